Source: an optimization exercise on an open RTL-to-GDS flow (aim: small area). Production flows keep margins and buffers that such runs may drop.
The RTL was checked by simulation tests, not by an equivalence proof against the original design.
Runs are listed by start time; runs that overlapped did not see each other's results, and the first one shown may already differ from the original design.
The series may have gaps, and a smaller design here may also do less where the tests do not look.
The clock port is modelled as an ideal driver; clocking choices that lean on that would not hold on a real chip.
Power and IR drop assume default switching activity.

--- design/flow/run.sh ---
#!/bin/bash
# synth_recipe.tcl (not shown) runs the flow's synth.tcl, then flattens the netlist and writes it again
# the make line also repeats each setting of config.mk as NAME=value (left out here)
make -C /OpenROAD-flow-scripts/flow DESIGN_CONFIG=/design/flow/config.mk WORK_HOME=/design/flow/orfs CLKGATE_MAP_FILE= SYNTH_SCRIPT=/design/flow/synth_recipe.tcl finish
--- design/flow/config.mk ---
export PLATFORM = sky130hd
export DESIGN_NAME = cacheline
export DESIGN_NICKNAME = cacheline
export VERILOG_FILES = /design/flow/design.v
export SDC_FILE = /design/flow/constraint.sdc
export NUM_CORES = 4
export LEC_CHECK = 0
export CAP_MARGIN = 20
export CORE_MARGIN = 2
export CORE_UTILIZATION = 40
export SLEW_MARGIN = 20
--- design/flow/constraint.sdc ---
create_clock -name core_clock -period 5.0 [get_ports {clk}]
set_input_delay 1.0000 -clock core_clock [delete_from_list [all_inputs] [get_ports {clk}]]
set_output_delay 1.0000 -clock core_clock [all_outputs]
set_load 0.01 [all_outputs]
--- design/flow/design.v ---
module cacheline (
    input clk,
    input reset,
    input os_req,
    input [8-1:0] hitmap,
    input user_req,
    input [32-1:0] addr,
    output reg hit
);
    reg [32-1:0] tags [8-1:0];
    reg [8-1:0] metadata;
    reg [8-1:0] valid;
    reg [8-1:0] policy_hitmap;
    wire [8-1:0] plru_policy;
    wire [8-1:0] plru_mask;
    assign plru_mask[4] = !(policy_hitmap[0] && policy_hitmap[1]);
    assign plru_mask[5] = !(policy_hitmap[2] && policy_hitmap[3]);
    assign plru_mask[6] = !(policy_hitmap[4] && policy_hitmap[5]);
    assign plru_mask[7] = !(policy_hitmap[6] && policy_hitmap[7]);
    assign plru_mask[2] = !(!plru_mask[4] && !plru_mask[5]);
    assign plru_mask[3] = !(!plru_mask[6] && !plru_mask[7]);
    assign plru_mask[1] = !(!plru_mask[2] && !plru_mask[3]);
    assign plru_mask[0] = 1'b1;
    assign plru_policy[0] = 1'b0;
    assign plru_policy[4] = policy_hitmap[1];
    assign plru_policy[5] = policy_hitmap[3];
    assign plru_policy[6] = policy_hitmap[5];
    assign plru_policy[7] = policy_hitmap[7];
    assign plru_policy[2] = policy_hitmap[3] || policy_hitmap[2];
    assign plru_policy[3] = policy_hitmap[6] || policy_hitmap[7];
    assign plru_policy[1] = policy_hitmap[6] || policy_hitmap[7] || policy_hitmap[5] || policy_hitmap[4];
    reg [3-1:0] victim_way;
    reg [3-1:0] hit_way;
    wire [32-1:0] tags_0;
    wire [32-1:0] tags_1;
    wire [32-1:0] tags_2;
    wire [32-1:0] tags_3;
    wire [32-1:0] tags_4;
    wire [32-1:0] tags_5;
    wire [32-1:0] tags_6;
    wire [32-1:0] tags_7;
    assign tags_0 = tags[0];
    assign tags_1 = tags[1];
    assign tags_2 = tags[2];
    assign tags_3 = tags[3];
    assign tags_4 = tags[4];
    assign tags_5 = tags[5];
    assign tags_6 = tags[6];
    assign tags_7 = tags[7];
    task switch_domain;
        input [8-1:0] _hitmap; 
        begin
            policy_hitmap[4] = _hitmap[4];
            policy_hitmap[5] = _hitmap[5];
            policy_hitmap[6] = _hitmap[6];
            policy_hitmap[7] = _hitmap[7];
            policy_hitmap[2] = _hitmap[2];
            policy_hitmap[3] = _hitmap[3];
            policy_hitmap[1] = _hitmap[1];
            policy_hitmap[0] = _hitmap[0];
        end
    endtask
    task flush_cache;
        begin
            if (policy_hitmap[0]) begin
                tags[0] = 0;
                valid[0] = 0;
            end
            if (policy_hitmap[1]) begin
                tags[1] = 0;
                valid[1] = 0;
            end
            if (policy_hitmap[2]) begin
                tags[2] = 0;
                valid[2] = 0;
            end
            if (policy_hitmap[3]) begin
                tags[3] = 0;
                valid[3] = 0;
            end
            if (policy_hitmap[4]) begin
                tags[4] = 0;
                valid[4] = 0;
            end
            if (policy_hitmap[5]) begin
                tags[5] = 0;
                valid[5] = 0;
            end
            if (policy_hitmap[6]) begin
                tags[6] = 0;
                valid[6] = 0;
            end
            if (policy_hitmap[7]) begin
                tags[7] = 0;
                valid[7] = 0;
            end
        end
    endtask
    task update_plru_tree;
        input [3-1:0] hit_ways;
        reg [8-1:0] plru_update;
        begin
            plru_update[0] = metadata[0];
            plru_update[1] = metadata[1];
            plru_update[2] = metadata[2];
            plru_update[3] = metadata[3];
            plru_update[4] = metadata[4];
            plru_update[5] = metadata[5];
            plru_update[6] = metadata[6];
            plru_update[7] = metadata[7];
            if (hit_ways == 0) begin
                plru_update[1] = 1;
                plru_update[2] = 1;
                plru_update[4] = 1;
            end
            if (hit_ways == 1) begin
                plru_update[1] = 1;
                plru_update[2] = 1;
                plru_update[4] = 0;
            end
            if (hit_ways == 2) begin
                plru_update[1] = 1;
                plru_update[2] = 0;
                plru_update[5] = 1;
            end
            if (hit_ways == 3) begin
                plru_update[1] = 1;
                plru_update[2] = 0;
                plru_update[5] = 0;
            end
            if (hit_ways == 4) begin
                plru_update[1] = 0;
                plru_update[3] = 1;
                plru_update[6] = 1;
            end
            if (hit_ways == 5) begin
                plru_update[1] = 0;
                plru_update[3] = 1;
                plru_update[6] = 0;
            end
            if (hit_ways == 6) begin
                plru_update[1] = 0;
                plru_update[3] = 0;
                plru_update[7] = 1;
            end
            if (hit_ways == 7) begin
                plru_update[1] = 0;
                plru_update[3] = 0;
                plru_update[7] = 0;
            end
            if (!plru_mask[0]) begin
                metadata[0] = plru_update[0];
            end
            if (!plru_mask[1]) begin
                metadata[1] = plru_update[1];
            end
            if (!plru_mask[2]) begin
                metadata[2] = plru_update[2];
            end
            if (!plru_mask[3]) begin
                metadata[3] = plru_update[3];
            end
            if (!plru_mask[4]) begin
                metadata[4] = plru_update[4];
            end
            if (!plru_mask[5]) begin
                metadata[5] = plru_update[5];
            end
            if (!plru_mask[6]) begin
                metadata[6] = plru_update[6];
            end
            if (!plru_mask[7]) begin
                metadata[7] = plru_update[7];
            end
        end
    endtask
    reg [8-1:0] v_plru_victim;
    task find_plru_victim;
        begin
            v_plru_victim[0] = (metadata[0] && !plru_mask[0]) || (plru_mask[0] && plru_policy[0]);
            v_plru_victim[1] = (metadata[1] && !plru_mask[1]) || (plru_mask[1] && plru_policy[1]);
            v_plru_victim[2] = (metadata[2] && !plru_mask[2]) || (plru_mask[2] && plru_policy[2]);
            v_plru_victim[3] = (metadata[3] && !plru_mask[3]) || (plru_mask[3] && plru_policy[3]);
            v_plru_victim[4] = (metadata[4] && !plru_mask[4]) || (plru_mask[4] && plru_policy[4]);
            v_plru_victim[5] = (metadata[5] && !plru_mask[5]) || (plru_mask[5] && plru_policy[5]);
            v_plru_victim[6] = (metadata[6] && !plru_mask[6]) || (plru_mask[6] && plru_policy[6]);
            v_plru_victim[7] = (metadata[7] && !plru_mask[7]) || (plru_mask[7] && plru_policy[7]);
            if (!v_plru_victim[1]) begin
                if (!v_plru_victim[2]) begin
                    if (!v_plru_victim[4]) begin
                        victim_way = 0;
                    end else begin
                        victim_way = 1;
                    end
                end else begin
                    if (!v_plru_victim[5]) begin
                        victim_way = 2;
                    end else begin
                        victim_way = 3;
                    end
                end
            end else begin
                if (!v_plru_victim[3]) begin
                    if (!v_plru_victim[6]) begin
                        victim_way = 4;
                    end else begin
                        victim_way = 5;
                    end
                end else begin
                    if (!v_plru_victim[7]) begin
                        victim_way = 6;
                    end else begin
                        victim_way = 7;
                    end
                end
            end
        end
    endtask
    task check_hit;
        input [32-1:0] _addr;
        begin
            if (valid[0] && tags[0] == _addr && policy_hitmap[0]) begin
                hit = 1;
                hit_way = 0;
            end else if (valid[1] && tags[1] == _addr && policy_hitmap[1]) begin
                hit = 1;
                hit_way = 1;
            end else if (valid[2] && tags[2] == _addr && policy_hitmap[2]) begin
                hit = 1;
                hit_way = 2;
            end else if (valid[3] && tags[3] == _addr && policy_hitmap[3]) begin
                hit = 1;
                hit_way = 3;
            end else if (valid[4] && tags[4] == _addr && policy_hitmap[4]) begin
                hit = 1;
                hit_way = 4;
            end else if (valid[5] && tags[5] == _addr && policy_hitmap[5]) begin
                hit = 1;
                hit_way = 5;
            end else if (valid[6] && tags[6] == _addr && policy_hitmap[6]) begin
                hit = 1;
                hit_way = 6;
            end else if (valid[7] && tags[7] == _addr && policy_hitmap[7]) begin
                hit = 1;
                hit_way = 7;
            end else begin
                hit = 0;
            end
        end
    endtask
    always @(posedge clk) begin
        if (reset) begin
            tags[0] = 0;
            tags[1] = 0;
            tags[2] = 0;
            tags[3] = 0;
            tags[4] = 0;
            tags[5] = 0;
            tags[6] = 0;
            tags[7] = 0;
            metadata = 0;
            valid = 0;
            policy_hitmap = 0;
            victim_way = 0;
            hit_way = 0;
            hit = 0;
        end else if (os_req) begin
            switch_domain(hitmap);
            hit = 0;
        end else if (user_req) begin
            check_hit(addr);
            if (hit) begin
                update_plru_tree(hit_way);
            end else begin
                find_plru_victim();
                update_plru_tree(victim_way);
                tags[victim_way] = addr;
                valid[victim_way] = 1;
            end
        end
    end
endmodule
==> results of run 1 <==
## per-layer routing
| metal | vias up | part of all wire | track usage |
|---|---|---|---|
| li1 | 5427 | - | - |
| met1 | 5473 | 0.48 | 0.3010 |
| met2 | 305 | 0.43 | 0.3264 |
| met3 | 68 | 0.059 | 0.02638 |
| met4 | 0 | 0.026 | 0.05796 |
| met5 | - | 0 | 0 |
## metrics by stage
step | util | setup slack, ps | instance area [sq um]
after floorplan | - | 1342 | 14560
after global placement | 0.4287 | 299.8 | 15320
after detailed placement | 0.4287 | 270.7 | 15320
after CTS | 0.4583 | 641.2 | 16380
after global routing | 0.4584 | 347.6 | 16380
final | 0.4584 | 643.3 | 16380
## worst max-delay path, delay by kind of cell, from the launching register on
| family | cells | cell delay, ps |
|---|---|---|
| and+or+nand+nor | 5 | 1280 |
| adders and majority gates | 1 | 310 |
| DFF | 1 | 490 |
| buffers and inverters | 3 | 640 |
| muxes | 1 | 250 |
| AOI/OAI and AO/OA | 4 | 1220 |
## flip-flops by register name, summed over array words and instances, names as in the netlist
| register | count |
|---|---|
| valid | 8 |
| policy_hitmap | 8 |
| tags | 256 |
| hit | 1 |
| metadata | 7 |
| hit_way | 2 |
## layout make-up
type | instances | share of cell area
Tap cell | 461 | 0.03521
Sequential cell | 282 | 0.3446
Inverter | 8 | 0.001909
Clock buffer | 44 | 0.05705
Timing Repair Buffer | 98 | 0.06354
Clock inverter | 11 | 0.007484
Multi-Input combinational cell | 1174 | 0.4902
## Yosys cell counts, drive strengths merged
cell type	instances	area [sq um]
a211o	1	8.760
a211oi	4	40.03
a21boi	1	7.510
a21o	1	7.510
a21oi	50	250.2
a31o	1	8.760
a31oi	3	18.77
a41oi	1	8.760
and3	3	18.77
buf	96	724.4
clkbuf	39	146.4
clkinv	1	5.000
dfxtp	282	5645
ha	6	75.07
inv	7	26.28
mux2i	234	2342
nand2	97	364.1
nand2b	5	31.28
nand3	13	70.07
nand3b	2	27.53
nand4	30	187.7
nand4b	2	17.52
nor2	273	1025
nor2b	5	31.28
nor3	23	115.1
nor3b	1	7.510
nor4	108	742.0
nor4b	3	26.28
o2111ai	1	8.760
o211ai	2	15.01
o21a	2	15.01
o21ai	13	65.06
o22ai	2	12.51
o311ai	1	8.760
o31ai	1	7.510
o32a	1	10.01
or2	5	31.28
or3	13	81.33
or4	7	52.55
or4b	2	20.02
xnor2	19	166.4
xor2	238	2085
## worst min path at each step
stage,endpoint,slack (ps),cells past startpoint,from
final,metadata[7],450,2,metadata[7]
after global routing,metadata[7],470,2,metadata[7]
after CTS,metadata[7],450,2,metadata[7]
after detailed placement,metadata[7],450,2,metadata[7]
after global placement,hit_way[1],440,2,hit_way[1]
after floorplan,hit_way[1],430,2,hit_way[1]
## kinds of logic after synthesis
logic type               Yosys count  synth area share
AO/OA/AOI/OAI                     85           0.03386
XOR/XNOR                         257            0.1546
adder cells (fa/ha/maj)            6          0.005157
buffers and inverters            143           0.06197
flip-flops                       282            0.3878
multiplexers                     234            0.1609
AND/OR/NAND/NOR                  592            0.1957
## power by group
group / switching, uW / leakage [uW] / total, uW / internal (uW)
sequential: 70.4 / 0.00228 / 2420 / 2350
clock: 952 / 0.000529 / 2350 / 1400
combinational: 538 / 0.00399 / 886 / 348
==> PnR_summary.wiki, run 1 <==
{| class="wikitable"
! Metric !! Value
|-
| First-pass GRT wire length || 62.08 mm
|-
| Crit share post-route || 0.8713
|-
| Total Negative Setup Slacks || 0 ps
|-
| Cell area power density || 345.0 nW/um^2
|-
| DPL Wire Length || 26.40 mm
|-
| Slew of the pin with the lowest slew margin || 850.4 ps
|-
| Die Y || 194.8 microns
|-
| Clock-pin transition on the worst setup and hold timing paths || 60 ps
|-
| Layout cells sized above 1 || 0.07669
|-
| Most common cell after layout, fill and taps aside || sky130_fd_sc_hd__dfxtp_1
|-
| Worst setup path start || policy_hitmap[6]
|-
| Library cell appearing most often on the critical path || sky130_fd_sc_hd__or3_1
|-
| Syn Nets || 1649
|-
| Origin of the critical flop-to-flop path || policy_hitmap[6]
|-
| Start-to-end type of the worst setup path || flip-flop to flip-flop
|-
| Area of combinational cells with multiple inputs || 8031 sq um
|-
| Area growth from synthesis to layout || 12.54%
|-
| Antenna violations before repair || 0
|-
| Reg2reg path depth || 14
|-
| Placed instance count || 2023
|-
| # IOs || 45
|-
| Residual overflow from global routing || 0
|-
| Upper clock frequency limit || 0.2295 GHz
|-
| Starting density of the core || 0.4073
|-
| Reg area || 5645 sq um
|-
| Instance count of the mapped netlist || 1599
|-
| Largest voltage drop on the vdd net || 0.2663 mV
|-
| Reported max-cap violation count || 0
|-
| Number of buffers on the longest clock path || 3
|-
| H-tree depth reported by CTS || 1
|-
| Share of synthesized area occupied by flip-flops and latches || 0.3878
|-
| Sink Count || 282
|-
| Destination of the critical timing path || tags[2][10]
|-
| Hold crit path type || flip-flop to flip-flop
|-
| Root buf cell || sky130_fd_sc_hd__clkbuf_16
|-
| Leading cell types in the layout, fill and taps excluded || 282 x sky130_fd_sc_hd__dfxtp_1, 272 x sky130_fd_sc_hd__nor2_1, 238 x sky130_fd_sc_hd__xor2_1, 234 x sky130_fd_sc_hd__mux2i_1, 103 x sky130_fd_sc_hd__nor4_1
|-
| Arrival time at the worst endpoint || 4790 ps
|-
| Post-CTS sizing || 0
|-
| Post-CTS Setup Repair Bufs || 0
|-
| Yosys synthesis warning count || 2
|-
| Cell with the largest stage delay on the worst path || sky130_fd_sc_hd__dfxtp_1
|-
| Insertion delay of the later-clocked pin in the worst-skew pair || 580 ps
|-
| Unrepaired setup endpoints after global routing || no
|-
| Iter 0 DRT Violations || 818
|-
| Required time reported for the critical path endpoint || 5430 ps
|-
| Filler instances || 3528
|-
| Leak pwr || 0.006802 uW
|-
| Number of slew-limit violations in the final report || 0
|-
| Cell Count, Final, Fillers Out || 2078
|-
| Final RePlAce weighted congestion || 0.8985
|-
| Flip-flop and latch count after synthesis || 282
|-
| Global-route usage over all layers || 0.2085
|-
| TritonCTS clock tree || yes
|-
| Avg Vias per Cell || 5.425
|-
| Routed wire length || 40.23 mm
|-
| Number of routed nets with antenna violations || 0
|-
| Largest fanout of any net on the critical path || 32
|-
| Setup crit end kind || flip-flop
|-
| Die area || 37940 sq um
|-
| Worst slew margin || 0.4287
|-
| Setup Viol. Count Final || 0
|-
| Pin count of the biggest net entering global routing || 169
|-
| Std-Cell Core Area || 35740 sq um
|-
| Reg-to-reg setup timing slack || 640 ps
|-
| Final Net Count || 1645
|-
| DRC Markers || 0
|-
| Hold Slack || 453.5 ps
|-
| Post-synthesis cell type count || 51
|-
| Antenna diode count || 0
|-
| Count of input and output buffers || 44
|-
| Result of the run || complete, no violations
|-
| Cell chain of the critical path || or3_1 -> o32a_1 -> clkinv_2 -> a21oi_1 -> a31o_1 -> nand3b_4 -> inv_1 -> ha_1 -> or2_2 -> or3_1 -> a211oi_4 -> buf_12 -> mux2i_1 -> nor2_1
|-
| Chip Width || 194.8 microns
|-
| Average instance area after synthesis || 9.104 sq um
|-
| Vias in the first global route || 10.76k
|-
| Average wire length per cell after detail routing || 19.36 microns
|-
| Startpoint type of the worst setup path || flip-flop
|-
| Reg-to-Reg End || tags[2][10]
|-
| Tot Pwr || 5653 uW
|-
| CTS Buf Count || 31
|-
| Worst stage delay on the critical path || 490 ps
|-
| Setup skew after layout || 22.95 ps
|-
| Total number of vias || 11.27k
|-
| Cell row count || 69
|-
| CTS Hold Bufs || 0
|-
| Cell area after synthesis || 14560 sq um
|-
| Number of hold-slack violations in the final timing report || 0
|-
| 1st-pass router iterations || 5
|-
| Final worst path period need || 4357 ps
|}
==> run 2: changes to the inputs <==
==> design/flow/design.v (replaced) <==
module cacheline (
    input clk,
    input reset,
    input os_req,
    input [8-1:0] hitmap,
    input user_req,
    input [32-1:0] addr,
    output reg hit
);
    reg [32-1:0] tag0, tag1, tag2, tag3, tag4, tag5, tag6, tag7;
    reg [7:0] valid;
    reg [7:0] dom;         
    reg [7:1] meta;        
    wire u4 = dom[0] & dom[1];
    wire u5 = dom[2] & dom[3];
    wire u6 = dom[4] & dom[5];
    wire u7 = dom[6] & dom[7];
    wire u2 = u4 & u5;
    wire u3 = u6 & u7;
    wire u1 = u2 & u3;
    wire v1 = u1 ? meta[1] : (dom[4] | dom[5] | dom[6] | dom[7]);
    wire v2 = u2 ? meta[2] : (dom[2] | dom[3]);
    wire v3 = u3 ? meta[3] : (dom[6] | dom[7]);
    wire v4 = u4 ? meta[4] : dom[1];
    wire v5 = u5 ? meta[5] : dom[3];
    wire v6 = u6 ? meta[6] : dom[5];
    wire v7 = u7 ? meta[7] : dom[7];
    wire [7:0] m;
    assign m[0] = valid[0] & dom[0] & (tag0 == addr);
    assign m[1] = valid[1] & dom[1] & (tag1 == addr);
    assign m[2] = valid[2] & dom[2] & (tag2 == addr);
    assign m[3] = valid[3] & dom[3] & (tag3 == addr);
    assign m[4] = valid[4] & dom[4] & (tag4 == addr);
    assign m[5] = valid[5] & dom[5] & (tag5 == addr);
    assign m[6] = valid[6] & dom[6] & (tag6 == addr);
    assign m[7] = valid[7] & dom[7] & (tag7 == addr);
    wire any = |m;
    reg [2:0] hw;
    always @* begin
        casez (m)
            8'b???????1: hw = 3'd0;
            8'b??????10: hw = 3'd1;
            8'b?????100: hw = 3'd2;
            8'b????1000: hw = 3'd3;
            8'b???10000: hw = 3'd4;
            8'b??100000: hw = 3'd5;
            8'b?1000000: hw = 3'd6;
            default:     hw = 3'd7;
        endcase
    end
    wire [2:0] vw;
    assign vw[2] = v1;
    assign vw[1] = v1 ? v3 : v2;
    assign vw[0] = v1 ? (v3 ? v7 : v6) : (v2 ? v5 : v4);
    wire [2:0] aw = any ? hw : vw;
    wire req = !reset && !os_req && user_req;
    wire fill = req && !any;
    wire [7:0] we = fill ? (8'd1 << vw) : 8'd0;
    always @(posedge clk) begin
        if (we[0]) tag0 <= addr;
        if (we[1]) tag1 <= addr;
        if (we[2]) tag2 <= addr;
        if (we[3]) tag3 <= addr;
        if (we[4]) tag4 <= addr;
        if (we[5]) tag5 <= addr;
        if (we[6]) tag6 <= addr;
        if (we[7]) tag7 <= addr;
    end
    always @(posedge clk) begin
        if (reset) begin
            valid <= 8'd0;
            dom <= 8'd0;
            meta <= 7'd0;
            hit <= 1'b0;
        end else if (os_req) begin
            dom <= hitmap;
            hit <= 1'b0;
        end else if (user_req) begin
            hit <= any;
            valid <= valid | we;
            if (u1) meta[1] <= !aw[2];
            if (u2 && !aw[2]) meta[2] <= !aw[1];
            if (u3 && aw[2]) meta[3] <= !aw[1];
            if (u4 && aw[2:1] == 2'd0) meta[4] <= !aw[0];
            if (u5 && aw[2:1] == 2'd1) meta[5] <= !aw[0];
            if (u6 && aw[2:1] == 2'd2) meta[6] <= !aw[0];
            if (u7 && aw[2:1] == 2'd3) meta[7] <= !aw[0];
        end
    end
endmodule
==> run 2 against run 1 <==
Final cell count fell by 30%. Non-clock buffer count rose by 26. Clock-buffer cell count fell by 3. Design area fell by 6.8%. Sequential share of layout area rose by 19 points. Clock power fell by 7%. Still clean. Sequential power rose by 8%. Clock skew fell by 3.8 ps. Synthesized cell count fell by 44%. Largest cell class is now flip-flops and latches. Via count fell by 30%.
==> PnR_summary.wiki, run 2 <==
{| class="wikitable"
! Metric !! Value
|-
| Vias in the first global route || 7786
|-
| Cell types occupying the most area after synthesis || sky130_fd_sc_hd__edfxtp_1 61%, sky130_fd_sc_hd__xor2_1 11%, sky130_fd_sc_hd__xnor2_1 6.9%
|-
| Chip Width || 181.9 microns
|-
| Number of buffers on the longest clock path || 3
|-
| H-tree depth reported by CTS || 1
|-
| Internal power consumption || 4056 uW
|-
| Reported max-cap violation count || 0
|-
| Largest fanout of any net on the critical path || 32
|-
| Leading cell types by count after synthesis || 256 x sky130_fd_sc_hd__edfxtp_1, 156 x sky130_fd_sc_hd__xor2_1, 100 x sky130_fd_sc_hd__xnor2_1, 54 x sky130_fd_sc_hd__nor4_1
|-
| Area share of the largest cell type after synthesis || 0.6071
|-
| Residual overflow from global routing || 0
|-
| Cell with the most instances after synthesis || sky130_fd_sc_hd__edfxtp_1
|-
| Switching share of total power || 0.2277
|-
| Leak pwr || 0.004996 uW
|-
| Flip-flop and latch count after synthesis || 280
|-
| TritonCTS clock tree || yes
|-
| Primary flip-flop cell chosen by synthesis mapping || sky130_fd_sc_hd__edfxtp_1
|-
| Pre-CTS setup slack || 138.8 ps
|-
| Die Y || 181.9 microns
|-
| Cell area power density || 343.8 nW/um^2
|-
| DPL Wire Length || 24.19 mm
|-
| Share of synthesized area occupied by flip-flops and latches || 0.6451
|-
| Origin of the critical flop-to-flop path || tag3[13]
|-
| Routed wire length || 34.45 mm
|-
| Leading cell types in the layout, fill and taps excluded || 256 x sky130_fd_sc_hd__edfxtp_1, 156 x sky130_fd_sc_hd__xor2_1, 100 x sky130_fd_sc_hd__xnor2_1, 60 x sky130_fd_sc_hd__buf_4, 52 x sky130_fd_sc_hd__nor4_1
|-
| Setup Viol. Count Final || 0
|-
| Clock-pin transition on the worst setup and hold timing paths || 60 ps
|-
| Antenna violations before repair || 0
|-
| Final Net Count || 1063
|-
| Unrepaired setup endpoints after global routing || no
|-
| Post-CTS Setup Repair Bufs || 0
|-
| Slew of the pin with the lowest slew margin || 937.1 ps
|-
| Fraction of power consumed by sequential logic || 0.497
|-
| Net switching power figure || 1196 uW
|-
| Most common cell after layout, fill and taps aside || sky130_fd_sc_hd__edfxtp_1
|-
| Pin count of the biggest net entering global routing || 33
|-
| Crit share post-route || 0.8664
|-
| CTS Hold Bufs || 0
|-
| Final worst-path setup slack || 667.9 ps
|-
| Fraction of power consumed by the clock network || 0.415
|-
| Start-to-end type of the worst setup path || input pin to flip-flop
|-
| Count of input and output buffers || 44
|-
| Avg Vias per Cell || 5.493
|-
| Total number of vias || 7937
|-
| Global-route usage over all layers || 0.2098
|-
| Required time reported for the critical path endpoint || 5180 ps
|-
| Layout cells sized above 1 || 0.1361
|-
| Post-CTS sizing || 0
|-
| Combinational group share of total power || 0.088
|-
| Instance count of the mapped netlist || 902
|-
| Worst setup path start || addr[18]
|-
| Std-Cell Core Area || 31390 sq um
|-
| Sink Count || 280
|-
| Number of routed nets with antenna violations || 0
|-
| Hold crit path type || flip-flop to flip-flop
|-
| Setup skew after layout || 19.19 ps
|-
| 1st-pass router iterations || 5
|-
| Number of synthesized flops with an enable pin || 256
|-
| Die area || 33090 sq um
|-
| # IOs || 45
|-
| CTS Buf Count || 30
|-
| Number of hold-slack violations in the final timing report || 0
|-
| Worst slew margin || 0.3738
|-
| Largest voltage drop on the vdd net || 0.2376 mV
|-
| Arrival time at the worst endpoint || 4510 ps
|-
| Average wire length per cell after detail routing || 23.84 microns
|-
| Syn Nets || 946
|-
| Number of slew-limit violations in the final report || 0
|-
| Antenna diode count || 0
|-
| Critical hold path startpoint || valid[4]
|-
| Root buf cell || sky130_fd_sc_hd__clkbuf_16
|-
| Starting density of the core || 0.4033
|-
| Proportion of register bits with asynchronous set or reset after synthesis || 0
|-
| Final RePlAce weighted congestion || 0.9278
|-
| Yosys synthesis warning count || 1
|-
| Setup crit end kind || flip-flop
|-
| Insertion delay of the later-clocked pin in the worst-skew pair || 560 ps
|-
| Final worst path period need || 4332 ps
|-
| Cell type with the highest aggregate area in the netlist || sky130_fd_sc_hd__edfxtp_1
|-
| Cell area after synthesis || 12660 sq um
|-
| First-pass GRT wire length || 51.14 mm
|-
| Tot Pwr || 5252 uW
|-
| DRC Markers || 0
|-
| Upper clock frequency limit || 0.2308 GHz
|-
| Startpoint type of the worst setup path || input pin
|-
| Iter 0 DRT Violations || 721
|-
| Average instance area after synthesis || 14.04 sq um
|-
| Area growth from synthesis to layout || 20.63%
|-
| Cell row count || 65
|-
| Result of the run || complete, no violations
|-
| Post-synthesis cell type count || 52
|}
## run 2: cell types whose count changed after synthesis, sizes merged, moves of 62 or more
cell,previous run,this run
nand2,97,28
edfxtp,0,256
dfxtp,282,24
nor2,273,38
xor2,238,156
xnor2,19,100
mux2i,234,13
buf,96,34
## run 2: cell type report
cell class	count	area, sq um
fill	2741	16120
clock inverter	15	121.4
multi-input combinational	571	4293
tap	402	503.0
inverter	12	45.04
timing repair buffer	124	1291
clock buffer	41	853.3
sequential	280	8168
## run 2: power groups by stage
stage,Clock [uW],Combinational (uW),Sequential (uW)
global route,2310,495,2610
finish,2180,463,2610
CTS,2220,463,2610
detailed placement,0,461,2660
global placement,0,458,2660
floorplan,0,233,2650
## run 2: routing by layer
metal	track usage	vias up	wire length, microns
met3	0.03710	78	2460
li1	-	3605	-
met1	0.3044	3914	15720
met2	0.3172	340	14980
met5	0	-	0
met4	0.07516	0	1290
## run 2: cell families (layout without fill, tap and decap cells)
| group | Yosys count | in the layout | share of synthesized area |
|---|---|---|---|
| mux | 13 | 13 | 0.01028 |
| xor+xnor | 256 | 256 | 0.1771 |
| flops | 280 | 280 | 0.6451 |
| simple gates | 263 | 263 | 0.1253 |
| buf+inv | 51 | 192 | 0.02006 |
| compound gates | 39 | 39 | 0.02223 |
## run 2: through the flow
stage | hold slack (ps) | TNS, ps | instances | area, sq um | util
after floorplan | 426.2 | -62750 | 902 | 12670 | -
after CTS | 459.0 | 0 | 1445 | 15270 | 0.4866
after detailed placement | 447.2 | 0 | 1389 | 14300 | 0.4555
after global routing | 475.2 | 0 | 1445 | 15270 | 0.4866
final | 455.9 | 0 | 1445 | 15270 | 0.4866
after global placement | 433.2 | 0 | 1389 | 14300 | 0.4555
## run 2: worst paths after layout
kind	to	slack, ps	cells past startpoint
worst max-delay path	tag5[12]	670	10
worst min register to register	valid[4]	460	2
worst max register to register	tag5[12]	1430	8
worst min-delay path	valid[4]	460	2
## run 2: worst max-delay path: stages
cell,delay [ps]
sky130_fd_sc_hd__clkdlybuf4s50_1,630
sky130_fd_sc_hd__buf_4,350
sky130_fd_sc_hd__xor2_1,220
sky130_fd_sc_hd__nor4_1,80
sky130_fd_sc_hd__nand4_1,110
sky130_fd_sc_hd__nor3_1,120
sky130_fd_sc_hd__nor4_1,560
sky130_fd_sc_hd__nand3_1,200
sky130_fd_sc_hd__or2_2,430
sky130_fd_sc_hd__nor2_4,760
==> run 3: changes to the inputs <==
--- a/design/flow/config.mk
+++ b/design/flow/config.mk
@@ -8,4 +8,6 @@
 export CAP_MARGIN = 20
 export CORE_MARGIN = 2
 export CORE_UTILIZATION = 40
+export CTS_BUF_LIST = sky130_fd_sc_hd__clkbuf_4
+export GPL_TIMING_DRIVEN = 0
 export SLEW_MARGIN = 20
==> run 3 against run 2 <==
Still clean on timing, DRC and antenna. Final cell count up 4.1%. Sequential cell count unchanged. Clock skew up 21 ps. First-iteration DRC count up 15%. Worst hold slack better by 2.5 ps. Clock power down 6%. Die area unchanged. Global-route usage up 3.3 points. Design area down 2.2%. Total power down 2.4%. Critical path type unchanged. Critical endpoint is now tag5[9].
==> PnR_summary.wiki, run 3 <==
{| class="wikitable"
! Metric !! Value
|-
| Leak pwr || 0.004938 uW
|-
| Average wire length per cell after detail routing || 26.40 microns
|-
| Area share of the largest cell type after synthesis || 0.6071
|-
| Total number of vias || 8258
|-
| Number of buffers on the longest clock path || 3
|-
| Start-to-end type of the worst setup path || input pin to flip-flop
|-
| Most common cell after layout, fill and taps aside || sky130_fd_sc_hd__edfxtp_1
|-
| Final RePlAce weighted congestion || 0.9375
|-
| Final worst-path setup slack || 352.2 ps
|-
| Setup Viol. Count Final || 0
|-
| Starting density of the core || 0.4033
|-
| Reg area || 8168 sq um
|-
| Residual overflow from global routing || 0
|-
| Largest voltage drop on the vdd net || 0.1764 mV
|-
| Startpoint type of the worst setup path || input pin
|-
| Count of input and output buffers || 43
|-
| Family of cells with the greatest summed delay on the critical path || simple AND/OR/NAND/NOR gates
|-
| Post-synthesis cell type count || 52
|-
| Leading cell types in the layout, fill and taps excluded || 256 x sky130_fd_sc_hd__edfxtp_1, 156 x sky130_fd_sc_hd__xor2_1, 108 x sky130_fd_sc_hd__clkbuf_4, 100 x sky130_fd_sc_hd__xnor2_1, 49 x sky130_fd_sc_hd__nor4_1
|-
| Instance count of the mapped netlist || 902
|-
| Primary flip-flop cell chosen by synthesis mapping || sky130_fd_sc_hd__edfxtp_1
|-
| Sink Count || 280
|-
| Xor/xnor share of the synthesized area || 0.1771
|-
| Leading cell types by count after synthesis || 256 x sky130_fd_sc_hd__edfxtp_1, 156 x sky130_fd_sc_hd__xor2_1, 100 x sky130_fd_sc_hd__xnor2_1, 54 x sky130_fd_sc_hd__nor4_1
|-
| Reported max-cap violation count || 0
|-
| Cell Count, Final, Fillers Out || 1504
|-
| Routed wire length || 39.70 mm
|-
| Iter 0 DRT Violations || 831
|-
| Setup skew after layout || 40.39 ps
|-
| CTS Hold Bufs || 0
|-
| First-pass GRT wire length || 56.19 mm
|-
| Pre-CTS setup slack || -1198 ps
|-
| Adder and majority cell fraction of the synthesized area || 0
|-
| DPL Wire Length || 30.34 mm
|-
| Worst stage delay on the critical path || 700 ps
|-
| Final worst path period need || 4648 ps
|-
| Average instance area after synthesis || 14.04 sq um
|-
| # IOs || 45
|-
| Placed instance count || 1369
|-
| Filler instances || 2857
|-
| Compound-gate portion of the synthesized area || 0.02223
|-
| Hold crit path type || flip-flop to flip-flop
|-
| Chip Width || 181.9 microns
|-
| Root buf cell || sky130_fd_sc_hd__clkbuf_4
|-
| Setup crit end kind || flip-flop
|-
| Upper clock frequency limit || 0.2152 GHz
|-
| Pin count of the biggest net entering global routing || 21
|-
| Cell type with the highest aggregate area in the netlist || sky130_fd_sc_hd__edfxtp_1
|-
| Cell with the largest stage delay on the worst path || sky130_fd_sc_hd__clkdlybuf4s50_1
|-
| Die Y || 181.9 microns
|-
| Cell row count || 65
|-
| TritonCTS clock tree || yes
|-
| Unrepaired setup endpoints after global routing || no
|-
| Tot Pwr || 5127 uW
|-
| Yosys synthesis warning count || 1
|-
| Layout cells sized above 1 || 0.1807
|-
| Flip-flop and latch count after synthesis || 280
|-
| Number of hold-slack violations in the final timing report || 0
|-
| Vias in the first global route || 8087
|-
| CTS Buf Count || 80
|-
| Arrival time at the worst endpoint || 5030 ps
|-
| Cell area after synthesis || 12660 sq um
|-
| Result of the run || complete, no violations
|-
| Area growth from synthesis to layout || 17.95%
|-
| 1st-pass router iterations || 5
|-
| Cell types occupying the most area after synthesis || sky130_fd_sc_hd__edfxtp_1 61%, sky130_fd_sc_hd__xor2_1 11%, sky130_fd_sc_hd__xnor2_1 6.9%
|-
| Fraction of synthesized area in multiplexers || 0.01028
|-
| Slew of the pin with the lowest slew margin || 1199 ps
|-
| Clock-pin transition on the worst setup and hold timing paths || 50 ps
|-
| Post-Route M1 WL || 17.03 mm
|-
| Cell chain of the critical path || clkdlybuf4s50_1 -> buf_2 -> xor2_1 -> nor4b_1 -> and4b_1 -> and4_1 -> nor4_2 -> nand3_1 -> or2_2 -> nor2_4 -> buf_16
|-
| Number of routed nets with antenna violations || 0
|-
| Share of synthesized area occupied by flip-flops and latches || 0.6451
|-
| Cell area power density || 343.2 nW/um^2
|-
| Area of combinational cells with multiple inputs || 4330 sq um
|-
| H-tree depth reported by CTS || 3
|-
| Die area || 33090 sq um
|-
| Cell with the most instances after synthesis || sky130_fd_sc_hd__edfxtp_1
|-
| Proportion of register bits with asynchronous set or reset after synthesis || 0
|-
| Std-Cell Core Area || 31390 sq um
|-
| Top routing layer in use || met4
|-
| Routed wire length on met2 || 18.96 mm
|-
| Required time reported for the critical path endpoint || 5380 ps
|-
| Global-route usage over all layers || 0.2427
|-
| Area share of and/or/nand/nor cells after synthesis || 0.1253
|-
| Final Net Count || 1097
|-
| Number of synthesized flops with an enable pin || 256
|-
| Largest fanout of any net on the critical path || 17
|-
| Crit share post-route || 0.9296
|-
| Number of slew-limit violations in the final report || 0
|-
| Insertion delay of the later-clocked pin in the worst-skew pair || 720 ps
|-
| Avg Vias per Cell || 5.491
|-
| Syn Nets || 946
|-
| Wire length on met3 || 2.549 mm
|-
| Worst slew margin || 0.1931
|-
| DRC Markers || 0
|-
| Combined buffer and inverter count along the critical path || 3
|-
| Antenna violations before repair || 1
|-
| Dominant combinational cell family by area after synthesis || XOR/XNOR gates
|}
run 3: path summary, 6_finish.rpt:
check / startpoint / to / depth (start not counted) / slack [ps]
min reg2reg: valid[4] / valid[4] / 2 / 460
max: addr[25] / tag5[9] / 11 / 350
max reg2reg: tag3[13] / tag4[7] / 11 / 1120
min: valid[4] / valid[4] / 2 / 460
run 3: stage by stage:
stage | cell area [sq um] | hold WS (ps) | setup TNS, ps | util
2_1_floorplan | 12670 | 426.2 | -62750 | -
3_3_place_gp | 13610 | 437.8 | -763540 | 0.4335
3_5_place_dp | 13900 | 444.7 | -145050 | 0.4428
4_1_cts | 14910 | 459.2 | 0 | 0.4749
5_1_grt | 14940 | 477.9 | 0 | 0.4758
6_report | 14940 | 458.4 | 0 | 0.4758
run 3: cells by family after synthesis:
family                 Yosys count
AO/OA/AOI/OAI                   39
flip-flops                     280
AND/OR/NAND/NOR                263
XOR/XNOR                       256
buffers and inverters           51
multiplexers                    13
run 3: what timing repair did:
action,CTS,global route
cloned,0,0
buffers inserted,3,2
hold endpoints to repair,0,0
pin swaps,4,1
resized for setup,4,2
setup endpoints to repair,77,106
run 3: worst min-delay path, stage by stage (launching register included):
cell and delay [ps]:
sky130_fd_sc_hd__dfxtp_1 310, sky130_fd_sc_hd__inv_1 50, sky130_fd_sc_hd__o32ai_1 50
run 3: cell type report:
type | instances | share of cell area
Sequential cell | 280 | 0.5469
Multi-Input combinational cell | 571 | 0.2899
Clock buffer | 108 | 0.05428
Timing Repair Buffer | 70 | 0.04817
Tap cell | 402 | 0.03368
Buffer | 38 | 0.01374
Clock inverter | 22 | 0.01014
Inverter | 12 | 0.003016
Antenna cell | 1 | 0.0001675
run 3: power breakdown:
| group | switching [uW] | internal [uW] | leakage, uW |
|---|---|---|---|
| combinational | 314 | 148 | 0.00186 |
| sequential | 16.9 | 2590 | 0.00250 |
| clock | 960 | 1100 | 0.000572 |
run 3: metal layers:
metal / vias to the layer above / GRT usage
met4: 0 / 0.09194
li1: 3724 / -
met2: 348 / 0.3960
met5: - / 0
met3: 78 / 0.04392
met1: 4108 / 0.3247
==> run 4: changes to the inputs <==
==> design/flow/flow/run.sh (new file) <==
#!/bin/bash
# Layout flow: the standard synthesis and layout, with two changes after
# synthesis: ports are buffered with a small buffer instead of the resizer's
# default pick, and clock-tree synthesis uses large clusters of clkbuf_16
# leaves without dummy balancing loads. Each step's full log is in
# orfs/logs/; the make output goes to synth.log and layout.log here.
set -euo pipefail
PORT_BUF=${PORT_BUF:-sky130_fd_sc_hd__buf_2}
CTS="-sink_clustering_enable -repair_clock_nets -dont_use_dummy_load -buf_list {sky130_fd_sc_hd__clkbuf_16} -sink_clustering_size 25 -sink_clustering_max_diameter 100"
bash standard.sh synth > synth.log 2>&1
bash standard.sh "BUFFER_PORTS_ARGS=-buffer_cell $PORT_BUF" "CTS_ARGS=$CTS" finish > layout.log 2>&1
==> design/flow/standard.sh (new file) <==
#!/bin/bash
# synth_recipe.tcl (not shown) runs the flow's synth.tcl, then flattens the netlist and writes it again
# the make line also repeats each setting of config.mk as NAME=value (left out here)
make -C /OpenROAD-flow-scripts/flow DESIGN_CONFIG=/design/flow/config.mk WORK_HOME=/design/flow/orfs CLKGATE_MAP_FILE= SYNTH_SCRIPT=/design/flow/synth_recipe.tcl "${@:-finish}"
--- a/design/flow/config.mk
+++ b/design/flow/config.mk
@@ -8,6 +8,5 @@
 export CAP_MARGIN = 20
 export CORE_MARGIN = 2
 export CORE_UTILIZATION = 40
-export CTS_BUF_LIST = sky130_fd_sc_hd__clkbuf_4
 export GPL_TIMING_DRIVEN = 0
 export SLEW_MARGIN = 20
removed: design/flow/run.sh
==> run 4 against run 3 <==
Worst hold slack worse by 2.1 ps. Setup slack worse by 110 ps. Register-to-register slack worse by 400 ps. Total power is 16% lower. Clock skew is 20 ps higher. Combinational power is 4.6% lower. Final cell count is 7.6% lower. Clock power is 38% lower. Non-clock buffer count is 2 higher. Global-route usage is 1.2 points lower. Critical path type unchanged. Largest cell class unchanged. Largest power group unchanged.
==> PnR_summary.wiki, run 4 <==
{| class="wikitable"
! Metric !! Value
|-
| CTS Buf Count || 15
|-
| Largest voltage drop on the vdd net || 0.2500 mV
|-
| Worst slew margin || 0.2277
|-
| Cell with the most instances after synthesis || sky130_fd_sc_hd__edfxtp_1
|-
| Number of slew-limit violations in the final report || 0
|-
| Leak pwr || 0.004548 uW
|-
| Arrival time at the worst endpoint || 5040 ps
|-
| First-pass GRT wire length || 53.46 mm
|-
| Instance count of the mapped netlist || 902
|-
| Final worst path period need || 4762 ps
|-
| Insertion delay of the later-clocked pin in the worst-skew pair || 530 ps
|-
| Die Y || 181.9 microns
|-
| Final RePlAce weighted congestion || 0.9542
|-
| Antenna diode count || 0
|-
| Global-route usage over all layers || 0.2308
|-
| Cell types occupying the most area after synthesis || sky130_fd_sc_hd__edfxtp_1 61%, sky130_fd_sc_hd__xor2_1 11%, sky130_fd_sc_hd__xnor2_1 6.9%
|-
| Primary flip-flop cell chosen by synthesis mapping || sky130_fd_sc_hd__edfxtp_1
|-
| Worst Hold Path EP || valid[4]
|-
| Slew of the pin with the lowest slew margin || 1148 ps
|-
| Average wire length per cell after detail routing || 27.36 microns
|-
| Area growth from synthesis to layout || 11.54%
|-
| Number of hold-slack violations in the final timing report || 0
|-
| Upper clock frequency limit || 0.2100 GHz
|-
| CTS Hold Bufs || 0
|-
| Pre-CTS setup slack || -561.3 ps
|-
| Iter 0 DRT Violations || 842
|-
| Root buf cell || sky130_fd_sc_hd__clkbuf_16
|-
| Critical hold path startpoint || valid[4]
|-
| Reg-to-reg setup timing slack || 720 ps
|-
| Chip Width || 181.9 microns
|-
| Pin count of the biggest net entering global routing || 26
|-
| Leading cell types by count after synthesis || 256 x sky130_fd_sc_hd__edfxtp_1, 156 x sky130_fd_sc_hd__xor2_1, 100 x sky130_fd_sc_hd__xnor2_1, 54 x sky130_fd_sc_hd__nor4_1
|-
| Unrepaired setup endpoints after global routing || no
|-
| DRC Markers || 0
|-
| Leading cell types in the layout, fill and taps excluded || 256 x sky130_fd_sc_hd__edfxtp_1, 156 x sky130_fd_sc_hd__xor2_1, 100 x sky130_fd_sc_hd__xnor2_1, 72 x sky130_fd_sc_hd__buf_2, 50 x sky130_fd_sc_hd__nor4_1
|-
| Total number of vias || 7714
|-
| Share of synthesized area occupied by flip-flops and latches || 0.6451
|-
| Startpoint type of the worst setup path || input pin
|-
| Syn Nets || 946
|-
| 1st-pass router iterations || 5
|-
| Cell type with the highest aggregate area in the netlist || sky130_fd_sc_hd__edfxtp_1
|-
| # IOs || 45
|-
| Sink Count || 280
|-
| TritonCTS clock tree || yes
|-
| Origin of the critical flop-to-flop path || tag2[9]
|-
| Post-synthesis cell type count || 52
|-
| Antenna violations before repair || 0
|-
| Residual overflow from global routing || 0
|-
| Count of input and output buffers || 43
|-
| H-tree depth reported by CTS || 1
|-
| Average instance area after synthesis || 14.04 sq um
|-
| Number of buffers on the longest clock path || 3
|-
| Die area || 33090 sq um
|-
| Required time reported for the critical path endpoint || 5280 ps
|-
| Clock-pin transition on the worst setup and hold timing paths || 90 ps
|-
| Final worst-path setup slack || 238.0 ps
|-
| Number of routed nets with antenna violations || 0
|-
| Std-Cell Core Area || 31390 sq um
|-
| Area share of the largest cell type after synthesis || 0.6071
|-
| DPL Wire Length || 29.75 mm
|-
| Setup skew after layout || 59.90 ps
|-
| Number of synthesized flops with an enable pin || 256
|-
| Reg-to-Reg End || tag4[15]
|-
| Hold depth || 2
|-
| Reported max-cap violation count || 0
|-
| Setup crit end kind || flip-flop
|-
| Avg Vias per Cell || 5.550
|-
| Final Net Count || 1034
|-
| Filler instances || 2828
|-
| Layout cells sized above 1 || 0.1427
|-
| Cell area power density || 305.1 nW/um^2
|-
| Setup Viol. Count Final || 0
|-
| Starting density of the core || 0.4033
|-
| Cell area after synthesis || 12660 sq um
|-
| Crit share post-route || 0.9524
|-
| Yosys synthesis warning count || 1
|-
| Hold crit path type || flip-flop to flip-flop
|-
| Largest fanout of any net on the critical path || 10
|-
| Total Negative Setup Slacks || 0 ps
|-
| Proportion of register bits with asynchronous set or reset after synthesis || 0
|-
| Routed wire length || 38.03 mm
|-
| Flip-flop and latch count after synthesis || 280
|-
| Result of the run || complete, no violations
|-
| Most common cell after layout, fill and taps aside || sky130_fd_sc_hd__edfxtp_1
|-
| Cell row count || 65
|-
| Reg2reg path depth || 12
|-
| Vias in the first global route || 7356
|-
| Start-to-end type of the worst setup path || input pin to flip-flop
|}
[run 4: cell counts after synthesis]
No cell type changed its count.
[run 4: kinds of logic (layout without fill, tap and decap cells)]
group                  after synthesis  count (layout)  share of synthesized area
XOR/XNOR                           256             256                     0.1771
multiplexers                        13              13                    0.01028
AND/OR/NAND/NOR                    263             263                     0.1253
buffers and inverters               51             137                    0.02006
flip-flops                         280             280                     0.6451
AO/OA/AOI/OAI                       39              39                    0.02223
[run 4: metal layers]
| metal | GRT usage | routed length, microns | vias up |
|---|---|---|---|
| met1 | 0.3249 | 16490 | 3832 |
| li1 | - | - | 3518 |
| met3 | 0.03730 | 2737 | 58 |
| met4 | 0.07806 | 1409 | 0 |
| met2 | 0.3657 | 17390 | 306 |
| met5 | 0 | 0 | - |
[run 4: through the flow]
step	util	total power (uW)	std cells	instance area [sq um]	hold WS, ps
finish	0.4499	4309	1390	14120	456.3
global placement	0.4266	3076	1347	13390	438.2
CTS	0.4485	4327	1386	14080	458.6
floorplan	-	2888	902	12670	426.2
global route	0.4499	4433	1390	14120	495.1
detailed placement	0.4364	3088	1371	13700	450.0
[run 4: repair_timing]
| action | CTS | global route |
|---|---|---|
| endpoints found under the setup margin | 8 | 46 |
| pin swaps | 0 | 1 |
| setup buffers | 0 | 4 |
| resized for setup | 1 | 2 |
[run 4: worst max path at each step]
| stage | start | to | slack [ps] | cells past startpoint |
|---|---|---|---|---|
| after floorplan | addr[25] | tag4[0] | -590 | 10 |
| after global placement | addr[24] | tag3[17] | -3900 | 11 |
| after detailed placement | addr[24] | tag4[0] | -560 | 14 |
| after CTS | addr[24] | tag1[0] | 40 | 13 |
| after global routing | addr[13] | tag4[15] | 40 | 14 |
| final | addr[13] | tag4[15] | 240 | 14 |
[run 4: layout make-up]
class | count | area [sq um] | area share
repair buffers | 71 | 511.7 | 0.03623
flip-flops and latches | 280 | 8168 | 0.5783
plain buffers | 39 | 209.0 | 0.01479
well taps | 402 | 503.0 | 0.03561
multi-input cells | 571 | 4312 | 0.3053
inverters | 12 | 45.04 | 0.003189
clock buffers | 15 | 375.4 | 0.02658
[run 4: power breakdown]
| group | switching (uW) | internal, uW |
|---|---|---|
| combinational | 308 | 131 |
| clock | 727 | 541 |
| sequential | 16.1 | 2590 |
[run 4: worst max-delay path, stage by stage]
cell	delay, ps
sky130_fd_sc_hd__buf_2	140
sky130_fd_sc_hd__buf_2	200
sky130_fd_sc_hd__xnor2_1	630
sky130_fd_sc_hd__or4b_2	640
sky130_fd_sc_hd__nor4_1	210
sky130_fd_sc_hd__and4_1	350
sky130_fd_sc_hd__nor4_2	100
sky130_fd_sc_hd__nand3_1	260
sky130_fd_sc_hd__or2_2	160
sky130_fd_sc_hd__clkbuf_1	550
sky130_fd_sc_hd__nor3_4	190
sky130_fd_sc_hd__buf_6	200
sky130_fd_sc_hd__buf_4	190
sky130_fd_sc_hd__buf_4	200
==> run 5: changes to the inputs <==
--- a/design/flow/design.v
+++ b/design/flow/design.v
@@ -26,14 +26,23 @@
     wire v6 = u6 ? meta[6] : dom[5];
     wire v7 = u7 ? meta[7] : dom[7];
     wire [7:0] m;
-    assign m[0] = valid[0] & dom[0] & (tag0 == addr);
-    assign m[1] = valid[1] & dom[1] & (tag1 == addr);
-    assign m[2] = valid[2] & dom[2] & (tag2 == addr);
-    assign m[3] = valid[3] & dom[3] & (tag3 == addr);
-    assign m[4] = valid[4] & dom[4] & (tag4 == addr);
-    assign m[5] = valid[5] & dom[5] & (tag5 == addr);
-    assign m[6] = valid[6] & dom[6] & (tag6 == addr);
-    assign m[7] = valid[7] & dom[7] & (tag7 == addr);
+    wire [7:0] e;
+    cacheline_tageq eq0 (.a(tag0), .b(addr), .eq(e[0]));
+    assign m[0] = valid[0] & dom[0] & e[0];
+    cacheline_tageq eq1 (.a(tag1), .b(addr), .eq(e[1]));
+    assign m[1] = valid[1] & dom[1] & e[1];
+    cacheline_tageq eq2 (.a(tag2), .b(addr), .eq(e[2]));
+    assign m[2] = valid[2] & dom[2] & e[2];
+    cacheline_tageq eq3 (.a(tag3), .b(addr), .eq(e[3]));
+    assign m[3] = valid[3] & dom[3] & e[3];
+    cacheline_tageq eq4 (.a(tag4), .b(addr), .eq(e[4]));
+    assign m[4] = valid[4] & dom[4] & e[4];
+    cacheline_tageq eq5 (.a(tag5), .b(addr), .eq(e[5]));
+    assign m[5] = valid[5] & dom[5] & e[5];
+    cacheline_tageq eq6 (.a(tag6), .b(addr), .eq(e[6]));
+    assign m[6] = valid[6] & dom[6] & e[6];
+    cacheline_tageq eq7 (.a(tag7), .b(addr), .eq(e[7]));
+    assign m[7] = valid[7] & dom[7] & e[7];
     wire any = |m;
     reg [2:0] hw;
     always @* begin
@@ -88,3 +97,10 @@
         end
     end
 endmodule
+module cacheline_tageq (
+    input [32-1:0] a,
+    input [32-1:0] b,
+    output eq
+);
+    assign eq = (a == b);
+endmodule
--- a/design/flow/config.mk
+++ b/design/flow/config.mk
@@ -10,3 +10,4 @@
 export CORE_UTILIZATION = 40
 export GPL_TIMING_DRIVEN = 0
 export SLEW_MARGIN = 20
+export SYNTH_HIERARCHICAL = 1
==> run 5 against run 4 <==
Final cell count is 13% lower. Register-to-register slack better by 1100 ps. Design area shrank 6.3%. Area after synthesis shrank 6.2%. Via count is 24% lower. Setup slack better by 1200 ps. Sequential cell count unchanged. Maximum frequency grew 32%. Sequential power about the same. Sequential share of layout area up 3.9 points. Critical endpoint is now tag2[28]. Clock power decreased by 5%. Largest power group unchanged. Critical path type unchanged. First-iteration DRC count is 54% lower.
==> PnR_summary.wiki, run 5 <==
{| class="wikitable"
! Metric !! Value
|-
| Result of the run || complete, no violations
|-
| Reg-to-reg setup timing slack || 1830 ps
|-
| Routed wire length || 21.70 mm
|-
| Proportion of register bits with asynchronous set or reset after synthesis || 0
|-
| Peak-usage layer in the global routing report || met2
|-
| Leading cell types in the layout, fill and taps excluded || 256 x sky130_fd_sc_hd__xor2_1, 256 x sky130_fd_sc_hd__edfxtp_1, 64 x sky130_fd_sc_hd__nor4_1, 43 x sky130_fd_sc_hd__buf_2, 29 x sky130_fd_sc_hd__nor2_1
|-
| Met2 capacity usage during global routing || 0.2376
|-
| Residual overflow from global routing || 0
|-
| CTS Hold Bufs || 0
|-
| Cell row count || 63
|-
| Hold depth || 2
|-
| Placed instance count || 1200
|-
| Hold Slack || 458.3 ps
|-
| Met3 track demand over resource || 0.01981
|-
| Upper clock frequency limit || 0.2775 GHz
|-
| 1st-pass router iterations || 4
|-
| Setup crit end kind || flip-flop
|-
| Syn Nets || 804
|-
| Global-route usage over all layers || 0.1426
|-
| Arrival time at the worst endpoint || 3810 ps
|-
| Cell area power density || 308.7 nW/um^2
|-
| Startpoint type of the worst setup path || input pin
|-
| Area of combinational cells with multiple inputs || 3711 sq um
|-
| Reg-to-Reg End || tag2[28]
|-
| Unrepaired setup endpoints after global routing || no
|-
| CTS Buf Count || 15
|-
| DRC Markers || 0
|-
| TritonCTS clock tree || yes
|-
| Number of buffers on the longest clock path || 3
|-
| Insertion delay of the later-clocked pin in the worst-skew pair || 490 ps
|-
| Vias in the first global route || 5774
|-
| Number of slew-limit violations in the final report || 0
|-
| Setup skew after layout || 39.34 ps
|-
| Worst slew margin || 0.3977
|-
| Leading cell types by count after synthesis || 256 x sky130_fd_sc_hd__edfxtp_1, 256 x sky130_fd_sc_hd__xor2_1, 64 x sky130_fd_sc_hd__nor4_1, 37 x sky130_fd_sc_hd__nor2_1, 24 x sky130_fd_sc_hd__dfxtp_1
|-
| Crit share post-route || 0.7208
|-
| Avg Vias per Cell || 4.845
|-
| Layout cells sized above 1 || 0.1200
|-
| First-pass GRT wire length || 34.00 mm
|-
| Antenna diode count || 0
|-
| Primary flip-flop cell chosen by synthesis mapping || sky130_fd_sc_hd__edfxtp_1
|-
| Final worst path period need || 3604 ps
|-
| Origin of the critical flop-to-flop path || tag3[24]
|-
| Starting density of the core || 0.4039
|-
| DPL Wire Length || 14.10 mm
|-
| Share of synthesized area occupied by flip-flops and latches || 0.6877
|-
| Cell type with the highest aggregate area in the netlist || sky130_fd_sc_hd__edfxtp_1
|-
| Root buf cell || sky130_fd_sc_hd__clkbuf_16
|-
| Worst Hold Path EP || meta[4]
|-
| Post-CTS Setup Repair Bufs || 0
|-
| Met1 Track Usage GR || 0.1998
|-
| Average instance area after synthesis || 15.63 sq um
|-
| Post-synthesis cell type count || 50
|-
| Reg2reg path depth || 11
|-
| Reg area || 8168 sq um
|-
| Number of hold-slack violations in the final timing report || 0
|-
| Total Negative Setup Slacks || 0 ps
|-
| Final Net Count || 871
|-
| Slew of the pin with the lowest slew margin || 894.1 ps
|-
| Largest voltage drop on the vdd net || 0.2252 mV
|-
| Total number of vias || 5887
|-
| Leak pwr || 0.004414 uW
|-
| Filler instances || 2574
|-
| Setup Viol. Count Final || 0
|-
| Antenna violations before repair || 0
|-
| Die area || 31090 sq um
|-
| Reported max-cap violation count || 0
|-
| Cell Count, Final, Fillers Out || 1215
|-
| Sink Count || 280
|-
| Cell area after synthesis || 11880 sq um
|-
| Flip-flop and latch count after synthesis || 280
|-
| Post-CTS sizing || 0
|-
| Final RePlAce weighted congestion || 0.7631
|-
| # IOs || 45
|-
| Critical hold path startpoint || meta[4]
|-
| Average wire length per cell after detail routing || 17.86 microns
|-
| Area growth from synthesis to layout || 11.40%
|-
| Yosys synthesis warning count || 7
|-
| Iter 0 DRT Violations || 388
|-
| Number of routed nets with antenna violations || 0
|-
| Instance count of the mapped netlist || 760
|-
| Clock-pin transition on the worst setup and hold timing paths || 90 ps
|-
| Largest fanout of any net on the critical path || 17
|-
| Cell types occupying the most area after synthesis || sky130_fd_sc_hd__edfxtp_1 65%, sky130_fd_sc_hd__xor2_1 19%, sky130_fd_sc_hd__dfxtp_1 4.0%
|-
| Required time reported for the critical path endpoint || 5210 ps
|-
| Std-Cell Core Area || 29400 sq um
|-
| H-tree depth reported by CTS || 1
|-
| Pin count of the biggest net entering global routing || 26
|-
| Count of input and output buffers || 42
|-
| Start-to-end type of the worst setup path || input pin to flip-flop
|-
| Chip Width || 176.3 microns
|-
| Die Y || 176.3 microns
|-
| Area share of the largest cell type after synthesis || 0.6473
|-
| Hold crit path type || flip-flop to flip-flop
|-
| Number of synthesized flops with an enable pin || 256
|}
==> run 5: cell count changes after synthesis, moves of 12 or more <==
| cell | delta |
|---|---|
| sky130_fd_sc_hd__nand4_1 | -17 |
| sky130_fd_sc_hd__nand4b_1 | -12 |
| sky130_fd_sc_hd__nand2_1 | -19 |
| sky130_fd_sc_hd__or4_1 | -13 |
| sky130_fd_sc_hd__xnor2_1 | -100 |
| sky130_fd_sc_hd__xor2_1 | +100 |
| sky130_fd_sc_hd__buf_2 | -28 |
| sky130_fd_sc_hd__nor3_1 | -13 |
==> run 5: power by group <==
group / internal [uW] / switching [uW] / leakage (uW) / total (uW)
clock network: 539 / 669 / 0.000185 / 1210
registers: 2580 / 15.2 / 0.00250 / 2600
logic: 98.8 / 181 / 0.00173 / 280
total: 3220 / 865 / 0.00441 / 4080
==> run 5: Yosys stat by module (local to each module, per instance) <==
module,cell area (sq um),times used,flops+latches
cacheline,9104,1,280
cacheline_tageq,346.6,8,0
==> run 5: per-layer routing <==
metal	wire, microns	up-vias	share of wire
met3	786	24	0.036
met4	391	0	0.018
met1	10180	2833	0.47
met2	10350	71	0.48
li1	-	2959	-
met5	0	-	0
==> run 5: cell families after synthesis <==
group | count (synthesis) | synth area share
AOI/OAI and AO/OA | 38 | 0.02760
xor gates and xnor gates | 256 | 0.1888
buffers and inverters | 8 | 0.004846
DFF | 280 | 0.6877
muxes | 12 | 0.01011
and+or+nand+nor | 166 | 0.08091
==> run 5: critical path, cell delays in order <==
cell                      delay, ps
sky130_fd_sc_hd__buf_2          330
sky130_fd_sc_hd__xor2_1         120
sky130_fd_sc_hd__nor4_1         510
sky130_fd_sc_hd__nand4_1        340
sky130_fd_sc_hd__nor2_1         260
sky130_fd_sc_hd__nand3_1        180
sky130_fd_sc_hd__and4_2         230
sky130_fd_sc_hd__nand4_1        160
sky130_fd_sc_hd__nor2_1          80
sky130_fd_sc_hd__nand2_1        180
sky130_fd_sc_hd__nor2_4         160
sky130_fd_sc_hd__buf_16         250
==> run 5: layout make-up <==
class                      instances  area share
sequential                       280      0.6174
clock buffer                      15     0.02837
inverter                           3   0.0008511
tap                              390     0.03688
multi-input combinational        472      0.2805
timing repair buffer              50     0.03253
buffer                             5    0.003499
==> run 5: through the flow <==
| step | power, uW | util | worst slack (ps) | instance area (sq um) |
|---|---|---|---|---|
| 2_1_floorplan | 2795 | - | 902.7 | 11880 |
| 3_5_place_dp | 2938 | 0.4372 | 787.2 | 12850 |
| 3_3_place_gp | 2924 | 0.4277 | -813.0 | 12570 |
| 4_1_cts | 4151 | 0.4500 | 1260 | 13230 |
| 5_1_grt | 4246 | 0.4500 | 1149 | 13230 |
| 6_report | 4084 | 0.4500 | 1396 | 13230 |
==> run 5: worst max path at each step <==
stage / end / start / slack (ps)
after CTS: tag2[28] / addr[25] / 1260
after global placement: tag4[0] / addr[25] / -810
after detailed placement: tag2[28] / addr[25] / 790
after global routing: tag2[28] / addr[25] / 1150
final: tag2[28] / addr[24] / 1400
after floorplan: tag4[0] / addr[27] / 900
==> run 6: changes to the inputs <==
==> design/flow/run.sh (new file) <==
#!/bin/bash
# synth_recipe.tcl (not shown) runs the flow's synth.tcl, then flattens the netlist and writes it again
# the make line also repeats each setting of config.mk as NAME=value (left out here)
make -C /OpenROAD-flow-scripts/flow DESIGN_CONFIG=/design/flow/config.mk WORK_HOME=/design/flow/orfs CLKGATE_MAP_FILE= SYNTH_SCRIPT=/design/flow/synth_recipe.tcl finish
--- a/design/flow/config.mk
+++ b/design/flow/config.mk
@@ -8,6 +8,9 @@
 export CAP_MARGIN = 20
 export CORE_MARGIN = 2
 export CORE_UTILIZATION = 40
+export CTS_BUF_LIST = sky130_fd_sc_hd__clkbuf_16
+export CTS_CLUSTER_DIAMETER = 100
+export CTS_CLUSTER_SIZE = 25
 export GPL_TIMING_DRIVEN = 0
 export SLEW_MARGIN = 20
 export SYNTH_HIERARCHICAL = 1
removed: design/flow/flow/run.sh
removed: design/flow/standard.sh
==> run 6 against run 5 <==
Via count is 1.7% higher. Clock power is 5% higher. Wire length is 0.39% higher. Largest power group unchanged. Highest routed layer unchanged.
==> PnR_summary.wiki, run 6 <==
{| class="wikitable"
! Metric !! Value
|-
| Post-CTS Setup Repair Bufs || 0
|-
| Cell chain of the critical path || clkdlybuf4s50_1 -> xor2_1 -> nor4_1 -> nand4_1 -> nor2_1 -> and3_1 -> nor2b_2 -> nand4_1 -> or3_1 -> nor2_4 -> buf_16
|-
| Primary flip-flop cell chosen by synthesis mapping || sky130_fd_sc_hd__edfxtp_1
|-
| Cell type with the highest aggregate area in the netlist || sky130_fd_sc_hd__edfxtp_1
|-
| Flip-flop and latch count after synthesis || 280
|-
| Required time reported for the critical path endpoint || 5200 ps
|-
| Die area || 31090 sq um
|-
| Leak pwr || 0.004461 uW
|-
| Chip Width || 176.3 microns
|-
| Library cell appearing most often on the critical path || sky130_fd_sc_hd__nand4_1
|-
| Avg Vias per Cell || 4.886
|-
| Crit share post-route || 0.8661
|-
| Insertion delay of the later-clocked pin in the worst-skew pair || 490 ps
|-
| Worst slew margin || 0.3497
|-
| Layout cells sized above 1 || 0.07066
|-
| Slew of the pin with the lowest slew margin || 965.2 ps
|-
| Combined buffer and inverter count along the critical path || 2
|-
| Number of routed nets with antenna violations || 0
|-
| Area share of the largest cell type after synthesis || 0.6473
|-
| Number of synthesized flops with an enable pin || 256
|-
| H-tree depth reported by CTS || 1
|-
| Cell with the largest stage delay on the worst path || sky130_fd_sc_hd__clkdlybuf4s50_1
|-
| Global-route usage over all layers || 0.1430
|-
| Worst stage delay on the critical path || 980 ps
|-
| Setup Viol. Count Final || 0
|-
| Unrepaired setup endpoints after global routing || no
|-
| Utilization after layout || 0.4586
|-
| Largest voltage drop on the vdd net || 0.2673 mV
|-
| Area growth from synthesis to layout || 13.54%
|-
| Hold crit path type || flip-flop to flip-flop
|-
| Start-to-end type of the worst setup path || input pin to flip-flop
|-
| Leading cell types in the layout, fill and taps excluded || 256 x sky130_fd_sc_hd__xor2_1, 256 x sky130_fd_sc_hd__edfxtp_1, 64 x sky130_fd_sc_hd__nor4_1, 42 x sky130_fd_sc_hd__clkdlybuf4s50_1, 29 x sky130_fd_sc_hd__nor2_1
|-
| Tot Pwr || 4164 uW
|-
| Yosys synthesis warning count || 7
|-
| Root buf cell || sky130_fd_sc_hd__clkbuf_16
|-
| Antenna diode count || 0
|-
| Reported max-cap violation count || 0
|-
| Syn Nets || 804
|-
| Count of input and output buffers || 42
|-
| Antenna violations before repair || 0
|-
| Family of cells with the greatest summed delay on the critical path || simple AND/OR/NAND/NOR gates
|-
| Final worst path period need || 4330 ps
|-
| Average instance area after synthesis || 15.63 sq um
|-
| DRC Markers || 0
|-
| Cell types occupying the most area after synthesis || sky130_fd_sc_hd__edfxtp_1 65%, sky130_fd_sc_hd__xor2_1 19%, sky130_fd_sc_hd__dfxtp_1 4.0%
|-
| Share of synthesized area occupied by flip-flops and latches || 0.6877
|-
| Post-CTS sizing || 0
|-
| Final RePlAce weighted congestion || 0.7634
|-
| Final non-filler cell area || 13480 sq um
|-
| Result of the run || complete, no violations
|-
| Arrival time at the worst endpoint || 4530 ps
|-
| Cell area power density || 308.8 nW/um^2
|-
| Iter 0 DRT Violations || 411
|-
| TritonCTS clock tree || yes
|-
| Number of buffers on the longest clock path || 3
|-
| Filler instances || 2601
|-
| Clock-pin transition on the worst setup and hold timing paths || 110 ps
|-
| Cell area after synthesis || 11880 sq um
|-
| Residual overflow from global routing || 0
|-
| Setup crit end kind || flip-flop
|-
| Total number of vias || 5985
|-
| Proportion of register bits with asynchronous set or reset after synthesis || 0
|-
| Hold depth || 2
|-
| Std-Cell Core Area || 29400 sq um
|-
| Instance count of the mapped netlist || 760
|-
| Die Y || 176.3 microns
|-
| Starting density of the core || 0.4039
|-
| First-pass GRT wire length || 34.40 mm
|-
| CTS Hold Bufs || 0
|-
| Leading cell types by count after synthesis || 256 x sky130_fd_sc_hd__edfxtp_1, 256 x sky130_fd_sc_hd__xor2_1, 64 x sky130_fd_sc_hd__nor4_1, 37 x sky130_fd_sc_hd__nor2_1, 24 x sky130_fd_sc_hd__dfxtp_1
|-
| CTS Buf Count || 15
|-
| Reg2reg path depth || 11
|-
| Startpoint type of the worst setup path || input pin
|-
| Setup skew after layout || 31.24 ps
|-
| Cell row count || 63
|-
| Routed wire length || 21.79 mm
|-
| Cell depth of the worst setup path || 11
|-
| Area post-placement || 13060 sq um
|-
| Number of slew-limit violations in the final report || 0
|-
| Post-synthesis cell type count || 50
|-
| 1st-pass router iterations || 4
|-
| Vias in the first global route || 5966
|-
| Number of hold-slack violations in the final timing report || 0
|-
| DPL Wire Length || 14.35 mm
|-
| # IOs || 45
|-
| Largest fanout of any net on the critical path || 17
|-
| Sink Count || 280
|-
| Upper clock frequency limit || 0.2309 GHz
|-
| Average wire length per cell after detail routing || 17.79 microns
|-
| Pin count of the biggest net entering global routing || 27
|-
| Final Net Count || 871
|}
run 6: layer usage:
layer	vias up	track usage	wire length, microns
met4	0	0.02927	393
met2	61	0.2407	10520
met5	-	0	0
met1	2937	0.2017	10280
met3	22	0.01593	600
li1	2965	-	-
run 6: per-module statistics from Yosys (local to each module, per instance):
module | flops+latches | copies in the design | cells inside
cacheline_tageq | 0 | 8 | 43
cacheline | 280 | 1 | 416
run 6: area by class of cell:
type	count	area, sq um	share of cell area
multi-input combinational	472	3711	0.2752
clock buffer	15	375.4	0.02784
timing repair buffer	50	633.1	0.04695
buffer	5	46.29	0.003433
tap	390	488.0	0.03619
sequential	280	8168	0.6057
clock inverter	10	51.30	0.003804
inverter	3	11.26	0.0008351
run 6: final timing paths:
kind                  from  slack [ps]  endpoint
hold reg to reg    meta[4]         470   meta[4]
setup / recovery  addr[24]         670  tag6[22]
hold / removal     meta[4]         470   meta[4]
setup reg to reg  tag0[23]        1780  valid[7]
run 6: metrics by stage:
step / hold WS (ps) / TNS, ps / setup WS [ps] / std cells
6_report: 471.1 / 0 / 669.6 / 1225
5_1_grt: 505.2 / 0 / 389.7 / 1225
4_1_cts: 475.2 / 0 / 611.9 / 1225
3_5_place_dp: 452.1 / 0 / 110.2 / 1200
3_3_place_gp: 441.7 / -333050 / -1443 / 1192
2_1_floorplan: 432.9 / 0 / 902.7 / 760
run 6: cell families after synthesis:
| group | synth area share |
|---|---|
| flops | 0.6877 |
| buf+inv | 0.004846 |
| mux | 0.01011 |
| xor+xnor | 0.1888 |
| simple gates | 0.08091 |
| compound gates | 0.02760 |
run 6: report_power, final:
group	internal (uW)	switching, uW	leakage [uW]
Sequential	2580	15.2	0.00250
Clock	560	710	0.000239
Combinational	116	181	0.00172
run 6: worst reg2reg max path, stage by stage, from the launching register on:
cell and delay [ps]:
sky130_fd_sc_hd__edfxtp_1 390, sky130_fd_sc_hd__xor2_1 150, sky130_fd_sc_hd__nor4_1 620, sky130_fd_sc_hd__nand4_1 230
sky130_fd_sc_hd__nor2_1 190, sky130_fd_sc_hd__nand3_1 190, sky130_fd_sc_hd__and4_2 310, sky130_fd_sc_hd__and3_1 230
sky130_fd_sc_hd__nand4_1 250, sky130_fd_sc_hd__nor2_4 190, sky130_fd_sc_hd__buf_16 200, sky130_fd_sc_hd__o21a_1 170
==> run 7: changes to the inputs <==
==> design/flow/flow/run.sh (new file) <==
#!/bin/bash
# Layout flow: the standard synthesis (standard.sh synth, unchanged), then
# the standard layout steps with these changes:
#  - ports are buffered with a small buffer instead of the resizer's default
#    pick (a slow delay cell);
#  - clock-tree synthesis uses clusters of clkbuf_16 leaves and no dummy
#    balancing loads;
#  - the largest plain buffers are kept out of the post-synthesis repair steps.
# Each ORFS step writes its full log under orfs/logs/; make's own output goes
# to synth.log and layout.log in this folder.
set -euo pipefail
PORT_BUF=sky130_fd_sc_hd__buf_1
CTS="-sink_clustering_enable -repair_clock_nets -dont_use_dummy_load -buf_list {sky130_fd_sc_hd__clkbuf_16} -sink_clustering_size 30 -sink_clustering_max_diameter 100"
PLATFORM_DONT_USE="sky130_fd_sc_hd__probe_p_8 sky130_fd_sc_hd__probec_p_8 sky130_fd_sc_hd__lpflow_bleeder_1 sky130_fd_sc_hd__lpflow_clkbufkapwr_1 sky130_fd_sc_hd__lpflow_clkbufkapwr_16 sky130_fd_sc_hd__lpflow_clkbufkapwr_2 sky130_fd_sc_hd__lpflow_clkbufkapwr_4 sky130_fd_sc_hd__lpflow_clkbufkapwr_8 sky130_fd_sc_hd__lpflow_clkinvkapwr_1 sky130_fd_sc_hd__lpflow_clkinvkapwr_16 sky130_fd_sc_hd__lpflow_clkinvkapwr_2 sky130_fd_sc_hd__lpflow_clkinvkapwr_4 sky130_fd_sc_hd__lpflow_clkinvkapwr_8 sky130_fd_sc_hd__lpflow_decapkapwr_12 sky130_fd_sc_hd__lpflow_decapkapwr_3 sky130_fd_sc_hd__lpflow_decapkapwr_4 sky130_fd_sc_hd__lpflow_decapkapwr_6 sky130_fd_sc_hd__lpflow_decapkapwr_8 sky130_fd_sc_hd__lpflow_inputiso0n_1 sky130_fd_sc_hd__lpflow_inputiso0p_1 sky130_fd_sc_hd__lpflow_inputiso1n_1 sky130_fd_sc_hd__lpflow_inputiso1p_1 sky130_fd_sc_hd__lpflow_inputisolatch_1 sky130_fd_sc_hd__lpflow_isobufsrc_1 sky130_fd_sc_hd__lpflow_isobufsrc_16 sky130_fd_sc_hd__lpflow_isobufsrc_2 sky130_fd_sc_hd__lpflow_isobufsrc_4 sky130_fd_sc_hd__lpflow_isobufsrc_8 sky130_fd_sc_hd__lpflow_isobufsrckapwr_16 sky130_fd_sc_hd__lpflow_lsbuf_lh_hl_isowell_tap_1 sky130_fd_sc_hd__lpflow_lsbuf_lh_hl_isowell_tap_2 sky130_fd_sc_hd__lpflow_lsbuf_lh_hl_isowell_tap_4 sky130_fd_sc_hd__lpflow_lsbuf_lh_isowell_4 sky130_fd_sc_hd__lpflow_lsbuf_lh_isowell_tap_1 sky130_fd_sc_hd__lpflow_lsbuf_lh_isowell_tap_2 sky130_fd_sc_hd__lpflow_lsbuf_lh_isowell_tap_4"
EXTRA_DONT_USE=""
bash standard.sh synth > synth.log 2>&1
bash standard.sh "BUFFER_PORTS_ARGS=-buffer_cell $PORT_BUF" "CTS_ARGS=$CTS" "DONT_USE_CELLS=$PLATFORM_DONT_USE $EXTRA_DONT_USE" finish > layout.log 2>&1
==> design/flow/standard.sh (new file) <==
#!/bin/bash
# synth_recipe.tcl (not shown) runs the flow's synth.tcl, then flattens the netlist and writes it again
# the make line also repeats each setting of config.mk as NAME=value (left out here)
make -C /OpenROAD-flow-scripts/flow DESIGN_CONFIG=/design/flow/config.mk WORK_HOME=/design/flow/orfs CLKGATE_MAP_FILE= SYNTH_SCRIPT=/design/flow/synth_recipe.tcl "${@:-finish}"
--- a/design/flow/config.mk
+++ b/design/flow/config.mk
@@ -8,9 +8,6 @@
 export CAP_MARGIN = 20
 export CORE_MARGIN = 2
 export CORE_UTILIZATION = 40
-export CTS_BUF_LIST = sky130_fd_sc_hd__clkbuf_16
-export CTS_CLUSTER_DIAMETER = 100
-export CTS_CLUSTER_SIZE = 25
 export GPL_TIMING_DRIVEN = 0
 export SLEW_MARGIN = 20
 export SYNTH_HIERARCHICAL = 1
removed: design/flow/run.sh
==> run 7 against run 6 <==
Clock skew grew 2.4 ps. Register-to-register slack improved by 90 ps. Total power is 3.9% lower. Sequential share of layout area grew 1.6 points. Highest routed layer unchanged. Maximum frequency is 9.1% higher. Via count fell by 1.2%. Non-clock buffer count stayed put. Wire length shrank 1.2%. Sequential cell count did not move. Worst hold slack worse by 3.8 ps.
==> PnR_summary.wiki, run 7 <==
{| class="wikitable"
! Metric !! Value
|-
| Starting density of the core || 0.4039
|-
| Setup crit end kind || flip-flop
|-
| Iter 0 DRT Violations || 388
|-
| Number of buffers on the longest clock path || 3
|-
| Cell type with the highest aggregate area in the netlist || sky130_fd_sc_hd__edfxtp_1
|-
| Startpoint type of the worst setup path || input pin
|-
| Area share of the largest cell type after synthesis || 0.6473
|-
| DRC Markers || 0
|-
| Leading cell types by count after synthesis || 256 x sky130_fd_sc_hd__edfxtp_1, 256 x sky130_fd_sc_hd__xor2_1, 64 x sky130_fd_sc_hd__nor4_1, 37 x sky130_fd_sc_hd__nor2_1, 24 x sky130_fd_sc_hd__dfxtp_1
|-
| Area growth from synthesis to layout || 10.54%
|-
| Tot Pwr || 4001 uW
|-
| Placed instance count || 1200
|-
| Antenna violations before repair || 0
|-
| Average wire length per cell after detail routing || 17.75 microns
|-
| Leak pwr || 0.004272 uW
|-
| Required time reported for the critical path endpoint || 5200 ps
|-
| Number of hold-slack violations in the final timing report || 0
|-
| Primary flip-flop cell chosen by synthesis mapping || sky130_fd_sc_hd__edfxtp_1
|-
| Cell area after synthesis || 11880 sq um
|-
| H-tree depth reported by CTS || 1
|-
| Worst slew margin || 0.3292
|-
| Total number of vias || 5915
|-
| Routed wire length || 21.54 mm
|-
| Cell types occupying the most area after synthesis || sky130_fd_sc_hd__edfxtp_1 65%, sky130_fd_sc_hd__xor2_1 19%, sky130_fd_sc_hd__dfxtp_1 4.0%
|-
| Upper clock frequency limit || 0.2520 GHz
|-
| Cell row count || 63
|-
| Count of input and output buffers || 42
|-
| CTS Hold Bufs || 0
|-
| CTS Buf Count || 13
|-
| Layout cells sized above 1 || 0.06683
|-
| Std-Cell Core Area || 29400 sq um
|-
| DPL Wire Length || 14.14 mm
|-
| # IOs || 45
|-
| Insertion delay of the later-clocked pin in the worst-skew pair || 480 ps
|-
| Flip-flop and latch count after synthesis || 280
|-
| Slew of the pin with the lowest slew margin || 1006 ps
|-
| Result of the run || complete, no violations
|-
| Sink Count || 280
|-
| 1st-pass router iterations || 6
|-
| Hold crit path type || flip-flop to flip-flop
|-
| Start-to-end type of the worst setup path || input pin to flip-flop
|-
| Number of routed nets with antenna violations || 0
|-
| Vias in the first global route || 5723
|-
| Unrepaired setup endpoints after global routing || no
|-
| Post-CTS Setup Repair Bufs || 0
|-
| Final Net Count || 869
|-
| Leading cell types in the layout, fill and taps excluded || 256 x sky130_fd_sc_hd__xor2_1, 256 x sky130_fd_sc_hd__edfxtp_1, 64 x sky130_fd_sc_hd__nor4_1, 42 x sky130_fd_sc_hd__buf_1, 29 x sky130_fd_sc_hd__nor2_1
|-
| Number of slew-limit violations in the final report || 0
|-
| Root buf cell || sky130_fd_sc_hd__clkbuf_16
|-
| Number of synthesized flops with an enable pin || 256
|-
| Reported max-cap violation count || 0
|-
| First-pass GRT wire length || 33.83 mm
|-
| Instance count of the mapped netlist || 760
|-
| Die Y || 176.3 microns
|-
| Antenna diode count || 0
|-
| Final worst path period need || 3968 ps
|-
| TritonCTS clock tree || yes
|-
| Clock-pin transition on the worst setup and hold timing paths || 100 ps
|-
| Arrival time at the worst endpoint || 4160 ps
|-
| Crit share post-route || 0.7935
|-
| Global-route usage over all layers || 0.1420
|-
| Avg Vias per Cell || 4.876
|-
| Largest fanout of any net on the critical path || 17
|-
| Chip Width || 176.3 microns
|-
| Setup skew after layout || 33.62 ps
|-
| Average instance area after synthesis || 15.63 sq um
|-
| Post-synthesis cell type count || 50
|-
| Die area || 31090 sq um
|-
| Post-CTS sizing || 0
|-
| Setup Viol. Count Final || 0
|-
| Final RePlAce weighted congestion || 0.7754
|-
| Yosys synthesis warning count || 7
|-
| Largest voltage drop on the vdd net || 0.2387 mV
|-
| Syn Nets || 804
|-
| Cell Count, Final, Fillers Out || 1213
|-
| Cell area power density || 304.8 nW/um^2
|-
| Residual overflow from global routing || 0
|-
| Share of synthesized area occupied by flip-flops and latches || 0.6877
|-
| Pin count of the biggest net entering global routing || 31
|-
| Proportion of register bits with asynchronous set or reset after synthesis || 0
|}
## run 7: cell count changes in the layout (fill, tap and decap cells not counted), sizes merged
cell,previous run,this run
buf,13,55
inv,11,2
clkdlybuf4s50,42,0
clkbuf,15,13
clkinv,2,1
## run 7: critical path, cell delays in order
cell,delay [ps]
sky130_fd_sc_hd__buf_1,680
sky130_fd_sc_hd__xor2_1,200
sky130_fd_sc_hd__nor4_1,110
sky130_fd_sc_hd__nand4_1,160
sky130_fd_sc_hd__nor2_1,100
sky130_fd_sc_hd__and3_2,240
sky130_fd_sc_hd__a31oi_4,240
sky130_fd_sc_hd__nand4_1,230
sky130_fd_sc_hd__or3_1,450
sky130_fd_sc_hd__nor2_4,510
sky130_fd_sc_hd__buf_16,230
## run 7: power by group
part           leakage [uW]  internal (uW)  switching (uW)  total, uW
clock              0.000160            472             658       1130
combinational       0.00161           93.8             181        275
sequential          0.00250           2580            15.2       2600
## run 7: worst paths after layout
check	start	end	slack, ps	cells after the start
max reg2reg	tag6[1]	tag4[23]	1870	10
min	valid[4]	valid[4]	470	1
max	addr[9]	tag4[23]	1030	11
min reg2reg	valid[4]	valid[4]	470	1
## run 7: Yosys stat by module (local to each module, per instance)
module / flops+latches / cells
cacheline: 280 / 416
cacheline_tageq: 0 / 43
## run 7: per-stage QoR
stage | setup slack, ps | setup TNS, ps | hold WS (ps) | cell area [sq um] | util
after global placement | -1115 | -254940 | 439.0 | 12520 | 0.4259
after CTS | 914.7 | 0 | 471.8 | 13130 | 0.4465
after detailed placement | 380.1 | 0 | 450.5 | 12800 | 0.4354
after floorplan | 902.7 | 0 | 432.9 | 11880 | -
final | 1032 | 0 | 467.4 | 13130 | 0.4465
after global routing | 781.1 | 0 | 484.7 | 13130 | 0.4465
## run 7: cells by family (layout without fill, tap and decap cells)
kind of cell,count (synthesis),after routing,synth area share
flip-flops,280,280,0.6877
XOR/XNOR,256,256,0.1888
AND/OR/NAND/NOR,166,166,0.08091
AO/OA/AOI/OAI,38,38,0.02760
multiplexers,12,12,0.01011
buffers and inverters,8,71,0.004846
## run 7: layout make-up
class                   count  area (sq um)
fillers                  2599         16270
well taps                 390         488.0
inverters                   3         11.26
flip-flops and latches    280          8168
repair buffers             50         377.9
clock buffers              13         325.3
plain buffers               5         46.29
multi-input cells         472          3711
## run 7: per-layer routing
| layer | track usage | share of wire | vias up |
|---|---|---|---|
| met2 | 0.2364 | 0.47 | 75 |
| met3 | 0.02024 | 0.030 | 23 |
| li1 | - | - | 2950 |
| met4 | 0.03237 | 0.020 | 0 |
| met1 | 0.1982 | 0.48 | 2867 |
| met5 | 0 | 0 | - |
==> run 8: changes to the inputs <==
--- a/design/flow/flow/run.sh
+++ b/design/flow/flow/run.sh
@@ -10,8 +10,8 @@
 # to synth.log and layout.log in this folder.
 set -euo pipefail
 PORT_BUF=sky130_fd_sc_hd__buf_1
-CTS="-sink_clustering_enable -repair_clock_nets -dont_use_dummy_load -buf_list {sky130_fd_sc_hd__clkbuf_16} -sink_clustering_size 30 -sink_clustering_max_diameter 100"
+CTS="-sink_clustering_enable -repair_clock_nets -dont_use_dummy_load -buf_list {sky130_fd_sc_hd__clkbuf_16} -sink_clustering_size 25 -sink_clustering_max_diameter 100"
 PLATFORM_DONT_USE="sky130_fd_sc_hd__probe_p_8 sky130_fd_sc_hd__probec_p_8 sky130_fd_sc_hd__lpflow_bleeder_1 sky130_fd_sc_hd__lpflow_clkbufkapwr_1 sky130_fd_sc_hd__lpflow_clkbufkapwr_16 sky130_fd_sc_hd__lpflow_clkbufkapwr_2 sky130_fd_sc_hd__lpflow_clkbufkapwr_4 sky130_fd_sc_hd__lpflow_clkbufkapwr_8 sky130_fd_sc_hd__lpflow_clkinvkapwr_1 sky130_fd_sc_hd__lpflow_clkinvkapwr_16 sky130_fd_sc_hd__lpflow_clkinvkapwr_2 sky130_fd_sc_hd__lpflow_clkinvkapwr_4 sky130_fd_sc_hd__lpflow_clkinvkapwr_8 sky130_fd_sc_hd__lpflow_decapkapwr_12 sky130_fd_sc_hd__lpflow_decapkapwr_3 sky130_fd_sc_hd__lpflow_decapkapwr_4 sky130_fd_sc_hd__lpflow_decapkapwr_6 sky130_fd_sc_hd__lpflow_decapkapwr_8 sky130_fd_sc_hd__lpflow_inputiso0n_1 sky130_fd_sc_hd__lpflow_inputiso0p_1 sky130_fd_sc_hd__lpflow_inputiso1n_1 sky130_fd_sc_hd__lpflow_inputiso1p_1 sky130_fd_sc_hd__lpflow_inputisolatch_1 sky130_fd_sc_hd__lpflow_isobufsrc_1 sky130_fd_sc_hd__lpflow_isobufsrc_16 sky130_fd_sc_hd__lpflow_isobufsrc_2 sky130_fd_sc_hd__lpflow_isobufsrc_4 sky130_fd_sc_hd__lpflow_isobufsrc_8 sky130_fd_sc_hd__lpflow_isobufsrckapwr_16 sky130_fd_sc_hd__lpflow_lsbuf_lh_hl_isowell_tap_1 sky130_fd_sc_hd__lpflow_lsbuf_lh_hl_isowell_tap_2 sky130_fd_sc_hd__lpflow_lsbuf_lh_hl_isowell_tap_4 sky130_fd_sc_hd__lpflow_lsbuf_lh_isowell_4 sky130_fd_sc_hd__lpflow_lsbuf_lh_isowell_tap_1 sky130_fd_sc_hd__lpflow_lsbuf_lh_isowell_tap_2 sky130_fd_sc_hd__lpflow_lsbuf_lh_isowell_tap_4"
-EXTRA_DONT_USE=""
+EXTRA_DONT_USE="sky130_fd_sc_hd__buf_8 sky130_fd_sc_hd__buf_12 sky130_fd_sc_hd__buf_16 sky130_fd_sc_hd__bufbuf_8 sky130_fd_sc_hd__bufbuf_16 sky130_fd_sc_hd__buf_6"
 bash standard.sh synth > synth.log 2>&1
 bash standard.sh "BUFFER_PORTS_ARGS=-buffer_cell $PORT_BUF" "CTS_ARGS=$CTS" "DONT_USE_CELLS=$PLATFORM_DONT_USE $EXTRA_DONT_USE" finish > layout.log 2>&1
==> run 8 against run 7 <==
Critical path depth unchanged. Die area unchanged. Register-to-register slack got worse by 90 ps. Setup slack got worse by 120 ps. First-iteration DRC count decreased by 11%. Design area decreased by 0.84%. Clock skew increased by 8.5 ps. Total power increased by 1.9%.
==> PnR_summary.wiki, run 8 <==
{| class="wikitable"
! Metric !! Value
|-
| Result of the run || complete, no violations
|-
| Setup skew after layout || 42.07 ps
|-
| Final worst-path setup slack || 908.8 ps
|-
| TritonCTS clock tree || yes
|-
| Hold crit path type || flip-flop to flip-flop
|-
| 1st-pass router iterations || 4
|-
| Number of routed nets with antenna violations || 0
|-
| Yosys synthesis warning count || 7
|-
| Area share of the largest cell type after synthesis || 0.6473
|-
| Flip-flop and latch count after synthesis || 280
|-
| Total Negative Setup Slacks || 0 ps
|-
| DRC Markers || 0
|-
| Post-CTS sizing || 0
|-
| Fraction of power consumed by sequential logic || 0.637
|-
| Met2 capacity usage during global routing || 0.2405
|-
| Reported max-cap violation count || 0
|-
| Hold Slack || 467.3 ps
|-
| Residual overflow from global routing || 0
|-
| Avg Vias per Cell || 4.851
|-
| Proportion of register bits with asynchronous set or reset after synthesis || 0
|-
| Primary flip-flop cell chosen by synthesis mapping || sky130_fd_sc_hd__edfxtp_1
|-
| Routed wire length || 21.61 mm
|-
| Cell types occupying the most area after synthesis || sky130_fd_sc_hd__edfxtp_1 65%, sky130_fd_sc_hd__xor2_1 19%, sky130_fd_sc_hd__dfxtp_1 4.0%
|-
| Average wire length per cell after detail routing || 17.79 microns
|-
| Antenna violations before repair || 0
|-
| Number of buffers on the longest clock path || 3
|-
| Cell Count, Final, Fillers Out || 1215
|-
| Share of synthesized area occupied by flip-flops and latches || 0.6877
|-
| Net switching power figure || 864.6 uW
|-
| Start-to-end type of the worst setup path || input pin to flip-flop
|-
| Clock-pin transition on the worst setup and hold timing paths || 90 ps
|-
| Chip Width || 176.3 microns
|-
| Total number of vias || 5894
|-
| Crit share post-route || 0.8182
|-
| Global-route usage over all layers || 0.1421
|-
| Sink Count || 280
|-
| Root buf cell || sky130_fd_sc_hd__clkbuf_16
|-
| Die area || 31090 sq um
|-
| Post-synthesis cell type count || 50
|-
| Worst slew margin || 0.3205
|-
| Internal power consumption || 3211 uW
|-
| Cell row count || 63
|-
| Starting density of the core || 0.4039
|-
| Pre-CTS setup slack || 294.4 ps
|-
| First-pass GRT wire length || 33.89 mm
|-
| Layout cells sized above 1 || 0.06909
|-
| Cell area after synthesis || 11880 sq um
|-
| # IOs || 45
|-
| Largest voltage drop on the vdd net || 0.2207 mV
|-
| Final RePlAce weighted congestion || 0.7754
|-
| Instance count of the mapped netlist || 760
|-
| H-tree depth reported by CTS || 1
|-
| Required time reported for the critical path endpoint || 5170 ps
|-
| Syn Nets || 804
|-
| Cell type with the highest aggregate area in the netlist || sky130_fd_sc_hd__edfxtp_1
|-
| Met1 Track Usage GR || 0.2000
|-
| Setup crit end kind || flip-flop
|-
| Origin of the critical flop-to-flop path || tag6[25]
|-
| Placed instance count || 1200
|-
| CTS Buf Count || 15
|-
| Leak pwr || 0.004249 uW
|-
| Number of synthesized flops with an enable pin || 256
|-
| DPL Wire Length || 14.09 mm
|-
| Reg-to-reg setup timing slack || 1780 ps
|-
| Combinational group share of total power || 0.066
|-
| Number of slew-limit violations in the final report || 0
|-
| Leading cell types by count after synthesis || 256 x sky130_fd_sc_hd__edfxtp_1, 256 x sky130_fd_sc_hd__xor2_1, 64 x sky130_fd_sc_hd__nor4_1, 37 x sky130_fd_sc_hd__nor2_1, 24 x sky130_fd_sc_hd__dfxtp_1
|-
| Largest fanout of any net on the critical path || 17
|-
| Slew of the pin with the lowest slew margin || 1019 ps
|-
| Std-Cell Core Area || 29400 sq um
|-
| Critical hold path startpoint || meta[5]
|-
| Fraction of power consumed by the clock network || 0.296
|-
| Arrival time at the worst endpoint || 4260 ps
|-
| Tot Pwr || 4076 uW
|-
| Count of input and output buffers || 42
|-
| Average instance area after synthesis || 15.63 sq um
|-
| Number of hold-slack violations in the final timing report || 0
|-
| Upper clock frequency limit || 0.2444 GHz
|-
| Vias in the first global route || 5726
|-
| Met3 track demand over resource || 0.01701
|-
| Post-CTS Setup Repair Bufs || 0
|-
| Iter 0 DRT Violations || 347
|-
| Antenna diode count || 0
|-
| Cell area power density || 313.1 nW/um^2
|-
| Worst setup path start || addr[1]
|-
| Final worst path period need || 4091 ps
|-
| Switching share of total power || 0.2121
|-
| Unrepaired setup endpoints after global routing || no
|-
| Setup Viol. Count Final || 0
|-
| Startpoint type of the worst setup path || input pin
|-
| Area growth from synthesis to layout || 9.608%
|-
| Peak-usage layer in the global routing report || met2
|-
| CTS Hold Bufs || 0
|-
| Leading cell types in the layout, fill and taps excluded || 256 x sky130_fd_sc_hd__xor2_1, 256 x sky130_fd_sc_hd__edfxtp_1, 64 x sky130_fd_sc_hd__nor4_1, 42 x sky130_fd_sc_hd__buf_1, 29 x sky130_fd_sc_hd__nor2_1
|-
| Pin count of the biggest net entering global routing || 26
|-
| Die Y || 176.3 microns
|-
| Insertion delay of the later-clocked pin in the worst-skew pair || 490 ps
|-
| Final Net Count || 871
|}
run 8: layout make-up:
class,count,area [sq um]
Fill cell,2603,16380
Sequential cell,280,8168
Multi-Input combinational cell,472,3711
Tap cell,390,488.0
Clock buffer,15,375.4
Timing Repair Buffer,50,217.7
Buffer,5,46.29
Inverter,3,11.26
run 8: final timing paths:
| kind | end | cells after the start |
|---|---|---|
| min | meta[5] | 2 |
| min reg2reg | meta[5] | 2 |
| max | tag4[26] | 11 |
| max reg2reg | tag4[26] | 10 |
run 8: layer usage:
layer / wire [microns] / up-vias
met5: 0 / -
met4: 332 / 0
met3: 622 / 17
met2: 10310 / 79
met1: 10340 / 2845
li1: - / 2953
run 8: modules after synthesis, one instance, submodules excluded:
module	times used	flip-flops and latches	cells	area, sq um
cacheline	1	280	416	9104
cacheline_tageq	8	0	43	346.6
run 8: kinds of logic after synthesis:
| logic type | after synthesis | synth area share |
|---|---|---|
| AO/OA/AOI/OAI | 38 | 0.02760 |
| XOR/XNOR | 256 | 0.1888 |
| buffers and inverters | 8 | 0.004846 |
| flip-flops | 280 | 0.6877 |
| multiplexers | 12 | 0.01011 |
| AND/OR/NAND/NOR | 166 | 0.08091 |
run 8: power by group through the flow:
stage | Clock (uW) | Sequential, uW | Combinational (uW)
global route | 1330 | 2600 | 303
floorplan | 0 | 2650 | 146
CTS | 1250 | 2600 | 279
detailed placement | 0 | 2650 | 278
global placement | 0 | 2650 | 267
finish | 1210 | 2600 | 270
run 8: stage by stage:
stage / utilization / instance area (sq um)
after global placement: 0.4259 / 12520
final: 0.4427 / 13020
after floorplan: - / 11880
after CTS: 0.4427 / 13020
after detailed placement: 0.4300 / 12640
after global routing: 0.4427 / 13020
run 8: worst max-delay path, cell delays in order:
cell	delay, ps
sky130_fd_sc_hd__buf_1	670
sky130_fd_sc_hd__xor2_1	200
sky130_fd_sc_hd__nor4_1	90
sky130_fd_sc_hd__nand4_1	170
sky130_fd_sc_hd__nor2_1	100
sky130_fd_sc_hd__and3_2	240
sky130_fd_sc_hd__a31oi_4	230
sky130_fd_sc_hd__nand4_1	230
sky130_fd_sc_hd__or3_1	450
sky130_fd_sc_hd__nor2_4	460
sky130_fd_sc_hd__buf_4	370
==> run 9: changes to the inputs <==
==> design/flow/design.v (replaced) <==
module cacheline (
    input clk,
    input reset,
    input os_req,
    input [8-1:0] hitmap,
    input user_req,
    input [32-1:0] addr,
    output reg hit
);
    reg [32-1:0] tag0, tag1, tag2, tag3, tag4, tag5, tag6, tag7;
    reg [7:0] valid;
    reg [7:0] dom;         
    reg [7:1] meta;        
    wire [7:0] act = valid & dom;
    wire [7:0] m;          
    cacheline_match c0 (.tag(tag0), .addr(addr), .act(act[0]), .m(m[0]));
    cacheline_match c1 (.tag(tag1), .addr(addr), .act(act[1]), .m(m[1]));
    cacheline_match c2 (.tag(tag2), .addr(addr), .act(act[2]), .m(m[2]));
    cacheline_match c3 (.tag(tag3), .addr(addr), .act(act[3]), .m(m[3]));
    cacheline_match c4 (.tag(tag4), .addr(addr), .act(act[4]), .m(m[4]));
    cacheline_match c5 (.tag(tag5), .addr(addr), .act(act[5]), .m(m[5]));
    cacheline_match c6 (.tag(tag6), .addr(addr), .act(act[6]), .m(m[6]));
    cacheline_match c7 (.tag(tag7), .addr(addr), .act(act[7]), .m(m[7]));
    wire [7:0] we;
    wire [7:0] valid_nx, dom_nx;
    wire [7:1] meta_nx;
    wire hit_nx;
    cacheline_ctrl ctrl (
        .reset(reset), .os_req(os_req), .hitmap(hitmap), .user_req(user_req),
        .m(m), .valid(valid), .dom(dom), .meta(meta), .hit(hit),
        .we(we), .valid_nx(valid_nx), .dom_nx(dom_nx), .meta_nx(meta_nx), .hit_nx(hit_nx)
    );
    always @(posedge clk) begin
        if (we[0]) tag0 <= addr;
        if (we[1]) tag1 <= addr;
        if (we[2]) tag2 <= addr;
        if (we[3]) tag3 <= addr;
        if (we[4]) tag4 <= addr;
        if (we[5]) tag5 <= addr;
        if (we[6]) tag6 <= addr;
        if (we[7]) tag7 <= addr;
        valid <= valid_nx;
        dom <= dom_nx;
        meta <= meta_nx;
        hit <= hit_nx;
    end
endmodule
module cacheline_match (
    input [32-1:0] tag,
    input [32-1:0] addr,
    input act,
    output m
);
    assign m = act & (tag == addr);
endmodule
module cacheline_ctrl (
    input reset,
    input os_req,
    input [7:0] hitmap,
    input user_req,
    input [7:0] m,
    input [7:0] valid,
    input [7:0] dom,
    input [7:1] meta,
    input hit,
    output [7:0] we,
    output [7:0] valid_nx,
    output [7:0] dom_nx,
    output [7:1] meta_nx,
    output hit_nx
);
    wire u4 = dom[0] & dom[1];
    wire u5 = dom[2] & dom[3];
    wire u6 = dom[4] & dom[5];
    wire u7 = dom[6] & dom[7];
    wire u2 = u4 & u5;
    wire u3 = u6 & u7;
    wire u1 = u2 & u3;
    wire v1 = u1 ? meta[1] : (dom[4] | dom[5] | dom[6] | dom[7]);
    wire v2 = u2 ? meta[2] : (dom[2] | dom[3]);
    wire v3 = u3 ? meta[3] : (dom[6] | dom[7]);
    wire v4 = u4 ? meta[4] : dom[1];
    wire v5 = u5 ? meta[5] : dom[3];
    wire v6 = u6 ? meta[6] : dom[5];
    wire v7 = u7 ? meta[7] : dom[7];
    wire any = |m;
    wire req = !reset && !os_req && user_req;
    wire [7:0] vic;
    assign vic[0] = !v1 & !v2 & !v4;
    assign vic[1] = !v1 & !v2 &  v4;
    assign vic[2] = !v1 &  v2 & !v5;
    assign vic[3] = !v1 &  v2 &  v5;
    assign vic[4] =  v1 & !v3 & !v6;
    assign vic[5] =  v1 & !v3 &  v6;
    assign vic[6] =  v1 &  v3 & !v7;
    assign vic[7] =  v1 &  v3 &  v7;
    assign we = (req && !any) ? vic : 8'd0;
    wire h01 = m[0] | m[1];
    wire h23 = m[2] | m[3];
    wire h45 = m[4] | m[5];
    wire hL = h01 | h23;
    wire aL   = any ? hL : !v1;                                  
    wire a01  = any ? h01 : (!v1 & !v2);                         
    wire a23  = any ? (!h01 & h23) : (!v1 & v2);                 
    wire a45  = any ? (!hL & h45) : (v1 & !v3);                  
    wire a67  = any ? (!hL & !h45) : (v1 & v3);                  
    wire a0   = any ? m[0] : !v4;                                
    wire a2   = any ? m[2] : !v5;
    wire a4   = any ? m[4] : !v6;
    wire a6   = any ? m[6] : !v7;
    wire a0123 = aL;
    wire a01_in_L = any ? h01 : !v2;                             
    wire a45_in_R = any ? h45 : !v3;                             
    wire [7:1] upd;
    wire [7:1] val;
    assign upd[1] = u1;              assign val[1] = a0123;
    assign upd[2] = u2 & aL;         assign val[2] = a01_in_L;
    assign upd[3] = u3 & !aL;        assign val[3] = a45_in_R;
    assign upd[4] = u4 & a01;        assign val[4] = a0;
    assign upd[5] = u5 & a23;        assign val[5] = a2;
    assign upd[6] = u6 & a45;        assign val[6] = a4;
    assign upd[7] = u7 & a67;        assign val[7] = a6;
    assign meta_nx  = reset ? 7'd0 : (req ? ((upd & val) | (~upd & meta)) : meta);
    assign valid_nx = reset ? 8'd0 : (valid | we);
    assign dom_nx   = reset ? 8'd0 : (os_req ? hitmap : dom);
    assign hit_nx   = !reset && !os_req && (user_req ? any : hit);
endmodule
--- a/design/flow/flow/run.sh
+++ b/design/flow/flow/run.sh
@@ -10,7 +10,7 @@
 # to synth.log and layout.log in this folder.
 set -euo pipefail
 PORT_BUF=sky130_fd_sc_hd__buf_1
-CTS="-sink_clustering_enable -repair_clock_nets -dont_use_dummy_load -buf_list {sky130_fd_sc_hd__clkbuf_16} -sink_clustering_size 25 -sink_clustering_max_diameter 100"
+CTS="-sink_clustering_enable -repair_clock_nets -dont_use_dummy_load -buf_list {sky130_fd_sc_hd__clkbuf_16} -sink_clustering_size 30 -sink_clustering_max_diameter 100"
 PLATFORM_DONT_USE="sky130_fd_sc_hd__probe_p_8 sky130_fd_sc_hd__probec_p_8 sky130_fd_sc_hd__lpflow_bleeder_1 sky130_fd_sc_hd__lpflow_clkbufkapwr_1 sky130_fd_sc_hd__lpflow_clkbufkapwr_16 sky130_fd_sc_hd__lpflow_clkbufkapwr_2 sky130_fd_sc_hd__lpflow_clkbufkapwr_4 sky130_fd_sc_hd__lpflow_clkbufkapwr_8 sky130_fd_sc_hd__lpflow_clkinvkapwr_1 sky130_fd_sc_hd__lpflow_clkinvkapwr_16 sky130_fd_sc_hd__lpflow_clkinvkapwr_2 sky130_fd_sc_hd__lpflow_clkinvkapwr_4 sky130_fd_sc_hd__lpflow_clkinvkapwr_8 sky130_fd_sc_hd__lpflow_decapkapwr_12 sky130_fd_sc_hd__lpflow_decapkapwr_3 sky130_fd_sc_hd__lpflow_decapkapwr_4 sky130_fd_sc_hd__lpflow_decapkapwr_6 sky130_fd_sc_hd__lpflow_decapkapwr_8 sky130_fd_sc_hd__lpflow_inputiso0n_1 sky130_fd_sc_hd__lpflow_inputiso0p_1 sky130_fd_sc_hd__lpflow_inputiso1n_1 sky130_fd_sc_hd__lpflow_inputiso1p_1 sky130_fd_sc_hd__lpflow_inputisolatch_1 sky130_fd_sc_hd__lpflow_isobufsrc_1 sky130_fd_sc_hd__lpflow_isobufsrc_16 sky130_fd_sc_hd__lpflow_isobufsrc_2 sky130_fd_sc_hd__lpflow_isobufsrc_4 sky130_fd_sc_hd__lpflow_isobufsrc_8 sky130_fd_sc_hd__lpflow_isobufsrckapwr_16 sky130_fd_sc_hd__lpflow_lsbuf_lh_hl_isowell_tap_1 sky130_fd_sc_hd__lpflow_lsbuf_lh_hl_isowell_tap_2 sky130_fd_sc_hd__lpflow_lsbuf_lh_hl_isowell_tap_4 sky130_fd_sc_hd__lpflow_lsbuf_lh_isowell_4 sky130_fd_sc_hd__lpflow_lsbuf_lh_isowell_tap_1 sky130_fd_sc_hd__lpflow_lsbuf_lh_isowell_tap_2 sky130_fd_sc_hd__lpflow_lsbuf_lh_isowell_tap_4"
 EXTRA_DONT_USE="sky130_fd_sc_hd__buf_8 sky130_fd_sc_hd__buf_12 sky130_fd_sc_hd__buf_16 sky130_fd_sc_hd__bufbuf_8 sky130_fd_sc_hd__bufbuf_16 sky130_fd_sc_hd__buf_6"
 bash standard.sh synth > synth.log 2>&1
==> run 9 against run 8 <==
Clock-buffer cell count shrank 2. Combinational power shrank 11%. Sequential power is essentially flat. First-iteration DRC count up 24%. Synthesized cell count unchanged. Core utilization grew 0.43 points. Clock skew down 9.4 ps. Critical path type unchanged. Sequential cell count stayed put. Register-to-register slack got worse by 210 ps. Critical endpoint is now tag3[18].
==> PnR_summary.wiki, run 9 <==
{| class="wikitable"
! Metric !! Value
|-
| Crit share post-route || 0.8554
|-
| Result of the run || complete, no violations
|-
| Required time reported for the critical path endpoint || 5190 ps
|-
| Most common cell after layout, fill and taps aside || sky130_fd_sc_hd__edfxtp_1
|-
| Setup crit end kind || flip-flop
|-
| Area growth from synthesis to layout || 9.316%
|-
| Syn Nets || 804
|-
| Cell area power density || 305.8 nW/um^2
|-
| Post-CTS Setup Repair Bufs || 0
|-
| Worst Hold Path EP || valid[3]
|-
| Number of buffers on the longest clock path || 3
|-
| CTS Buf Count || 13
|-
| Library cell appearing most often on the critical path || sky130_fd_sc_hd__nor4_1
|-
| Arrival time at the worst endpoint || 4460 ps
|-
| Worst stage delay on the critical path || 640 ps
|-
| Chip Width || 176.0 microns
|-
| Dominant combinational cell family by area after synthesis || XOR/XNOR gates
|-
| Slew of the pin with the lowest slew margin || 930.5 ps
|-
| Residual overflow from global routing || 0
|-
| Post-synthesis cell type count || 44
|-
| Insertion delay of the later-clocked pin in the worst-skew pair || 480 ps
|-
| Cell types occupying the most area after synthesis || sky130_fd_sc_hd__edfxtp_1 65%, sky130_fd_sc_hd__xor2_1 18%, sky130_fd_sc_hd__dfxtp_1 4.1%
|-
| Primary flip-flop cell chosen by synthesis mapping || sky130_fd_sc_hd__edfxtp_1
|-
| Yosys synthesis warning count || 7
|-
| Tot Pwr || 3956 uW
|-
| Avg Vias per Cell || 4.855
|-
| Routed wire length || 20.99 mm
|-
| Share of synthesized area occupied by flip-flops and latches || 0.6903
|-
| Average instance area after synthesis || 15.57 sq um
|-
| Setup skew after layout || 32.67 ps
|-
| Layout cells sized above 1 || 0.07367
|-
| DRC Markers || 0
|-
| Unrepaired setup endpoints after global routing || no
|-
| Leak pwr || 0.004179 uW
|-
| Origin of the critical flop-to-flop path || tag0[22]
|-
| Proportion of register bits with asynchronous set or reset after synthesis || 0
|-
| Cell type with the highest aggregate area in the netlist || sky130_fd_sc_hd__edfxtp_1
|-
| Worst slew margin || 0.3796
|-
| Reg-to-Reg End || tag3[18]
|-
| Utilization after layout || 0.4470
|-
| Critical hold path startpoint || valid[3]
|-
| CTS Hold Bufs || 0
|-
| Largest fanout of any net on the critical path || 16
|-
| Compound-gate portion of the synthesized area || 0.02062
|-
| Area share of the largest cell type after synthesis || 0.6497
|-
| Leading cell types by count after synthesis || 256 x sky130_fd_sc_hd__edfxtp_1, 248 x sky130_fd_sc_hd__xor2_1, 59 x sky130_fd_sc_hd__nor4_1, 27 x sky130_fd_sc_hd__nor2_1, 24 x sky130_fd_sc_hd__dfxtp_1
|-
| Cell chain of the critical path || buf_1 -> xor2_1 -> nor4_1 -> nand4_1 -> nor3_2 -> nor4_1 -> nand3_1 -> nor4_4 -> buf_2 -> buf_4
|-
| Final worst-path setup slack || 722.9 ps
|-
| Final RePlAce weighted congestion || 0.8066
|-
| 1st-pass router iterations || 4
|-
| Clock-pin transition on the worst setup and hold timing paths || 100 ps
|-
| Total Negative Setup Slacks || 0 ps
|-
| Antenna violations before repair || 0
|-
| Adder and majority cell fraction of the synthesized area || 0
|-
| DPL Wire Length || 14.04 mm
|-
| Cell with the most instances after synthesis || sky130_fd_sc_hd__edfxtp_1
|-
| Antenna diode count || 0
|-
| Cell area after synthesis || 11830 sq um
|-
| First-pass GRT wire length || 33.09 mm
|-
| Pin count of the biggest net entering global routing || 31
|-
| Largest voltage drop on the vdd net || 0.1957 mV
|-
| Final Net Count || 874
|-
| Area share of and/or/nand/nor cells after synthesis || 0.08692
|-
| Hold Slack || 470.2 ps
|-
| Std-Cell Core Area || 28940 sq um
|-
| Hold depth || 2
|-
| Root buf cell || sky130_fd_sc_hd__clkbuf_16
|-
| Global-route usage over all layers || 0.1375
|-
| Cell with the largest stage delay on the worst path || sky130_fd_sc_hd__buf_1
|-
| Hold crit path type || flip-flop to flip-flop
|-
| Final worst path period need || 4277 ps
|-
| Cell row count || 62
|-
| Iter 0 DRT Violations || 430
|-
| Instance count of the mapped netlist || 760
|-
| Count of input and output buffers || 43
|-
| Flip-flop and latch count after synthesis || 280
|-
| Startpoint type of the worst setup path || input pin
|-
| Setup Viol. Count Final || 0
|-
| Total number of vias || 5884
|-
| Reg-to-reg setup timing slack || 1570 ps
|-
| Start-to-end type of the worst setup path || input pin to flip-flop
|-
| Xor/xnor share of the synthesized area || 0.1895
|-
| Number of hold-slack violations in the final timing report || 0
|-
| # IOs || 45
|-
| Vias in the first global route || 5642
|-
| Reg2reg path depth || 9
|-
| Number of synthesized flops with an enable pin || 256
|-
| Average wire length per cell after detail routing || 17.32 microns
|-
| Upper clock frequency limit || 0.2338 GHz
|-
| Post-CTS sizing || 0
|-
| Leading cell types in the layout, fill and taps excluded || 256 x sky130_fd_sc_hd__edfxtp_1, 248 x sky130_fd_sc_hd__xor2_1, 58 x sky130_fd_sc_hd__nor4_1, 43 x sky130_fd_sc_hd__buf_1, 26 x sky130_fd_sc_hd__nor2_1
|-
| Die area || 30970 sq um
|-
| Filler instances || 2592
|-
| H-tree depth reported by CTS || 1
|-
| Number of routed nets with antenna violations || 0
|-
| TritonCTS clock tree || yes
|-
| Starting density of the core || 0.4089
|-
| Pre-CTS setup slack || 228.7 ps
|-
| Die Y || 176.0 microns
|-
| Reported max-cap violation count || 0
|-
| Sink Count || 280
|-
| Number of slew-limit violations in the final report || 0
|-
| Fraction of synthesized area in multiplexers || 0.009517
|}
## run 9: cell families (layout without fill, tap and decap cells)
kind of cell,Yosys count,in the layout
compound gates,34,34
buf+inv,9,77
simple gates,170,170
xor+xnor,256,256
mux,11,11
flops,280,280
## run 9: worst max-delay path by stage
stage,to,start,depth (start not counted)
after floorplan,tag6[0],addr[28],7
after global placement,tag3[4],addr[4],8
after detailed placement,tag3[11],addr[4],10
after CTS,tag3[16],addr[4],10
after global routing,tag3[18],addr[1],10
final,tag3[18],addr[25],10
## run 9: final cells by class
type / count / area [sq um] / share of cell area
flip-flops and latches: 280 / 8168 / 0.6315
multi-input cells: 471 / 3677 / 0.2843
well taps: 384 / 480.5 / 0.03714
clock buffers: 13 / 325.3 / 0.02515
repair buffers: 55 / 246.5 / 0.01906
plain buffers: 5 / 22.52 / 0.001741
inverters: 4 / 15.01 / 0.001161
## run 9: where the power goes
group / switching (uW) / internal [uW] / total, uW
Combinational: 159 / 81.0 / 240
Sequential: 13.6 / 2580 / 2590
Clock: 652 / 472 / 1120
Total: 825 / 3130 / 3960
## run 9: critical path: cells and delay by family
family        cells  cell delay, ps
buf+inv           3            1260
xor+xnor          1             200
simple gates      6            1980
## run 9: per-layer routing
| layer | up-vias | track usage | share of wire |
|---|---|---|---|
| met3 | 17 | 0.01615 | 0.023 |
| met1 | 2853 | 0.2025 | 0.50 |
| met5 | - | 0 | 0 |
| met2 | 74 | 0.2216 | 0.46 |
| li1 | 2940 | - | - |
| met4 | 0 | 0.02789 | 0.015 |
## run 9: modules after synthesis (local to each module, per instance)
module	cell area, sq um	times used
cacheline_ctrl	772.0	1
cacheline_match	355.3	8
cacheline	8218	1
## run 9: stage by stage
| step | instance area, sq um | std cells |
|---|---|---|
| floorplan | 11840 | 760 |
| global placement | 12480 | 1187 |
| detailed placement | 12610 | 1199 |
| CTS | 12930 | 1212 |
| global route | 12930 | 1212 |
| finish | 12930 | 1212 |
==> run 10: changes to the inputs <==
--- a/design/flow/config.mk
+++ b/design/flow/config.mk
@@ -5,9 +5,9 @@
 export SDC_FILE = /design/flow/constraint.sdc
 export NUM_CORES = 4
 export LEC_CHECK = 0
-export CAP_MARGIN = 20
+export CAP_MARGIN = 5
 export CORE_MARGIN = 2
 export CORE_UTILIZATION = 40
 export GPL_TIMING_DRIVEN = 0
-export SLEW_MARGIN = 20
+export SLEW_MARGIN = 5
 export SYNTH_HIERARCHICAL = 1
==> run 10 against run 9 <==
Still clean on timing, DRC and antenna. Global-route usage increased by 0.15 points. Sequential cell count unchanged. Sequential share of layout area increased by 0.13 points. Total power increased by 0.19%. Synthesized cell count unchanged. Register-to-register slack about the same.
==> PnR_summary.wiki, run 10 <==
{| class="wikitable"
! Metric !! Value
|-
| Result of the run || complete, no violations
|-
| Net switching power figure || 832.3 uW
|-
| Vias in the first global route || 5678
|-
| Proportion of register bits with asynchronous set or reset after synthesis || 0
|-
| Startpoint type of the worst setup path || input pin
|-
| Die area || 30970 sq um
|-
| DPL Wire Length || 13.67 mm
|-
| Internal power consumption || 3131 uW
|-
| Arrival time at the worst endpoint || 4450 ps
|-
| Primary flip-flop cell chosen by synthesis mapping || sky130_fd_sc_hd__edfxtp_1
|-
| Cell with the most instances after synthesis || sky130_fd_sc_hd__edfxtp_1
|-
| Antenna diode count || 0
|-
| Leading cell types by count after synthesis || 256 x sky130_fd_sc_hd__edfxtp_1, 248 x sky130_fd_sc_hd__xor2_1, 59 x sky130_fd_sc_hd__nor4_1, 27 x sky130_fd_sc_hd__nor2_1, 24 x sky130_fd_sc_hd__dfxtp_1
|-
| First-pass GRT wire length || 33.39 mm
|-
| Area growth from synthesis to layout || 9.083%
|-
| Die Y || 176.0 microns
|-
| Insertion delay of the later-clocked pin in the worst-skew pair || 490 ps
|-
| Global-route usage over all layers || 0.1390
|-
| Chip Width || 176.0 microns
|-
| Cell type with the highest aggregate area in the netlist || sky130_fd_sc_hd__edfxtp_1
|-
| Yosys synthesis warning count || 7
|-
| Average instance area after synthesis || 15.57 sq um
|-
| Post-CTS Setup Repair Bufs || 0
|-
| Area post-placement || 12580 sq um
|-
| Number of routed nets with antenna violations || 0
|-
| Routed wire length || 21.14 mm
|-
| Utilization after layout || 0.4461
|-
| Count of input and output buffers || 43
|-
| Instance count of the mapped netlist || 760
|-
| Clock-pin transition on the worst setup and hold timing paths || 110 ps
|-
| Final non-filler cell area || 12910 sq um
|-
| Post-CTS sizing || 0
|-
| Cell row count || 62
|-
| Antenna violations before repair || 0
|-
| Share of synthesized area occupied by flip-flops and latches || 0.6903
|-
| Final RePlAce weighted congestion || 0.8066
|-
| Required time reported for the critical path endpoint || 5190 ps
|-
| Fraction of power consumed by sequential logic || 0.654
|-
| DRC Markers || 0
|-
| Hold crit path type || flip-flop to flip-flop
|-
| Start-to-end type of the worst setup path || input pin to flip-flop
|-
| Starting density of the core || 0.4089
|-
| Reported max-cap violation count || 0
|-
| H-tree depth reported by CTS || 1
|-
| Setup crit end kind || flip-flop
|-
| Largest fanout of any net on the critical path || 16
|-
| 1st-pass router iterations || 5
|-
| Flip-flop and latch count after synthesis || 280
|-
| Worst slew margin || 0.3630
|-
| Average wire length per cell after detail routing || 17.50 microns
|-
| Pre-CTS setup slack || 223.2 ps
|-
| TritonCTS clock tree || yes
|-
| Iter 0 DRT Violations || 491
|-
| Most common cell after layout, fill and taps aside || sky130_fd_sc_hd__edfxtp_1
|-
| Crit share post-route || 0.8525
|-
| Syn Nets || 804
|-
| Fraction of power consumed by the clock network || 0.285
|-
| Slew of the pin with the lowest slew margin || 955.4 ps
|-
| Std-Cell Core Area || 28940 sq um
|-
| Area share of the largest cell type after synthesis || 0.6497
|-
| Total number of vias || 5944
|-
| Pin count of the biggest net entering global routing || 33
|-
| Sink Count || 280
|-
| Cell types occupying the most area after synthesis || sky130_fd_sc_hd__edfxtp_1 65%, sky130_fd_sc_hd__xor2_1 18%, sky130_fd_sc_hd__dfxtp_1 4.1%
|-
| Largest voltage drop on the vdd net || 0.1957 mV
|-
| Cell area power density || 307.1 nW/um^2
|-
| Final worst-path setup slack || 737.3 ps
|-
| Residual overflow from global routing || 0
|-
| Final worst path period need || 4263 ps
|-
| Avg Vias per Cell || 4.921
|-
| Unrepaired setup endpoints after global routing || no
|-
| Cell area after synthesis || 11830 sq um
|-
| Post-synthesis cell type count || 44
|-
| Setup Viol. Count Final || 0
|-
| Number of hold-slack violations in the final timing report || 0
|-
| Final Net Count || 870
|-
| Root buf cell || sky130_fd_sc_hd__clkbuf_16
|-
| Switching share of total power || 0.2100
|-
| Combinational group share of total power || 0.060
|-
| Upper clock frequency limit || 0.2346 GHz
|-
| CTS Buf Count || 13
|-
| Number of slew-limit violations in the final report || 0
|-
| Number of synthesized flops with an enable pin || 256
|-
| Leak pwr || 0.004157 uW
|-
| Reg-to-reg setup timing slack || 1560 ps
|-
| CTS Hold Bufs || 0
|-
| Leading cell types in the layout, fill and taps excluded || 256 x sky130_fd_sc_hd__edfxtp_1, 248 x sky130_fd_sc_hd__xor2_1, 58 x sky130_fd_sc_hd__nor4_1, 43 x sky130_fd_sc_hd__buf_1, 26 x sky130_fd_sc_hd__nor2_1
|-
| Number of buffers on the longest clock path || 3
|-
| Setup skew after layout || 41.62 ps
|-
| # IOs || 45
|-
| Layout cells sized above 1 || 0.06917
|}
run 10: cell count changes in the layout (fill, tap and decap cells not counted):
cell                    change
sky130_fd_sc_hd__buf_4      -3
sky130_fd_sc_hd__buf_2      -1
run 10: cell type report:
type	instances	area [sq um]
clock buffers	13	325.3
fillers	2605	16030
multi-input cells	471	3677
well taps	384	480.5
plain buffers	5	22.52
flip-flops and latches	280	8168
repair buffers	51	219.0
inverters	4	15.01
run 10: cells by family (layout without fill, tap and decap cells):
group                     Yosys count  in the layout  share of synthesized area
DFF                               280            280                     0.6903
xor gates and xnor gates          256            256                     0.1895
and+or+nand+nor                   170            170                    0.08692
buffers and inverters               9             73                   0.003172
muxes                              11             11                   0.009517
AOI/OAI and AO/OA                  34             34                    0.02062
run 10: path summary, 6_finish.rpt:
kind                 start        to  cells past startpoint
setup / recovery  addr[16]  tag3[19]                     10
hold reg to reg   valid[3]  valid[3]                      2
hold / removal    valid[3]  valid[3]                      2
setup reg to reg  tag0[25]  tag3[19]                      9
run 10: worst max-delay path: stages:
cell and delay, ps:
sky130_fd_sc_hd__buf_1 690, sky130_fd_sc_hd__xor2_1 210, sky130_fd_sc_hd__nor4_1 90, sky130_fd_sc_hd__nand4_1 200, sky130_fd_sc_hd__nor3_2 120, sky130_fd_sc_hd__nor4_1 560, sky130_fd_sc_hd__nand3_1 350, sky130_fd_sc_hd__nor4_4 620
sky130_fd_sc_hd__buf_2 340, sky130_fd_sc_hd__buf_4 260
run 10: routing by layer:
metal | track usage | part of all wire | vias up | routed length, microns
met1 | 0.2041 | 0.49 | 2889 | 10390
met4 | 0.03134 | 0.018 | 0 | 378
met5 | 0 | 0 | - | 0
met3 | 0.01809 | 0.030 | 25 | 634
li1 | - | - | 2934 | -
met2 | 0.2219 | 0.46 | 96 | 9742
run 10: power by group through the flow:
stage,clock [uW],combinational (uW),sequential (uW)
finish,1130,240,2590
global route,1250,273,2600
CTS,1190,248,2590
detailed placement,0,247,2650
global placement,0,239,2650
floorplan,0,127,2640
run 10: per-module statistics from Yosys (local to each module, per instance):
module,flops+latches,area (sq um),copies in the design
cacheline_match,0,355.3,8
cacheline,280,8218,1
cacheline_ctrl,0,772.0,1
run 10: metrics by stage:
step                TNS, ps  hold slack, ps  std cells  total power (uW)
CTS                       0           482.5       1208              4027
detailed placement        0           455.0       1195              2893
finish                    0           476.5       1208              3963
global placement    -233560           443.5       1187              2886
global route              0           502.0       1208              4121
floorplan                 0           429.2        760              2770
==> run 11: changes to the inputs <==
--- a/design/flow/flow/run.sh
+++ b/design/flow/flow/run.sh
@@ -5,7 +5,9 @@
 #    pick (a slow delay cell);
 #  - clock-tree synthesis uses clusters of clkbuf_16 leaves and no dummy
 #    balancing loads;
-#  - the largest plain buffers are kept out of the post-synthesis repair steps.
+#  - the largest plain buffers are kept out of the post-synthesis repair steps;
+#  - after the placement-stage repair, cells are sized down where timing has
+#    slack (flow/recover.tcl).
 # Each ORFS step writes its full log under orfs/logs/; make's own output goes
 # to synth.log and layout.log in this folder.
 set -euo pipefail
@@ -14,4 +16,4 @@
 PLATFORM_DONT_USE="sky130_fd_sc_hd__probe_p_8 sky130_fd_sc_hd__probec_p_8 sky130_fd_sc_hd__lpflow_bleeder_1 sky130_fd_sc_hd__lpflow_clkbufkapwr_1 sky130_fd_sc_hd__lpflow_clkbufkapwr_16 sky130_fd_sc_hd__lpflow_clkbufkapwr_2 sky130_fd_sc_hd__lpflow_clkbufkapwr_4 sky130_fd_sc_hd__lpflow_clkbufkapwr_8 sky130_fd_sc_hd__lpflow_clkinvkapwr_1 sky130_fd_sc_hd__lpflow_clkinvkapwr_16 sky130_fd_sc_hd__lpflow_clkinvkapwr_2 sky130_fd_sc_hd__lpflow_clkinvkapwr_4 sky130_fd_sc_hd__lpflow_clkinvkapwr_8 sky130_fd_sc_hd__lpflow_decapkapwr_12 sky130_fd_sc_hd__lpflow_decapkapwr_3 sky130_fd_sc_hd__lpflow_decapkapwr_4 sky130_fd_sc_hd__lpflow_decapkapwr_6 sky130_fd_sc_hd__lpflow_decapkapwr_8 sky130_fd_sc_hd__lpflow_inputiso0n_1 sky130_fd_sc_hd__lpflow_inputiso0p_1 sky130_fd_sc_hd__lpflow_inputiso1n_1 sky130_fd_sc_hd__lpflow_inputiso1p_1 sky130_fd_sc_hd__lpflow_inputisolatch_1 sky130_fd_sc_hd__lpflow_isobufsrc_1 sky130_fd_sc_hd__lpflow_isobufsrc_16 sky130_fd_sc_hd__lpflow_isobufsrc_2 sky130_fd_sc_hd__lpflow_isobufsrc_4 sky130_fd_sc_hd__lpflow_isobufsrc_8 sky130_fd_sc_hd__lpflow_isobufsrckapwr_16 sky130_fd_sc_hd__lpflow_lsbuf_lh_hl_isowell_tap_1 sky130_fd_sc_hd__lpflow_lsbuf_lh_hl_isowell_tap_2 sky130_fd_sc_hd__lpflow_lsbuf_lh_hl_isowell_tap_4 sky130_fd_sc_hd__lpflow_lsbuf_lh_isowell_4 sky130_fd_sc_hd__lpflow_lsbuf_lh_isowell_tap_1 sky130_fd_sc_hd__lpflow_lsbuf_lh_isowell_tap_2 sky130_fd_sc_hd__lpflow_lsbuf_lh_isowell_tap_4"
 EXTRA_DONT_USE="sky130_fd_sc_hd__buf_8 sky130_fd_sc_hd__buf_12 sky130_fd_sc_hd__buf_16 sky130_fd_sc_hd__bufbuf_8 sky130_fd_sc_hd__bufbuf_16 sky130_fd_sc_hd__buf_6"
 bash standard.sh synth > synth.log 2>&1
-bash standard.sh "BUFFER_PORTS_ARGS=-buffer_cell $PORT_BUF" "CTS_ARGS=$CTS" "DONT_USE_CELLS=$PLATFORM_DONT_USE $EXTRA_DONT_USE" finish > layout.log 2>&1
+bash standard.sh "POST_RESIZE_TCL=$(pwd)/flow/recover.tcl" "BUFFER_PORTS_ARGS=-buffer_cell $PORT_BUF" "CTS_ARGS=$CTS" "DONT_USE_CELLS=$PLATFORM_DONT_USE $EXTRA_DONT_USE" finish > layout.log 2>&1
==> design/flow/flow/recover.tcl (new file) <==
# After the placement-stage repair: size cells down wherever timing has slack.
log_cmd repair_timing -recover_power 100 -setup_margin 0.2 -verbose
--- a/design/flow/config.mk
+++ b/design/flow/config.mk
@@ -5,9 +5,9 @@
 export SDC_FILE = /design/flow/constraint.sdc
 export NUM_CORES = 4
 export LEC_CHECK = 0
-export CAP_MARGIN = 5
+export CAP_MARGIN = 20
 export CORE_MARGIN = 2
 export CORE_UTILIZATION = 40
 export GPL_TIMING_DRIVEN = 0
-export SLEW_MARGIN = 5
+export SLEW_MARGIN = 20
 export SYNTH_HIERARCHICAL = 1
==> run 11 against run 10 <==
Clock skew is essentially flat. First-iteration DRC count shrank 19%. Largest power group unchanged. Critical path depth shrank 1. Synthesized cell count is the same. Global-route usage is essentially flat. Core utilization shrank 0.069 points. Clock-buffer cell count is the same. Final cell count grew 0.33%. Setup slack lost 180 ps. Maximum frequency shrank 4.1%. Worst hold slack lost 0.59 ps. Non-clock buffer count grew 4.
==> PnR_summary.wiki, run 11 <==
{| class="wikitable"
! Metric !! Value
|-
| Result of the run || complete, no violations
|-
| Cell types occupying the most area after synthesis || sky130_fd_sc_hd__edfxtp_1 65%, sky130_fd_sc_hd__xor2_1 18%, sky130_fd_sc_hd__dfxtp_1 4.1%
|-
| Met2 capacity usage during global routing || 0.2218
|-
| Met3 track demand over resource || 0.01723
|-
| Starting density of the core || 0.4089
|-
| Leading cell types in the layout, fill and taps excluded || 256 x sky130_fd_sc_hd__edfxtp_1, 248 x sky130_fd_sc_hd__xor2_1, 58 x sky130_fd_sc_hd__nor4_1, 37 x sky130_fd_sc_hd__clkbuf_1, 27 x sky130_fd_sc_hd__nor2_1
|-
| Chip Width || 176.0 microns
|-
| Sink Count || 280
|-
| Setup Viol. Count Final || 0
|-
| Hold Slack || 476.0 ps
|-
| Cell Count, Final, Fillers Out || 1212
|-
| Insertion delay of the later-clocked pin in the worst-skew pair || 490 ps
|-
| Setup crit end kind || flip-flop
|-
| Unrepaired setup endpoints after global routing || no
|-
| Yosys synthesis warning count || 7
|-
| Number of routed nets with antenna violations || 0
|-
| Utilization after layout || 0.4454
|-
| Slew of the pin with the lowest slew margin || 928.0 ps
|-
| Hold crit path type || flip-flop to flip-flop
|-
| Primary flip-flop cell chosen by synthesis mapping || sky130_fd_sc_hd__edfxtp_1
|-
| Count of input and output buffers || 43
|-
| Post-CTS sizing || 0
|-
| Worst slew margin || 0.3814
|-
| Instance count of the mapped netlist || 760
|-
| Upper clock frequency limit || 0.2251 GHz
|-
| Reported max-cap violation count || 0
|-
| # IOs || 45
|-
| H-tree depth reported by CTS || 1
|-
| Final RePlAce weighted congestion || 0.8066
|-
| TritonCTS clock tree || yes
|-
| Total number of vias || 5892
|-
| Share of synthesized area occupied by flip-flops and latches || 0.6903
|-
| DRC Markers || 0
|-
| Post-CTS Setup Repair Bufs || 0
|-
| Iter 0 DRT Violations || 396
|-
| Residual overflow from global routing || 0
|-
| Number of slew-limit violations in the final report || 0
|-
| Pin count of the biggest net entering global routing || 31
|-
| Crit share post-route || 0.8887
|-
| Largest voltage drop on the vdd net || 0.1706 mV
|-
| Die Y || 176.0 microns
|-
| Leading cell types by count after synthesis || 256 x sky130_fd_sc_hd__edfxtp_1, 248 x sky130_fd_sc_hd__xor2_1, 59 x sky130_fd_sc_hd__nor4_1, 27 x sky130_fd_sc_hd__nor2_1, 24 x sky130_fd_sc_hd__dfxtp_1
|-
| Total Negative Setup Slacks || 0 ps
|-
| Std-Cell Core Area || 28940 sq um
|-
| CTS Hold Bufs || 0
|-
| Routed wire length || 21.09 mm
|-
| 1st-pass router iterations || 6
|-
| Area growth from synthesis to layout || 8.914%
|-
| Leak pwr || 0.004159 uW
|-
| Vias in the first global route || 5680
|-
| Number of hold-slack violations in the final timing report || 0
|-
| Largest fanout of any net on the critical path || 16
|-
| Final Net Count || 874
|-
| Cell area after synthesis || 11830 sq um
|-
| Number of buffers on the longest clock path || 3
|-
| Met1 Track Usage GR || 0.2055
|-
| Avg Vias per Cell || 4.861
|-
| Area share of the largest cell type after synthesis || 0.6497
|-
| Peak-usage layer in the global routing report || met2
|-
| Average instance area after synthesis || 15.57 sq um
|-
| Global-route usage over all layers || 0.1390
|-
| Most common cell after layout, fill and taps aside || sky130_fd_sc_hd__edfxtp_1
|-
| Cell row count || 62
|-
| DPL Wire Length || 14.08 mm
|-
| Placed instance count || 1199
|-
| Required time reported for the critical path endpoint || 5080 ps
|-
| Post-synthesis cell type count || 44
|-
| Proportion of register bits with asynchronous set or reset after synthesis || 0
|-
| Start-to-end type of the worst setup path || input pin to flip-flop
|-
| Number of synthesized flops with an enable pin || 256
|-
| Startpoint type of the worst setup path || input pin
|-
| Cell type with the highest aggregate area in the netlist || sky130_fd_sc_hd__edfxtp_1
|-
| Antenna diode count || 0
|-
| Final worst path period need || 4443 ps
|-
| Setup skew after layout || 42.05 ps
|-
| Cell with the most instances after synthesis || sky130_fd_sc_hd__edfxtp_1
|-
| Syn Nets || 804
|-
| Antenna violations before repair || 0
|-
| Average wire length per cell after detail routing || 17.40 microns
|-
| First-pass GRT wire length || 33.49 mm
|-
| Root buf cell || sky130_fd_sc_hd__clkbuf_16
|-
| Layout cells sized above 1 || 0.06159
|-
| Cell area power density || 307.1 nW/um^2
|-
| Die area || 30970 sq um
|-
| Clock-pin transition on the worst setup and hold timing paths || 110 ps
|-
| CTS Buf Count || 13
|-
| Arrival time at the worst endpoint || 4520 ps
|-
| Flip-flop and latch count after synthesis || 280
|}
[run 11: cell counts after synthesis]
No cell type changed its count.
[run 11: final timing paths]
path            start        to  slack, ps  cells past startpoint
max          addr[25]  tag6[30]        560                      9
min          valid[7]  valid[7]        480                      2
min reg2reg  valid[7]  valid[7]        480                      2
max reg2reg  tag0[25]  tag6[30]       1380                      8
[run 11: final cells by class]
| class | instances | area (sq um) |
|---|---|---|
| Fill cell | 2616 | 16050 |
| Sequential cell | 280 | 8168 |
| Multi-Input combinational cell | 471 | 3643 |
| Tap cell | 384 | 480.5 |
| Clock buffer | 13 | 325.3 |
| Timing Repair Buffer | 55 | 234.0 |
| Buffer | 5 | 21.27 |
| Inverter | 4 | 15.01 |
[run 11: per-layer routing]
layer | wire [microns] | part of all wire
met1 | 10450 | 0.50
met2 | 9663 | 0.46
met3 | 581 | 0.028
met4 | 393 | 0.019
met5 | 0 | 0
[run 11: logic make-up after synthesis]
kind of cell | synth area share
simple gates | 0.08692
flops | 0.6903
compound gates | 0.02062
buf+inv | 0.003172
mux | 0.009517
xor+xnor | 0.1895
[run 11: power by group]
group	switching (uW)	internal [uW]	total, uW
registers	13.6	2580	2590
logic	159	80.2	239
clock network	655	472	1130
total	827	3130	3960
[run 11: Yosys stat by module (local to each module, per instance)]
module           times used  flops+latches
cacheline_ctrl            1              0
cacheline                 1            280
cacheline_match           8              0
[run 11: worst max-delay path, cell delays in order]
cell and delay, ps:
sky130_fd_sc_hd__clkbuf_1 640, sky130_fd_sc_hd__xor2_1 210, sky130_fd_sc_hd__nor4_1 110, sky130_fd_sc_hd__nand4_1 230, sky130_fd_sc_hd__nor3_1 160, sky130_fd_sc_hd__nor4_1 570, sky130_fd_sc_hd__nand3_1 350, sky130_fd_sc_hd__nor4_4 590
sky130_fd_sc_hd__clkbuf_1 640
[run 11: metrics by stage]
| step | power [uW] | worst slack (ps) | cell area [sq um] |
|---|---|---|---|
| after floorplan | 2770 | 558.4 | 11840 |
| after global placement | 2886 | -1801 | 12480 |
| after detailed placement | 2892 | 103.3 | 12560 |
| after CTS | 4019 | 539.1 | 12890 |
| after global routing | 4115 | 274.1 | 12890 |
| final | 3958 | 556.5 | 12890 |
==> run 12: changes to the inputs <==
--- a/design/flow/config.mk
+++ b/design/flow/config.mk
@@ -5,9 +5,9 @@
 export SDC_FILE = /design/flow/constraint.sdc
 export NUM_CORES = 4
 export LEC_CHECK = 0
-export CAP_MARGIN = 20
+export CAP_MARGIN = 5
 export CORE_MARGIN = 2
 export CORE_UTILIZATION = 40
 export GPL_TIMING_DRIVEN = 0
-export SLEW_MARGIN = 20
+export SLEW_MARGIN = 5
 export SYNTH_HIERARCHICAL = 1
==> run 12 against run 11 <==
Still clean on timing, DRC and antenna. Total power is essentially flat. Clock-buffer cell count is the same. Final cell count shrank 0.33%. Critical path depth grew 1.
==> PnR_summary.wiki, run 12 <==
{| class="wikitable"
! Metric !! Value
|-
| TritonCTS clock tree || yes
|-
| Sink Count || 280
|-
| Pre-CTS setup slack || 107.6 ps
|-
| Vias in the first global route || 5727
|-
| Chip Width || 176.0 microns
|-
| Top routing layer in use || met4
|-
| Die area || 30970 sq um
|-
| Number of buffers on the longest clock path || 3
|-
| Leading cell types by count after synthesis || 256 x sky130_fd_sc_hd__edfxtp_1, 248 x sky130_fd_sc_hd__xor2_1, 59 x sky130_fd_sc_hd__nor4_1, 27 x sky130_fd_sc_hd__nor2_1, 24 x sky130_fd_sc_hd__dfxtp_1
|-
| Primary flip-flop cell chosen by synthesis mapping || sky130_fd_sc_hd__edfxtp_1
|-
| CTS Hold Bufs || 0
|-
| Total Negative Setup Slacks || 0 ps
|-
| Antenna violations before repair || 0
|-
| Cell type with the highest aggregate area in the netlist || sky130_fd_sc_hd__edfxtp_1
|-
| Pin count of the biggest net entering global routing || 33
|-
| Start-to-end type of the worst setup path || input pin to flip-flop
|-
| Insertion delay of the later-clocked pin in the worst-skew pair || 490 ps
|-
| Setup skew after layout || 49.00 ps
|-
| Syn Nets || 804
|-
| Leak pwr || 0.004145 uW
|-
| CTS Buf Count || 13
|-
| Flip-flop and latch count after synthesis || 280
|-
| Wire length on met3 || 518 microns
|-
| Largest voltage drop on the vdd net || 0.1869 mV
|-
| Final worst-path setup slack || 618.8 ps
|-
| Global-route usage over all layers || 0.1390
|-
| Setup Viol. Count Final || 0
|-
| Origin of the critical flop-to-flop path || tag0[25]
|-
| Largest fanout of any net on the critical path || 21
|-
| Proportion of register bits with asynchronous set or reset after synthesis || 0
|-
| Net switching power figure || 828.8 uW
|-
| H-tree depth reported by CTS || 1
|-
| Placed instance count || 1195
|-
| Switching share of total power || 0.2093
|-
| Starting density of the core || 0.4089
|-
| Reported max-cap violation count || 0
|-
| Most common cell after layout, fill and taps aside || sky130_fd_sc_hd__edfxtp_1
|-
| Cell types occupying the most area after synthesis || sky130_fd_sc_hd__edfxtp_1 65%, sky130_fd_sc_hd__xor2_1 18%, sky130_fd_sc_hd__dfxtp_1 4.1%
|-
| Routed wire length || 21.19 mm
|-
| Post-CTS sizing || 0
|-
| Reg2reg path depth || 8
|-
| Layout cells sized above 1 || 0.05947
|-
| Area share of the largest cell type after synthesis || 0.6497
|-
| Yosys synthesis warning count || 7
|-
| Cell area after synthesis || 11830 sq um
|-
| Final RePlAce weighted congestion || 0.8066
|-
| Iter 0 DRT Violations || 425
|-
| Combinational group share of total power || 0.060
|-
| Cell Count, Final, Fillers Out || 1208
|-
| DRC Markers || 0
|-
| Final Net Count || 870
|-
| Area growth from synthesis to layout || 8.723%
|-
| Destination of the critical timing path || tag4[25]
|-
| Unrepaired setup endpoints after global routing || no
|-
| 1st-pass router iterations || 4
|-
| Number of routed nets with antenna violations || 0
|-
| # IOs || 45
|-
| Reg-to-Reg End || tag6[30]
|-
| Fraction of power consumed by the clock network || 0.285
|-
| Cell area power density || 307.8 nW/um^2
|-
| Upper clock frequency limit || 0.2283 GHz
|-
| Fraction of power consumed by sequential logic || 0.655
|-
| Root buf cell || sky130_fd_sc_hd__clkbuf_16
|-
| Instance count of the mapped netlist || 760
|-
| Hold Slack || 484.3 ps
|-
| Startpoint type of the worst setup path || input pin
|-
| Antenna diode count || 0
|-
| Count of input and output buffers || 43
|-
| Number of synthesized flops with an enable pin || 256
|-
| Worst slew margin || 0.3641
|-
| Clock-pin transition on the worst setup and hold timing paths || 110 ps
|-
| Total number of vias || 5931
|-
| Avg Vias per Cell || 4.910
|-
| Utilization after layout || 0.4446
|-
| Std-Cell Core Area || 28940 sq um
|-
| Leading cell types in the layout, fill and taps excluded || 256 x sky130_fd_sc_hd__edfxtp_1, 248 x sky130_fd_sc_hd__xor2_1, 58 x sky130_fd_sc_hd__nor4_1, 36 x sky130_fd_sc_hd__clkbuf_1, 27 x sky130_fd_sc_hd__nor2_1
|-
| Average instance area after synthesis || 15.57 sq um
|-
| Hold crit path type || flip-flop to flip-flop
|-
| Average wire length per cell after detail routing || 17.54 microns
|-
| Cell row count || 62
|-
| Post-CTS Setup Repair Bufs || 0
|-
| Share of synthesized area occupied by flip-flops and latches || 0.6903
|-
| Crit share post-route || 0.8762
|-
| Residual overflow from global routing || 0
|-
| First-pass GRT wire length || 33.38 mm
|-
| Die Y || 176.0 microns
|-
| Setup crit end kind || flip-flop
|-
| Post-synthesis cell type count || 44
|-
| Worst setup path start || addr[19]
|-
| Final worst path period need || 4381 ps
|-
| Cell with the most instances after synthesis || sky130_fd_sc_hd__edfxtp_1
|-
| Number of slew-limit violations in the final report || 0
|-
| DPL Wire Length || 13.68 mm
|-
| Result of the run || complete, no violations
|-
| Routed wire length on met2 || 9.751 mm
|-
| Number of hold-slack violations in the final timing report || 0
|-
| Required time reported for the critical path endpoint || 5080 ps
|-
| Reg-to-reg setup timing slack || 1480 ps
|-
| Arrival time at the worst endpoint || 4460 ps
|-
| Post-Route M1 WL || 10.50 mm
|-
| Slew of the pin with the lowest slew margin || 953.9 ps
|-
| Internal power consumption || 3131 uW
|}
==> run 12: cell counts after synthesis <==
No cell type changed its count.
==> run 12: kinds of logic (layout without fill, tap and decap cells) <==
family / count (synthesis) / count (layout) / share of synthesized area
AO/OA/AOI/OAI: 34 / 34 / 0.02062
buffers and inverters: 9 / 73 / 0.003172
AND/OR/NAND/NOR: 170 / 170 / 0.08692
multiplexers: 11 / 11 / 0.009517
XOR/XNOR: 256 / 256 / 0.1895
flip-flops: 280 / 280 / 0.6903
==> run 12: modules after synthesis, one instance, submodules excluded <==
module	cells	flip-flops and latches
cacheline_ctrl	120	0
cacheline_match	44	0
cacheline	288	280
==> run 12: worst min-delay path by stage <==
| stage | start | endpoint | slack (ps) | cells past startpoint |
|---|---|---|---|---|
| floorplan | valid[7] | valid[7] | 430 | 2 |
| global placement | valid[7] | valid[7] | 440 | 2 |
| detailed placement | valid[7] | valid[7] | 450 | 2 |
| CTS | valid[7] | valid[7] | 480 | 2 |
| global route | valid[7] | valid[7] | 500 | 2 |
| finish | valid[3] | valid[3] | 480 | 2 |
==> run 12: through the flow <==
step	cell area, sq um	power (uW)
6_report	12860	3959
3_3_place_gp	12480	2886
4_1_cts	12860	4020
2_1_floorplan	11840	2770
5_1_grt	12860	4121
3_5_place_dp	12540	2892
==> run 12: power groups by stage <==
stage	logic (uW)	registers, uW	clock network, uW
4_1_cts	246	2590	1180
2_1_floorplan	127	2640	0
3_5_place_dp	245	2650	0
3_3_place_gp	239	2650	0
5_1_grt	272	2600	1250
6_report	239	2590	1130
==> run 12: critical path: stages <==
cell	delay [ps]
sky130_fd_sc_hd__clkbuf_1	690
sky130_fd_sc_hd__xor2_1	200
sky130_fd_sc_hd__nor4_1	90
sky130_fd_sc_hd__nand4_1	150
sky130_fd_sc_hd__nor3_1	140
sky130_fd_sc_hd__or4_1	590
sky130_fd_sc_hd__nor3_1	290
sky130_fd_sc_hd__nand3_1	270
sky130_fd_sc_hd__nor2b_4	460
sky130_fd_sc_hd__clkbuf_2	550
==> run 12: cell type report <==
cell class              count  area, sq um
fillers                  2606        16070
multi-input cells         471         3650
plain buffers               5        21.27
inverters                   4        15.01
repair buffers             51        205.2
well taps                 384        480.5
flip-flops and latches    280         8168
clock buffers              13        325.3
==> run 12: routing by layer <==
| layer | GRT usage | vias to the layer above |
|---|---|---|
| met5 | 0 | - |
| met4 | 0.03512 | 0 |
| met3 | 0.01744 | 22 |
| met2 | 0.2215 | 67 |
| met1 | 0.2035 | 2911 |
| li1 | - | 2931 |
==> run 13: changes to the inputs <==
--- a/design/flow/config.mk
+++ b/design/flow/config.mk
@@ -7,7 +7,8 @@
 export LEC_CHECK = 0
 export CAP_MARGIN = 5
 export CORE_MARGIN = 2
-export CORE_UTILIZATION = 40
+export CORE_UTILIZATION = 65
 export GPL_TIMING_DRIVEN = 0
+export PLACE_DENSITY = 0.8
 export SLEW_MARGIN = 5
 export SYNTH_HIERARCHICAL = 1
==> run 13 against run 12 <==
Clock-buffer cell count unchanged. Global-route usage up 8.3 points. Total power decreased by 0.31%. Via count grew 5.5%. First-iteration DRC count rose by 0.24%. Largest power group unchanged. Sequential cell count unchanged. Clock power barely moved. Sequential share of layout area increased by 1.1 points. Largest cell class unchanged. Combinational power increased by 2%.
==> PnR_summary.wiki, run 13 <==
{| class="wikitable"
! Metric !! Value
|-
| Final worst-path setup slack || 485.1 ps
|-
| Syn Nets || 804
|-
| Slew of the pin with the lowest slew margin || 964.6 ps
|-
| Leak pwr || 0.004144 uW
|-
| Starting density of the core || 0.6610
|-
| Hold Slack || 483.5 ps
|-
| Post-CTS Setup Repair Bufs || 0
|-
| Area growth from synthesis to layout || 6.937%
|-
| Antenna violations before repair || 0
|-
| Upper clock frequency limit || 0.2215 GHz
|-
| Final RePlAce weighted congestion || 0.8907
|-
| DRC Markers || 0
|-
| Yosys synthesis warning count || 7
|-
| Number of hold-slack violations in the final timing report || 0
|-
| Pin count of the biggest net entering global routing || 33
|-
| Chip Width || 138.9 microns
|-
| 1st-pass router iterations || 5
|-
| Die area || 19300 sq um
|-
| Crit share post-route || 0.9030
|-
| Primary flip-flop cell chosen by synthesis mapping || sky130_fd_sc_hd__edfxtp_1
|-
| Required time reported for the critical path endpoint || 5160 ps
|-
| Routed wire length || 21.25 mm
|-
| Cell with the most instances after synthesis || sky130_fd_sc_hd__edfxtp_1
|-
| Die Y || 138.9 microns
|-
| Vias in the first global route || 6258
|-
| Cell type with the highest aggregate area in the netlist || sky130_fd_sc_hd__edfxtp_1
|-
| Flip-flop and latch count after synthesis || 280
|-
| Total number of vias || 6258
|-
| Cell area power density || 311.9 nW/um^2
|-
| Cell area after synthesis || 11830 sq um
|-
| Largest fanout of any net on the critical path || 16
|-
| First-pass GRT wire length || 33.60 mm
|-
| Instance count of the mapped netlist || 760
|-
| CTS Buf Count || 13
|-
| Cell types occupying the most area after synthesis || sky130_fd_sc_hd__edfxtp_1 65%, sky130_fd_sc_hd__xor2_1 18%, sky130_fd_sc_hd__dfxtp_1 4.1%
|-
| Start-to-end type of the worst setup path || input pin to flip-flop
|-
| Global-route usage over all layers || 0.2220
|-
| Largest voltage drop on the vdd net || 0.2870 mV
|-
| Setup skew after layout || 52.66 ps
|-
| Final Net Count || 869
|-
| Root buf cell || sky130_fd_sc_hd__clkbuf_16
|-
| Reported max-cap violation count || 0
|-
| Worst slew margin || 0.3570
|-
| Share of synthesized area occupied by flip-flops and latches || 0.6903
|-
| TritonCTS clock tree || yes
|-
| Avg Vias per Cell || 5.949
|-
| Reg-to-reg setup timing slack || 1370 ps
|-
| Count of input and output buffers || 43
|-
| DPL Wire Length || 13.83 mm
|-
| Std-Cell Core Area || 17900 sq um
|-
| Layout cells sized above 1 || 0.05711
|-
| Number of routed nets with antenna violations || 0
|-
| CTS Hold Bufs || 0
|-
| Leading cell types in the layout, fill and taps excluded || 256 x sky130_fd_sc_hd__edfxtp_1, 248 x sky130_fd_sc_hd__xor2_1, 58 x sky130_fd_sc_hd__nor4_1, 35 x sky130_fd_sc_hd__clkbuf_1, 28 x sky130_fd_sc_hd__nor2_1
|-
| Result of the run || complete, no violations
|-
| H-tree depth reported by CTS || 1
|-
| Number of buffers on the longest clock path || 3
|-
| Final worst path period need || 4515 ps
|-
| Post-synthesis cell type count || 44
|-
| Setup Viol. Count Final || 0
|-
| Antenna diode count || 0
|-
| Clock-pin transition on the worst setup and hold timing paths || 110 ps
|-
| Sink Count || 280
|-
| Setup crit end kind || flip-flop
|-
| Most common cell after layout, fill and taps aside || sky130_fd_sc_hd__edfxtp_1
|-
| Pre-CTS setup slack || 7.306 ps
|-
| Insertion delay of the later-clocked pin in the worst-skew pair || 500 ps
|-
| Average wire length per cell after detail routing || 20.20 microns
|-
| Hold crit path type || flip-flop to flip-flop
|-
| Number of slew-limit violations in the final report || 0
|-
| Number of synthesized flops with an enable pin || 256
|-
| Startpoint type of the worst setup path || input pin
|-
| Cell row count || 49
|-
| Area share of the largest cell type after synthesis || 0.6497
|-
| Average instance area after synthesis || 15.57 sq um
|-
| Residual overflow from global routing || 0
|-
| Unrepaired setup endpoints after global routing || no
|-
| Arrival time at the worst endpoint || 4670 ps
|-
| Proportion of register bits with asynchronous set or reset after synthesis || 0
|-
| Iter 0 DRT Violations || 426
|-
| Leading cell types by count after synthesis || 256 x sky130_fd_sc_hd__edfxtp_1, 248 x sky130_fd_sc_hd__xor2_1, 59 x sky130_fd_sc_hd__nor4_1, 27 x sky130_fd_sc_hd__nor2_1, 24 x sky130_fd_sc_hd__dfxtp_1
|-
| # IOs || 45
|-
| Post-CTS sizing || 0
|}
==> run 13: path summary, 6_finish.rpt <==
path / end / start / cells after the start
worst max register to register: tag5[6] / tag5[22] / 9
worst min-delay path: valid[7] / valid[7] / 2
worst min register to register: valid[7] / valid[7] / 2
worst max-delay path: tag6[11] / addr[25] / 9
==> run 13: kinds of logic (layout without fill, tap and decap cells) <==
family	count (synthesis)	in the layout	synth area share
flip-flops	280	280	0.6903
XOR/XNOR	256	256	0.1895
AND/OR/NAND/NOR	170	170	0.08692
AO/OA/AOI/OAI	34	34	0.02062
multiplexers	11	11	0.009517
buffers and inverters	9	72	0.003172
==> run 13: per-module statistics from Yosys, one instance, submodules excluded <==
| module | times used | area (sq um) | flip-flops and latches | cells inside |
|---|---|---|---|---|
| cacheline | 1 | 8218 | 280 | 288 |
| cacheline_ctrl | 1 | 772.0 | 0 | 120 |
| cacheline_match | 8 | 355.3 | 0 | 44 |
==> run 13: cell type report <==
type | count | area, sq um
flip-flops and latches | 280 | 8168
fillers | 1180 | 5249
multi-input cells | 471 | 3638
clock buffers | 13 | 325.3
well taps | 229 | 286.5
repair buffers | 50 | 198.9
plain buffers | 5 | 21.27
inverters | 4 | 15.01
==> run 13: metal layers <==
layer	up-vias	part of all wire	global-route usage	routed length, microns
li1	2938	-	-	-
met1	3120	0.42	0.3040	9000
met3	40	0.043	0.02279	918
met2	160	0.51	0.3835	10760
met4	0	0.027	0.06699	578
met5	-	0	0	0
==> run 13: per-stage QoR <==
stage / area [sq um] / TNS [ps] / instances / util / total power [uW]
2_1_floorplan: 11840 / 0 / 760 / - / 2770
6_report: 12650 / 0 / 1052 / 0.7068 / 3947
3_3_place_gp: 12290 / -173290 / 1032 / 0.6863 / 2873
5_1_grt: 12650 / 0 / 1052 / 0.7068 / 4081
3_5_place_dp: 12330 / 0 / 1039 / 0.6886 / 2892
4_1_cts: 12650 / 0 / 1052 / 0.7068 / 3980
==> run 13: power breakdown <==
| group | total [uW] | internal [uW] | switching [uW] |
|---|---|---|---|
| Combinational | 243 | 79.7 | 163 |
| Sequential | 2590 | 2580 | 14.9 |
| Clock | 1110 | 471 | 639 |
==> run 13: worst max-delay path, stage by stage <==
cell,delay [ps]
sky130_fd_sc_hd__clkbuf_1,660
sky130_fd_sc_hd__xor2_1,200
sky130_fd_sc_hd__nor4_1,120
sky130_fd_sc_hd__nand4_1,210
sky130_fd_sc_hd__nor3_1,150
sky130_fd_sc_hd__nor4_1,580
sky130_fd_sc_hd__nand3_1,360
sky130_fd_sc_hd__nor4_4,870
sky130_fd_sc_hd__clkbuf_2,510
==> run 14: changes to the inputs <==
--- a/design/flow/flow/run.sh
+++ b/design/flow/flow/run.sh
@@ -12,7 +12,7 @@
 # to synth.log and layout.log in this folder.
 set -euo pipefail
 PORT_BUF=sky130_fd_sc_hd__buf_1
-CTS="-sink_clustering_enable -repair_clock_nets -dont_use_dummy_load -buf_list {sky130_fd_sc_hd__clkbuf_16} -sink_clustering_size 30 -sink_clustering_max_diameter 100"
+CTS="-sink_clustering_enable -repair_clock_nets -dont_use_dummy_load -buf_list {sky130_fd_sc_hd__clkbuf_16} -sink_clustering_size 40 -sink_clustering_max_diameter 60"
 PLATFORM_DONT_USE="sky130_fd_sc_hd__probe_p_8 sky130_fd_sc_hd__probec_p_8 sky130_fd_sc_hd__lpflow_bleeder_1 sky130_fd_sc_hd__lpflow_clkbufkapwr_1 sky130_fd_sc_hd__lpflow_clkbufkapwr_16 sky130_fd_sc_hd__lpflow_clkbufkapwr_2 sky130_fd_sc_hd__lpflow_clkbufkapwr_4 sky130_fd_sc_hd__lpflow_clkbufkapwr_8 sky130_fd_sc_hd__lpflow_clkinvkapwr_1 sky130_fd_sc_hd__lpflow_clkinvkapwr_16 sky130_fd_sc_hd__lpflow_clkinvkapwr_2 sky130_fd_sc_hd__lpflow_clkinvkapwr_4 sky130_fd_sc_hd__lpflow_clkinvkapwr_8 sky130_fd_sc_hd__lpflow_decapkapwr_12 sky130_fd_sc_hd__lpflow_decapkapwr_3 sky130_fd_sc_hd__lpflow_decapkapwr_4 sky130_fd_sc_hd__lpflow_decapkapwr_6 sky130_fd_sc_hd__lpflow_decapkapwr_8 sky130_fd_sc_hd__lpflow_inputiso0n_1 sky130_fd_sc_hd__lpflow_inputiso0p_1 sky130_fd_sc_hd__lpflow_inputiso1n_1 sky130_fd_sc_hd__lpflow_inputiso1p_1 sky130_fd_sc_hd__lpflow_inputisolatch_1 sky130_fd_sc_hd__lpflow_isobufsrc_1 sky130_fd_sc_hd__lpflow_isobufsrc_16 sky130_fd_sc_hd__lpflow_isobufsrc_2 sky130_fd_sc_hd__lpflow_isobufsrc_4 sky130_fd_sc_hd__lpflow_isobufsrc_8 sky130_fd_sc_hd__lpflow_isobufsrckapwr_16 sky130_fd_sc_hd__lpflow_lsbuf_lh_hl_isowell_tap_1 sky130_fd_sc_hd__lpflow_lsbuf_lh_hl_isowell_tap_2 sky130_fd_sc_hd__lpflow_lsbuf_lh_hl_isowell_tap_4 sky130_fd_sc_hd__lpflow_lsbuf_lh_isowell_4 sky130_fd_sc_hd__lpflow_lsbuf_lh_isowell_tap_1 sky130_fd_sc_hd__lpflow_lsbuf_lh_isowell_tap_2 sky130_fd_sc_hd__lpflow_lsbuf_lh_isowell_tap_4"
 EXTRA_DONT_USE="sky130_fd_sc_hd__buf_8 sky130_fd_sc_hd__buf_12 sky130_fd_sc_hd__buf_16 sky130_fd_sc_hd__bufbuf_8 sky130_fd_sc_hd__bufbuf_16 sky130_fd_sc_hd__buf_6"
 bash standard.sh synth > synth.log 2>&1
==> run 14 against run 13 <==
Via count is 0.67% higher. Area after synthesis did not move. Core utilization grew 0.84 points. Largest power group unchanged. Setup slack worse by 18 ps. Critical path depth stayed put. Sequential cell count did not move. Sequential share of layout area decreased by 0.76 points. Largest cell class unchanged. Register-to-register slack lost 70 ps.
==> PnR_summary.wiki, run 14 <==
{| class="wikitable"
! Metric !! Value
|-
| Result of the run || complete, no violations
|-
| Largest voltage drop on the vdd net || 0.2651 mV
|-
| Utilization after layout || 0.7152
|-
| Leak pwr || 0.004218 uW
|-
| Total number of vias || 6300
|-
| Slew of the pin with the lowest slew margin || 958.4 ps
|-
| Root buf cell || sky130_fd_sc_hd__clkbuf_16
|-
| Leading cell types in the layout, fill and taps excluded || 256 x sky130_fd_sc_hd__edfxtp_1, 248 x sky130_fd_sc_hd__xor2_1, 58 x sky130_fd_sc_hd__nor4_1, 35 x sky130_fd_sc_hd__clkbuf_1, 28 x sky130_fd_sc_hd__nor2_1
|-
| Area share of the largest cell type after synthesis || 0.6497
|-
| # IOs || 45
|-
| First-pass GRT wire length || 33.63 mm
|-
| Residual overflow from global routing || 0
|-
| Cell with the most instances after synthesis || sky130_fd_sc_hd__edfxtp_1
|-
| Antenna diode count || 0
|-
| Most common cell after layout, fill and taps aside || sky130_fd_sc_hd__edfxtp_1
|-
| Layout cells sized above 1 || 0.06393
|-
| Routed wire length || 21.53 mm
|-
| Post-CTS Setup Repair Bufs || 0
|-
| Setup crit end kind || flip-flop
|-
| Die Y || 138.9 microns
|-
| Final RePlAce weighted congestion || 0.8907
|-
| Iter 0 DRT Violations || 417
|-
| Avg Vias per Cell || 5.955
|-
| CTS Hold Bufs || 0
|-
| Worst stage delay on the critical path || 870 ps
|-
| Leading cell types by count after synthesis || 256 x sky130_fd_sc_hd__edfxtp_1, 248 x sky130_fd_sc_hd__xor2_1, 59 x sky130_fd_sc_hd__nor4_1, 27 x sky130_fd_sc_hd__nor2_1, 24 x sky130_fd_sc_hd__dfxtp_1
|-
| Number of routed nets with antenna violations || 0
|-
| CTS Buf Count || 19
|-
| Reported max-cap violation count || 0
|-
| Tot Pwr || 4203 uW
|-
| Insertion delay of the later-clocked pin in the worst-skew pair || 510 ps
|-
| Final Net Count || 875
|-
| Yosys synthesis warning count || 7
|-
| Instance count of the mapped netlist || 760
|-
| Average instance area after synthesis || 15.57 sq um
|-
| Unrepaired setup endpoints after global routing || no
|-
| Hold Slack || 482.3 ps
|-
| Number of slew-limit violations in the final report || 0
|-
| Die area || 19300 sq um
|-
| Syn Nets || 804
|-
| Vias in the first global route || 6325
|-
| Cell depth of the worst setup path || 9
|-
| Cell area power density || 328.3 nW/um^2
|-
| Placed instance count || 1039
|-
| Area growth from synthesis to layout || 8.205%
|-
| Reg-to-reg setup timing slack || 1300 ps
|-
| Arrival time at the worst endpoint || 4650 ps
|-
| Cell with the largest stage delay on the worst path || sky130_fd_sc_hd__nor4_4
|-
| Library cell appearing most often on the critical path || sky130_fd_sc_hd__nor4_1
|-
| 1st-pass router iterations || 5
|-
| Clock-pin transition on the worst setup and hold timing paths || 60 ps
|-
| Final worst path period need || 4532 ps
|-
| Cell area after synthesis || 11830 sq um
|-
| Number of synthesized flops with an enable pin || 256
|-
| Startpoint type of the worst setup path || input pin
|-
| Post-CTS sizing || 0
|-
| Cell type with the highest aggregate area in the netlist || sky130_fd_sc_hd__edfxtp_1
|-
| Number of buffers on the longest clock path || 3
|-
| Primary flip-flop cell chosen by synthesis mapping || sky130_fd_sc_hd__edfxtp_1
|-
| Setup Viol. Count Final || 0
|-
| Post-synthesis cell type count || 44
|-
| Starting density of the core || 0.6610
|-
| Largest fanout of any net on the critical path || 16
|-
| H-tree depth reported by CTS || 1
|-
| Sink Count || 280
|-
| Cell types occupying the most area after synthesis || sky130_fd_sc_hd__edfxtp_1 65%, sky130_fd_sc_hd__xor2_1 18%, sky130_fd_sc_hd__dfxtp_1 4.1%
|-
| Std-Cell Core Area || 17900 sq um
|-
| Required time reported for the critical path endpoint || 5120 ps
|-
| Chip Width || 138.9 microns
|-
| Setup skew after layout || 41.68 ps
|-
| Antenna violations before repair || 0
|-
| Cell Count, Final, Fillers Out || 1058
|-
| DRC Markers || 0
|-
| Cell chain of the critical path || clkbuf_1 -> xor2_1 -> nor4_1 -> nand4_1 -> nor3_1 -> nor4_1 -> nand3_1 -> nor4_4 -> clkbuf_2
|-
| Proportion of register bits with asynchronous set or reset after synthesis || 0
|-
| Flip-flop and latch count after synthesis || 280
|-
| Number of hold-slack violations in the final timing report || 0
|-
| Hold depth || 2
|-
| Worst slew margin || 0.3611
|-
| Combined buffer and inverter count along the critical path || 2
|-
| Crit share post-route || 0.9065
|-
| Count of input and output buffers || 43
|-
| Reg2reg path depth || 10
|-
| TritonCTS clock tree || yes
|-
| Upper clock frequency limit || 0.2206 GHz
|-
| Global-route usage over all layers || 0.2231
|-
| Share of synthesized area occupied by flip-flops and latches || 0.6903
|-
| Pin count of the biggest net entering global routing || 33
|-
| Average wire length per cell after detail routing || 20.35 microns
|-
| Family of cells with the greatest summed delay on the critical path || simple AND/OR/NAND/NOR gates
|-
| Cell row count || 49
|-
| DPL Wire Length || 13.83 mm
|-
| Hold crit path type || flip-flop to flip-flop
|-
| Start-to-end type of the worst setup path || input pin to flip-flop
|}
## run 14: cell counts after synthesis
Identical to the previous run, type by type.
## run 14: metrics by stage
| step | setup WS, ps | cell area [sq um] | setup TNS, ps |
|---|---|---|---|
| 6_report | 467.5 | 12800 | 0 |
| 5_1_grt | 259.2 | 12800 | 0 |
| 4_1_cts | 499.3 | 12800 | 0 |
| 3_5_place_dp | 7.306 | 12330 | 0 |
| 3_3_place_gp | -1473 | 12290 | -173290 |
| 2_1_floorplan | 558.4 | 11840 | 0 |
## run 14: kinds of logic after synthesis
kind of cell	Yosys count	synth area share
DFF	280	0.6903
xor gates and xnor gates	256	0.1895
and+or+nand+nor	170	0.08692
AOI/OAI and AO/OA	34	0.02062
muxes	11	0.009517
buffers and inverters	9	0.003172
## run 14: power by group
part           internal [uW]  switching (uW)  leakage, uW
Sequential              2580            15.1      0.00250
Combinational           79.7             163      0.00148
Clock                    674             691     0.000234
Total                   3330             869      0.00422
## run 14: final timing paths
check,start,to
setup reg to reg,tag0[25],valid[5]
setup / recovery,addr[25],tag6[11]
hold / removal,valid[2],valid[2]
hold reg to reg,valid[2],valid[2]
## run 14: worst min-delay path, cell delays in order (launching register included)
cell                      delay, ps
sky130_fd_sc_hd__dfxtp_1        320
sky130_fd_sc_hd__a21oi_1         50
sky130_fd_sc_hd__nor2_1          80
## run 14: area by class of cell
type / instances / area (sq um)
timing repair buffer: 50 / 198.9
inverter: 4 / 15.01
tap: 229 / 286.5
sequential: 280 / 8168
fill: 1156 / 5099
clock buffer: 19 / 475.5
buffer: 5 / 21.27
multi-input combinational: 471 / 3638
## run 14: layer usage
layer  track usage  up-vias  wire [microns]
li1              -     2944               -
met1        0.3028     3150            9059
met2        0.3788      160           10800
met3       0.03004       46             983
met4       0.07549        0             686
met5             0        -               0
## run 14: modules after synthesis, one instance, submodules excluded
module,area (sq um),flip-flops and latches,copies in the design
cacheline,8218,280,1
cacheline_ctrl,772.0,0,1
cacheline_match,355.3,0,8
==> run 15: changes to the inputs <==
--- a/design/flow/design.v
+++ b/design/flow/design.v
@@ -95,31 +95,25 @@
     assign vic[6] =  v1 &  v3 & !v7;
     assign vic[7] =  v1 &  v3 &  v7;
     assign we = (req && !any) ? vic : 8'd0;
-    wire h01 = m[0] | m[1];
-    wire h23 = m[2] | m[3];
-    wire h45 = m[4] | m[5];
-    wire hL = h01 | h23;
-    wire aL   = any ? hL : !v1;                                  
-    wire a01  = any ? h01 : (!v1 & !v2);                         
-    wire a23  = any ? (!h01 & h23) : (!v1 & v2);                 
-    wire a45  = any ? (!hL & h45) : (v1 & !v3);                  
-    wire a67  = any ? (!hL & !h45) : (v1 & v3);                  
-    wire a0   = any ? m[0] : !v4;                                
-    wire a2   = any ? m[2] : !v5;
-    wire a4   = any ? m[4] : !v6;
-    wire a6   = any ? m[6] : !v7;
-    wire a0123 = aL;
-    wire a01_in_L = any ? h01 : !v2;                             
-    wire a45_in_R = any ? h45 : !v3;                             
+    wire [7:0] first;
+    assign first[0] = m[0];
+    assign first[1] = m[1] & !m[0];
+    assign first[2] = m[2] & !(|m[1:0]);
+    assign first[3] = m[3] & !(|m[2:0]);
+    assign first[4] = m[4] & !(|m[3:0]);
+    assign first[5] = m[5] & !(|m[4:0]);
+    assign first[6] = m[6] & !(|m[5:0]);
+    assign first[7] = m[7] & !(|m[6:0]);
+    wire [7:0] acc = any ? first : vic;
     wire [7:1] upd;
     wire [7:1] val;
-    assign upd[1] = u1;              assign val[1] = a0123;
-    assign upd[2] = u2 & aL;         assign val[2] = a01_in_L;
-    assign upd[3] = u3 & !aL;        assign val[3] = a45_in_R;
-    assign upd[4] = u4 & a01;        assign val[4] = a0;
-    assign upd[5] = u5 & a23;        assign val[5] = a2;
-    assign upd[6] = u6 & a45;        assign val[6] = a4;
-    assign upd[7] = u7 & a67;        assign val[7] = a6;
+    assign upd[1] = u1;                          assign val[1] = |acc[3:0];
+    assign upd[2] = u2 & (|acc[3:0]);            assign val[2] = |acc[1:0];
+    assign upd[3] = u3 & (|acc[7:4]);            assign val[3] = |acc[5:4];
+    assign upd[4] = u4 & (|acc[1:0]);            assign val[4] = acc[0];
+    assign upd[5] = u5 & (|acc[3:2]);            assign val[5] = acc[2];
+    assign upd[6] = u6 & (|acc[5:4]);            assign val[6] = acc[4];
+    assign upd[7] = u7 & (|acc[7:6]);            assign val[7] = acc[6];
     assign meta_nx  = reset ? 7'd0 : (req ? ((upd & val) | (~upd & meta)) : meta);
     assign valid_nx = reset ? 8'd0 : (valid | we);
     assign dom_nx   = reset ? 8'd0 : (os_req ? hitmap : dom);
--- a/design/flow/flow/run.sh
+++ b/design/flow/flow/run.sh
@@ -12,7 +12,7 @@
 # to synth.log and layout.log in this folder.
 set -euo pipefail
 PORT_BUF=sky130_fd_sc_hd__buf_1
-CTS="-sink_clustering_enable -repair_clock_nets -dont_use_dummy_load -buf_list {sky130_fd_sc_hd__clkbuf_16} -sink_clustering_size 40 -sink_clustering_max_diameter 60"
+CTS="-sink_clustering_enable -repair_clock_nets -dont_use_dummy_load -buf_list {sky130_fd_sc_hd__clkbuf_16} -sink_clustering_size 30 -sink_clustering_max_diameter 100"
 PLATFORM_DONT_USE="sky130_fd_sc_hd__probe_p_8 sky130_fd_sc_hd__probec_p_8 sky130_fd_sc_hd__lpflow_bleeder_1 sky130_fd_sc_hd__lpflow_clkbufkapwr_1 sky130_fd_sc_hd__lpflow_clkbufkapwr_16 sky130_fd_sc_hd__lpflow_clkbufkapwr_2 sky130_fd_sc_hd__lpflow_clkbufkapwr_4 sky130_fd_sc_hd__lpflow_clkbufkapwr_8 sky130_fd_sc_hd__lpflow_clkinvkapwr_1 sky130_fd_sc_hd__lpflow_clkinvkapwr_16 sky130_fd_sc_hd__lpflow_clkinvkapwr_2 sky130_fd_sc_hd__lpflow_clkinvkapwr_4 sky130_fd_sc_hd__lpflow_clkinvkapwr_8 sky130_fd_sc_hd__lpflow_decapkapwr_12 sky130_fd_sc_hd__lpflow_decapkapwr_3 sky130_fd_sc_hd__lpflow_decapkapwr_4 sky130_fd_sc_hd__lpflow_decapkapwr_6 sky130_fd_sc_hd__lpflow_decapkapwr_8 sky130_fd_sc_hd__lpflow_inputiso0n_1 sky130_fd_sc_hd__lpflow_inputiso0p_1 sky130_fd_sc_hd__lpflow_inputiso1n_1 sky130_fd_sc_hd__lpflow_inputiso1p_1 sky130_fd_sc_hd__lpflow_inputisolatch_1 sky130_fd_sc_hd__lpflow_isobufsrc_1 sky130_fd_sc_hd__lpflow_isobufsrc_16 sky130_fd_sc_hd__lpflow_isobufsrc_2 sky130_fd_sc_hd__lpflow_isobufsrc_4 sky130_fd_sc_hd__lpflow_isobufsrc_8 sky130_fd_sc_hd__lpflow_isobufsrckapwr_16 sky130_fd_sc_hd__lpflow_lsbuf_lh_hl_isowell_tap_1 sky130_fd_sc_hd__lpflow_lsbuf_lh_hl_isowell_tap_2 sky130_fd_sc_hd__lpflow_lsbuf_lh_hl_isowell_tap_4 sky130_fd_sc_hd__lpflow_lsbuf_lh_isowell_4 sky130_fd_sc_hd__lpflow_lsbuf_lh_isowell_tap_1 sky130_fd_sc_hd__lpflow_lsbuf_lh_isowell_tap_2 sky130_fd_sc_hd__lpflow_lsbuf_lh_isowell_tap_4"
 EXTRA_DONT_USE="sky130_fd_sc_hd__buf_8 sky130_fd_sc_hd__buf_12 sky130_fd_sc_hd__buf_16 sky130_fd_sc_hd__bufbuf_8 sky130_fd_sc_hd__bufbuf_16 sky130_fd_sc_hd__buf_6"
 bash standard.sh synth > synth.log 2>&1
==> run 15 against run 14 <==
Final cell count fell by 0.57%. Critical path depth grew 1. Sequential cell count stayed put. Area after synthesis shrank 0.22%. Core utilization fell by 0.74 points. Sequential share of layout area up 0.67 points. Clock power fell by 19%. Synthesized cell count grew 0.13%. Global-route usage up 0.38 points. Critical path type unchanged.
==> PnR_summary.wiki, run 15 <==
{| class="wikitable"
! Metric !! Value
|-
| Instance count of the mapped netlist || 761
|-
| Antenna violations before repair || 0
|-
| Cell with the largest stage delay on the worst path || sky130_fd_sc_hd__or4_1
|-
| Result of the run || complete, no violations
|-
| Number of synthesized flops with an enable pin || 256
|-
| Global-route usage over all layers || 0.2269
|-
| Final worst path period need || 4581 ps
|-
| Origin of the critical flop-to-flop path || tag0[6]
|-
| Leak pwr || 0.004150 uW
|-
| Largest fanout of any net on the critical path || 17
|-
| Arrival time at the worst endpoint || 4750 ps
|-
| Utilization after layout || 0.7078
|-
| Clock-pin transition on the worst setup and hold timing paths || 110 ps
|-
| Critical hold path startpoint || valid[3]
|-
| Root buf cell || sky130_fd_sc_hd__clkbuf_16
|-
| Average instance area after synthesis || 15.51 sq um
|-
| Most common cell after layout, fill and taps aside || sky130_fd_sc_hd__edfxtp_1
|-
| Reg2reg path depth || 9
|-
| Setup crit end kind || flip-flop
|-
| Hold depth || 2
|-
| Fraction of synthesized area in multiplexers || 0.009326
|-
| Worst Hold Path EP || valid[3]
|-
| Number of routed nets with antenna violations || 0
|-
| Upper clock frequency limit || 0.2183 GHz
|-
| TritonCTS clock tree || yes
|-
| Worst slew margin || 0.3037
|-
| Start-to-end type of the worst setup path || input pin to flip-flop
|-
| Crit share post-route || 0.9162
|-
| Primary flip-flop cell chosen by synthesis mapping || sky130_fd_sc_hd__edfxtp_1
|-
| Post-synthesis cell type count || 46
|-
| Startpoint type of the worst setup path || input pin
|-
| CTS Hold Bufs || 0
|-
| Vias in the first global route || 6386
|-
| Layout cells sized above 1 || 0.05225
|-
| Starting density of the core || 0.6595
|-
| CTS Buf Count || 13
|-
| Std-Cell Core Area || 17900 sq um
|-
| Cell chain of the critical path || clkbuf_1 -> xor2_1 -> nor4_1 -> nand4_1 -> nor3_2 -> nor4_4 -> nand3_1 -> or4_1 -> a21oi_4 -> buf_4
|-
| Setup skew after layout || 54.16 ps
|-
| Worst stage delay on the critical path || 670 ps
|-
| Residual overflow from global routing || 0
|-
| Cell area power density || 312.2 nW/um^2
|-
| DRC Markers || 0
|-
| Filler instances || 1161
|-
| Chip Width || 138.8 microns
|-
| Routed wire length || 21.76 mm
|-
| Final Net Count || 869
|-
| Cell row count || 49
|-
| Total Negative Setup Slacks || 0 ps
|-
| Reg-to-Reg End || tag2[18]
|-
| Avg Vias per Cell || 6.009
|-
| Insertion delay of the later-clocked pin in the worst-skew pair || 480 ps
|-
| Total number of vias || 6321
|-
| Area growth from synthesis to layout || 7.323%
|-
| # IOs || 45
|-
| Iter 0 DRT Violations || 578
|-
| Final worst-path setup slack || 419.1 ps
|-
| Reg-to-reg setup timing slack || 1240 ps
|-
| Compound-gate portion of the synthesized area || 0.02014
|-
| Xor/xnor share of the synthesized area || 0.1899
|-
| Number of slew-limit violations in the final report || 0
|-
| Flip-flop and latch count after synthesis || 280
|-
| H-tree depth reported by CTS || 1
|-
| Syn Nets || 805
|-
| Cell type with the highest aggregate area in the netlist || sky130_fd_sc_hd__edfxtp_1
|-
| Antenna diode count || 0
|-
| Final RePlAce weighted congestion || 0.9125
|-
| Average wire length per cell after detail routing || 20.68 microns
|-
| Leading cell types in the layout, fill and taps excluded || 256 x sky130_fd_sc_hd__edfxtp_1, 248 x sky130_fd_sc_hd__xor2_1, 57 x sky130_fd_sc_hd__nor4_1, 37 x sky130_fd_sc_hd__clkbuf_1, 24 x sky130_fd_sc_hd__dfxtp_1
|-
| Pin count of the biggest net entering global routing || 34
|-
| Die area || 19260 sq um
|-
| Area share of and/or/nand/nor cells after synthesis || 0.08478
|-
| Hold crit path type || flip-flop to flip-flop
|-
| Cell with the most instances after synthesis || sky130_fd_sc_hd__edfxtp_1
|-
| Unrepaired setup endpoints after global routing || no
|-
| Count of input and output buffers || 43
|-
| Tot Pwr || 3956 uW
|-
| Setup Viol. Count Final || 0
|-
| Pre-CTS setup slack || -214.3 ps
|-
| Die Y || 138.8 microns
|-
| Cell types occupying the most area after synthesis || sky130_fd_sc_hd__edfxtp_1 65%, sky130_fd_sc_hd__xor2_1 18%, sky130_fd_sc_hd__dfxtp_1 4.1%
|-
| Number of hold-slack violations in the final timing report || 0
|-
| DPL Wire Length || 13.97 mm
|-
| Dominant combinational cell family by area after synthesis || XOR/XNOR gates
|-
| Proportion of register bits with asynchronous set or reset after synthesis || 0
|-
| First-pass GRT wire length || 34.32 mm
|-
| Required time reported for the critical path endpoint || 5170 ps
|-
| Share of synthesized area occupied by flip-flops and latches || 0.6918
|-
| Slew of the pin with the lowest slew margin || 1042 ps
|-
| Cell area after synthesis || 11810 sq um
|-
| Number of buffers on the longest clock path || 3
|-
| Sink Count || 280
|-
| Hold Slack || 484.9 ps
|-
| Adder and majority cell fraction of the synthesized area || 0
|-
| Area share of the largest cell type after synthesis || 0.6511
|-
| Yosys synthesis warning count || 7
|-
| Reported max-cap violation count || 0
|-
| 1st-pass router iterations || 5
|-
| Largest voltage drop on the vdd net || 0.3000 mV
|-
| Leading cell types by count after synthesis || 256 x sky130_fd_sc_hd__edfxtp_1, 248 x sky130_fd_sc_hd__xor2_1, 58 x sky130_fd_sc_hd__nor4_1, 24 x sky130_fd_sc_hd__dfxtp_1, 22 x sky130_fd_sc_hd__nor2_1
|}
-- run 15: cell count changes in the layout (fill, tap and decap cells not counted), sizes merged, moves of 3 or more --
cell,delta
clkbuf,-4
and3,+3
nand2,+7
o21ai,-3
nor3,-3
nand2b,+3
nor2,-6
a311oi,-3
nor2b,-3
-- run 15: stage by stage --
stage	cells	area, sq um
after floorplan	761	11820
after global placement	1033	12270
after detailed placement	1039	12330
after CTS	1052	12650
after global routing	1052	12670
final	1052	12670
-- run 15: logic make-up (layout without fill, tap and decap cells) --
family,count (synthesis),in the layout
AOI/OAI and AO/OA,34,34
xor gates and xnor gates,256,256
buffers and inverters,12,74
DFF,280,280
muxes,11,11
and+or+nand+nor,168,168
-- run 15: Yosys stat by module (local to each module, per instance) --
module,flops+latches,times used
cacheline,280,1
cacheline_ctrl,0,1
cacheline_match,0,8
-- run 15: per-layer routing --
layer,vias up,global-route usage,share of wire
li1,2939,-,-
met1,3150,0.3141,0.41
met2,184,0.3863,0.51
met3,48,0.02383,0.041
met4,0,0.07230,0.032
met5,-,0,0
-- run 15: cell type report --
class,instances,area (sq um),share of cell area
sequential,280,8168,0.6446
multi-input combinational,469,3642,0.2874
tap,229,286.5,0.02261
timing repair buffer,49,202.7,0.01600
inverter,5,18.77,0.001481
buffer,7,27.53,0.002172
clock buffer,13,325.3,0.02567
-- run 15: worst max path at each step --
stage	startpoint	to	slack, ps
6_report	addr[6]	tag2[18]	420
5_1_grt	addr[25]	tag6[19]	120
4_1_cts	addr[25]	tag7[14]	320
3_5_place_dp	addr[25]	tag1[18]	-210
3_3_place_gp	addr[4]	tag6[19]	-1500
2_1_floorplan	addr[28]	tag2[0]	420
-- run 15: repair_timing --
item / 4_1_cts / 5_1_grt
setup buffers: 0 / 0
setup endpoints to repair: 0 / 17
gates resized for setup: 0 / 3
endpoints found under the hold margin: 0 / 0
-- run 15: report_power, final --
group          internal, uW  total, uW  leakage (uW)  switching [uW]
Combinational          79.2        246       0.00149             167
Sequential             2580       2600       0.00250            15.2
Clock                   471       1110      0.000160             643
-- run 15: critical path, delay by kind of cell --
| kind | cells | cell delay [ps] |
|---|---|---|
| AOI/OAI and AO/OA | 1 | 550 |
| xor gates and xnor gates | 1 | 230 |
| and+or+nand+nor | 6 | 1910 |
| buffers and inverters | 2 | 1030 |
==> run 16: changes to the inputs <==
--- a/design/flow/flow/run.sh
+++ b/design/flow/flow/run.sh
@@ -3,7 +3,7 @@
 # the standard layout steps with these changes:
 #  - ports are buffered with a small buffer instead of the resizer's default
 #    pick (a slow delay cell);
-#  - clock-tree synthesis uses clusters of clkbuf_16 leaves and no dummy
+#  - clock-tree synthesis uses clusters of clkbuf_16 leaves under a tree of smaller clock buffers and no dummy
 #    balancing loads;
 #  - the largest plain buffers are kept out of the post-synthesis repair steps;
 #  - after the placement-stage repair, cells are sized down where timing has
@@ -12,7 +12,7 @@
 # to synth.log and layout.log in this folder.
 set -euo pipefail
 PORT_BUF=sky130_fd_sc_hd__buf_1
-CTS="-sink_clustering_enable -repair_clock_nets -dont_use_dummy_load -buf_list {sky130_fd_sc_hd__clkbuf_16} -sink_clustering_size 30 -sink_clustering_max_diameter 100"
+CTS="-sink_clustering_enable -repair_clock_nets -dont_use_dummy_load -buf_list {sky130_fd_sc_hd__clkbuf_4 sky130_fd_sc_hd__clkbuf_8} -root_buf sky130_fd_sc_hd__clkbuf_8 -sink_clustering_buffer sky130_fd_sc_hd__clkbuf_16 -sink_clustering_size 30 -sink_clustering_max_diameter 100"
 PLATFORM_DONT_USE="sky130_fd_sc_hd__probe_p_8 sky130_fd_sc_hd__probec_p_8 sky130_fd_sc_hd__lpflow_bleeder_1 sky130_fd_sc_hd__lpflow_clkbufkapwr_1 sky130_fd_sc_hd__lpflow_clkbufkapwr_16 sky130_fd_sc_hd__lpflow_clkbufkapwr_2 sky130_fd_sc_hd__lpflow_clkbufkapwr_4 sky130_fd_sc_hd__lpflow_clkbufkapwr_8 sky130_fd_sc_hd__lpflow_clkinvkapwr_1 sky130_fd_sc_hd__lpflow_clkinvkapwr_16 sky130_fd_sc_hd__lpflow_clkinvkapwr_2 sky130_fd_sc_hd__lpflow_clkinvkapwr_4 sky130_fd_sc_hd__lpflow_clkinvkapwr_8 sky130_fd_sc_hd__lpflow_decapkapwr_12 sky130_fd_sc_hd__lpflow_decapkapwr_3 sky130_fd_sc_hd__lpflow_decapkapwr_4 sky130_fd_sc_hd__lpflow_decapkapwr_6 sky130_fd_sc_hd__lpflow_decapkapwr_8 sky130_fd_sc_hd__lpflow_inputiso0n_1 sky130_fd_sc_hd__lpflow_inputiso0p_1 sky130_fd_sc_hd__lpflow_inputiso1n_1 sky130_fd_sc_hd__lpflow_inputiso1p_1 sky130_fd_sc_hd__lpflow_inputisolatch_1 sky130_fd_sc_hd__lpflow_isobufsrc_1 sky130_fd_sc_hd__lpflow_isobufsrc_16 sky130_fd_sc_hd__lpflow_isobufsrc_2 sky130_fd_sc_hd__lpflow_isobufsrc_4 sky130_fd_sc_hd__lpflow_isobufsrc_8 sky130_fd_sc_hd__lpflow_isobufsrckapwr_16 sky130_fd_sc_hd__lpflow_lsbuf_lh_hl_isowell_tap_1 sky130_fd_sc_hd__lpflow_lsbuf_lh_hl_isowell_tap_2 sky130_fd_sc_hd__lpflow_lsbuf_lh_hl_isowell_tap_4 sky130_fd_sc_hd__lpflow_lsbuf_lh_isowell_4 sky130_fd_sc_hd__lpflow_lsbuf_lh_isowell_tap_1 sky130_fd_sc_hd__lpflow_lsbuf_lh_isowell_tap_2 sky130_fd_sc_hd__lpflow_lsbuf_lh_isowell_tap_4"
 EXTRA_DONT_USE="sky130_fd_sc_hd__buf_8 sky130_fd_sc_hd__buf_12 sky130_fd_sc_hd__buf_16 sky130_fd_sc_hd__bufbuf_8 sky130_fd_sc_hd__bufbuf_16 sky130_fd_sc_hd__buf_6"
 bash standard.sh synth > synth.log 2>&1
==> run 16 against run 15 <==
Synthesized cell count unchanged. Sequential power hardly changed. Design area decreased by 0.27%. Wire length shrank 0.49%. Final cell count stayed put. Core utilization down 0.19 points. Clock skew increased by 2.1 ps.
==> PnR_summary.wiki, run 16 <==
{| class="wikitable"
! Metric !! Value
|-
| Die area || 19260 sq um
|-
| Iter 0 DRT Violations || 508
|-
| Number of routed nets with antenna violations || 0
|-
| Antenna violations before repair || 0
|-
| Reg-to-Reg End || tag6[19]
|-
| Crit share post-route || 0.9156
|-
| Largest voltage drop on the vdd net || 0.3022 mV
|-
| Number of buffers on the longest clock path || 3
|-
| Starting density of the core || 0.6595
|-
| Required time reported for the critical path endpoint || 5120 ps
|-
| Syn Nets || 805
|-
| Antenna diode count || 0
|-
| TritonCTS clock tree || yes
|-
| Result of the run || complete, no violations
|-
| Reported max-cap violation count || 0
|-
| Most common cell after layout, fill and taps aside || sky130_fd_sc_hd__edfxtp_1
|-
| Yosys synthesis warning count || 7
|-
| Hold crit path type || flip-flop to flip-flop
|-
| Worst slew margin || 0.2694
|-
| Number of synthesized flops with an enable pin || 256
|-
| Vias in the first global route || 6345
|-
| Cell row count || 49
|-
| Primary flip-flop cell chosen by synthesis mapping || sky130_fd_sc_hd__edfxtp_1
|-
| Placed instance count || 1039
|-
| Root buf cell || sky130_fd_sc_hd__clkbuf_8
|-
| First-pass GRT wire length || 34.13 mm
|-
| Leak pwr || 0.004135 uW
|-
| Cell types occupying the most area after synthesis || sky130_fd_sc_hd__edfxtp_1 65%, sky130_fd_sc_hd__xor2_1 18%, sky130_fd_sc_hd__dfxtp_1 4.1%
|-
| Setup crit end kind || flip-flop
|-
| H-tree depth reported by CTS || 1
|-
| Leading cell types in the layout, fill and taps excluded || 256 x sky130_fd_sc_hd__edfxtp_1, 248 x sky130_fd_sc_hd__xor2_1, 57 x sky130_fd_sc_hd__nor4_1, 37 x sky130_fd_sc_hd__clkbuf_1, 24 x sky130_fd_sc_hd__dfxtp_1
|-
| Routed wire length || 21.65 mm
|-
| Cell with the most instances after synthesis || sky130_fd_sc_hd__edfxtp_1
|-
| Tot Pwr || 3893 uW
|-
| Unrepaired setup endpoints after global routing || no
|-
| Insertion delay of the later-clocked pin in the worst-skew pair || 520 ps
|-
| Count of input and output buffers || 43
|-
| # IOs || 45
|-
| Final RePlAce weighted congestion || 0.9125
|-
| Setup Viol. Count Final || 0
|-
| Worst stage delay on the critical path || 1030 ps
|-
| Post-CTS Setup Repair Bufs || 0
|-
| Pin count of the biggest net entering global routing || 34
|-
| Critical hold path startpoint || valid[3]
|-
| Area of combinational cells with multiple inputs || 3642 sq um
|-
| Arrival time at the worst endpoint || 4700 ps
|-
| Pre-CTS setup slack || -214.3 ps
|-
| 1st-pass router iterations || 5
|-
| CTS Buf Count || 13
|-
| Final worst path period need || 4578 ps
|-
| Share of synthesized area occupied by flip-flops and latches || 0.6918
|-
| Average wire length per cell after detail routing || 20.58 microns
|-
| Largest fanout of any net on the critical path || 16
|-
| Hold Slack || 484.8 ps
|-
| Cell area power density || 308.1 nW/um^2
|-
| Slew of the pin with the lowest slew margin || 1093 ps
|-
| Proportion of register bits with asynchronous set or reset after synthesis || 0
|-
| Final worst-path setup slack || 421.8 ps
|-
| Leading cell types by count after synthesis || 256 x sky130_fd_sc_hd__edfxtp_1, 248 x sky130_fd_sc_hd__xor2_1, 58 x sky130_fd_sc_hd__nor4_1, 24 x sky130_fd_sc_hd__dfxtp_1, 22 x sky130_fd_sc_hd__nor2_1
|-
| Std-Cell Core Area || 17900 sq um
|-
| Layout cells sized above 1 || 0.05225
|-
| Area growth from synthesis to layout || 7.037%
|-
| Sink Count || 280
|-
| Residual overflow from global routing || 0
|-
| Cell with the largest stage delay on the worst path || sky130_fd_sc_hd__nor4b_2
|-
| Startpoint type of the worst setup path || input pin
|-
| Number of slew-limit violations in the final report || 0
|-
| DPL Wire Length || 13.97 mm
|-
| Chip Width || 138.8 microns
|-
| Reg area || 8168 sq um
|-
| Average instance area after synthesis || 15.51 sq um
|-
| Post-synthesis cell type count || 46
|-
| Die Y || 138.8 microns
|-
| Area share of the largest cell type after synthesis || 0.6511
|-
| Origin of the critical flop-to-flop path || tag0[6]
|-
| Cell type with the highest aggregate area in the netlist || sky130_fd_sc_hd__edfxtp_1
|-
| Worst Hold Path EP || valid[3]
|-
| Avg Vias per Cell || 5.940
|-
| Setup skew after layout || 56.30 ps
|-
| Final Net Count || 869
|-
| Number of hold-slack violations in the final timing report || 0
|-
| DRC Markers || 0
|-
| Cell chain of the critical path || clkbuf_1 -> xor2_1 -> nor4_1 -> nand4_1 -> nor3_2 -> nor4_4 -> nand3_1 -> nor4b_2 -> clkbuf_2
|-
| Hold depth || 2
|-
| Upper clock frequency limit || 0.2184 GHz
|-
| Instance count of the mapped netlist || 761
|-
| Global-route usage over all layers || 0.2254
|-
| Total number of vias || 6249
|-
| Reg2reg path depth || 8
|-
| Reg-to-reg setup timing slack || 1200 ps
|-
| Utilization after layout || 0.7059
|-
| Flip-flop and latch count after synthesis || 280
|-
| Cell Count, Final, Fillers Out || 1052
|-
| Cell area after synthesis || 11810 sq um
|-
| Clock-pin transition on the worst setup and hold timing paths || 110 ps
|-
| Start-to-end type of the worst setup path || input pin to flip-flop
|-
| Filler instances || 1169
|}
## run 16: cell types whose count changed in the layout (fill, tap and decap cells not counted)
cell / delta
sky130_fd_sc_hd__clkbuf_16: -3
sky130_fd_sc_hd__clkbuf_8: +3
## run 16: cell type report
cell class,count,share of cell area
multi-input combinational,469,0.2882
tap,229,0.02267
sequential,280,0.6463
clock buffer,13,0.02307
inverter,5,0.001485
timing repair buffer,49,0.01604
buffer,7,0.002178
## run 16: cell families after synthesis
kind of cell    count (synthesis)  share of synthesized area
simple gates                  168                    0.08479
flops                         280                     0.6918
buf+inv                        12                   0.004027
xor+xnor                      256                     0.1899
compound gates                 34                    0.02014
mux                            11                   0.009326
## run 16: power by group
group,total (uW),leakage (uW),internal (uW),switching [uW]
combinational,245,0.00149,79.2,166
clock,1050,0.000145,417,635
sequential,2600,0.00250,2580,15.1
## run 16: critical path: cells and delay by family
| kind | cells | cell delay (ps) |
|---|---|---|
| AND/OR/NAND/NOR | 6 | 2290 |
| buffers and inverters | 2 | 1140 |
| XOR/XNOR | 1 | 230 |
## run 16: worst max-delay path by stage
stage	start	slack [ps]	to	cells after the start
global route	addr[25]	160	tag6[19]	9
floorplan	addr[28]	420	tag2[0]	8
detailed placement	addr[25]	-210	tag1[18]	11
CTS	addr[25]	370	tag7[4]	9
finish	addr[6]	420	tag6[19]	9
global placement	addr[4]	-1500	tag6[19]	8
## run 16: layer usage
metal  track usage  share of wire
met5             0              0
met4       0.06752          0.028
met3       0.02348          0.035
met2        0.3848           0.52
met1        0.3131           0.42
## run 16: repair_timing
| item | in CTS | in global routing |
|---|---|---|
| endpoints found under the setup margin | 0 | 17 |
| resized for setup | 0 | 3 |
| hold buffers | 0 | 0 |
## run 16: per-module statistics from Yosys (local to each module, per instance)
module           cell area [sq um]  flops+latches  cells  times used
cacheline                     8218            280    288           1
cacheline_ctrl               745.7              0    121           1
cacheline_match              355.3              0     44           8
## run 16: per-stage QoR
step | cell area, sq um | setup TNS, ps
2_1_floorplan | 11820 | 0
3_3_place_gp | 12270 | -211330
3_5_place_dp | 12330 | -12000
4_1_cts | 12620 | 0
5_1_grt | 12640 | 0
6_report | 12640 | 0
==> run 17: changes to the inputs <==
--- a/design/flow/flow/run.sh
+++ b/design/flow/flow/run.sh
@@ -7,7 +7,8 @@
 #    balancing loads;
 #  - the largest plain buffers are kept out of the post-synthesis repair steps;
 #  - after the placement-stage repair, cells are sized down where timing has
-#    slack (flow/recover.tcl).
+#    slack (flow/recover.tcl), and again after clock-tree synthesis
+#    (flow/recover_cts.tcl).
 # Each ORFS step writes its full log under orfs/logs/; make's own output goes
 # to synth.log and layout.log in this folder.
 set -euo pipefail
@@ -16,4 +17,4 @@
 PLATFORM_DONT_USE="sky130_fd_sc_hd__probe_p_8 sky130_fd_sc_hd__probec_p_8 sky130_fd_sc_hd__lpflow_bleeder_1 sky130_fd_sc_hd__lpflow_clkbufkapwr_1 sky130_fd_sc_hd__lpflow_clkbufkapwr_16 sky130_fd_sc_hd__lpflow_clkbufkapwr_2 sky130_fd_sc_hd__lpflow_clkbufkapwr_4 sky130_fd_sc_hd__lpflow_clkbufkapwr_8 sky130_fd_sc_hd__lpflow_clkinvkapwr_1 sky130_fd_sc_hd__lpflow_clkinvkapwr_16 sky130_fd_sc_hd__lpflow_clkinvkapwr_2 sky130_fd_sc_hd__lpflow_clkinvkapwr_4 sky130_fd_sc_hd__lpflow_clkinvkapwr_8 sky130_fd_sc_hd__lpflow_decapkapwr_12 sky130_fd_sc_hd__lpflow_decapkapwr_3 sky130_fd_sc_hd__lpflow_decapkapwr_4 sky130_fd_sc_hd__lpflow_decapkapwr_6 sky130_fd_sc_hd__lpflow_decapkapwr_8 sky130_fd_sc_hd__lpflow_inputiso0n_1 sky130_fd_sc_hd__lpflow_inputiso0p_1 sky130_fd_sc_hd__lpflow_inputiso1n_1 sky130_fd_sc_hd__lpflow_inputiso1p_1 sky130_fd_sc_hd__lpflow_inputisolatch_1 sky130_fd_sc_hd__lpflow_isobufsrc_1 sky130_fd_sc_hd__lpflow_isobufsrc_16 sky130_fd_sc_hd__lpflow_isobufsrc_2 sky130_fd_sc_hd__lpflow_isobufsrc_4 sky130_fd_sc_hd__lpflow_isobufsrc_8 sky130_fd_sc_hd__lpflow_isobufsrckapwr_16 sky130_fd_sc_hd__lpflow_lsbuf_lh_hl_isowell_tap_1 sky130_fd_sc_hd__lpflow_lsbuf_lh_hl_isowell_tap_2 sky130_fd_sc_hd__lpflow_lsbuf_lh_hl_isowell_tap_4 sky130_fd_sc_hd__lpflow_lsbuf_lh_isowell_4 sky130_fd_sc_hd__lpflow_lsbuf_lh_isowell_tap_1 sky130_fd_sc_hd__lpflow_lsbuf_lh_isowell_tap_2 sky130_fd_sc_hd__lpflow_lsbuf_lh_isowell_tap_4"
 EXTRA_DONT_USE="sky130_fd_sc_hd__buf_8 sky130_fd_sc_hd__buf_12 sky130_fd_sc_hd__buf_16 sky130_fd_sc_hd__bufbuf_8 sky130_fd_sc_hd__bufbuf_16 sky130_fd_sc_hd__buf_6"
 bash standard.sh synth > synth.log 2>&1
-bash standard.sh "POST_RESIZE_TCL=$(pwd)/flow/recover.tcl" "BUFFER_PORTS_ARGS=-buffer_cell $PORT_BUF" "CTS_ARGS=$CTS" "DONT_USE_CELLS=$PLATFORM_DONT_USE $EXTRA_DONT_USE" finish > layout.log 2>&1
+bash standard.sh "POST_RESIZE_TCL=$(pwd)/flow/recover.tcl" "POST_CTS_TCL=$(pwd)/flow/recover_cts.tcl" "BUFFER_PORTS_ARGS=-buffer_cell $PORT_BUF" "CTS_ARGS=$CTS" "DONT_USE_CELLS=$PLATFORM_DONT_USE $EXTRA_DONT_USE" finish > layout.log 2>&1
==> design/flow/flow/recover_cts.tcl (new file) <==
# After clock-tree synthesis and its repair: size cells down wherever timing
# still has slack, then legalize.
log_cmd estimate_parasitics -placement
log_cmd repair_timing -recover_power 100 -setup_margin 0.05 -verbose
log_cmd detailed_placement
==> run 17 against run 16 <==
Synthesized cell count unchanged. Non-clock buffer count unchanged. Wire length about the same. Combinational power about the same. Maximum frequency down 0.85%. Global-route usage about the same. Clock-buffer cell count unchanged. Largest power group unchanged. Area after synthesis unchanged. Register-to-register slack worse by 20 ps. Critical path depth up 1. Total power about the same. Worst hold slack about the same.
==> PnR_summary.wiki, run 17 <==
{| class="wikitable"
! Metric !! Value
|-
| Result of the run || complete, no violations
|-
| Number of routed nets with antenna violations || 0
|-
| Total number of vias || 6272
|-
| Final Net Count || 869
|-
| Area share of the largest cell type after synthesis || 0.6511
|-
| Start-to-end type of the worst setup path || input pin to flip-flop
|-
| Filler instances || 1169
|-
| Global-route usage over all layers || 0.2250
|-
| Final worst path period need || 4617 ps
|-
| Setup skew after layout || 61.96 ps
|-
| Share of synthesized area occupied by flip-flops and latches || 0.6918
|-
| Iter 0 DRT Violations || 534
|-
| Largest voltage drop on the vdd net || 0.3033 mV
|-
| TritonCTS clock tree || yes
|-
| Antenna diode count || 0
|-
| Number of slew-limit violations in the final report || 0
|-
| Area growth from synthesis to layout || 6.973%
|-
| First-pass GRT wire length || 34.08 mm
|-
| Leading cell types by count after synthesis || 256 x sky130_fd_sc_hd__edfxtp_1, 248 x sky130_fd_sc_hd__xor2_1, 58 x sky130_fd_sc_hd__nor4_1, 24 x sky130_fd_sc_hd__dfxtp_1, 22 x sky130_fd_sc_hd__nor2_1
|-
| Startpoint type of the worst setup path || input pin
|-
| Final worst-path setup slack || 382.7 ps
|-
| Leak pwr || 0.004131 uW
|-
| Slew of the pin with the lowest slew margin || 1007 ps
|-
| Crit share post-route || 0.9235
|-
| Final RePlAce weighted congestion || 0.9125
|-
| Cell area after synthesis || 11810 sq um
|-
| Die Y || 138.8 microns
|-
| Worst slew margin || 0.3270
|-
| Cell area power density || 308.5 nW/um^2
|-
| Primary flip-flop cell chosen by synthesis mapping || sky130_fd_sc_hd__edfxtp_1
|-
| Die area || 19260 sq um
|-
| Count of input and output buffers || 43
|-
| Std-Cell Core Area || 17900 sq um
|-
| Yosys synthesis warning count || 7
|-
| Pre-CTS setup slack || -214.3 ps
|-
| Average instance area after synthesis || 15.51 sq um
|-
| Post-synthesis cell type count || 46
|-
| Most common cell after layout, fill and taps aside || sky130_fd_sc_hd__edfxtp_1
|-
| Syn Nets || 805
|-
| 1st-pass router iterations || 6
|-
| Number of hold-slack violations in the final timing report || 0
|-
| Routed wire length || 21.65 mm
|-
| Placed instance count || 1039
|-
| Reg2reg path depth || 9
|-
| Insertion delay of the later-clocked pin in the worst-skew pair || 520 ps
|-
| Cell row count || 49
|-
| Residual overflow from global routing || 0
|-
| Starting density of the core || 0.6595
|-
| Arrival time at the worst endpoint || 4820 ps
|-
| # IOs || 45
|-
| Setup Viol. Count Final || 0
|-
| Sink Count || 280
|-
| Average wire length per cell after detail routing || 20.58 microns
|-
| Cell types occupying the most area after synthesis || sky130_fd_sc_hd__edfxtp_1 65%, sky130_fd_sc_hd__xor2_1 18%, sky130_fd_sc_hd__dfxtp_1 4.1%
|-
| Avg Vias per Cell || 5.962
|-
| Clock-pin transition on the worst setup and hold timing paths || 110 ps
|-
| Largest fanout of any net on the critical path || 17
|-
| Leading cell types in the layout, fill and taps excluded || 256 x sky130_fd_sc_hd__edfxtp_1, 248 x sky130_fd_sc_hd__xor2_1, 57 x sky130_fd_sc_hd__nor4_1, 40 x sky130_fd_sc_hd__clkbuf_1, 24 x sky130_fd_sc_hd__dfxtp_1
|-
| Chip Width || 138.8 microns
|-
| Flip-flop and latch count after synthesis || 280
|-
| Number of synthesized flops with an enable pin || 256
|-
| Required time reported for the critical path endpoint || 5200 ps
|-
| DPL Wire Length || 13.97 mm
|-
| Upper clock frequency limit || 0.2166 GHz
|-
| Unrepaired setup endpoints after global routing || no
|-
| Cell type with the highest aggregate area in the netlist || sky130_fd_sc_hd__edfxtp_1
|-
| Cell with the most instances after synthesis || sky130_fd_sc_hd__edfxtp_1
|-
| Instance count of the mapped netlist || 761
|-
| DRC Markers || 0
|-
| Reported max-cap violation count || 0
|-
| Proportion of register bits with asynchronous set or reset after synthesis || 0
|-
| Hold crit path type || flip-flop to flip-flop
|-
| Antenna violations before repair || 0
|-
| Setup crit end kind || flip-flop
|-
| Vias in the first global route || 6363
|-
| Pin count of the biggest net entering global routing || 34
|-
| Cell Count, Final, Fillers Out || 1052
|-
| Layout cells sized above 1 || 0.04617
|-
| Hold depth || 2
|}
run 17: cell counts after synthesis:
Identical to the previous run, type by type.
run 17: stage by stage:
stage / hold slack (ps) / total power [uW] / cell area [sq um] / setup TNS, ps / utilization
after floorplan: 429.2 / 2772 / 11820 / 0 / -
after global placement: 445.2 / 2876 / 12270 / -211330 / 0.6852
after detailed placement: 458.5 / 2894 / 12330 / -12000 / 0.6885
after global routing: 507.6 / 4027 / 12630 / 0 / 0.7055
final: 485.0 / 3896 / 12630 / 0 / 0.7055
run 17: Yosys stat by module, one instance, submodules excluded:
| module | area, sq um | flops+latches | cells |
|---|---|---|---|
| cacheline | 8218 | 280 | 288 |
| cacheline_match | 355.3 | 0 | 44 |
| cacheline_ctrl | 745.7 | 0 | 121 |
run 17: worst paths after layout:
path	start	endpoint	slack (ps)
worst max-delay path	addr[4]	tag2[3]	380
worst max register to register	tag1[25]	tag2[3]	1180
worst min register to register	valid[3]	valid[3]	490
worst min-delay path	valid[3]	valid[3]	490
run 17: worst max-delay path, stage by stage:
cell,delay [ps]
sky130_fd_sc_hd__clkbuf_1,660
sky130_fd_sc_hd__xor2_1,200
sky130_fd_sc_hd__nor4_1,110
sky130_fd_sc_hd__nand4_1,180
sky130_fd_sc_hd__nor3_1,160
sky130_fd_sc_hd__nor4_4,490
sky130_fd_sc_hd__nand3_1,390
sky130_fd_sc_hd__or4_1,680
sky130_fd_sc_hd__a21oi_4,540
sky130_fd_sc_hd__buf_4,380
run 17: logic make-up (layout without fill, tap and decap cells):
| group | after synthesis | after routing | share of synthesized area |
|---|---|---|---|
| flops | 280 | 280 | 0.6918 |
| mux | 11 | 11 | 0.009326 |
| simple gates | 168 | 168 | 0.08479 |
| compound gates | 34 | 34 | 0.02014 |
| xor+xnor | 256 | 256 | 0.1899 |
| buf+inv | 12 | 74 | 0.004027 |
run 17: where the power goes:
part	leakage, uW	total (uW)	internal [uW]	switching, uW
logic	0.00148	246	79.3	167
clock network	0.000145	1050	417	637
registers	0.00250	2600	2580	15.2
total	0.00413	3900	3080	819
run 17: final cells by class:
type | instances | area [sq um] | share of cell area
Buffer | 7 | 27.53 | 0.002180
Clock buffer | 13 | 291.5 | 0.02308
Inverter | 5 | 18.77 | 0.001486
Multi-Input combinational cell | 469 | 3641 | 0.2883
Sequential cell | 280 | 8168 | 0.6467
Tap cell | 229 | 286.5 | 0.02269
Timing Repair Buffer | 49 | 196.4 | 0.01555
run 17: routing by layer:
| metal | share of wire | global-route usage |
|---|---|---|
| met1 | 0.42 | 0.3109 |
| met2 | 0.51 | 0.3853 |
| met3 | 0.039 | 0.02314 |
| met4 | 0.030 | 0.06858 |
| met5 | 0 | 0 |
==> run 18: changes to the inputs <==
==> design/flow/flow/run.sh (replaced) <==
#!/bin/bash
# Layout flow: the standard synthesis (standard.sh synth, unchanged), then
# the standard layout steps with these changes:
#  - ports are buffered with a small buffer instead of the resizer's default
#    pick (a slow delay cell);
#  - clock-tree synthesis uses clusters of clkbuf_16 leaves under a tree of smaller clock buffers and no dummy
#    balancing loads;
#  - the largest plain buffers are kept out of the post-synthesis repair steps;
#  - after the placement-stage repair, cells are sized down where timing has
#    slack (flow/recover.tcl).
# Each ORFS step writes its full log under orfs/logs/; make's own output goes
# to synth.log and layout.log in this folder.
set -euo pipefail
PORT_BUF=sky130_fd_sc_hd__buf_1
CTS="-sink_clustering_enable -repair_clock_nets -dont_use_dummy_load -buf_list {sky130_fd_sc_hd__clkbuf_4 sky130_fd_sc_hd__clkbuf_8} -root_buf sky130_fd_sc_hd__clkbuf_8 -sink_clustering_buffer sky130_fd_sc_hd__clkbuf_16 -sink_clustering_size 33 -sink_clustering_max_diameter 100"
PLATFORM_DONT_USE="sky130_fd_sc_hd__probe_p_8 sky130_fd_sc_hd__probec_p_8 sky130_fd_sc_hd__lpflow_bleeder_1 sky130_fd_sc_hd__lpflow_clkbufkapwr_1 sky130_fd_sc_hd__lpflow_clkbufkapwr_16 sky130_fd_sc_hd__lpflow_clkbufkapwr_2 sky130_fd_sc_hd__lpflow_clkbufkapwr_4 sky130_fd_sc_hd__lpflow_clkbufkapwr_8 sky130_fd_sc_hd__lpflow_clkinvkapwr_1 sky130_fd_sc_hd__lpflow_clkinvkapwr_16 sky130_fd_sc_hd__lpflow_clkinvkapwr_2 sky130_fd_sc_hd__lpflow_clkinvkapwr_4 sky130_fd_sc_hd__lpflow_clkinvkapwr_8 sky130_fd_sc_hd__lpflow_decapkapwr_12 sky130_fd_sc_hd__lpflow_decapkapwr_3 sky130_fd_sc_hd__lpflow_decapkapwr_4 sky130_fd_sc_hd__lpflow_decapkapwr_6 sky130_fd_sc_hd__lpflow_decapkapwr_8 sky130_fd_sc_hd__lpflow_inputiso0n_1 sky130_fd_sc_hd__lpflow_inputiso0p_1 sky130_fd_sc_hd__lpflow_inputiso1n_1 sky130_fd_sc_hd__lpflow_inputiso1p_1 sky130_fd_sc_hd__lpflow_inputisolatch_1 sky130_fd_sc_hd__lpflow_isobufsrc_1 sky130_fd_sc_hd__lpflow_isobufsrc_16 sky130_fd_sc_hd__lpflow_isobufsrc_2 sky130_fd_sc_hd__lpflow_isobufsrc_4 sky130_fd_sc_hd__lpflow_isobufsrc_8 sky130_fd_sc_hd__lpflow_isobufsrckapwr_16 sky130_fd_sc_hd__lpflow_lsbuf_lh_hl_isowell_tap_1 sky130_fd_sc_hd__lpflow_lsbuf_lh_hl_isowell_tap_2 sky130_fd_sc_hd__lpflow_lsbuf_lh_hl_isowell_tap_4 sky130_fd_sc_hd__lpflow_lsbuf_lh_isowell_4 sky130_fd_sc_hd__lpflow_lsbuf_lh_isowell_tap_1 sky130_fd_sc_hd__lpflow_lsbuf_lh_isowell_tap_2 sky130_fd_sc_hd__lpflow_lsbuf_lh_isowell_tap_4"
EXTRA_DONT_USE="sky130_fd_sc_hd__buf_8 sky130_fd_sc_hd__buf_12 sky130_fd_sc_hd__buf_16 sky130_fd_sc_hd__bufbuf_8 sky130_fd_sc_hd__bufbuf_16 sky130_fd_sc_hd__buf_6"
bash standard.sh synth > synth.log 2>&1
bash standard.sh "POST_RESIZE_TCL=$(pwd)/flow/recover.tcl" "BUFFER_PORTS_ARGS=-buffer_cell $PORT_BUF" "CTS_ARGS=$CTS" "DONT_USE_CELLS=$PLATFORM_DONT_USE $EXTRA_DONT_USE" finish > layout.log 2>&1
removed: design/flow/flow/recover_cts.tcl
==> run 18 against run 17 <==
Still clean. Synthesized cell count unchanged. Design area decreased by 0.14%. Core utilization decreased by 0.098 points. Critical path depth decreased by 1. Non-clock buffer count unchanged. Register-to-register slack about the same. Clock-buffer cell count decreased by 1. Largest power group unchanged.
==> PnR_summary.wiki, run 18 <==
{| class="wikitable"
! Metric !! Value
|-
| Result of the run || complete, no violations
|-
| 1st-pass router iterations || 6
|-
| Cell with the largest stage delay on the worst path || sky130_fd_sc_hd__nor4b_2
|-
| Residual overflow from global routing || 0
|-
| Cell type with the highest aggregate area in the netlist || sky130_fd_sc_hd__edfxtp_1
|-
| Final non-filler cell area || 12610 sq um
|-
| Flip-flop and latch count after synthesis || 280
|-
| Final worst path period need || 4649 ps
|-
| Reported max-cap violation count || 0
|-
| First-pass GRT wire length || 33.62 mm
|-
| Compound-gate portion of the synthesized area || 0.02014
|-
| Primary flip-flop cell chosen by synthesis mapping || sky130_fd_sc_hd__edfxtp_1
|-
| Number of slew-limit violations in the final report || 0
|-
| Antenna violations before repair || 0
|-
| Share of synthesized area occupied by flip-flops and latches || 0.6918
|-
| Area share of the largest cell type after synthesis || 0.6511
|-
| Leading cell types in the layout, fill and taps excluded || 256 x sky130_fd_sc_hd__edfxtp_1, 248 x sky130_fd_sc_hd__xor2_1, 57 x sky130_fd_sc_hd__nor4_1, 37 x sky130_fd_sc_hd__clkbuf_1, 24 x sky130_fd_sc_hd__dfxtp_1
|-
| Switching share of total power || 0.2111
|-
| Cell row count || 49
|-
| Post-Route M1 WL || 8.994 mm
|-
| Fraction of synthesized area in multiplexers || 0.009326
|-
| Routed wire length on met2 || 10.80 mm
|-
| Xor/xnor share of the synthesized area || 0.1899
|-
| Number of synthesized flops with an enable pin || 256
|-
| Fraction of power consumed by sequential logic || 0.673
|-
| H-tree depth reported by CTS || 1
|-
| CTS Hold Bufs || 0
|-
| Area share of and/or/nand/nor cells after synthesis || 0.08478
|-
| Routed wire length || 21.34 mm
|-
| CTS Buf Count || 12
|-
| Cell types occupying the most area after synthesis || sky130_fd_sc_hd__edfxtp_1 65%, sky130_fd_sc_hd__xor2_1 18%, sky130_fd_sc_hd__dfxtp_1 4.1%
|-
| Largest voltage drop on the vdd net || 0.2684 mV
|-
| Proportion of register bits with asynchronous set or reset after synthesis || 0
|-
| Crit share post-route || 0.9298
|-
| Start-to-end type of the worst setup path || input pin to flip-flop
|-
| Clock-pin transition on the worst setup and hold timing paths || 120 ps
|-
| Root buf cell || sky130_fd_sc_hd__clkbuf_8
|-
| Wire length on met3 || 946 microns
|-
| Final RePlAce weighted congestion || 0.9125
|-
| TritonCTS clock tree || yes
|-
| Antenna diode count || 0
|-
| Chip Width || 138.8 microns
|-
| Cell area after synthesis || 11810 sq um
|-
| Sink Count || 280
|-
| Cell chain of the critical path || clkdlybuf4s15_1 -> xor2_1 -> nor4_1 -> nand4_1 -> nor3_2 -> nor4_4 -> nand3_1 -> nor4b_2 -> clkbuf_2
|-
| Required time reported for the critical path endpoint || 5130 ps
|-
| Leading cell types by count after synthesis || 256 x sky130_fd_sc_hd__edfxtp_1, 248 x sky130_fd_sc_hd__xor2_1, 58 x sky130_fd_sc_hd__nor4_1, 24 x sky130_fd_sc_hd__dfxtp_1, 22 x sky130_fd_sc_hd__nor2_1
|-
| Fraction of power consumed by the clock network || 0.264
|-
| Cell area power density || 305.9 nW/um^2
|-
| Cell with the most instances after synthesis || sky130_fd_sc_hd__edfxtp_1
|-
| DPL Wire Length || 13.97 mm
|-
| Iter 0 DRT Violations || 555
|-
| Instance count of the mapped netlist || 761
|-
| Count of input and output buffers || 43
|-
| Area post-placement || 12330 sq um
|-
| Filler instances || 1161
|-
| Average instance area after synthesis || 15.51 sq um
|-
| Area growth from synthesis to layout || 6.825%
|-
| Worst slew margin || 0.2669
|-
| Dominant combinational cell family by area after synthesis || XOR/XNOR gates
|-
| Setup Viol. Count Final || 0
|-
| Number of buffers on the longest clock path || 3
|-
| DRC Markers || 0
|-
| Adder and majority cell fraction of the synthesized area || 0
|-
| Most common cell after layout, fill and taps aside || sky130_fd_sc_hd__edfxtp_1
|-
| Arrival time at the worst endpoint || 4780 ps
|-
| Layout cells sized above 1 || 0.05109
|-
| Worst stage delay on the critical path || 1030 ps
|-
| Internal power consumption || 3043 uW
|-
| Average wire length per cell after detail routing || 20.31 microns
|-
| Top routing layer in use || met4
|-
| Syn Nets || 805
|-
| Starting density of the core || 0.6595
|-
| Tot Pwr || 3858 uW
|-
| # IOs || 45
|-
| Yosys synthesis warning count || 7
|-
| Upper clock frequency limit || 0.2151 GHz
|-
| Post-synthesis cell type count || 46
|-
| Vias in the first global route || 6247
|-
| Leak pwr || 0.004122 uW
|-
| Setup skew after layout || 63.80 ps
|-
| Die area || 19260 sq um
|-
| Insertion delay of the later-clocked pin in the worst-skew pair || 530 ps
|-
| Number of routed nets with antenna violations || 0
|-
| Die Y || 138.8 microns
|-
| Number of hold-slack violations in the final timing report || 0
|-
| Net switching power figure || 814.5 uW
|-
| Startpoint type of the worst setup path || input pin
|-
| Setup crit end kind || flip-flop
|-
| Std-Cell Core Area || 17900 sq um
|-
| Pin count of the biggest net entering global routing || 34
|-
| Avg Vias per Cell || 5.945
|-
| Final Net Count || 868
|-
| Largest fanout of any net on the critical path || 16
|-
| Slew of the pin with the lowest slew margin || 1097 ps
|-
| Unrepaired setup endpoints after global routing || no
|-
| Global-route usage over all layers || 0.2222
|-
| Hold crit path type || flip-flop to flip-flop
|-
| Total number of vias || 6248
|-
| Combinational group share of total power || 0.063
|}
==> run 18: cell families (layout without fill, tap and decap cells) <==
logic type / count (synthesis) / in the layout
buffers and inverters: 12 / 73
muxes: 11 / 11
and+or+nand+nor: 168 / 168
AOI/OAI and AO/OA: 34 / 34
DFF: 280 / 280
xor gates and xnor gates: 256 / 256
==> run 18: cell type report <==
class | instances | area, sq um | area share
multi-input cells | 469 | 3642 | 0.2888
clock buffers | 12 | 266.5 | 0.02113
flip-flops and latches | 280 | 8168 | 0.6476
plain buffers | 7 | 27.53 | 0.002183
repair buffers | 49 | 202.7 | 0.01607
well taps | 229 | 286.5 | 0.02272
inverters | 5 | 18.77 | 0.001488
==> run 18: power by group through the flow <==
| stage | Clock [uW] | Combinational [uW] | Sequential, uW |
|---|---|---|---|
| final | 1020 | 245 | 2600 |
| after global routing | 1110 | 272 | 2600 |
| after CTS | 1030 | 247 | 2600 |
| after detailed placement | 0 | 245 | 2650 |
| after global placement | 0 | 229 | 2650 |
| after floorplan | 0 | 127 | 2640 |
==> run 18: metal layers <==
| layer | up-vias | track usage |
|---|---|---|
| met4 | 0 | 0.07018 |
| met2 | 168 | 0.3733 |
| met5 | - | 0 |
| met1 | 3098 | 0.3131 |
| li1 | 2938 | - |
| met3 | 44 | 0.02244 |
==> run 18: timing repair <==
item | CTS | global route
resized for setup | 0 | 3
setup buffers | 0 | 0
setup endpoints to repair | 0 | 17
hold endpoints to repair | 0 | 0
==> run 18: per-stage QoR <==
stage	setup WS, ps	std cells	hold WS, ps	TNS (ps)	utilization
2_1_floorplan	417.3	761	429.2	0	-
3_3_place_gp	-1497	1033	445.2	-211330	0.6852
3_5_place_dp	-214.3	1039	458.5	-12000	0.6885
4_1_cts	295.7	1051	485.1	0	0.7034
5_1_grt	108.2	1051	507.7	0	0.7045
6_report	351.0	1051	487.1	0	0.7045
==> run 18: critical path: cells and delay by family <==
| kind | cells | cell delay (ps) |
|---|---|---|
| buffers and inverters | 2 | 1080 |
| AND/OR/NAND/NOR | 6 | 2350 |
| XOR/XNOR | 1 | 320 |
==> run 18: path summary, 6_finish.rpt <==
| path | endpoint | slack [ps] | startpoint | cells past startpoint |
|---|---|---|---|---|
| max reg2reg | tag6[25] | 1190 | tag1[7] | 8 |
| min reg2reg | meta[1] | 490 | meta[1] | 2 |
| max | tag6[25] | 350 | addr[25] | 9 |
| min | meta[1] | 490 | meta[1] | 2 |
==> run 18: Yosys stat by module, one instance, submodules excluded <==
| module | times used | cells inside |
|---|---|---|
| cacheline | 1 | 288 |
| cacheline_ctrl | 1 | 121 |
| cacheline_match | 8 | 44 |
==> run 19: changes to the inputs <==
--- a/design/flow/flow/run.sh
+++ b/design/flow/flow/run.sh
@@ -12,7 +12,7 @@
 # to synth.log and layout.log in this folder.
 set -euo pipefail
 PORT_BUF=sky130_fd_sc_hd__buf_1
-CTS="-sink_clustering_enable -repair_clock_nets -dont_use_dummy_load -buf_list {sky130_fd_sc_hd__clkbuf_4 sky130_fd_sc_hd__clkbuf_8} -root_buf sky130_fd_sc_hd__clkbuf_8 -sink_clustering_buffer sky130_fd_sc_hd__clkbuf_16 -sink_clustering_size 33 -sink_clustering_max_diameter 100"
+CTS="-sink_clustering_enable -repair_clock_nets -dont_use_dummy_load -buf_list {sky130_fd_sc_hd__clkbuf_4 sky130_fd_sc_hd__clkbuf_8} -root_buf sky130_fd_sc_hd__clkbuf_8 -sink_clustering_buffer sky130_fd_sc_hd__clkbuf_16 -sink_clustering_size 30 -sink_clustering_max_diameter 100"
 PLATFORM_DONT_USE="sky130_fd_sc_hd__probe_p_8 sky130_fd_sc_hd__probec_p_8 sky130_fd_sc_hd__lpflow_bleeder_1 sky130_fd_sc_hd__lpflow_clkbufkapwr_1 sky130_fd_sc_hd__lpflow_clkbufkapwr_16 sky130_fd_sc_hd__lpflow_clkbufkapwr_2 sky130_fd_sc_hd__lpflow_clkbufkapwr_4 sky130_fd_sc_hd__lpflow_clkbufkapwr_8 sky130_fd_sc_hd__lpflow_clkinvkapwr_1 sky130_fd_sc_hd__lpflow_clkinvkapwr_16 sky130_fd_sc_hd__lpflow_clkinvkapwr_2 sky130_fd_sc_hd__lpflow_clkinvkapwr_4 sky130_fd_sc_hd__lpflow_clkinvkapwr_8 sky130_fd_sc_hd__lpflow_decapkapwr_12 sky130_fd_sc_hd__lpflow_decapkapwr_3 sky130_fd_sc_hd__lpflow_decapkapwr_4 sky130_fd_sc_hd__lpflow_decapkapwr_6 sky130_fd_sc_hd__lpflow_decapkapwr_8 sky130_fd_sc_hd__lpflow_inputiso0n_1 sky130_fd_sc_hd__lpflow_inputiso0p_1 sky130_fd_sc_hd__lpflow_inputiso1n_1 sky130_fd_sc_hd__lpflow_inputiso1p_1 sky130_fd_sc_hd__lpflow_inputisolatch_1 sky130_fd_sc_hd__lpflow_isobufsrc_1 sky130_fd_sc_hd__lpflow_isobufsrc_16 sky130_fd_sc_hd__lpflow_isobufsrc_2 sky130_fd_sc_hd__lpflow_isobufsrc_4 sky130_fd_sc_hd__lpflow_isobufsrc_8 sky130_fd_sc_hd__lpflow_isobufsrckapwr_16 sky130_fd_sc_hd__lpflow_lsbuf_lh_hl_isowell_tap_1 sky130_fd_sc_hd__lpflow_lsbuf_lh_hl_isowell_tap_2 sky130_fd_sc_hd__lpflow_lsbuf_lh_hl_isowell_tap_4 sky130_fd_sc_hd__lpflow_lsbuf_lh_isowell_4 sky130_fd_sc_hd__lpflow_lsbuf_lh_isowell_tap_1 sky130_fd_sc_hd__lpflow_lsbuf_lh_isowell_tap_2 sky130_fd_sc_hd__lpflow_lsbuf_lh_isowell_tap_4"
 EXTRA_DONT_USE="sky130_fd_sc_hd__buf_8 sky130_fd_sc_hd__buf_12 sky130_fd_sc_hd__buf_16 sky130_fd_sc_hd__bufbuf_8 sky130_fd_sc_hd__bufbuf_16 sky130_fd_sc_hd__buf_6"
 bash standard.sh synth > synth.log 2>&1
--- a/design/flow/config.mk
+++ b/design/flow/config.mk
@@ -8,7 +8,7 @@
 export CAP_MARGIN = 5
 export CORE_MARGIN = 2
 export CORE_UTILIZATION = 65
-export GPL_TIMING_DRIVEN = 0
+export GPL_TIMING_DRIVEN = 1
 export PLACE_DENSITY = 0.8
 export SLEW_MARGIN = 5
 export SYNTH_HIERARCHICAL = 1
==> run 19 against run 18 <==
Sequential power is essentially flat. Setup slack gained 330 ps. Critical path type unchanged. Via count grew 4.2%. Maximum frequency grew 7.6%. Sequential cell count is the same. Clock power grew 4%. Worst hold slack lost 9.4 ps. Combinational power grew 6%. Largest power group unchanged. Clock-buffer cell count grew 1. Sequential share of layout area shrank 1.1 points.
==> PnR_summary.wiki, run 19 <==
{| class="wikitable"
! Metric !! Value
|-
| Pre-CTS setup slack || 146.6 ps
|-
| Die area || 19260 sq um
|-
| Utilization after layout || 0.7168
|-
| Leading cell types by count after synthesis || 256 x sky130_fd_sc_hd__edfxtp_1, 248 x sky130_fd_sc_hd__xor2_1, 58 x sky130_fd_sc_hd__nor4_1, 24 x sky130_fd_sc_hd__dfxtp_1, 22 x sky130_fd_sc_hd__nor2_1
|-
| Iter 0 DRT Violations || 609
|-
| Result of the run || complete, no violations
|-
| Setup crit end kind || flip-flop
|-
| Final RePlAce weighted congestion || 0.8708
|-
| Post-synthesis cell type count || 46
|-
| H-tree depth reported by CTS || 1
|-
| Total number of vias || 6509
|-
| Leading cell types in the layout, fill and taps excluded || 256 x sky130_fd_sc_hd__edfxtp_1, 248 x sky130_fd_sc_hd__xor2_1, 57 x sky130_fd_sc_hd__nor4_1, 57 x sky130_fd_sc_hd__clkbuf_1, 42 x sky130_fd_sc_hd__buf_1
|-
| CTS Buf Count || 13
|-
| Unrepaired setup endpoints after global routing || no
|-
| Leak pwr || 0.004219 uW
|-
| First-pass GRT wire length || 35.47 mm
|-
| Fraction of power consumed by the clock network || 0.271
|-
| Cell area after synthesis || 11810 sq um
|-
| Slew of the pin with the lowest slew margin || 1178 ps
|-
| Hold crit path type || flip-flop to flip-flop
|-
| # IOs || 45
|-
| Internal power consumption || 3083 uW
|-
| Average wire length per cell after detail routing || 20.36 microns
|-
| Placed instance count || 1093
|-
| Pin count of the biggest net entering global routing || 33
|-
| Antenna diode count || 0
|-
| Setup Viol. Count Final || 0
|-
| Worst stage delay on the critical path || 620 ps
|-
| Total Negative Setup Slacks || 0 ps
|-
| Syn Nets || 805
|-
| 1st-pass router iterations || 5
|-
| Largest fanout of any net on the critical path || 15
|-
| Cell chain of the critical path || clkbuf_1 -> clkbuf_1 -> xor2_1 -> nor4_1 -> nand3_1 -> nor3_2 -> nor2_1 -> nand3_1 -> or4_1 -> a21oi_2 -> buf_4
|-
| Average instance area after synthesis || 15.51 sq um
|-
| Arrival time at the worst endpoint || 4550 ps
|-
| Setup skew after layout || 28.47 ps
|-
| Die Y || 138.8 microns
|-
| Most common cell after layout, fill and taps aside || sky130_fd_sc_hd__edfxtp_1
|-
| Cell with the largest stage delay on the worst path || sky130_fd_sc_hd__a21oi_2
|-
| Post-CTS sizing || 0
|-
| Startpoint type of the worst setup path || input pin
|-
| Global-route usage over all layers || 0.2353
|-
| DPL Wire Length || 15.83 mm
|-
| Largest voltage drop on the vdd net || 0.3428 mV
|-
| Vias in the first global route || 6476
|-
| Required time reported for the critical path endpoint || 5230 ps
|-
| Number of slew-limit violations in the final report || 0
|-
| Cell Count, Final, Fillers Out || 1106
|-
| Residual overflow from global routing || 0
|-
| Clock-pin transition on the worst setup and hold timing paths || 110 ps
|-
| Switching share of total power || 0.2126
|-
| Reported max-cap violation count || 0
|-
| Start-to-end type of the worst setup path || input pin to flip-flop
|-
| Number of routed nets with antenna violations || 0
|-
| CTS Hold Bufs || 0
|-
| Tot Pwr || 3916 uW
|-
| Final Net Count || 923
|-
| Combinational group share of total power || 0.066
|-
| Yosys synthesis warning count || 7
|-
| Root buf cell || sky130_fd_sc_hd__clkbuf_8
|-
| Worst slew margin || 0.2085
|-
| Share of synthesized area occupied by flip-flops and latches || 0.6918
|-
| TritonCTS clock tree || yes
|-
| Number of hold-slack violations in the final timing report || 0
|-
| Cell with the most instances after synthesis || sky130_fd_sc_hd__edfxtp_1
|-
| Insertion delay of the later-clocked pin in the worst-skew pair || 530 ps
|-
| Primary flip-flop cell chosen by synthesis mapping || sky130_fd_sc_hd__edfxtp_1
|-
| Antenna violations before repair || 0
|-
| Crit share post-route || 0.8639
|-
| Upper clock frequency limit || 0.2315 GHz
|-
| Flip-flop and latch count after synthesis || 280
|-
| Routed wire length || 22.52 mm
|-
| Avg Vias per Cell || 5.885
|-
| Number of synthesized flops with an enable pin || 256
|-
| Fraction of power consumed by sequential logic || 0.663
|-
| Cell row count || 49
|-
| Cell area power density || 305.2 nW/um^2
|-
| Layout cells sized above 1 || 0.04903
|-
| Starting density of the core || 0.6595
|-
| Post-CTS Setup Repair Bufs || 0
|-
| Filler instances || 1180
|-
| Area share of the largest cell type after synthesis || 0.6511
|-
| Net switching power figure || 832.5 uW
|-
| Count of input and output buffers || 44
|-
| Sink Count || 280
|-
| DRC Markers || 0
|-
| Area growth from synthesis to layout || 8.690%
|-
| Chip Width || 138.8 microns
|-
| Instance count of the mapped netlist || 761
|-
| Proportion of register bits with asynchronous set or reset after synthesis || 0
|-
| Final worst-path setup slack || 680.6 ps
|-
| Cell type with the highest aggregate area in the netlist || sky130_fd_sc_hd__edfxtp_1
|-
| Final worst path period need || 4319 ps
|-
| Cell types occupying the most area after synthesis || sky130_fd_sc_hd__edfxtp_1 65%, sky130_fd_sc_hd__xor2_1 18%, sky130_fd_sc_hd__dfxtp_1 4.1%
|-
| Number of buffers on the longest clock path || 3
|-
| Std-Cell Core Area || 17900 sq um
|}
## run 19: worst paths after layout
path,startpoint,end,slack (ps),cells after the start
max,addr[12],tag2[4],680,11
min,valid[1],valid[1],480,2
max reg2reg,tag1[2],tag2[4],1340,9
min reg2reg,valid[1],valid[1],480,2
## run 19: per-layer routing
layer / wire (microns) / vias to the layer above / part of all wire / global-route usage
met5: 0 / - / 0 / 0
met1: 9689 / 3253 / 0.43 / 0.3337
met4: 539 / 0 / 0.024 / 0.06752
li1: - / 3049 / - / -
met2: 11100 / 172 / 0.49 / 0.3876
met3: 1186 / 35 / 0.053 / 0.03488
## run 19: power groups by stage
stage	logic [uW]	registers (uW)	clock network (uW)
floorplan	127	2640	0
global placement	254	2650	0
detailed placement	261	2650	0
CTS	262	2590	1090
global route	288	2600	1160
finish	260	2590	1060
## run 19: modules after synthesis, one instance, submodules excluded
| module | cells | copies in the design |
|---|---|---|
| cacheline | 288 | 1 |
| cacheline_ctrl | 121 | 1 |
| cacheline_match | 44 | 8 |
## run 19: cells by family after synthesis
| family | after synthesis | share of synthesized area |
|---|---|---|
| and+or+nand+nor | 168 | 0.08479 |
| xor gates and xnor gates | 256 | 0.1899 |
| DFF | 280 | 0.6918 |
| buffers and inverters | 12 | 0.004027 |
| muxes | 11 | 0.009326 |
| AOI/OAI and AO/OA | 34 | 0.02014 |
## run 19: final cells by class
type                            instances  area [sq um]  area share
Tap cell                              229         286.5     0.02233
Inverter                                5         18.77    0.001463
Timing Repair Buffer                  110         439.2     0.03422
Sequential cell                       280          8168      0.6365
Clock buffer                           13         291.5     0.02272
Multi-Input combinational cell        469          3628      0.2828
## run 19: stage by stage
stage | hold WS, ps | area [sq um]
global route | 497.2 | 12830
finish | 477.7 | 12830
CTS | 481.3 | 12830
detailed placement | 455.6 | 12540
global placement | 447.1 | 12610
floorplan | 429.2 | 11820
## run 19: critical path: cells and delay by family
kind	cells	cell delay [ps]
xor+xnor	1	230
compound gates	1	620
simple gates	6	1420
buf+inv	3	1270

## port drivers added, routing unchanged
In the flow no input, the clock included, has a driving cell. The finished layouts below were timed again as built, in two steps. Step 1 assumes that a clkbuf_16 drives the clock port and a buf_2 every other input. Step 2 adds t to the input delays and takes it off the output delays; t is the mean of the earliest and latest rising clock arrival at the registers after step 1. Input paths then give back, and output paths get back, about the clock's delay inside the block. Slacks: ideal ports / drivers / drivers and shift; pairs: ideal ports / drivers.
run	t (ns)	setup WS [ns]	worst setup path at the end	clock arrival spread, ns	worst data-port slew with drivers (ns)
run 1	0.625	0.643 / 0.643 / 0.221	input to register	0.023 / 0.023	0.04
run 2	0.599	0.668 / 0.695 / 0.097	input to register	0.020 / 0.019	0.04
run 3	0.738	0.352 / 0.371 / -0.367	input to register	0.040 / 0.041	0.04
run 4	0.549	0.238 / 0.261 / -0.288	input to register	0.060 / 0.060	0.04
run 5	0.516	1.396 / 1.408 / 0.892	input to register	0.039 / 0.040	0.04
run 6	0.522	0.670 / 0.694 / 0.172	input to register	0.031 / 0.031	0.05
run 7	0.515	1.032 / 1.046 / 0.531	input to register	0.034 / 0.034	0.04
run 8	0.515	0.909 / 0.932 / 0.417	input to register	0.042 / 0.042	0.04
run 9	0.514	0.723 / 0.726 / 0.212	input to register	0.033 / 0.032	0.05
run 10	0.512	0.737 / 0.744 / 0.232	input to register	0.042 / 0.042	0.04
run 11	0.512	0.557 / 0.561 / 0.049	input to register	0.042 / 0.042	0.04
run 12	0.508	0.619 / 0.634 / 0.125	input to register	0.049 / 0.049	0.05
run 13	0.516	0.485 / 0.502 / -0.014	input to register	0.053 / 0.052	0.03
run 14	0.530	0.468 / 0.485 / -0.045	input to register	0.041 / 0.042	0.03
run 15	0.499	0.419 / 0.436 / -0.063	input to register	0.054 / 0.054	0.04
run 16	0.530	0.422 / 0.432 / -0.097	input to register	0.056 / 0.057	0.04
run 17	0.532	0.383 / 0.395 / -0.137	input to register	0.062 / 0.062	0.04
run 18	0.541	0.351 / 0.369 / -0.172	input to register	0.064 / 0.064	0.04
run 19	0.558	0.681 / 0.695 / 0.137	input to register	0.028 / 0.029	0.04
With both steps, setup timing fails in 8 of these runs, where it was met with ideal ports. The setup slack of run 3, which loses most, moves by +0.019 ns with the drivers and by -0.719 ns with both steps.
